This design comes from an exercise in tuning for small area, a short achievable clock period and few clock cycles per item on the open sky130 flow, not from production work. In this exercise RTL edits were held to simulation tests only and were not proved equivalent to the original. Order is by start time. A run may have started before the one above it ended, and the first run may already hold edits. The series may have gaps, and a smaller design here may also do less where the tests do not look.

==> flow/design.v <==
module present (
  input               clk,
  input               nrst,
  input               start,
  output logic        eoc,
  input        [63:0] plaintext,
  input       [127:0] key,
  output       [63:0] ciphertext
);
function automatic [3:0] sbox(input [3:0] x);
  case (x)
    4'h0: sbox = 4'hC;  4'h1: sbox = 4'h5;  4'h2: sbox = 4'h6;  4'h3: sbox = 4'hB;
    4'h4: sbox = 4'h9;  4'h5: sbox = 4'h0;  4'h6: sbox = 4'hA;  4'h7: sbox = 4'hD;
    4'h8: sbox = 4'h3;  4'h9: sbox = 4'hE;  4'hA: sbox = 4'hF;  4'hB: sbox = 4'h8;
    4'hC: sbox = 4'h4;  4'hD: sbox = 4'h7;  4'hE: sbox = 4'h1;  default: sbox = 4'h2;
  endcase
endfunction
logic [63:0]  state;
logic [127:0] key_r;
logic [4:0]   round;
logic         busy;
logic [63:0] added, sboxed, permuted;
always_comb begin
  added = state ^ key_r[127:64];
  for (int i = 0; i < 16; i++)
    sboxed[4*i +: 4] = sbox(added[4*i +: 4]);
  for (int i = 0; i < 63; i++)
    permuted[(16*i) % 63] = sboxed[i];
  permuted[63] = sboxed[63];
end
logic [127:0] rotated, next_key;
always_comb begin
  rotated = {key_r[66:0], key_r[127:67]};
  next_key = rotated;
  next_key[127:124] = sbox(rotated[127:124]);
  next_key[123:120] = sbox(rotated[123:120]);
  next_key[66:62] = rotated[66:62] ^ round;
end
always_ff @(posedge clk or negedge nrst)
  if (!nrst) begin
    state <= '0;
    key_r <= '0;
    round <= '0;
    busy  <= 1'b0;
    eoc   <= 1'b0;
  end else begin
    eoc <= 1'b0;
    if (start) begin
      state <= plaintext;
      key_r <= key;
      round <= 5'd1;
      busy  <= 1'b1;
    end else if (busy) begin
      state <= permuted;
      key_r <= next_key;
      round <= round + 5'd1;
      if (round == 5'd31) begin
        busy <= 1'b0;
        eoc  <= 1'b1;
      end
    end
  end
assign ciphertext = state ^ key_r[127:64];
endmodule
module avalon_accel(
  input  clk,
  input  reset_n,
  input         avs_write,
  input  [31:0] avs_writedata,
  output [31:0] avs_readdata,
  input  [4:0]  avs_address,
  output        avm_write,
  output        avm_read,
  input         avm_waitrequest,
  output [31:0] avm_writedata,
  input  [31:0] avm_readdata,
  output [31:0] avm_address,
  output  irq
);
logic[31:0] R[0:7];
wire[3:0][31:0] key_reg  = {R[3],R[2],R[1],R[0]};
wire[31:0]      src_addr_reg = R[4];
wire[31:0]     dest_addr_reg = R[5];
wire[31:0]       num_blk_reg = R[6];
wire[31:0]          ctrl_reg = R[7];
wire start_dma = ctrl_reg;
always_ff@(posedge clk or negedge reset_n)
  if(!reset_n)
    for(int i=0; i<8;i++)
      R[i] <= '0;
  else if(avs_write)
      R[avs_address[4:2]] <= avs_writedata;
assign avs_readdata = R[avs_address[4:2]];
logic start;
logic eoc;
logic [63:0] plaintext;
logic [63:0] ciphertext;
present present_inst (
            .clk(clk),
            .nrst(reset_n),
            .start(start),
            .eoc(eoc),
            .plaintext(plaintext),
            .key(key_reg),
            .ciphertext(ciphertext)
);
enum logic[2:0] { I, R1, R2, C, W1, W2, E } state;
logic[31:0] count;
logic[31:0] src_addr;
logic[31:0] dest_addr;
always_ff@(posedge clk or negedge reset_n)
if(!reset_n)
begin
  state <= I;
  count <= 0;
  start <= 0;
  src_addr <= 0;
  dest_addr <= 0;
  plaintext <= 0;
end
else
  case (state)
  I:  if (start_dma == 1)
      begin
        count <= 0;
        state <= R1;
        src_addr <= src_addr_reg;
        dest_addr <= dest_addr_reg;
      end
      else
        state <= I;
  R1: if (!avm_waitrequest)
      begin
        plaintext[31:0] <= avm_readdata;
        state <= R2;
        src_addr <= src_addr + 4;
        count <= count + 1;
      end
      else
        state <= R1;
  R2: if (!avm_waitrequest)
      begin
        plaintext[63:32] <= avm_readdata;
        state <= C;
        start <= 1;
        src_addr <= src_addr + 4;
      end
      else
        begin
        state <= R2;
        end
  C:  begin
      if (start)
        start <= 0;
      if (eoc)
      begin
        state <= W1;
        plaintext <= ciphertext;  
      end
      else
        state <= C;
      end
  W1: if (!avm_waitrequest)
      begin
        state <= W2;
        dest_addr <= dest_addr + 4;
      end
      else
        state <= W1;
  W2: if (!avm_waitrequest)
      begin
        if (count == num_blk_reg)  
          state <= E;
        else
          state <= R1;
        dest_addr <= dest_addr + 4;
      end
      else
        state <= W2;
  E:  if (ctrl_reg == 0)
        state <= I;
      else
           state <= E;
  default:
      state <= I;
  endcase
assign irq = (state == E)? 1 : 0;
assign avm_read = ((state == R1) || (state == R2))? 1 : 0;
assign avm_address = ((state == R1) || (state == R2))? src_addr : dest_addr;
assign avm_write = ((state == W1) || (state == W2))? 1 : 0;
assign avm_writedata = (state == W1)? plaintext[31:0] : plaintext[63:32];  
endmodule
==> flow/run.sh <==
#!/bin/bash
# synth_recipe.tcl (not shown) runs the flow's synth.tcl, then flattens the netlist and writes it again
# the make line also repeats each setting of config.mk as NAME=value (left out here)
make -C /OpenROAD-flow-scripts/flow DESIGN_CONFIG=/design/flow/config.mk WORK_HOME=/design/flow/orfs CLKGATE_MAP_FILE= SYNTH_SCRIPT=/design/flow/synth_recipe.tcl finish
==> flow/config.mk <==
export PLATFORM = sky130hd
export DESIGN_NAME = avalon_accel
export DESIGN_NICKNAME = avalon_accel
export VERILOG_FILES = /design/flow/design.v
export SDC_FILE = /design/flow/constraint.sdc
export NUM_CORES = 4
export LEC_CHECK = 0
export CAP_MARGIN = 20
export CORE_MARGIN = 2
export CORE_UTILIZATION = 40
export SLEW_MARGIN = 20
==> flow/constraint.sdc <==
create_clock -name core_clock -period 5.0 [get_ports {clk}]
set_input_delay 1.0000 -clock core_clock [delete_from_list [all_inputs] [get_ports {clk}]]
set_output_delay 1.0000 -clock core_clock [all_outputs]
set_load 0.01 [all_outputs]
==> results.py, run 1 <==
metrics = {
    "logic_synthesis": {
        "synth_edf_count": 0,
        "synth_area_um2": 33900,
        "synth_area_leaders": "dfrtp_1 (46%), mux2_2 (11%), mux2i_1 (6.4%), nand2_1 (5.1%), o21ai_0 (5.0%)",
        "async_reset_ff_share_pct": 100,
        "ys_seq_area_share_pct": 45.7,
        "netlist.area_leader.share_pct": 45.7,
        "synth_ff_type": "dfrtp_1",
        "yosys_warnings": 3,
        "synth.avg_cell_area_um2": 10.3,
        "synth_top_area_cell": "dfrtp_1",
        "synthDistinctLibCells": 68,
        "ys_ff_latch": 619,
        "syn-instance-count": 3285,
    },
    "floorplanning": {
        "fp.dieH_um": 295,
        "start_util_pct": 40.5,
        "dieWidth_um": 295,
        "row_count": 106,
        "coreArea_um2": 83800,
        "die_area_um2": 87100,
        "ios": 172,
    },
    "timing": {
        "fmax_mhz": 230,
        "drv_slew": 0,
        "fin_tns_setup_ns": 0,
        "layout_min_cycle_time_ns": 4.35,
        "finalWorstSetupSlack_ns": 0.654,
        "hold_viol": 0,
        "finalCritPeriodShare_pct": 86.9,
        "rsz0062_at_grt": "false",
        "skew_ns": 0.0330,
        "worstMarginPinSlew_ns": 1.09,
        "setup_violations": 0,
        "slew_headroom_pct": 26.7,
    },
    "global_routing": {
        "grt_max_degree": 120,
        "grt_pass1_vias": 24600,
        "grt_pass1_wl_mm": 160,
        "antenna_found_initial": 3,
        "grt_overflow": 0,
        "grtUsageTotal_pct": 24.3,
    },
    "cts": {
        "clk_latency_ns": 0.63,
        "cts_resized": 0,
        "cts_sinks": 619,
        "htree_num_levels": 3,
        "cts_buffers": 69,
        "ctsRootBufferMaster": "clkbuf_16",
        "post_cts_buffers": 0,
        "cts_tree": "done",
        "holdBufCountCts": 0,
        "cts.clk_slew.worst_paths_ns": 0.06,
        "clock_path_buffers": 3,
    },
    "worst_setup_path": {
        "slowest_delay_ns": 0.64,
        "cp_slowest_cell": "clkdlybuf4s50_1",
        "cp-start-kind": "input port",
        "worstPathCellList": "buf_4 -> clkinv_1 -> nand3_1 -> buf_4 -> nor2_1 -> a21oi_1 -> clkdlybuf4s50_1",
        "crit_arrival_ns": 3.35,
        "end_kind": "output pin",
        "critPathKind": "in -> out",
        "required_ns": 4.00,
        "cp_max_fo": 35,
        "path_common_cell": "buf_4",
    },
    "cells_and_area": {
        "syn2layout_area_growth_pct": 15.1,
        "reg_top3": "R x256, present_inst.key_r x128",
        "final_nets": 3541,
        "n_fill_cell": 7937,
        "multi_input_area_um2": 17300,
        "largest_reg_flops": 256,
        "seq_area_um2": 15500,
        "drive_above_1_share_pct": 16.8,
        "top_register": "R",
    },
    "route": {
        "wl_per_cell_um": 23.3,
        "via_per_inst": 5.57,
        "wl_mm": 106,
        "firstDrtPassIters": 6,
        "drc_errors": 0,
        "drt_iter0_markers": 2026,
        "antenna_left": 0,
        "via_count": 25400,
    },
    "placed_design": {
        "gp_congestion": 0.879,
        "dpl_worst_slack_ns": 0.684,
        "hpwl_mm": 78.1,
        "io_buffers": 169,
    },
    "flow_run": {
        "max_cap_viol_count": 0,
    },
    "status": {
        "status": "complete, no violations",
    },
    "hold_path": {
        "hp-class": "in -> async",
    },
}
==> worst max-delay path, delay by kind of cell <==
family | cells | cell delay [ns]
buffers and inverters | 4 | 1.64
AOI/OAI and AO/OA | 1 | 0.41
and+or+nand+nor | 2 | 0.25
==> synthesized netlist by cell type (8+ instances only) <==
cell,number
nor3_1,29
inv_1,93
nor4_1,22
a2bb2oi_1,22
mux2i_1,216
o21ai_0,338
mux2_2,320
and4_1,9
nand3_1,55
a22oi_1,8
buf_2,26
xor2_1,27
mux4_2,57
nand2_1,460
xnor2_1,111
o211ai_1,9
o31ai_1,11
nor2b_1,12
ha_1,95
a21oi_1,131
nand4_1,40
a21o_1,17
nor2_1,153
dfrtp_1,619
and3_1,21
a31oi_1,11
o22ai_1,33
a211oi_1,27
o22a_1,12
buf_1,33
o221ai_1,17
clkbuf_1,159
==> placed cells by master, fill, tap and decap left out, types with 11 or more instances in the layout <==
master / synthesis / routed
a31oi_1: 11 / 11
nand2_1: 460 / 458
a2bb2oi_1: 22 / 22
o21ai_0: 338 / 338
o22a_1: 12 / 12
nor2_1: 153 / 151
nand3_1: 55 / 54
mux2i_1: 216 / 216
nor3_1: 29 / 28
mux2_2: 320 / 320
a21o_1: 17 / 17
dfrtp_1: 619 / 617
nand4_1: 40 / 40
clkbuf_16: 0 / 69
clkdlybuf4s50_1: 0 / 165
o22ai_1: 33 / 33
nor2b_1: 12 / 12
inv_1: 93 / 92
ha_1: 95 / 95
xnor2_1: 111 / 111
xor2_1: 27 / 27
a21oi_1: 131 / 130
clkbuf_8: 0 / 12
clkbuf_1: 159 / 18
o31ai_1: 11 / 11
o221ai_1: 17 / 17
buf_4: 0 / 59
and3_1: 21 / 21
mux4_2: 57 / 57
nor4_1: 22 / 21
a211oi_1: 27 / 27
==> per-stage QoR <==
step / std cells / util (%) / hold slack, ns / cell area, um2
floorplan: 3285 / - / 0.439 / 33900
global placement: 4436 / 44.0 / 0.456 / 36900
detailed placement: 4436 / 44.0 / 0.461 / 36900
CTS: 4554 / 46.6 / 0.474 / 39000
global route: 4554 / 46.6 / 0.491 / 39000
finish: 4557 / 46.6 / 0.427 / 39000
==> kinds of logic (layout without fill, tap and decap cells) <==
| logic type | count (synthesis) | after routing | share of synthesized area [%] |
|---|---|---|---|
| buf+inv | 314 | 449 | 3.57 |
| fa+ha+maj | 95 | 95 | 3.50 |
| xor+xnor | 138 | 138 | 3.56 |
| other cells | 0 | 3 | 0 |
| compound gates | 686 | 686 | 11.9 |
| flops | 619 | 619 | 45.7 |
| mux | 595 | 595 | 20.9 |
| simple gates | 838 | 838 | 10.9 |
==> path summary, 6_finish.rpt <==
check,slack (ns),depth (start not counted),from,to
max,0.65,7,avs_address[2],avs_readdata[19]
min,0.43,1,reset_n,plaintext[7]
max reg2reg,1.74,9,state[1],dest_addr[30]
min reg2reg,0.48,2,dest_addr[1],dest_addr[1]
max in group asynchronous,3.42,2,reset_n,src_addr[15]
min in group core_clock,0.48,2,dest_addr[1],dest_addr[1]
==> area by class of cell <==
| type | instances | share of cell area, % |
|---|---|---|
| multi-input cells | 2352 | 44.3 |
| flip-flops and latches | 619 | 39.7 |
| repair buffers | 236 | 5.89 |
| clock buffers | 99 | 5.02 |
| well taps | 1134 | 3.64 |
| inverters | 95 | 0.914 |
| clock inverters | 19 | 0.529 |
| diodes | 3 | 0.0192 |
==> per-layer routing <==
metal  global-route usage [%]  routed length, um
met2                     37.1              47500
met3                     3.20               4860
met4                     6.85               3130
met5                        0                 23
met1                     36.1              50800
Testbench counts, summed over its fixed seeds: cycles 33,427, blocks 799.
Power of run 1 is not shown: the default activity estimate is doubtful for this run.
==> run 2, diff against run 1 <==
==> flow/design.v (replaced) <==
module present_rounds (
  input        [63:0]  s0,
  input       [127:0]  k0,
  input        [2:0]   c,
  output logic [63:0]  s4,
  output logic [127:0] k4,
  output logic [63:0]  ct
);
function automatic [3:0] sbox(input [3:0] x);
  case (x)
    4'h0: sbox = 4'hC;  4'h1: sbox = 4'h5;  4'h2: sbox = 4'h6;  4'h3: sbox = 4'hB;
    4'h4: sbox = 4'h9;  4'h5: sbox = 4'h0;  4'h6: sbox = 4'hA;  4'h7: sbox = 4'hD;
    4'h8: sbox = 4'h3;  4'h9: sbox = 4'hE;  4'hA: sbox = 4'hF;  4'hB: sbox = 4'h8;
    4'hC: sbox = 4'h4;  4'hD: sbox = 4'h7;  4'hE: sbox = 4'h1;  default: sbox = 4'h2;
  endcase
endfunction
function automatic [63:0] round(input [63:0] s, input [63:0] rk);
  logic [63:0] a, b;
  a = s ^ rk;
  for (int i = 0; i < 16; i++)
    b[4*i +: 4] = sbox(a[4*i +: 4]);
  for (int i = 0; i < 63; i++)
    round[(16*i) % 63] = b[i];
  round[63] = b[63];
endfunction
function automatic [127:0] kstep(input [127:0] k, input [4:0] rc);
  logic [127:0] r;
  r = {k[66:0], k[127:67]};
  r[127:124] = sbox(r[127:124]);
  r[123:120] = sbox(r[123:120]);
  r[66:62] = r[66:62] ^ rc;
  kstep = r;
endfunction
logic [63:0]  s1, s2, s3;
logic [127:0] k1, k2, k3;
logic [2:0]   c1;
always_comb begin
  c1 = c + 3'd1;
  s1 = round(s0, k0[127:64]);
  k1 = kstep(k0, {c, 2'd1});
  s2 = round(s1, k1[127:64]);
  k2 = kstep(k1, {c, 2'd2});
  s3 = round(s2, k2[127:64]);
  k3 = kstep(k2, {c, 2'd3});
  s4 = round(s3, k3[127:64]);
  k4 = kstep(k3, {c1, 2'd0});
  ct = s3 ^ k3[127:64];
end
endmodule
module avalon_accel(
  input  clk,
  input  reset_n,
  input         avs_write,
  input  [31:0] avs_writedata,
  output [31:0] avs_readdata,
  input  [4:0]  avs_address,
  output        avm_write,
  output        avm_read,
  input         avm_waitrequest,
  output [31:0] avm_writedata,
  input  [31:0] avm_readdata,
  output [31:0] avm_address,
  output  irq
);
logic [31:0] R [0:7];
always_ff @(posedge clk or negedge reset_n)
  if (!reset_n)
    for (int i = 0; i < 8; i++)
      R[i] <= '0;
  else if (avs_write)
    R[avs_address[4:2]] <= avs_writedata;
assign avs_readdata = R[avs_address[4:2]];
wire ctrl_wr = avs_write && (avs_address[4:2] == 3'd7);
localparam [2:0] B_EMPTY = 3'd0, B_PTLO = 3'd1, B_PTFULL = 3'd2, B_CT = 3'd3, B_CTHI = 3'd4;
logic [2:0]  bst;       
logic        job;       
logic        done;      
logic        run;       
logic [2:0]  c;         
logic [31:0] rrem;      
logic [29:0] rd_addr, wr_addr;
logic [63:0] buff;
logic [63:0] st;
logic [127:0] key;
wire start = ctrl_wr && avs_writedata[0] && !job && !done;
wire clear = ctrl_wr && (avs_writedata == 32'd0);
wire ack     = !avm_waitrequest;
wire rrem_nz = |rrem;
wire rd_lo   = job && (bst == B_EMPTY) && rrem_nz;
wire rd_hi   = (bst == B_PTLO);
wire wr_lo   = (bst == B_CT);
wire wr_hi   = (bst == B_CTHI);
wire rd_req  = rd_lo || rd_hi;
wire wr_req  = wr_lo || wr_hi;
wire rd_done_lo = rd_lo && ack;
wire rd_done_hi = rd_hi && ack;
wire wr_done_hi = wr_hi && ack;
wire [63:0]  s4, ct;
wire [127:0] k4;
present_rounds u_rounds (.s0(st), .k0(key), .c(c), .s4(s4), .k4(k4), .ct(ct));
wire cfin     = run && (c == 3'd7);
wire pt_avail = (bst == B_PTFULL) || rd_done_hi;
wire [63:0] pt = {(bst == B_PTFULL) ? buff[63:32] : avm_readdata, buff[31:0]};
wire load_pt  = pt_avail && (!run || cfin);
wire no_more  = !rrem_nz && (bst != B_PTFULL);
wire ct_last  = cfin && no_more && (bst == B_EMPTY);
wire ct_to_b  = (cfin && pt_avail) || ct_last;
wire advance  = run && !cfin;
wire irq_set = job && wr_done_hi && !rrem_nz && !run;
always_ff @(posedge clk or negedge reset_n)
  if (!reset_n) begin
    bst  <= B_EMPTY;
    job  <= 1'b0;
    done <= 1'b0;
    run  <= 1'b0;
  end else begin
    if (start) job <= 1'b1;
    else if (irq_set) job <= 1'b0;
    if (clear) done <= 1'b0;
    else if (irq_set) done <= 1'b1;
    if (load_pt) run <= 1'b1;
    else if (ct_last) run <= 1'b0;
    case (bst)
      B_EMPTY:  if (ct_last) bst <= B_CT;
                else if (rd_done_lo) bst <= B_PTLO;
      B_PTLO:   if (rd_done_hi) bst <= load_pt ? (cfin ? B_CT : B_EMPTY) : B_PTFULL;
      B_PTFULL: if (load_pt) bst <= cfin ? B_CT : B_EMPTY;
      B_CT:     if (ack) bst <= B_CTHI;
      B_CTHI:   if (ack) bst <= B_EMPTY;
      default:  bst <= B_EMPTY;
    endcase
  end
always_ff @(posedge clk) begin
  if (start) begin
    rd_addr <= R[4][31:2];
    wr_addr <= R[5][31:2];
    rrem    <= R[6];
  end else begin
    if (rd_req && ack) rd_addr <= rd_addr + 30'd1;
    if (wr_req && ack) wr_addr <= wr_addr + 30'd1;
    if (rd_done_hi) rrem <= rrem - 32'd1;
  end
  if (load_pt) begin
    st  <= pt;
    key <= {R[3], R[2], R[1], R[0]};
    c   <= 3'd0;
  end else if (advance) begin
    st  <= s4;
    key <= k4;
    c   <= c + 3'd1;
  end
  if (ct_to_b) buff <= ct;
  else begin
    if (rd_done_lo) buff[31:0] <= avm_readdata;
    if (rd_done_hi) buff[63:32] <= avm_readdata;
  end
end
assign irq           = done || irq_set;
assign avm_read      = rd_req;
assign avm_write     = wr_req;
assign avm_address   = {wr_req ? wr_addr : rd_addr, 2'b00};
assign avm_writedata = wr_hi ? buff[63:32] : buff[31:0];
endmodule
==> results.py, run 2 <==
metrics = {
    "timing": {
        "setup_violations": 18,
        "worstMarginPinSlew_ns": 1.10,
        "finalCritPeriodShare_pct": 103,
        "finalWorstSetupSlack_ns": -0.170,
        "slew_headroom_pct": 26.5,
        "skew_ns": 0.0476,
        "layout_min_cycle_time_ns": 5.17,
        "hold_viol": 0,
        "drv_slew": 0,
        "fin_tns_setup_ns": -0.873,
        "fmax_mhz": 193,
        "rsz0062_at_grt": "true",
    },
    "placed_design": {
        "io_buffers": 167,
        "dpl_worst_slack_ns": -0.693,
        "gp_congestion": 1.03,
        "hpwl_mm": 143,
    },
    "cts": {
        "holdBufCountCts": 0,
        "clk_latency_ns": 0.68,
        "htree_num_levels": 3,
        "cts_buffers": 77,
        "clock_path_buffers": 3,
        "cts.clk_slew.worst_paths_ns": 0.06,
        "cts_tree": "done",
        "cts_sinks": 621,
        "ctsRootBufferMaster": "clkbuf_16",
    },
    "worst_setup_path": {
        "rr_startpoint": "key[65]",
        "critPathKind": "reg -> reg",
        "r2r_slack_ns": -0.17,
        "end_kind": "flip-flop",
        "crit_arrival_ns": 5.66,
        "r2r_end": "st[0]",
        "cp_max_fo": 4,
        "required_ns": 5.49,
        "cp-start-kind": "flip-flop",
        "r2r_cells": 22,
    },
    "floorplanning": {
        "coreArea_um2": 113000,
        "ios": 172,
        "row_count": 123,
        "dieWidth_um": 341,
        "fp.dieH_um": 341,
        "die_area_um2": 116000,
        "start_util_pct": 40.4,
    },
    "cells_and_area": {
        "multi_input_area_um2": 29900,
        "n_fill_cell": 9939,
        "seq_area_um2": 17200,
        "drive_above_1_share_pct": 34.3,
        "largest_reg_flops": 256,
        "syn2layout_area_growth_pct": 35.4,
        "top_register": "R",
        "layout_commonest_cell": "buf_4",
        "reg_top3": "R x256, key x128",
        "final_nets": 5897,
        "final_cell_mix": "buf_4 (764), nand2_1 (735), edfxtp_1 (348), nor2_1 (306), mux2_2 (306)",
    },
    "logic_synthesis": {
        "synthTopCellsByCount": "nand2_1 (742), edfxtp_1 (348), ha_1 (330), nor2_1 (324), mux2_2 (311)",
        "synth.avg_cell_area_um2": 9.96,
        "synth_edf_count": 348,
        "synth_top_area_cell": "edfxtp_1",
        "async_reset_ff_share_pct": 42.2,
        "synth_area_leaders": "edfxtp_1 (23%), dfrtp_1 (14%), ha_1 (9.1%), mux2_2 (7.7%), nand2_1 (6.1%)",
        "syn-instance-count": 4571,
        "yosysMostFrequentCell": "nand2_1",
        "netlist.area_leader.share_pct": 23.0,
        "ys_ff_latch": 621,
        "synthDistinctLibCells": 98,
        "yosys_warnings": 3,
        "synth_ff_type": "edfxtp_1",
        "synth_area_um2": 45500,
        "ys_seq_area_share_pct": 37.9,
    },
    "global_routing": {
        "grt_pass1_vias": 38200,
        "grt_pass1_wl_mm": 260,
        "grt_max_degree": 103,
        "grt_overflow": 0,
        "antenna_found_initial": 6,
        "grtUsageTotal_pct": 30.6,
    },
    "route": {
        "via_count": 39900,
        "wl_per_cell_um": 26.0,
        "via_per_inst": 5.65,
        "wl_mm": 183,
        "drt_iter0_markers": 4058,
        "firstDrtPassIters": 8,
        "antenna_left": 0,
        "drc_errors": 0,
    },
    "hold_path": {
        "hp-class": "in -> async",
    },
    "status": {
        "status": "complete, but fails checks",
        "violatedChecks": "setup timing",
    },
    "flow_run": {
        "max_cap_viol_count": 0,
    },
}
-- run 2: changes by cell type in the layout (fill, tap and decap cells not counted), moves of 96 or more --
cell | previous run | this run
buf_4 | 59 | 764
dfrtp_1 | 617 | 262
edfxtp_1 | 0 | 348
nand2_1 | 458 | 735
o21ai_0 | 338 | 131
nor2_1 | 151 | 306
ha_1 | 95 | 233
inv_1 | 92 | 219
xor2_1 | 27 | 123
-- run 2: final cells by class --
class / instances / share of cell area (%)
Multi-Input combinational cell: 3480 / 48.6
Sequential cell: 621 / 28.0
Timing Repair Buffer: 1029 / 14.3
Clock buffer: 100 / 3.43
Tap cell: 1500 / 3.05
Inverter: 285 / 1.80
Clock inverter: 42 / 0.875
Antenna cell: 4 / 0.0162
-- run 2: per-stage QoR --
step	instance area [um2]	hold slack, ns	cells	util [%]
final	61600	0.307	7061	54.7
after global routing	61600	0.365	7059	54.7
after CTS	59100	0.329	7001	52.5
after detailed placement	54800	0.490	6817	48.6
after global placement	54800	0.481	6817	48.6
after floorplan	45700	0.474	4572	-
-- run 2: cells by family after synthesis --
group | share of synthesized area (%)
and+or+nand+nor | 13.5
other | 0.00824
adders and majority gates | 9.07
buffers and inverters | 3.93
DFF | 37.9
AOI/OAI and AO/OA | 9.42
muxes | 18.0
xor gates and xnor gates | 8.27
-- run 2: critical path, cell delays in order (launching register included) --
cell and delay [ns]:
edfxtp_1 0.43, xor2_2 0.23, ha_1 0.31, inv_1 0.05, or4_1 0.50, o311a_1 0.14
and2_4 0.19, ha_4 0.17, or3_4 0.38, a32oi_2 0.22, buf_6 0.16, xnor2_4 0.12
buf_12 0.15, buf_6 0.10, ha_4 0.20, or3_4 0.39, and4_4 0.16, a2111oi_4 0.26
clkbuf_16 0.22, mux2i_2 0.22, o22ai_2 0.11, a21oi_2 0.13, buf_4 0.17
-- run 2: metal layers --
layer	up-vias	GRT usage [%]	wire, um
li1	18000	-	-
met1	20000	41.1	75900
met2	1556	48.7	84000
met3	341	3.67	12100
met4	2	15.6	11300
met5	-	0	11
-- run 2: how the worst max path moves through the flow --
stage | from | to | slack [ns] | cells after the start
floorplan | st[16] | st[42] | 0.02 | 22
global placement | key[65] | st[0] | -0.67 | 21
detailed placement | key[65] | st[0] | -0.69 | 21
CTS | st[5] | st[58] | -0.11 | 21
global route | st[5] | st[61] | -0.27 | 25
finish | key[65] | st[0] | -0.17 | 22
-- run 2: what timing repair did --
item / CTS / global route
pin swaps: 84 / 138
gates cloned: 0 / 0
buffers inserted: 44 / 68
resized for setup: 243 / 383
setup endpoints to repair: 79 / 77
Testbench counts for the RTL of run 2, summed over its fixed seeds: cycles 8,153, blocks 799.
Power of run 2 is not shown: default switching activity piles up to over one toggle a cycle in this logic, so the estimate is an artifact.
==> run 3, diff against run 2 <==
--- a/flow/design.v
+++ b/flow/design.v
@@ -2,16 +2,18 @@
   input        [63:0]  s0,
   input       [127:0]  k0,
-  input        [2:0]   c,
-  output logic [63:0]  s4,
-  output logic [127:0] k4,
+  input        [4:0]   rc,
+  output logic [63:0]  s3,
+  output logic [127:0] k3,
   output logic [63:0]  ct
 );
 function automatic [3:0] sbox(input [3:0] x);
-  case (x)
-    4'h0: sbox = 4'hC;  4'h1: sbox = 4'h5;  4'h2: sbox = 4'h6;  4'h3: sbox = 4'hB;
-    4'h4: sbox = 4'h9;  4'h5: sbox = 4'h0;  4'h6: sbox = 4'hA;  4'h7: sbox = 4'hD;
-    4'h8: sbox = 4'h3;  4'h9: sbox = 4'hE;  4'hA: sbox = 4'hF;  4'hB: sbox = 4'h8;
-    4'hC: sbox = 4'h4;  4'hD: sbox = 4'h7;  4'hE: sbox = 4'h1;  default: sbox = 4'h2;
-  endcase
+  sbox[0] = (~x[0] & ~x[1] &  x[2] & ~x[3]) | (~x[0] &  x[1] &  x[3]) | (~x[0] & ~x[2] &  x[3]) |
+            ( x[0] & ~x[1] &  x[2] &  x[3]) | ( x[0] &  x[1] & ~x[3]) | ( x[0] & ~x[2] & ~x[3]);
+  sbox[1] = (~x[0] &  x[1] & ~x[2]) | (~x[0] &  x[1] & ~x[3]) | ( x[0] &  x[2] &  x[3]) |
+            (~x[1] & ~x[2] &  x[3]) | ( x[1] & ~x[2] & ~x[3]);
+  sbox[2] = (~x[0] &  x[1] & ~x[2]) | (~x[0] & ~x[2] & ~x[3]) | ( x[0] & ~x[1] & ~x[2]) |
+            ( x[0] &  x[1] &  x[2] & ~x[3]) | (~x[1] &  x[2] &  x[3]);
+  sbox[3] = (~x[0] & ~x[1] & ~x[3]) | (~x[0] &  x[2] & ~x[3]) | ( x[0] &  x[1] & ~x[3]) |
+            ( x[0] & ~x[2] &  x[3]) | ( x[1] & ~x[2] &  x[3]);
 endfunction
 function automatic [63:0] round(input [63:0] s, input [63:0] rk);
@@ -24,26 +26,22 @@
   round[63] = b[63];
 endfunction
-function automatic [127:0] kstep(input [127:0] k, input [4:0] rc);
-  logic [127:0] r;
-  r = {k[66:0], k[127:67]};
-  r[127:124] = sbox(r[127:124]);
-  r[123:120] = sbox(r[123:120]);
-  r[66:62] = r[66:62] ^ rc;
-  kstep = r;
+function automatic [127:0] kstep(input [127:0] k, input [4:0] r);
+  logic [127:0] t;
+  t = {k[66:0], k[127:67]};
+  t[127:124] = sbox(t[127:124]);
+  t[123:120] = sbox(t[123:120]);
+  t[66:62] = t[66:62] ^ r;
+  kstep = t;
 endfunction
-logic [63:0]  s1, s2, s3;
-logic [127:0] k1, k2, k3;
-logic [2:0]   c1;
+logic [63:0]  s1, s2;
+logic [127:0] k1, k2;
 always_comb begin
-  c1 = c + 3'd1;
   s1 = round(s0, k0[127:64]);
-  k1 = kstep(k0, {c, 2'd1});
+  k1 = kstep(k0, rc);
   s2 = round(s1, k1[127:64]);
-  k2 = kstep(k1, {c, 2'd2});
+  k2 = kstep(k1, rc + 5'd1);
   s3 = round(s2, k2[127:64]);
-  k3 = kstep(k2, {c, 2'd3});
-  s4 = round(s3, k3[127:64]);
-  k4 = kstep(k3, {c1, 2'd0});
-  ct = s3 ^ k3[127:64];
+  k3 = kstep(k2, rc + 5'd2);
+  ct = s1 ^ k1[127:64];
 end
 endmodule
@@ -77,5 +75,5 @@
 logic        done;      
 logic        run;       
-logic [2:0]  c;         
+logic [4:0]  rc;        
 logic [31:0] rrem;      
 logic [29:0] rd_addr, wr_addr;
@@ -96,10 +94,10 @@
 wire rd_done_hi = rd_hi && ack;
 wire wr_done_hi = wr_hi && ack;
-wire [63:0]  s4, ct;
-wire [127:0] k4;
-present_rounds u_rounds (.s0(st), .k0(key), .c(c), .s4(s4), .k4(k4), .ct(ct));
-wire cfin     = run && (c == 3'd7);
-wire pt_avail = (bst == B_PTFULL) || rd_done_hi;
-wire [63:0] pt = {(bst == B_PTFULL) ? buff[63:32] : avm_readdata, buff[31:0]};
+wire [63:0]  s3, ct;
+wire [127:0] k3;
+present_rounds u_rounds (.s0(st), .k0(key), .rc(rc), .s3(s3), .k3(k3), .ct(ct));
+wire cfin     = run && (rc == 5'd31);
+wire pt_avail = (bst == B_PTFULL);
+wire [63:0] pt = buff;
 wire load_pt  = pt_avail && (!run || cfin);
 wire no_more  = !rrem_nz && (bst != B_PTFULL);
@@ -124,5 +122,5 @@
       B_EMPTY:  if (ct_last) bst <= B_CT;
                 else if (rd_done_lo) bst <= B_PTLO;
-      B_PTLO:   if (rd_done_hi) bst <= load_pt ? (cfin ? B_CT : B_EMPTY) : B_PTFULL;
+      B_PTLO:   if (rd_done_hi) bst <= B_PTFULL;
       B_PTFULL: if (load_pt) bst <= cfin ? B_CT : B_EMPTY;
       B_CT:     if (ack) bst <= B_CTHI;
@@ -144,9 +142,9 @@
     st  <= pt;
     key <= {R[3], R[2], R[1], R[0]};
-    c   <= 3'd0;
+    rc  <= 5'd1;
   end else if (advance) begin
-    st  <= s4;
-    key <= k4;
-    c   <= c + 3'd1;
+    st  <= s3;
+    key <= k3;
+    rc  <= rc + 5'd3;
   end
   if (ct_to_b) buff <= ct;
==> results.py, run 3 <==
metrics = {
    "route": {
        "antenna_left": 0,
        "drc_errors": 0,
        "wl_mm": 133,
        "via_count": 30100,
        "wl_per_cell_um": 25.8,
        "drt_iter0_markers": 3283,
        "firstDrtPassIters": 7,
        "via_per_inst": 5.85,
    },
    "timing": {
        "slew_headroom_pct": 27.7,
        "drv_slew": 0,
        "setup_violations": 0,
        "fin_tns_setup_ns": 0,
        "layout_min_cycle_time_ns": 4.75,
        "skew_ns": 0.0328,
        "worstMarginPinSlew_ns": 1.08,
        "rsz0062_at_grt": "false",
        "finalCritPeriodShare_pct": 95.0,
        "hold_viol": 0,
        "fmax_mhz": 211,
        "finalWorstSetupSlack_ns": 0.250,
    },
    "cells_and_area": {
        "layout_commonest_cell": "nand2_1",
        "reg_top3": "R x256, key x128",
        "syn2layout_area_growth_pct": 15.3,
        "multi_input_area_um2": 19600,
        "utilization_pct": 46.3,
        "n_fill_cell": 8920,
        "final_nets": 3904,
        "top_register": "R",
        "final_cell_mix": "nand2_1 (621), edfxtp_1 (348), nor2_1 (344), mux2_2 (299), dfrtp_1 (262)",
        "seq_area_um2": 17100,
        "drive_above_1_share_pct": 15.2,
        "largest_reg_flops": 256,
    },
    "worst_setup_path": {
        "crit_arrival_ns": 3.75,
        "cp-start-kind": "flip-flop",
        "worstPathCellList": "or4_1 -> nor4_1 -> nand4_1 -> buf_4 -> o21bai_1 -> clkdlybuf4s50_1",
        "end_kind": "output pin",
        "required_ns": 4.00,
        "cp_max_fo": 7,
        "cp_top_family": "simple AND/OR/NAND/NOR gates",
        "slowest_delay_ns": 0.64,
        "critPathBufInv": 2,
        "critPathKind": "reg -> out",
        "cp_slowest_cell": "or4_1",
    },
    "placed_design": {
        "io_buffers": 167,
        "hpwl_mm": 100,
        "gp_congestion": 1.01,
        "dpl_worst_slack_ns": 0.596,
    },
    "logic_synthesis": {
        "synthDistinctLibCells": 98,
        "synthTopCellsByCount": "nand2_1 (623), edfxtp_1 (348), nor2_1 (346), mux2_2 (299), dfrtp_1 (262)",
        "yosys.area_share.adder_pct": 0.268,
        "yosys_warnings": 3,
        "synth_area_leaders": "edfxtp_1 (28%), dfrtp_1 (18%), mux2_2 (9.0%), nand2_1 (6.3%), xnor2_1 (4.8%)",
        "synth_top_family_by_area": "simple AND/OR/NAND/NOR gates",
        "netlist.area_leader.share_pct": 27.9,
        "syn-instance-count": 3683,
        "synth.avg_cell_area_um2": 10.2,
        "synth_ff_type": "edfxtp_1",
        "synth-xor-area-share_pct": 12.6,
        "ys_ff_latch": 615,
        "yosysMostFrequentCell": "nand2_1",
        "synth_top_area_cell": "edfxtp_1",
        "synth_compound_area_share_pct": 11.6,
        "yosys.area_share.simple_pct": 16.4,
        "ys_seq_area_share_pct": 45.7,
        "async_reset_ff_share_pct": 42.6,
        "synth_area_um2": 37400,
        "synth_mux_area_share_pct": 11.3,
        "synth_edf_count": 348,
    },
    "floorplanning": {
        "die_area_um2": 96000,
        "dieWidth_um": 310,
        "row_count": 112,
        "fp.dieH_um": 310,
        "ios": 172,
        "start_util_pct": 40.2,
        "coreArea_um2": 93000,
    },
    "cts": {
        "cts_buffers": 70,
        "cts_tree": "done",
        "cts_sinks": 615,
        "ctsRootBufferMaster": "clkbuf_16",
        "htree_num_levels": 3,
        "holdBufCountCts": 0,
        "cts.clk_slew.worst_paths_ns": 0.06,
        "cts_resized": 0,
        "post_cts_buffers": 0,
        "clk_latency_ns": 0.66,
        "clock_path_buffers": 3,
    },
    "global_routing": {
        "grt_max_degree": 114,
        "grt_pass1_vias": 27700,
        "grtUsageTotal_pct": 27.3,
        "grt_overflow": 0,
        "antenna_found_initial": 2,
        "grt_pass1_wl_mm": 191,
    },
    "flow_run": {
        "max_cap_viol_count": 0,
    },
    "hold_path": {
        "hp-class": "in -> async",
    },
    "status": {
        "status": "complete, no violations",
    },
}
==> run 3: cell families (layout without fill, tap and decap cells) <==
logic type | Yosys count | count (layout)
AND/OR/NAND/NOR | 1370 | 1370
AO/OA/AOI/OAI | 668 | 668
other | 1 | 4
multiplexers | 360 | 360
XOR/XNOR | 452 | 452
adder cells (fa/ha/maj) | 8 | 8
buffers and inverters | 209 | 404
flip-flops | 615 | 615
==> run 3: metrics by stage <==
| step | area [um2] | std cells | hold slack, ns |
|---|---|---|---|
| after floorplan | 37400 | 3684 | 0.471 |
| after global placement | 40700 | 5005 | 0.480 |
| after detailed placement | 40700 | 5005 | 0.486 |
| after CTS | 43100 | 5133 | 0.371 |
| after global routing | 43100 | 5134 | 0.414 |
| final | 43100 | 5135 | 0.346 |
==> run 3: worst reg2reg max path: stages, from the launching register on <==
cell      delay [ns]
edfxtp_1        0.54
xnor2_1         0.41
o21ai_0         0.15
o22ai_1         0.31
xor2_1          0.61
xnor2_1         0.30
a211oi_2        0.29
xor2_1          0.74
nor2b_1         0.25
a211oi_1        0.07
o32a_1          0.38
==> run 3: final timing paths <==
| kind | cells past startpoint | slack [ns] | from | to |
|---|---|---|---|---|
| hold reg to reg | 1 | 0.50 | R[7][4] | R[7][4] |
| setup / recovery | 6 | 0.25 | rrem[18] | irq |
| setup reg to reg | 10 | 0.71 | key[66] | st[47] |
| max in group asynchronous | 2 | 3.58 | reset_n | R[0][1] |
| hold / removal | 1 | 0.35 | reset_n | R[4][12] |
| min in group core_clock | 1 | 0.50 | R[7][4] | R[7][4] |
==> run 3: final cells by class <==
| cell class | instances | area share, % |
|---|---|---|
| Tap cell | 1254 | 3.64 |
| Clock buffer | 98 | 4.61 |
| Antenna cell | 2 | 0.0116 |
| Inverter | 38 | 0.331 |
| Multi-Input combinational cell | 2860 | 45.5 |
| Timing Repair Buffer | 238 | 5.39 |
| Clock inverter | 30 | 0.888 |
| Sequential cell | 615 | 39.7 |
==> run 3: metal layers <==
layer	vias to the layer above	share of wire (%)	GRT usage (%)
met5	-	0.0098	0
met4	2	5.6	13.3
met3	231	7.3	3.50
met2	1312	44	42.1
met1	14900	43	38.1
li1	13600	-	-
Testbench counts for the RTL of run 3, summed over its fixed seeds: cycles 10,277, blocks 799.
Power of run 3 is left out for the same reason.
==> run 4, diff against run 3 <==
--- a/flow/design.v
+++ b/flow/design.v
@@ -77,4 +77,5 @@
 logic [4:0]  rc;        
 logic [31:0] rrem;      
+logic        all_read;  
 logic [29:0] rd_addr, wr_addr;
 logic [63:0] buff;
@@ -84,5 +85,5 @@
 wire clear = ctrl_wr && (avs_writedata == 32'd0);
 wire ack     = !avm_waitrequest;
-wire rrem_nz = |rrem;
+wire rrem_nz = !all_read;
 wire rd_lo   = job && (bst == B_EMPTY) && rrem_nz;
 wire rd_hi   = (bst == B_PTLO);
@@ -112,4 +113,5 @@
     done <= 1'b0;
     run  <= 1'b0;
+    all_read <= 1'b0;
   end else begin
     if (start) job <= 1'b1;
@@ -117,4 +119,6 @@
     if (clear) done <= 1'b0;
     else if (irq_set) done <= 1'b1;
+    if (start) all_read <= 1'b0;
+    else if (rd_done_hi && rrem == 32'd1) all_read <= 1'b1;
     if (load_pt) run <= 1'b1;
     else if (ct_last) run <= 1'b0;
--- a/flow/config.mk
+++ b/flow/config.mk
@@ -9,3 +9,4 @@
 export CORE_MARGIN = 2
 export CORE_UTILIZATION = 40
+export SETUP_SLACK_MARGIN = 1.3
 export SLEW_MARGIN = 20
==> results.py, run 4 <==
metrics = {
    "status": {
        "status": "complete, no violations",
    },
    "global_routing": {
        "antenna_found_initial": 3,
        "grt_pass1_wl_mm": 199,
        "grt_overflow": 0,
        "grt_max_degree": 144,
        "grt_pass1_vias": 28700,
        "grtUsageTotal_pct": 27.9,
    },
    "route": {
        "via_per_inst": 5.92,
        "antenna_left": 0,
        "firstDrtPassIters": 5,
        "via_count": 31200,
        "drt_iter0_markers": 3769,
        "drc_errors": 0,
        "wl_mm": 140,
        "wl_per_cell_um": 26.6,
    },
    "logic_synthesis": {
        "ys_seq_area_share_pct": 45.3,
        "synth.avg_cell_area_um2": 10.2,
        "synth_top_area_cell": "edfxtp_1",
        "synthTopCellsByCount": "nand2_1 (605), edfxtp_1 (348), nor2_1 (339), mux2_2 (306), dfrtp_1 (263)",
        "synth_ff_type": "edfxtp_1",
        "netlist.area_leader.share_pct": 27.6,
        "synth_edf_count": 348,
        "yosys_warnings": 3,
        "synthDistinctLibCells": 99,
        "synth_area_um2": 37900,
        "yosysMostFrequentCell": "nand2_1",
        "syn-instance-count": 3704,
        "ys_ff_latch": 616,
        "async_reset_ff_share_pct": 42.7,
        "synth_area_leaders": "edfxtp_1 (28%), dfrtp_1 (17%), mux2_2 (9.1%), nand2_1 (6.0%), xnor2_1 (4.5%)",
    },
    "worst_setup_path": {
        "slowest_delay_ns": 0.50,
        "end_kind": "output pin",
        "critPathKind": "in -> out",
        "startpoint": "avs_address[3]",
        "cp-start-kind": "input port",
        "critPathBufInv": 3,
        "required_ns": 4.00,
        "r2r_end": "st[10]",
        "cp_max_fo": 32,
        "r2r_cells": 10,
        "crit_arrival_ns": 2.73,
        "cp_top_family": "buffers and inverters",
        "rr_startpoint": "key[86]",
        "r2r_slack_ns": 1.29,
        "worstPathCellList": "buf_12 -> buf_16 -> mux2i_1 -> o22ai_1 -> o22a_1 -> clkdlybuf4s50_1",
        "cp_slowest_cell": "clkdlybuf4s50_1",
    },
    "timing": {
        "worstMarginPinSlew_ns": 1.16,
        "drv_slew": 0,
        "rsz0062_at_grt": "true",
        "finalCritPeriodShare_pct": 74.6,
        "layout_min_cycle_time_ns": 3.73,
        "slew_headroom_pct": 22.8,
        "hold_viol": 0,
        "skew_ns": 0.0469,
        "setup_violations": 0,
        "fmax_mhz": 268,
        "fin_tns_setup_ns": 0,
    },
    "cts": {
        "ctsRootBufferMaster": "clkbuf_16",
        "htree_num_levels": 3,
        "cts_sinks": 616,
        "clk_latency_ns": 0.67,
        "cts.clk_slew.worst_paths_ns": 0.06,
        "holdBufCountCts": 0,
        "cts_buffers": 74,
        "cts_tree": "done",
        "clock_path_buffers": 3,
    },
    "floorplanning": {
        "coreArea_um2": 93600,
        "start_util_pct": 40.4,
        "fp.dieH_um": 312,
        "die_area_um2": 97100,
        "dieWidth_um": 312,
        "row_count": 112,
        "ios": 172,
    },
    "placed_design": {
        "hpwl_mm": 103,
        "post-place-cells": 5014,
        "io_buffers": 167,
        "gp_congestion": 1.02,
    },
    "cells_and_area": {
        "utilization_pct": 49.7,
        "reg_top3": "R x256, key x128",
        "top_register": "R",
        "n_fill_cell": 8643,
        "layout_commonest_cell": "nand2_1",
        "final_cell_mix": "nand2_1 (603), edfxtp_1 (348), nor2_1 (326), mux2_2 (304), dfrtp_1 (260)",
        "drive_above_1_share_pct": 22.4,
        "layout.cells.non_filler": 5271,
        "final_nets": 4035,
        "largest_reg_flops": 256,
        "syn2layout_area_growth_pct": 22.9,
    },
    "flow_run": {
        "max_cap_viol_count": 0,
    },
    "hold_path": {
        "hp-class": "in -> async",
    },
}
[run 4: worst max path at each step]
stage / end / slack [ns] / cells after the start
after detailed placement: avs_readdata[16] / 0.64 / 8
after global placement: avs_readdata[16] / 0.63 / 8
after CTS: avs_readdata[25] / 1.20 / 8
after global routing: avs_readdata[20] / 1.19 / 10
after floorplan: rd_addr[0] / 1.26 / 9
final: avs_readdata[10] / 1.27 / 6
[run 4: layer usage]
metal  GRT usage (%)  wire length [um]  vias up
li1                -                 -    14000
met1            38.6             58100    15500
met5               0                31        -
met2            43.7             63100     1427
met4            12.4              7520        4
met3            3.81             11300      273
[run 4: logic make-up after synthesis]
logic type                 count (synthesis)  synth area share, %
xor gates and xnor gates                 433                 12.2
adders and majority gates                  9                0.297
other                                      1              0.00991
AOI/OAI and AO/OA                        713                 12.4
buffers and inverters                    208                 2.15
DFF                                      616                 45.3
muxes                                    373                 11.7
and+or+nand+nor                         1351                 16.0
[run 4: cell type report]
| cell class | count | area, um2 | area share, % |
|---|---|---|---|
| Antenna cell | 3 | 7.51 | 0.0161 |
| Tap cell | 1254 | 1570 | 3.37 |
| Timing Repair inverter | 1 | 7.51 | 0.0161 |
| Inverter | 30 | 120 | 0.258 |
| Timing Repair Buffer | 348 | 3520 | 7.56 |
| Multi-Input combinational cell | 2882 | 21600 | 46.4 |
| Clock buffer | 105 | 2130 | 4.58 |
| Sequential cell | 616 | 17100 | 36.8 |
| Clock inverter | 32 | 464 | 0.998 |
[run 4: metrics by stage]
stage	hold WS [ns]	setup WS (ns)	cell area, um2
floorplan	0.474	1.26	37900
global placement	0.481	0.627	41100
detailed placement	0.488	0.639	41100
CTS	0.387	1.20	45100
global route	0.431	1.19	46500
finish	0.346	1.27	46500
[run 4: what timing repair did]
item                                    in CTS  in global routing
gates resized for setup                    154                161
endpoints found under the setup margin     157                 92
setup buffers                               51                 59
gates cloned                                 5                  2
endpoints found under the hold margin        0                  0
pin swaps                                   14                 37
[run 4: worst register-to-register path: cells and delay by family, from the launching register on]
kind	cells	cell delay [ns]
xor+xnor	4	1.15
flops	1	0.66
simple gates	3	0.68
compound gates	3	1.05
Testbench counts for the RTL of run 4, summed over its fixed seeds: cycles 10,277, blocks 799.
Power of run 4 is left out for the same reason.
==> run 5, diff against run 4 <==
--- a/flow/config.mk
+++ b/flow/config.mk
@@ -6,7 +6,8 @@
 export NUM_CORES = 4
 export LEC_CHECK = 0
+export ABC_CLOCK_PERIOD_IN_PS = 3300
 export CAP_MARGIN = 20
 export CORE_MARGIN = 2
 export CORE_UTILIZATION = 40
-export SETUP_SLACK_MARGIN = 1.3
+export SETUP_SLACK_MARGIN = 1.6
 export SLEW_MARGIN = 20
==> results.py, run 5 <==
metrics = {
    "status": {
        "status": "complete, no violations",
    },
    "cts": {
        "clock_path_buffers": 3,
        "htree_num_levels": 3,
        "cts_buffers": 71,
        "cts_sinks": 616,
        "clk_latency_ns": 0.63,
        "holdBufCountCts": 0,
        "cts.clk_slew.worst_paths_ns": 0.06,
        "ctsRootBufferMaster": "clkbuf_16",
        "cts_tree": "done",
    },
    "route": {
        "via_count": 32900,
        "firstDrtPassIters": 5,
        "via_per_inst": 5.96,
        "wl_per_cell_um": 27.2,
        "wl_mm": 150,
        "antenna_left": 0,
        "drt_iter0_markers": 3578,
        "drc_errors": 0,
    },
    "timing": {
        "finalCritPeriodShare_pct": 74.0,
        "layout_min_cycle_time_ns": 3.70,
        "fmax_mhz": 270,
        "worstMarginPinSlew_ns": 1.31,
        "setup_violations": 0,
        "drv_slew": 0,
        "slew_headroom_pct": 12.5,
        "hold_viol": 0,
        "rsz0062_at_grt": "true",
        "fin_tns_setup_ns": 0,
        "skew_ns": 0.0221,
    },
    "worst_setup_path": {
        "cp-start-kind": "flip-flop",
        "end_kind": "flip-flop",
        "rr_startpoint": "key[76]",
        "critPathKind": "reg -> reg",
        "cp-endpoint": "st[42]",
        "startpoint": "key[76]",
        "r2r_slack_ns": 1.30,
        "r2r_cells": 12,
        "cp_max_fo": 5,
        "r2r_end": "st[42]",
        "required_ns": 5.38,
        "crit_arrival_ns": 4.08,
    },
    "logic_synthesis": {
        "synth_top_area_cell": "edfxtp_1",
        "yosysMostFrequentCell": "nand2_1",
        "synthDistinctLibCells": 99,
        "ys_ff_latch": 616,
        "synth_ff_type": "edfxtp_1",
        "ys_seq_area_share_pct": 45.3,
        "yosys_warnings": 3,
        "synth_edf_count": 348,
        "syn-instance-count": 3704,
        "async_reset_ff_share_pct": 42.7,
        "synth.avg_cell_area_um2": 10.2,
        "synthTopCellsByCount": "nand2_1 (605), edfxtp_1 (348), nor2_1 (339), mux2_2 (306), dfrtp_1 (263)",
        "synth_area_um2": 37900,
        "netlist.area_leader.share_pct": 27.6,
        "synth_area_leaders": "edfxtp_1 (28%), dfrtp_1 (17%), mux2_2 (9.1%), nand2_1 (6.0%), xnor2_1 (4.5%)",
    },
    "cells_and_area": {
        "drive_above_1_share_pct": 33.9,
        "largest_reg_flops": 256,
        "final_cell_mix": "nand2_1 (584), edfxtp_1 (348), buf_4 (330), nor2_1 (312), mux2_2 (292)",
        "syn2layout_area_growth_pct": 34.1,
        "reg_top3": "R x256, key x128",
        "layout.cells.non_filler": 5510,
        "n_fill_cell": 8152,
        "layout_commonest_cell": "nand2_1",
        "utilization_pct": 54.2,
        "final_nets": 4279,
        "top_register": "R",
    },
    "floorplanning": {
        "ios": 172,
        "die_area_um2": 97100,
        "row_count": 112,
        "fp.dieH_um": 312,
        "coreArea_um2": 93600,
        "dieWidth_um": 312,
        "start_util_pct": 40.4,
    },
    "global_routing": {
        "grtUsageTotal_pct": 29.6,
        "grt_pass1_wl_mm": 211,
        "grt_pass1_vias": 30500,
        "antenna_found_initial": 3,
        "grt_max_degree": 118,
        "grt_overflow": 0,
    },
    "flow_run": {
        "max_cap_viol_count": 0,
    },
    "hold_path": {
        "hp-class": "in -> async",
    },
    "placed_design": {
        "gp_congestion": 0.979,
        "post-place-cells": 5019,
        "io_buffers": 167,
        "hpwl_mm": 104,
    },
}
-- run 5: cell counts after synthesis --
Identical to the previous run, type by type.
-- run 5: critical path, cell delays in order, from the launching register on --
cell and delay, ns:
edfxtp_1 0.54, xnor2_2 0.32, a211oi_2 0.11, nor4_2 0.41, xnor2_2 0.22, or3b_1 0.40
o211a_1 0.30, buf_4 0.16, o21ai_0 0.32, o311ai_2 0.18, a21boi_2 0.20, o31ai_1 0.10
buf_4 0.16
-- run 5: cells by family after synthesis --
group	after synthesis	share of synthesized area (%)
muxes	373	11.7
and+or+nand+nor	1351	16.0
other	1	0.00991
AOI/OAI and AO/OA	713	12.4
adders and majority gates	9	0.297
buffers and inverters	208	2.15
DFF	616	45.3
xor gates and xnor gates	433	12.2
-- run 5: repair_timing --
| item | in CTS | in global routing |
|---|---|---|
| buffers inserted | 225 | 117 |
| resized for setup | 522 | 456 |
| setup endpoints to repair | 253 | 150 |
| hold endpoints to repair | 0 | 0 |
| gates cloned | 13 | 4 |
| pin swaps | 122 | 174 |
-- run 5: layout make-up --
class | instances | area [um2] | share of cell area [%]
sequential | 616 | 17100 | 33.8
clock buffer | 100 | 2020 | 3.98
timing repair inverter | 1 | 7.51 | 0.0148
tap | 1254 | 1570 | 3.09
clock inverter | 30 | 302 | 0.594
inverter | 30 | 124 | 0.244
timing repair buffer | 593 | 5720 | 11.3
multi-input combinational | 2884 | 23900 | 47.0
antenna | 2 | 5.00 | 0.00986
-- run 5: worst min path at each step --
stage / start / end / slack [ns]
final: reset_n / R[5][30] / 0.44
after global placement: R[7][17] / R[7][17] / 0.48
after floorplan: R[7][11] / R[7][11] / 0.47
after detailed placement: R[7][20] / R[7][20] / 0.49
after global routing: R[7][17] / R[7][17] / 0.50
after CTS: reset_n / R[5][30] / 0.49
-- run 5: routing by layer --
metal	wire, um	vias to the layer above	track usage (%)
met2	68100	1621	46.1
met1	59400	16400	40.2
li1	-	14500	-
met5	16	-	0
met3	13100	340	4.05
met4	9410	2	15.5
-- run 5: metrics by stage --
step	hold slack (ns)	instance area, um2	worst slack, ns
6_report	0.438	50700	1.30
3_3_place_gp	0.481	41200	0.664
3_5_place_dp	0.487	41200	0.698
5_1_grt	0.505	50700	1.26
2_1_floorplan	0.474	37900	1.60
4_1_cts	0.486	48000	1.39
Power of run 5 is left out for the same reason.
==> run 6, diff against run 5 <==
--- a/flow/config.mk
+++ b/flow/config.mk
@@ -6,8 +6,8 @@
 export NUM_CORES = 4
 export LEC_CHECK = 0
-export ABC_CLOCK_PERIOD_IN_PS = 3300
 export CAP_MARGIN = 20
 export CORE_MARGIN = 2
-export CORE_UTILIZATION = 40
-export SETUP_SLACK_MARGIN = 1.6
+export CORE_UTILIZATION = 65
+export PLACE_DENSITY = 0.75
+export SETUP_SLACK_MARGIN = 1.3
 export SLEW_MARGIN = 20
==> results.py, run 6 <==
metrics = {
    "logic_synthesis": {
        "netlist.area_leader.share_pct": 27.6,
        "ys_ff_latch": 616,
        "yosys.area_share.simple_pct": 16.0,
        "synth_ff_type": "edfxtp_1",
        "synth-xor-area-share_pct": 12.2,
        "synth_area_um2": 37900,
        "yosys.area_share.adder_pct": 0.297,
        "synth_top_area_cell": "edfxtp_1",
        "synthDistinctLibCells": 99,
        "synth_area_leaders": "edfxtp_1 (28%), dfrtp_1 (17%), mux2_2 (9.1%), nand2_1 (6.0%), xnor2_1 (4.5%)",
        "syn-instance-count": 3704,
        "ys_seq_area_share_pct": 45.3,
        "yosysMostFrequentCell": "nand2_1",
        "synth_edf_count": 348,
        "synth_compound_area_share_pct": 12.4,
        "synth_mux_area_share_pct": 11.7,
        "synth.avg_cell_area_um2": 10.2,
        "async_reset_ff_share_pct": 42.7,
        "synth_top_family_by_area": "simple AND/OR/NAND/NOR gates",
        "yosys_warnings": 3,
        "synthTopCellsByCount": "nand2_1 (605), edfxtp_1 (348), nor2_1 (339), mux2_2 (306), dfrtp_1 (263)",
    },
    "worst_setup_path": {
        "cp-start-kind": "input port",
        "critPathKind": "in -> out",
        "r2r_cells": 10,
        "rr_startpoint": "key[104]",
        "crit_arrival_ns": 3.13,
        "cp_max_fo": 20,
        "r2r_end": "st[38]",
        "r2r_slack_ns": 1.20,
        "end_kind": "output pin",
        "required_ns": 4.00,
    },
    "hold_path": {
        "hp-class": "in -> async",
    },
    "placed_design": {
        "io_buffers": 167,
        "post-place-cells": 4538,
        "hpwl_mm": 101,
        "dpl_worst_slack_ns": 0.652,
        "placed_area_um2": 40600,
        "gp_congestion": 1.07,
    },
    "cells_and_area": {
        "final_area_um2": 46300,
        "syn2layout_area_growth_pct": 22.4,
        "final_nets": 4091,
        "layout.cells.non_filler": 4832,
        "reg_top3": "R x256, key x128",
        "final_cell_mix": "nand2_1 (601), edfxtp_1 (348), nor2_1 (325), mux2_2 (305), dfrtp_1 (260)",
        "top_register": "R",
        "layout_commonest_cell": "nand2_1",
        "drive_above_1_share_pct": 24.4,
        "n_fill_cell": 3215,
        "largest_reg_flops": 256,
    },
    "cts": {
        "htree_num_levels": 3,
        "cts_tree": "done",
        "cts_buffers": 66,
        "cts_sinks": 616,
        "ctsRootBufferMaster": "clkbuf_16",
        "clk_latency_ns": 0.64,
        "cts.clk_slew.worst_paths_ns": 0.07,
        "clock_path_buffers": 3,
    },
    "flow_run": {
        "max_cap_viol_count": 0,
    },
    "timing": {
        "hold_viol": 0,
        "fin_tns_setup_ns": 0,
        "fmax_mhz": 242,
        "rsz0062_at_grt": "true",
        "layout_min_cycle_time_ns": 4.13,
        "worstMarginPinSlew_ns": 1.16,
        "slew_headroom_pct": 22.2,
        "drv_slew": 0,
        "finalWorstSetupSlack_ns": 0.873,
        "finalCritPeriodShare_pct": 82.5,
        "setup_violations": 0,
        "skew_ns": 0.0229,
    },
    "route": {
        "antenna_left": 0,
        "via_per_inst": 7.30,
        "wl_mm": 156,
        "maxUsedRoutingLayer": "met5",
        "dr_wl_met3_mm": 21.4,
        "via_count": 35300,
        "drc_errors": 0,
        "firstDrtPassIters": 10,
        "wl_per_cell_um": 32.4,
        "drt_iter0_markers": 5687,
        "drt-met1-wl_mm": 50.1,
        "route.met2.wl_mm": 67.4,
    },
    "floorplanning": {
        "coreArea_um2": 57600,
        "fp.dieH_um": 245,
        "start_util_pct": 65.7,
        "row_count": 88,
        "dieWidth_um": 245,
        "ios": 172,
        "die_area_um2": 60200,
    },
    "status": {
        "status": "complete, no violations",
    },
    "global_routing": {
        "grt_pass1_wl_mm": 217,
        "grt_pass1_vias": 32700,
        "grt_max_degree": 162,
        "antenna_found_initial": 18,
        "grtUsageTotal_pct": 49.9,
        "grt_overflow": 0,
    },
}
run 6: logic make-up after synthesis:
group,Yosys count
buf+inv,208
simple gates,1351
flops,616
xor+xnor,433
mux,373
compound gates,713
fa+ha+maj,9
other cells,1
run 6: what timing repair did:
item | CTS | global route
pin swaps | 18 | 58
buffers inserted | 65 | 97
gates resized for setup | 180 | 187
hold buffers | 0 | 0
gates cloned | 3 | 2
endpoints found under the setup margin | 152 | 108
run 6: per-layer routing:
layer	GRT usage (%)	vias up
met3	14.4	1103
met1	59.9	16700
met5	0	-
met2	75.0	3351
met4	40.5	20
li1	-	14100
run 6: critical path: stages:
cell and delay, ns:
buf_12 0.18, clkinvlp_4 0.27, buf_4 0.22, buf_6 0.15, o21ai_0 0.22, a21boi_1 0.29
o22ai_1 0.18, o22a_1 0.29, dlygate4sd2_1 0.32
run 6: cell type report:
| cell class | instances | area (um2) | area share, % |
|---|---|---|---|
| Antenna cell | 6 | 15.0 | 0.0324 |
| Clock buffer | 80 | 1790 | 3.85 |
| Clock inverter | 40 | 508 | 1.10 |
| Inverter | 30 | 124 | 0.267 |
| Multi-Input combinational cell | 2881 | 21900 | 47.2 |
| Sequential cell | 616 | 17100 | 37.0 |
| Tap cell | 765 | 957 | 2.07 |
| Timing Repair Buffer | 413 | 3930 | 8.47 |
| Timing Repair inverter | 1 | 7.51 | 0.0162 |
run 6: worst max path at each step:
stage,startpoint,end,slack [ns],depth (start not counted)
2_1_floorplan,avs_address[2],rd_addr[0],1.26,9
3_3_place_gp,avs_address[3],avs_readdata[24],0.81,7
3_5_place_dp,key[67],st[11],0.65,10
4_1_cts,avs_address[3],avs_readdata[20],1.17,8
5_1_grt,avs_address[2],avs_readdata[17],1.03,9
6_report,avs_address[2],avs_readdata[17],0.87,9
run 6: metrics by stage:
step | utilization, % | hold slack (ns)
finish | 80.5 | 0.402
global route | 80.4 | 0.477
CTS | 77.1 | 0.447
floorplan | - | 0.474
detailed placement | 70.5 | 0.492
global placement | 70.4 | 0.481
Power of run 6 is left out for the same reason.
==> run 7, diff against run 6 <==
--- a/flow/design.v
+++ b/flow/design.v
@@ -3,6 +3,6 @@
   input       [127:0]  k0,
   input        [4:0]   rc,
-  output logic [63:0]  s3,
-  output logic [127:0] k3,
+  output logic [63:0]  s2,
+  output logic [127:0] k2,
   output logic [63:0]  ct
 );
@@ -34,6 +34,6 @@
   kstep = t;
 endfunction
-logic [63:0]  s1, s2;
-logic [127:0] k1, k2;
+logic [63:0]  s1;
+logic [127:0] k1;
 always_comb begin
   s1 = round(s0, k0[127:64]);
@@ -41,6 +41,4 @@
   s2 = round(s1, k1[127:64]);
   k2 = kstep(k1, rc + 5'd1);
-  s3 = round(s2, k2[127:64]);
-  k3 = kstep(k2, rc + 5'd2);
   ct = s1 ^ k1[127:64];
 end
@@ -95,7 +93,7 @@
 wire rd_done_hi = rd_hi && ack;
 wire wr_done_hi = wr_hi && ack;
-wire [63:0]  s3, ct;
-wire [127:0] k3;
-present_rounds u_rounds (.s0(st), .k0(key), .rc(rc), .s3(s3), .k3(k3), .ct(ct));
+wire [63:0]  s2, ct;
+wire [127:0] k2;
+present_rounds u_rounds (.s0(st), .k0(key), .rc(rc), .s2(s2), .k2(k2), .ct(ct));
 wire cfin     = run && (rc == 5'd31);
 wire pt_avail = (bst == B_PTFULL);
@@ -148,7 +146,7 @@
     rc  <= 5'd1;
   end else if (advance) begin
-    st  <= s3;
-    key <= k3;
-    rc  <= rc + 5'd3;
+    st  <= s2;
+    key <= k2;
+    rc  <= rc + 5'd2;
   end
   if (ct_to_b) buff <= ct;
--- a/flow/config.mk
+++ b/flow/config.mk
@@ -8,6 +8,5 @@
 export CAP_MARGIN = 20
 export CORE_MARGIN = 2
-export CORE_UTILIZATION = 65
-export PLACE_DENSITY = 0.75
-export SETUP_SLACK_MARGIN = 1.3
+export CORE_UTILIZATION = 40
+export SETUP_SLACK_MARGIN = 1.9
 export SLEW_MARGIN = 20
==> results.py, run 7 <==
metrics = {
    "status": {
        "status": "complete, no violations",
    },
    "timing": {
        "rsz0062_at_grt": "true",
        "skew_ns": 0.0367,
        "fin_tns_setup_ns": 0,
        "fmax_mhz": 292,
        "worstMarginPinSlew_ns": 1.22,
        "drv_slew": 0,
        "finalCritPeriodShare_pct": 68.4,
        "setup_violations": 0,
        "hold_viol": 0,
        "hold_slack_ns": 0.412,
        "layout_min_cycle_time_ns": 3.42,
        "slew_headroom_pct": 17.7,
    },
    "worst_setup_path": {
        "cp_slowest_cell": "dlygate4sd2_1",
        "r2r_cells": 7,
        "cp_num_cells": 8,
        "end_kind": "output pin",
        "r2r_slack_ns": 1.97,
        "crit_arrival_ns": 2.42,
        "rr_startpoint": "key[122]",
        "critPathBufInv": 4,
        "slowest_delay_ns": 0.29,
        "path_common_cell": "buf_16",
        "critPathKind": "in -> out",
        "cp-start-kind": "input port",
        "worstPathCellList": "buf_16 -> buf_16 -> nor2b_4 -> buf_6 -> a22oi_1 -> o21ai_1 -> o21a_1 -> dlygate4sd2_1",
        "cp_max_fo": 6,
        "required_ns": 4.00,
        "cp_top_family": "buffers and inverters",
        "r2r_end": "st[47]",
    },
    "logic_synthesis": {
        "synth_top_area_cell": "edfxtp_1",
        "synth_edf_count": 348,
        "ys_seq_area_share_pct": 49.6,
        "yosys_warnings": 3,
        "synth-xor-area-share_pct": 9.62,
        "synth_ff_type": "edfxtp_1",
        "synth_compound_area_share_pct": 11.0,
        "synth_area_leaders": "edfxtp_1 (30%), dfrtp_1 (19%), mux2_2 (9.3%), nand2_1 (6.9%), xnor2_1 (4.3%)",
        "async_reset_ff_share_pct": 42.8,
        "yosysMostFrequentCell": "nand2_1",
        "yosys.area_share.simple_pct": 15.1,
        "syn-instance-count": 3278,
        "synth_mux_area_share_pct": 12.2,
        "synth.avg_cell_area_um2": 10.5,
        "synth_top_family_by_area": "simple AND/OR/NAND/NOR gates",
        "netlist.area_leader.share_pct": 30.3,
        "ys_ff_latch": 615,
        "synthDistinctLibCells": 93,
        "synthTopCellsByCount": "nand2_1 (638), edfxtp_1 (348), mux2_2 (286), dfrtp_1 (263), nor2_1 (240)",
        "yosys.area_share.adder_pct": 0.182,
        "synth_area_um2": 34500,
    },
    "global_routing": {
        "grt_pass1_wl_mm": 178,
        "grt_overflow": 0,
        "antenna_found_initial": 4,
        "grt_max_degree": 158,
        "grt_pass1_vias": 25900,
        "grtUsageTotal_pct": 27.6,
    },
    "floorplanning": {
        "coreArea_um2": 85300,
        "start_util_pct": 40.4,
        "row_count": 107,
        "ios": 172,
        "die_area_um2": 88500,
        "dieWidth_um": 298,
        "fp.dieH_um": 298,
    },
    "placed_design": {
        "post-place-cells": 4475,
        "gp_congestion": 0.927,
        "io_buffers": 167,
        "hpwl_mm": 88.0,
    },
    "cells_and_area": {
        "largest_reg_flops": 256,
        "final_cell_mix": "nand2_1 (623), edfxtp_1 (348), dfrtp_1 (260), mux2_2 (219), nor2_1 (218)",
        "utilization_pct": 50.7,
        "final_nets": 3626,
        "reg_top3": "R x256, key x128",
        "drive_above_1_share_pct": 24.9,
        "top_register": "R",
        "layout_commonest_cell": "nand2_1",
        "layout.cells.non_filler": 4748,
        "syn2layout_area_growth_pct": 25.5,
    },
    "route": {
        "firstDrtPassIters": 6,
        "via_count": 28000,
        "via_per_inst": 5.91,
        "antenna_left": 0,
        "drt_iter0_markers": 3012,
        "drc_errors": 0,
        "wl_per_cell_um": 26.9,
        "wl_mm": 128,
    },
    "cts": {
        "cts_buffers": 72,
        "cts.clk_slew.worst_paths_ns": 0.06,
        "cts_tree": "done",
        "clock_path_buffers": 3,
        "cts_sinks": 615,
        "htree_num_levels": 3,
        "ctsRootBufferMaster": "clkbuf_16",
        "clk_latency_ns": 0.65,
        "holdBufCountCts": 0,
    },
    "flow_run": {
        "max_cap_viol_count": 0,
    },
    "hold_path": {
        "hp-class": "in -> async",
    },
}
[run 7: cell count changes in the layout (fill, tap and decap cells not counted), moves of 31 or more]
cell,change
a21oi_1,-110
buf_4,-147
buf_6,+109
clkdlybuf4s50_1,-70
mux2_1,+31
mux2_2,-86
mux2_4,+66
nor2_1,-107
o21ai_0,+45
xnor2_2,-40
xor2_2,-39
[run 7: cell type report]
type	count	area [um2]
timing repair buffer	350	4240
inverter	31	169
clock inverter	29	383
antenna	2	5.00
tap	1144	1430
multi-input combinational	2478	17900
sequential	615	17100
fill	7605	42000
clock buffer	99	2010
[run 7: worst register-to-register path: stages (launching register included)]
cell and delay, ns:
edfxtp_1 0.50, xnor2_2 0.43, a31oi_1 0.15, o22ai_1 0.43
xnor2_1 0.26, or2_1 0.30, o211a_1 0.22, nor3_2 0.45
[run 7: worst max-delay path by stage]
stage              startpoint          endpoint  slack, ns
5_1_grt        avs_address[2]  avs_readdata[17]       1.51
2_1_floorplan  avs_address[2]  avs_readdata[21]       1.71
3_3_place_gp   avs_address[2]  avs_readdata[24]       0.54
6_report       avs_address[2]  avs_readdata[17]       1.58
4_1_cts                bst[1]               irq       1.59
3_5_place_dp   avs_address[2]  avs_readdata[24]       0.54
[run 7: cells by family (layout without fill, tap and decap cells)]
family	after synthesis	after routing
flops	615	615
xor+xnor	331	331
mux	362	362
compound gates	591	592
buf+inv	188	509
other cells	1	4
fa+ha+maj	5	5
simple gates	1185	1186
[run 7: per-layer routing]
metal	global-route usage [%]	part of all wire, %
met1	37.1	40
met2	42.9	45
met3	7.13	11
met4	9.88	4.2
met5	0	0.036
[run 7: timing repair]
action	4_1_cts	5_1_grt
gates resized for setup	672	174
pin swaps	57	62
endpoints found under the setup margin	173	162
cloned	22	7
setup buffers	82	32
[run 7: per-stage QoR]
stage | setup slack, ns | cell area (um2)
2_1_floorplan | 1.71 | 34600
6_report | 1.58 | 43300
5_1_grt | 1.51 | 43300
3_5_place_dp | 0.543 | 37500
4_1_cts | 1.59 | 42000
3_3_place_gp | 0.545 | 37500
Testbench counts for the RTL of run 7, summed over its fixed seeds: cycles 14,161, blocks 799.
Power of run 7 is not shown: the default activity estimate is doubtful for this run.
==> run 8, diff against run 7 <==
==> flow/design.v (replaced) <==
module present_rounds (
  input       [127:0]  s0,
  input       [127:0]  k0,
  input        [4:0]   rc,
  output logic [127:0] s2,
  output logic [127:0] k2,
  output logic [127:0] ct
);
function automatic [3:0] sbox(input [3:0] x);
  sbox[0] = (~x[0] & ~x[1] &  x[2] & ~x[3]) | (~x[0] &  x[1] &  x[3]) | (~x[0] & ~x[2] &  x[3]) |
            ( x[0] & ~x[1] &  x[2] &  x[3]) | ( x[0] &  x[1] & ~x[3]) | ( x[0] & ~x[2] & ~x[3]);
  sbox[1] = (~x[0] &  x[1] & ~x[2]) | (~x[0] &  x[1] & ~x[3]) | ( x[0] &  x[2] &  x[3]) |
            (~x[1] & ~x[2] &  x[3]) | ( x[1] & ~x[2] & ~x[3]);
  sbox[2] = (~x[0] &  x[1] & ~x[2]) | (~x[0] & ~x[2] & ~x[3]) | ( x[0] & ~x[1] & ~x[2]) |
            ( x[0] &  x[1] &  x[2] & ~x[3]) | (~x[1] &  x[2] &  x[3]);
  sbox[3] = (~x[0] & ~x[1] & ~x[3]) | (~x[0] &  x[2] & ~x[3]) | ( x[0] &  x[1] & ~x[3]) |
            ( x[0] & ~x[2] &  x[3]) | ( x[1] & ~x[2] &  x[3]);
endfunction
function automatic [63:0] round(input [63:0] s, input [63:0] rk);
  logic [63:0] a, b;
  a = s ^ rk;
  for (int i = 0; i < 16; i++)
    b[4*i +: 4] = sbox(a[4*i +: 4]);
  for (int i = 0; i < 63; i++)
    round[(16*i) % 63] = b[i];
  round[63] = b[63];
endfunction
function automatic [127:0] kstep(input [127:0] k, input [4:0] r);
  logic [127:0] t;
  t = {k[66:0], k[127:67]};
  t[127:124] = sbox(t[127:124]);
  t[123:120] = sbox(t[123:120]);
  t[66:62] = t[66:62] ^ r;
  kstep = t;
endfunction
logic [127:0] s1;
logic [127:0] k1;
always_comb begin
  k1 = kstep(k0, rc);
  k2 = kstep(k1, rc + 5'd1);
  s1[63:0]   = round(s0[63:0],   k0[127:64]);
  s1[127:64] = round(s0[127:64], k0[127:64]);
  s2[63:0]   = round(s1[63:0],   k1[127:64]);
  s2[127:64] = round(s1[127:64], k1[127:64]);
  ct = s1 ^ {k1[127:64], k1[127:64]};
end
endmodule
module avalon_accel(
  input  clk,
  input  reset_n,
  input         avs_write,
  input  [31:0] avs_writedata,
  output [31:0] avs_readdata,
  input  [4:0]  avs_address,
  output        avm_write,
  output        avm_read,
  input         avm_waitrequest,
  output [31:0] avm_writedata,
  input  [31:0] avm_readdata,
  output [31:0] avm_address,
  output  irq
);
logic [31:0] R [0:7];
always_ff @(posedge clk or negedge reset_n)
  if (!reset_n)
    for (int i = 0; i < 8; i++)
      R[i] <= '0;
  else if (avs_write)
    R[avs_address[4:2]] <= avs_writedata;
assign avs_readdata = R[avs_address[4:2]];
wire ctrl_wr = avs_write && (avs_address[4:2] == 3'd7);
localparam [1:0] M_FILL = 2'd0, M_FULL = 2'd1, M_CT = 2'd2;
logic [1:0]   bmode;     
logic [1:0]   widx;      
logic         bsingle;   
logic         csingle;   
logic         job;       
logic         done;      
logic         run;       
logic [4:0]   rc;        
logic [31:0]  rrem;      
logic         all_read;  
logic [29:0]  rd_addr, wr_addr;
logic [127:0] buff;
logic [127:0] st;
logic [127:0] key;
wire start = ctrl_wr && avs_writedata[0] && !job && !done;
wire clear = ctrl_wr && (avs_writedata == 32'd0);
wire ack      = !avm_waitrequest;
wire filling  = (bmode == M_FILL);
wire draining = (bmode == M_CT);
wire rd_req   = job && filling && !all_read;
wire rd_done  = rd_req && ack;
wire wr_done  = draining && ack;
wire dummy    = filling && all_read && widx[1];
wire shift    = rd_done || wr_done || dummy;
wire wr_last  = (widx == 2'd3) || (bsingle && widx == 2'd1);
wire [127:0] s2, ct, k2;
present_rounds u_rounds (.s0(st), .k0(key), .rc(rc), .s2(s2), .k2(k2), .ct(ct));
wire cfin     = run && (rc == 5'd31);
wire pt_avail = (bmode == M_FULL);
wire load_pt  = pt_avail && (!run || cfin);
wire no_more  = all_read && filling && (widx == 2'd0);
wire ct_last  = cfin && no_more;
wire ct_to_b  = (cfin && pt_avail) || ct_last;
wire advance  = run && !cfin;
wire irq_set = job && wr_done && wr_last && all_read && !run;
always_ff @(posedge clk or negedge reset_n)
  if (!reset_n) begin
    bmode    <= M_FILL;
    widx     <= 2'd0;
    job      <= 1'b0;
    done     <= 1'b0;
    run      <= 1'b0;
    all_read <= 1'b0;
  end else begin
    if (start) job <= 1'b1;
    else if (irq_set) job <= 1'b0;
    if (clear) done <= 1'b0;
    else if (irq_set) done <= 1'b1;
    if (start) all_read <= 1'b0;
    else if (rd_done && widx[0] && rrem == 32'd1) all_read <= 1'b1;
    if (load_pt) run <= 1'b1;
    else if (ct_last) run <= 1'b0;
    if (ct_to_b) begin
      bmode <= M_CT;
      widx  <= 2'd0;
    end else if (load_pt) begin
      bmode <= M_FILL;
      widx  <= 2'd0;
    end else if (shift) begin
      widx <= widx + 2'd1;
      if (filling && widx == 2'd3) bmode <= M_FULL;
      if (draining && wr_last) begin
        bmode <= M_FILL;
        widx  <= 2'd0;
      end
    end
  end
always_ff @(posedge clk) begin
  if (start) begin
    rd_addr <= R[4][31:2];
    wr_addr <= R[5][31:2];
    rrem    <= R[6];
  end else begin
    if (rd_done) rd_addr <= rd_addr + 30'd1;
    if (wr_done) wr_addr <= wr_addr + 30'd1;
    if (rd_done && widx[0]) rrem <= rrem - 32'd1;
  end
  if (filling && shift && widx == 2'd3) bsingle <= dummy;
  else if (ct_to_b) bsingle <= csingle;
  if (load_pt) begin
    st      <= buff;
    key     <= {R[3], R[2], R[1], R[0]};
    rc      <= 5'd1;
    csingle <= bsingle;
  end else if (advance) begin
    st  <= s2;
    key <= k2;
    rc  <= rc + 5'd2;
  end
  if (ct_to_b) buff <= ct;
  else if (shift) buff <= {avm_readdata, buff[127:32]};
end
assign irq           = done || irq_set;
assign avm_read      = rd_req;
assign avm_write     = draining;
assign avm_address   = {draining ? wr_addr : rd_addr, 2'b00};
assign avm_writedata = buff[31:0];
endmodule
--- a/flow/config.mk
+++ b/flow/config.mk
@@ -9,4 +9,4 @@
 export CORE_MARGIN = 2
 export CORE_UTILIZATION = 40
-export SETUP_SLACK_MARGIN = 1.9
+export SETUP_SLACK_MARGIN = 1.5
 export SLEW_MARGIN = 20
==> results.py, run 8 <==
metrics = {
    "route": {
        "firstDrtPassIters": 8,
        "wl_mm": 162,
        "via_count": 36600,
        "via_per_inst": 5.89,
        "drc_errors": 0,
        "wl_per_cell_um": 26.1,
        "antenna_left": 0,
        "drt_iter0_markers": 4277,
    },
    "cells_and_area": {
        "utilization_pct": 46.4,
        "seq_area_um2": 21100,
        "syn2layout_area_growth_pct": 15.5,
        "multi_input_area_um2": 23100,
        "top_register": "R",
        "drive_above_1_share_pct": 14.1,
        "diodes": 0,
        "final_area_um2": 52000,
        "final_nets": 4709,
        "layout.cells.non_filler": 6201,
        "largest_reg_flops": 256,
        "final_cell_mix": "nand2_1 (914), edfxtp_1 (478), nor2_1 (310), xnor2_1 (283), mux2_2 (274)",
        "layout_commonest_cell": "nand2_1",
        "n_fill_cell": 10600,
    },
    "placed_design": {
        "gp_congestion": 0.966,
        "io_buffers": 167,
        "post-place-cells": 6005,
        "hpwl_mm": 120,
        "placed_area_um2": 48200,
    },
    "cts": {
        "clk_latency_ns": 0.69,
        "ctsRootBufferMaster": "clkbuf_16",
        "cts_tree": "done",
        "clock_path_buffers": 3,
        "cts.clk_slew.worst_paths_ns": 0.06,
        "htree_num_levels": 3,
        "holdBufCountCts": 0,
        "cts_buffers": 86,
        "cts_sinks": 746,
    },
    "timing": {
        "drv_slew": 0,
        "rsz0062_at_grt": "true",
        "fmax_mhz": 281,
        "slew_headroom_pct": 27.6,
        "setup_violations": 0,
        "skew_ns": 0.0378,
        "hold_slack_ns": 0.328,
        "hold_viol": 0,
        "layout_min_cycle_time_ns": 3.56,
        "worstMarginPinSlew_ns": 1.08,
        "finalCritPeriodShare_pct": 71.3,
    },
    "floorplanning": {
        "die_area_um2": 115000,
        "fp.dieH_um": 340,
        "row_count": 123,
        "dieWidth_um": 340,
        "ios": 172,
        "start_util_pct": 40.2,
        "coreArea_um2": 112000,
    },
    "worst_setup_path": {
        "rr_startpoint": "key[65]",
        "slowest_delay_ns": 0.66,
        "required_ns": 5.37,
        "crit_arrival_ns": 3.94,
        "cp_slowest_cell": "edfxtp_1",
        "end_kind": "flip-flop",
        "r2r_slack_ns": 1.44,
        "cp-start-kind": "flip-flop",
        "r2r_cells": 7,
        "worstPathCellList": "xnor2_1 -> nand2b_1 -> and3_1 -> nor3_1 -> or2_1 -> o22ai_1 -> o21ai_0",
        "critPathKind": "reg -> reg",
        "r2r_end": "st[88]",
        "cp_max_fo": 11,
    },
    "global_routing": {
        "grtUsageTotal_pct": 27.3,
        "antenna_found_initial": 5,
        "grt_overflow": 0,
        "grt_max_degree": 150,
        "grt_pass1_vias": 33900,
        "grt_pass1_wl_mm": 233,
    },
    "logic_synthesis": {
        "async_reset_ff_share_pct": 35.4,
        "netlist.area_leader.share_pct": 31.9,
        "synth.avg_cell_area_um2": 9.92,
        "synthDistinctLibCells": 101,
        "yosys_warnings": 3,
        "synth_edf_count": 478,
        "synth_top_area_cell": "edfxtp_1",
        "ys_ff_latch": 746,
        "yosysMostFrequentCell": "nand2_1",
        "synth_area_leaders": "edfxtp_1 (32%), dfrtp_1 (15%), nand2_1 (7.6%), mux2_2 (6.9%), xnor2_1 (5.6%)",
        "synthTopCellsByCount": "nand2_1 (917), edfxtp_1 (478), nor2_1 (329), xnor2_1 (288), mux2_2 (275)",
        "ys_seq_area_share_pct": 46.7,
        "syn-instance-count": 4541,
        "synth_area_um2": 45100,
        "synth_ff_type": "edfxtp_1",
    },
    "status": {
        "status": "complete, no violations",
    },
    "flow_run": {
        "max_cap_viol_count": 0,
    },
    "hold_path": {
        "hp-class": "in -> async",
    },
}
## run 8: cell count changes in the layout (fill, tap and decap cells not counted), sizes merged, moves of 24 or more
cell / before / now
a211oi: 28 / 73
a21oi: 130 / 238
buf: 268 / 92
clkdlybuf4s50: 66 / 126
edfxtp: 348 / 478
mux2: 317 / 275
nand2: 639 / 917
nand3: 82 / 124
nor2: 240 / 329
nor3: 48 / 80
o21ai: 201 / 235
o22ai: 22 / 46
xnor2: 178 / 297
xor2: 139 / 212
## run 8: what timing repair did
item                       in CTS  in global routing
setup buffers                  18                 10
gates resized for setup        99                 47
hold endpoints to repair        0                  0
pin swaps                      12                  8
cloned                          5                  2
setup endpoints to repair      68                 52
## run 8: worst max path at each step
stage               cells past startpoint     end  slack (ns)       startpoint
floorplan                               5  key[0]       -0.08            rc[1]
global placement                        5     irq        0.63  avm_waitrequest
detailed placement                      5     irq        0.61  avm_waitrequest
CTS                                     7     irq        1.38          widx[1]
global route                            7  st[88]        1.37          key[65]
finish                                  7  st[88]        1.44          key[65]
## run 8: cells by family after synthesis
group,Yosys count,share of synthesized area [%]
buf+inv,297,2.88
compound gates,905,12.9
other cells,1,0.00832
flops,746,46.7
fa+ha+maj,8,0.222
mux,324,8.66
xor+xnor,543,11.9
simple gates,1717,16.7
## run 8: critical path: cells and delay by family, from the launching register on
kind | cells | cell delay [ns]
flops | 1 | 0.66
compound gates | 2 | 0.78
simple gates | 4 | 1.31
xor+xnor | 1 | 0.53
## run 8: metrics by stage
stage | TNS [ns] | setup slack [ns]
finish | 0 | 1.44
global route | 0 | 1.37
CTS | 0 | 1.38
detailed placement | 0 | 0.608
global placement | 0 | 0.633
floorplan | -19.38 | -0.0757
## run 8: area by class of cell
class	count	share of cell area [%]
Timing Repair Buffer	260	5.32
Tap cell	1500	3.61
Clock buffer	121	4.98
Multi-Input combinational cell	3499	44.4
Clock inverter	40	0.938
Sequential cell	746	40.5
Inverter	35	0.293
## run 8: per-layer routing
layer	global-route usage, %	part of all wire, %
met1	37.4	42
met5	0	0.0080
met2	43.2	45
met3	4.36	7.5
met4	11.1	4.8
Testbench counts for the RTL of run 8, summed over its fixed seeds: cycles 8,822, blocks 799.
Power of run 8 is not shown: default switching activity piles up to over one toggle a cycle in this logic, so the estimate is an artifact.
==> run 9, diff against run 8 <==
==> flow/flow/run.sh (new file) <==
#!/bin/bash
# The standard layout, with the input and output port buffers inserted as
# buf_4 cells instead of buffer_ports' default delay buffers.
set -euo pipefail
export BUFFER_PORTS_ARGS="-buffer_cell sky130_fd_sc_hd__buf_4"
bash standard.sh > standard.log 2>&1
==> flow/standard.sh (new file) <==
#!/bin/bash
# synth_recipe.tcl (not shown) runs the flow's synth.tcl, then flattens the netlist and writes it again
# the make line also repeats each setting of config.mk as NAME=value (left out here)
make -C /OpenROAD-flow-scripts/flow DESIGN_CONFIG=/design/flow/config.mk WORK_HOME=/design/flow/orfs CLKGATE_MAP_FILE= SYNTH_SCRIPT=/design/flow/synth_recipe.tcl "${@:-finish}"
--- a/flow/config.mk
+++ b/flow/config.mk
@@ -9,4 +9,4 @@
 export CORE_MARGIN = 2
 export CORE_UTILIZATION = 40
-export SETUP_SLACK_MARGIN = 1.5
+export SETUP_SLACK_MARGIN = 1.7
 export SLEW_MARGIN = 20
removed: flow/run.sh
==> results.py, run 9 <==
metrics = {
    "status": {
        "status": "complete, no violations",
    },
    "timing": {
        "skew_ns": 0.0230,
        "setup_violations": 0,
        "finalWorstSetupSlack_ns": 1.48,
        "drv_slew": 0,
        "fin_tns_setup_ns": 0,
        "worstMarginPinSlew_ns": 1.07,
        "rsz0062_at_grt": "true",
        "hold_viol": 0,
        "finalCritPeriodShare_pct": 70.3,
        "fmax_mhz": 284,
        "slew_headroom_pct": 28.4,
        "layout_min_cycle_time_ns": 3.52,
    },
    "floorplanning": {
        "ios": 172,
        "row_count": 123,
        "coreArea_um2": 112000,
        "fp.dieH_um": 340,
        "start_util_pct": 40.2,
        "dieWidth_um": 340,
        "die_area_um2": 115000,
    },
    "logic_synthesis": {
        "synth_top_area_cell": "edfxtp_1",
        "yosys_warnings": 3,
        "synthTopCellsByCount": "nand2_1 (917), edfxtp_1 (478), nor2_1 (329), xnor2_1 (288), mux2_2 (275)",
        "yosysMostFrequentCell": "nand2_1",
        "ys_ff_latch": 746,
        "synth_edf_count": 478,
        "netlist.area_leader.share_pct": 31.9,
        "synth.avg_cell_area_um2": 9.92,
        "synth_area_um2": 45100,
        "synth_ff_type": "edfxtp_1",
        "syn-instance-count": 4541,
        "synth_area_leaders": "edfxtp_1 (32%), dfrtp_1 (15%), nand2_1 (7.6%), mux2_2 (6.9%), xnor2_1 (5.6%)",
        "synthDistinctLibCells": 101,
        "ys_seq_area_share_pct": 46.7,
        "async_reset_ff_share_pct": 35.4,
    },
    "placed_design": {
        "placed_area_um2": 47800,
        "post-place-cells": 6012,
        "dpl_worst_slack_ns": 0.949,
        "gp_congestion": 0.978,
        "io_buffers": 167,
        "hpwl_mm": 120,
    },
    "global_routing": {
        "grtUsageTotal_pct": 27.1,
        "grt_pass1_wl_mm": 230,
        "grt_max_degree": 129,
        "grt_pass1_vias": 33300,
        "antenna_found_initial": 7,
        "grt_overflow": 0,
    },
    "worst_setup_path": {
        "r2r_cells": 7,
        "critPathKind": "reg -> out",
        "crit_arrival_ns": 2.52,
        "required_ns": 4.00,
        "r2r_end": "st[107]",
        "r2r_slack_ns": 1.74,
        "rr_startpoint": "key[114]",
        "cp_max_fo": 3,
        "end_kind": "output pin",
        "cp-start-kind": "flip-flop",
    },
    "cells_and_area": {
        "final_nets": 4737,
        "n_fill_cell": 10600,
        "drive_above_1_share_pct": 19.0,
        "largest_reg_flops": 256,
        "final_area_um2": 52200,
        "top_register": "R",
        "layout.cells.non_filler": 6227,
        "final_cell_mix": "nand2_1 (911), edfxtp_1 (478), nor2_1 (292), mux2_2 (274), xnor2_1 (269)",
        "syn2layout_area_growth_pct": 15.9,
        "layout_commonest_cell": "nand2_1",
    },
    "cts": {
        "htree_num_levels": 3,
        "clk_latency_ns": 0.67,
        "cts_buffers": 85,
        "cts_sinks": 746,
        "cts_tree": "done",
        "holdBufCountCts": 0,
        "clock_path_buffers": 3,
        "ctsRootBufferMaster": "clkbuf_16",
        "cts.clk_slew.worst_paths_ns": 0.06,
    },
    "route": {
        "firstDrtPassIters": 6,
        "drc_errors": 0,
        "antenna_left": 0,
        "via_count": 36500,
        "wl_per_cell_um": 26.1,
        "wl_mm": 162,
        "drt_iter0_markers": 3963,
        "drt-met1-wl_mm": 68.1,
        "maxUsedRoutingLayer": "met5",
        "route.met2.wl_mm": 73.0,
        "dr_wl_met3_mm": 12.1,
        "via_per_inst": 5.87,
    },
    "hold_path": {
        "hp-class": "in -> async",
    },
    "flow_run": {
        "max_cap_viol_count": 0,
    },
}
run 9: cell counts after synthesis:
No cell type changed its count.
run 9: worst max path at each step:
| stage | startpoint | to | cells past startpoint |
|---|---|---|---|
| 2_1_floorplan | rc[1] | key[0] | 5 |
| 3_3_place_gp | avs_address[2] | avs_readdata[6] | 7 |
| 3_5_place_dp | avs_address[2] | avs_readdata[6] | 7 |
| 4_1_cts | widx[1] | irq | 7 |
| 5_1_grt | widx[1] | irq | 7 |
| 6_report | widx[1] | irq | 7 |
run 9: logic make-up after synthesis:
family	after synthesis	synth area share (%)
DFF	746	46.7
other	1	0.00832
xor gates and xnor gates	543	11.9
and+or+nand+nor	1717	16.7
adders and majority gates	8	0.222
buffers and inverters	297	2.88
AOI/OAI and AO/OA	905	12.9
muxes	324	8.66
run 9: what timing repair did:
| item | in CTS | in global routing |
|---|---|---|
| setup buffers | 21 | 23 |
| hold endpoints to repair | 0 | 0 |
| pin swaps | 10 | 13 |
| cloned | 9 | 4 |
| setup endpoints to repair | 74 | 88 |
| resized for setup | 100 | 103 |
run 9: per-layer routing:
layer	global-route usage (%)	vias to the layer above
met5	0	-
li1	-	16600
met4	13.0	2
met3	3.61	302
met2	42.2	1624
met1	37.4	18000
run 9: cell type report:
cell class              count  area (um2)  share of cell area [%]
diodes                      2        5.00                 0.00959
clock buffers             120        2440                    4.68
clock inverters            36         417                   0.798
inverters                  35         158                   0.302
multi-input cells        3499       23500                    45.0
flip-flops and latches    746       21100                    40.3
well taps                1500        1880                    3.59
repair buffers            287        2740                    5.26
repair inverters            2        15.0                  0.0288
run 9: critical path: stages, from the launching register on:
cell     delay, ns
dfrtp_1       0.42
inv_2         0.10
ha_4          0.12
a21oi_1       0.06
or3_4         0.41
nor3b_4       0.35
a21o_1        0.27
buf_6         0.14
run 9: per-stage QoR:
stage          hold WS, ns  utilization, %
2_1_floorplan        0.427               -
3_3_place_gp         0.477            42.6
3_5_place_dp         0.486            42.6
4_1_cts              0.383            45.9
5_1_grt              0.417            46.6
6_report             0.322            46.6
Power of run 9 is left out for the same reason.
==> run 10, diff against run 9 <==
==> flow/run.sh (new file) <==
#!/bin/bash
# synth_recipe.tcl (not shown) runs the flow's synth.tcl, then flattens the netlist and writes it again
# the make line also repeats each setting of config.mk as NAME=value (left out here)
make -C /OpenROAD-flow-scripts/flow DESIGN_CONFIG=/design/flow/config.mk WORK_HOME=/design/flow/orfs CLKGATE_MAP_FILE= SYNTH_SCRIPT=/design/flow/synth_recipe.tcl finish
--- a/flow/config.mk
+++ b/flow/config.mk
@@ -9,4 +9,4 @@
 export CORE_MARGIN = 2
 export CORE_UTILIZATION = 40
-export SETUP_SLACK_MARGIN = 1.7
+export SETUP_SLACK_MARGIN = 1.8
 export SLEW_MARGIN = 20
removed: flow/flow/run.sh
removed: flow/standard.sh
==> results.py, run 10 <==
metrics = {
    "timing": {
        "slew_headroom_pct": 24.7,
        "layout_min_cycle_time_ns": 3.47,
        "rsz0062_at_grt": "true",
        "finalCritPeriodShare_pct": 69.4,
        "hold_viol": 0,
        "fmax_mhz": 288,
        "skew_ns": 0.0325,
        "setup_violations": 0,
        "finalWorstSetupSlack_ns": 1.53,
        "drv_slew": 0,
        "worstMarginPinSlew_ns": 1.13,
    },
    "route": {
        "via_per_inst": 5.88,
        "drc_errors": 0,
        "antenna_left": 0,
        "via_count": 36800,
        "wl_mm": 164,
        "firstDrtPassIters": 6,
        "dr_wl_met3_mm": 12.5,
        "drt_iter0_markers": 4088,
        "wl_per_cell_um": 26.1,
        "route.met2.wl_mm": 74.9,
        "maxUsedRoutingLayer": "met5",
        "drt-met1-wl_mm": 68.2,
    },
    "cells_and_area": {
        "largest_reg_flops": 256,
        "drive_above_1_share_pct": 18.2,
        "final_cell_mix": "nand2_1 (908), edfxtp_1 (478), nor2_1 (286), mux2_2 (272), dfrtp_1 (261)",
        "n_fill_cell": 10400,
        "layout_commonest_cell": "nand2_1",
        "top_register": "R",
        "syn2layout_area_growth_pct": 19.1,
        "final_area_um2": 53700,
        "final_nets": 4774,
    },
    "floorplanning": {
        "start_util_pct": 40.2,
        "die_area_um2": 115000,
        "coreArea_um2": 112000,
        "ios": 172,
        "row_count": 123,
        "fp.dieH_um": 340,
        "dieWidth_um": 340,
    },
    "logic_synthesis": {
        "synth_area_leaders": "edfxtp_1 (32%), dfrtp_1 (15%), nand2_1 (7.6%), mux2_2 (6.9%), xnor2_1 (5.6%)",
        "syn-instance-count": 4541,
        "ys_seq_area_share_pct": 46.7,
        "yosys_warnings": 3,
        "ys_ff_latch": 746,
        "synth_edf_count": 478,
        "synth_area_um2": 45100,
        "async_reset_ff_share_pct": 35.4,
        "synth_top_area_cell": "edfxtp_1",
        "synth.avg_cell_area_um2": 9.92,
        "synthDistinctLibCells": 101,
        "synth_ff_type": "edfxtp_1",
        "yosysMostFrequentCell": "nand2_1",
        "synthTopCellsByCount": "nand2_1 (917), edfxtp_1 (478), nor2_1 (329), xnor2_1 (288), mux2_2 (275)",
        "netlist.area_leader.share_pct": 31.9,
    },
    "global_routing": {
        "antenna_found_initial": 4,
        "grt_max_degree": 130,
        "grtUsageTotal_pct": 27.5,
        "grt_pass1_wl_mm": 234,
        "grt_pass1_vias": 34000,
        "grt_overflow": 0,
    },
    "status": {
        "status": "complete, no violations",
    },
    "worst_setup_path": {
        "end_kind": "output pin",
        "critPathKind": "in -> out",
        "required_ns": 4.00,
        "crit_arrival_ns": 2.47,
        "r2r_cells": 7,
        "r2r_slack_ns": 1.84,
        "cp_max_fo": 3,
        "rr_startpoint": "key[81]",
        "r2r_end": "st[41]",
        "startpoint": "avm_waitrequest",
        "cp-endpoint": "irq",
        "cp-start-kind": "input port",
    },
    "flow_run": {
        "max_cap_viol_count": 0,
    },
    "placed_design": {
        "hpwl_mm": 120,
        "dpl_worst_slack_ns": 0.596,
        "io_buffers": 167,
        "placed_area_um2": 48100,
        "gp_congestion": 0.954,
    },
    "cts": {
        "clock_path_buffers": 3,
        "cts_sinks": 746,
        "ctsRootBufferMaster": "clkbuf_16",
        "clk_latency_ns": 0.68,
        "cts_buffers": 86,
        "cts.clk_slew.worst_paths_ns": 0.06,
        "htree_num_levels": 3,
        "holdBufCountCts": 0,
        "cts_tree": "done",
    },
    "hold_path": {
        "hp-class": "in -> async",
    },
}
## run 10: cell counts after synthesis
No cell type changed its count.
## run 10: per-stage QoR
| stage | util (%) | instances | hold slack (ns) | setup TNS, ns |
|---|---|---|---|---|
| global route | 47.9 | 6265 | 0.387 | 0 |
| floorplan | - | 4542 | 0.427 | -19.38 |
| finish | 47.9 | 6266 | 0.317 | 0 |
| detailed placement | 43.0 | 6004 | 0.485 | 0 |
| CTS | 47.1 | 6235 | 0.354 | 0 |
| global placement | 43.0 | 6003 | 0.479 | 0 |
## run 10: cell families after synthesis
family	Yosys count	synth area share [%]
fa+ha+maj	8	0.222
simple gates	1717	16.7
mux	324	8.66
other cells	1	0.00832
xor+xnor	543	11.9
compound gates	905	12.9
buf+inv	297	2.88
flops	746	46.7
## run 10: worst min path at each step
| stage | start | endpoint | slack [ns] | cells after the start |
|---|---|---|---|---|
| global placement | bsingle | csingle | 0.48 | 0 |
| detailed placement | R[7][24] | R[7][24] | 0.48 | 1 |
| finish | reset_n | R[5][18] | 0.32 | 1 |
| floorplan | bsingle | csingle | 0.43 | 0 |
| CTS | reset_n | R[4][23] | 0.35 | 1 |
| global route | reset_n | R[4][23] | 0.39 | 1 |
## run 10: per-layer routing
layer  global-route usage (%)  up-vias
li1                         -    16700
met1                     37.8    18100
met2                     43.6     1682
met3                     3.55      311
met4                     11.9        6
met5                        0        -
## run 10: worst max-delay path, stage by stage
cell,delay (ns)
dlygate4sd2_1,0.33
or3_4,0.46
nor3b_4,0.33
a21o_4,0.23
buf_6,0.11
## run 10: area by class of cell
type	instances	area, um2	area share (%)
Timing Repair inverter	2	15.0	0.0280
Multi-Input combinational cell	3499	23900	44.6
Clock buffer	120	2540	4.73
Tap cell	1500	1880	3.50
Inverter	35	163	0.303
Timing Repair Buffer	323	3590	6.69
Sequential cell	746	21100	39.2
Clock inverter	40	490	0.914
Antenna cell	1	2.50	0.00466
## run 10: timing repair
item | CTS | global route
pin swaps | 30 | 40
setup endpoints to repair | 95 | 81
cloned | 14 | 2
setup buffers | 57 | 27
gates resized for setup | 335 | 151
Power of run 10 is left out for the same reason.
==> run 11, diff against run 10 <==
--- a/flow/design.v
+++ b/flow/design.v
@@ -73,4 +73,5 @@
 logic [1:0]   bmode;     
 logic [1:0]   widx;      
+logic         wlast;     
 logic         bsingle;   
 logic         csingle;   
@@ -95,5 +96,4 @@
 wire dummy    = filling && all_read && widx[1];
 wire shift    = rd_done || wr_done || dummy;
-wire wr_last  = (widx == 2'd3) || (bsingle && widx == 2'd1);
 wire [127:0] s2, ct, k2;
 present_rounds u_rounds (.s0(st), .k0(key), .rc(rc), .s2(s2), .k2(k2), .ct(ct));
@@ -105,9 +105,10 @@
 wire ct_to_b  = (cfin && pt_avail) || ct_last;
 wire advance  = run && !cfin;
-wire irq_set = job && wr_done && wr_last && all_read && !run;
+wire irq_set = job && all_read && !run && wlast && wr_done;
 always_ff @(posedge clk or negedge reset_n)
   if (!reset_n) begin
     bmode    <= M_FILL;
     widx     <= 2'd0;
+    wlast    <= 1'b0;
     job      <= 1'b0;
     done     <= 1'b0;
@@ -123,4 +124,6 @@
     if (load_pt) run <= 1'b1;
     else if (ct_last) run <= 1'b0;
+    if (ct_to_b) wlast <= 1'b0;
+    else if (wr_done) wlast <= !wlast && (widx == 2'd2 || (bsingle && widx == 2'd0));
     if (ct_to_b) begin
       bmode <= M_CT;
@@ -132,5 +135,5 @@
       widx <= widx + 2'd1;
       if (filling && widx == 2'd3) bmode <= M_FULL;
-      if (draining && wr_last) begin
+      if (draining && wlast) begin
         bmode <= M_FILL;
         widx  <= 2'd0;
==> flow/flow/run.sh (new file) <==
#!/bin/bash
# The standard layout, with the input and output port buffers inserted as
# buf_4 cells instead of buffer_ports' default delay buffers.
set -euo pipefail
export BUFFER_PORTS_ARGS="-buffer_cell sky130_fd_sc_hd__buf_4"
bash standard.sh > standard.log 2>&1
==> flow/standard.sh (new file) <==
#!/bin/bash
# synth_recipe.tcl (not shown) runs the flow's synth.tcl, then flattens the netlist and writes it again
# the make line also repeats each setting of config.mk as NAME=value (left out here)
make -C /OpenROAD-flow-scripts/flow DESIGN_CONFIG=/design/flow/config.mk WORK_HOME=/design/flow/orfs CLKGATE_MAP_FILE= SYNTH_SCRIPT=/design/flow/synth_recipe.tcl "${@:-finish}"
--- a/flow/config.mk
+++ b/flow/config.mk
@@ -9,4 +9,4 @@
 export CORE_MARGIN = 2
 export CORE_UTILIZATION = 40
-export SETUP_SLACK_MARGIN = 1.8
+export SETUP_SLACK_MARGIN = 1.7
 export SLEW_MARGIN = 20
removed: flow/run.sh
==> results.py, run 11 <==
metrics = {
    "logic_synthesis": {
        "synth_area_um2": 44700,
        "yosysMostFrequentCell": "nand2_1",
        "synth_area_leaders": "edfxtp_1 (32%), dfrtp_1 (15%), nand2_1 (8.0%), mux2_2 (7.1%), xnor2_1 (5.7%)",
        "yosys_warnings": 3,
        "ys_ff_latch": 747,
        "synth_edf_count": 478,
        "synth_ff_type": "edfxtp_1",
        "synth.avg_cell_area_um2": 9.96,
        "async_reset_ff_share_pct": 35.5,
        "synthTopCellsByCount": "nand2_1 (956), edfxtp_1 (478), o21ai_0 (306), xnor2_1 (292), mux2_2 (283)",
        "netlist.area_leader.share_pct": 32.1,
        "syn-instance-count": 4486,
        "ys_seq_area_share_pct": 47.2,
        "synthDistinctLibCells": 91,
        "synth_top_area_cell": "edfxtp_1",
    },
    "cells_and_area": {
        "layout_commonest_cell": "nand2_1",
        "final_cell_mix": "nand2_1 (947), edfxtp_1 (478), o21ai_0 (297), mux2_2 (279), xnor2_1 (271)",
        "largest_reg_flops": 256,
        "syn2layout_area_growth_pct": 17.2,
        "n_fill_cell": 10300,
        "final_nets": 4698,
        "utilization_pct": 47.3,
        "drive_above_1_share_pct": 19.7,
        "top_register": "R",
    },
    "worst_setup_path": {
        "critPathKind": "in -> out",
        "end_kind": "output pin",
        "worstPathCellList": "buf_16 -> buf_12 -> buf_16 -> mux4_2 -> a21oi_4 -> nor2_4 -> buf_4",
        "slowest_delay_ns": 0.57,
        "required_ns": 4.00,
        "startpoint": "avs_address[2]",
        "cp-start-kind": "input port",
        "path_common_cell": "buf_16",
        "crit_arrival_ns": 2.37,
        "rr_startpoint": "key[112]",
        "cp_slowest_cell": "mux4_2",
        "r2r_slack_ns": 1.74,
        "cp_max_fo": 7,
    },
    "global_routing": {
        "grt_overflow": 0,
        "antenna_found_initial": 9,
        "grt_pass1_vias": 33600,
        "grt_pass1_wl_mm": 238,
        "grtUsageTotal_pct": 28.5,
        "grt_max_degree": 122,
    },
    "floorplanning": {
        "fp.dieH_um": 338,
        "start_util_pct": 40.4,
        "row_count": 122,
        "coreArea_um2": 111000,
        "ios": 172,
        "dieWidth_um": 338,
        "die_area_um2": 114000,
    },
    "timing": {
        "finalWorstSetupSlack_ns": 1.63,
        "fmax_mhz": 297,
        "setup_violations": 0,
        "drv_slew": 0,
        "slew_headroom_pct": 28.2,
        "layout_min_cycle_time_ns": 3.37,
        "fin_tns_setup_ns": 0,
        "hold_viol": 0,
        "rsz0062_at_grt": "true",
        "finalCritPeriodShare_pct": 67.4,
        "worstMarginPinSlew_ns": 1.07,
        "hold_slack_ns": 0.278,
        "skew_ns": 0.0699,
    },
    "route": {
        "drt_iter0_markers": 4651,
        "wl_mm": 169,
        "antenna_left": 0,
        "via_per_inst": 5.97,
        "firstDrtPassIters": 5,
        "wl_per_cell_um": 27.3,
        "via_count": 36900,
        "drc_errors": 0,
    },
    "cts": {
        "cts_buffers": 88,
        "cts_tree": "done",
        "ctsRootBufferMaster": "clkbuf_16",
        "cts.clk_slew.worst_paths_ns": 0.06,
        "clock_path_buffers": 3,
        "holdBufCountCts": 0,
        "cts_sinks": 747,
        "clk_latency_ns": 0.72,
        "htree_num_levels": 3,
    },
    "placed_design": {
        "hpwl_mm": 124,
        "io_buffers": 167,
        "gp_congestion": 0.959,
        "dpl_worst_slack_ns": 0.921,
    },
    "flow_run": {
        "max_cap_viol_count": 0,
    },
    "status": {
        "status": "complete, no violations",
    },
    "hold_path": {
        "hp-class": "in -> async",
    },
}
[run 11: cell count changes in the layout (fill, tap and decap cells not counted), sizes merged, moves of 24 or more]
cell and change:
nand3 -26, dlygate4sd2 -27, nand2 +39, a21oi -81, clkdlybuf4s50 -98, xor2 +24, o21ai +74, nor2 -70
buf +112
[run 11: cells by family (layout without fill, tap and decap cells)]
family                     Yosys count  in the layout  synth area share [%]
and+or+nand+nor                   1690           1690                  16.7
buffers and inverters              297            499                  2.90
xor gates and xnor gates           558            558                  11.9
DFF                                747            747                  47.2
other                                1              5               0.00840
adders and majority gates            8              8                 0.224
muxes                              325            325                  8.75
AOI/OAI and AO/OA                  860            860                  12.4
[run 11: what timing repair did]
action | in CTS | in global routing
resized for setup | 130 | 83
gates cloned | 11 | 2
setup buffers | 26 | 27
endpoints found under the setup margin | 93 | 116
pin swaps | 22 | 29
[run 11: cell type report]
| cell class | count | area, um2 | share of cell area (%) |
|---|---|---|---|
| inverter | 34 | 146 | 0.280 |
| sequential | 747 | 21100 | 40.2 |
| multi-input combinational | 3443 | 23200 | 44.3 |
| tap | 1488 | 1860 | 3.56 |
| clock buffer | 119 | 2440 | 4.66 |
| clock inverter | 43 | 598 | 1.14 |
| timing repair buffer | 303 | 3020 | 5.77 |
| antenna | 3 | 7.51 | 0.0143 |
[run 11: worst paths after layout]
kind                       cells after the start                to
min reg2reg                                    0           csingle
min in group core_clock                        0           csingle
max in group asynchronous                      2           widx[1]
min                                            1          R[1][18]
max                                            7  avs_readdata[26]
max reg2reg                                    6            st[11]
[run 11: per-stage QoR]
step,instances,cell area (um2)
finish,6180,52400
global route,6177,52400
CTS,6148,51600
detailed placement,5949,47400
global placement,5949,47400
floorplan,4487,44800
[run 11: worst max-delay path, delay by kind of cell]
family	cells	cell delay, ns
AO/OA/AOI/OAI	1	0.18
buffers and inverters	4	0.55
multiplexers	1	0.57
AND/OR/NAND/NOR	1	0.07
[run 11: layer usage]
layer	up-vias	GRT usage, %	wire [um]
met5	-	0	0
met4	0	10.4	7090
met3	281	4.81	15900
met2	1735	42.9	74000
met1	18500	41.1	72000
li1	16400	-	-
Testbench counts for the RTL of run 11, summed over its fixed seeds: cycles 8,822, blocks 799.
Power of run 11 is not shown: the default activity estimate is doubtful for this run.
==> run 12, diff against run 11 <==
--- a/flow/design.v
+++ b/flow/design.v
@@ -80,5 +80,5 @@
 logic         run;       
 logic [4:0]   rc;        
-logic [31:0]  rrem;      
+logic [29:0]  rrem;      
 logic         all_read;  
 logic [29:0]  rd_addr, wr_addr;
@@ -105,4 +105,6 @@
 wire ct_to_b  = (cfin && pt_avail) || ct_last;
 wire advance  = run && !cfin;
+wire [29:0] cur_addr  = draining ? wr_addr : rd_addr;
+wire [29:0] next_addr = cur_addr + 30'd1;
 wire irq_set = job && all_read && !run && wlast && wr_done;
 always_ff @(posedge clk or negedge reset_n)
@@ -121,5 +123,5 @@
     else if (irq_set) done <= 1'b1;
     if (start) all_read <= 1'b0;
-    else if (rd_done && widx[0] && rrem == 32'd1) all_read <= 1'b1;
+    else if (rd_done && widx[0] && rrem == 30'd1) all_read <= 1'b1;
     if (load_pt) run <= 1'b1;
     else if (ct_last) run <= 1'b0;
@@ -145,9 +147,9 @@
     rd_addr <= R[4][31:2];
     wr_addr <= R[5][31:2];
-    rrem    <= R[6];
+    rrem    <= R[6][29:0];
   end else begin
-    if (rd_done) rd_addr <= rd_addr + 30'd1;
-    if (wr_done) wr_addr <= wr_addr + 30'd1;
-    if (rd_done && widx[0]) rrem <= rrem - 32'd1;
+    if (rd_done) rd_addr <= next_addr;
+    if (wr_done) wr_addr <= next_addr;
+    if (rd_done && widx[0]) rrem <= rrem - 30'd1;
   end
   if (filling && shift && widx == 2'd3) bsingle <= dummy;
@@ -169,5 +171,5 @@
 assign avm_read      = rd_req;
 assign avm_write     = draining;
-assign avm_address   = {draining ? wr_addr : rd_addr, 2'b00};
+assign avm_address   = {cur_addr, 2'b00};
 assign avm_writedata = buff[31:0];
 endmodule
==> flow/flow/run.sh (replaced) <==
#!/bin/bash
# The standard layout, with the input and output port buffers inserted as
# buf_2 cells instead of buffer_ports' default delay buffers.
set -euo pipefail
export BUFFER_PORTS_ARGS="-buffer_cell sky130_fd_sc_hd__buf_2"
bash standard.sh > standard.log 2>&1
==> results.py, run 12 <==
metrics = {
    "status": {
        "status": "complete, no violations",
    },
    "cts": {
        "ctsRootBufferMaster": "clkbuf_16",
        "clock_path_buffers": 3,
        "cts_buffers": 87,
        "holdBufCountCts": 0,
        "cts.clk_slew.worst_paths_ns": 0.06,
        "htree_num_levels": 3,
        "clk_latency_ns": 0.73,
        "cts_sinks": 745,
        "cts_tree": "done",
    },
    "timing": {
        "hold_viol": 0,
        "layout_min_cycle_time_ns": 3.41,
        "finalCritPeriodShare_pct": 68.2,
        "slew_headroom_pct": 25.9,
        "setup_violations": 0,
        "fmax_mhz": 293,
        "drv_slew": 0,
        "skew_ns": 0.0903,
        "worstMarginPinSlew_ns": 1.11,
        "fin_tns_setup_ns": 0,
        "rsz0062_at_grt": "true",
    },
    "route": {
        "drt_iter0_markers": 4208,
        "firstDrtPassIters": 5,
        "antenna_left": 0,
        "wl_mm": 165,
        "via_count": 36200,
        "via_per_inst": 6.03,
        "wl_per_cell_um": 27.5,
        "drc_errors": 0,
    },
    "worst_setup_path": {
        "cp_max_fo": 7,
        "rr_startpoint": "key[119]",
        "r2r_end": "st[83]",
        "r2r_slack_ns": 1.76,
        "crit_arrival_ns": 2.41,
        "r2r_cells": 6,
        "critPathKind": "in -> out",
        "cp-start-kind": "input port",
        "end_kind": "output pin",
        "required_ns": 4.00,
    },
    "logic_synthesis": {
        "syn-instance-count": 4290,
        "synth.avg_cell_area_um2": 10.4,
        "synthTopCellsByCount": "nand2_1 (833), edfxtp_1 (476), mux2_2 (314), dfrtp_1 (265), o21ai_0 (248)",
        "synth_ff_type": "edfxtp_1",
        "yosysMostFrequentCell": "nand2_1",
        "synth_area_um2": 44600,
        "synth_area_leaders": "edfxtp_1 (32%), dfrtp_1 (15%), mux2_2 (7.9%), nand2_1 (7.0%), xnor2_1 (4.4%)",
        "ys_seq_area_share_pct": 47.1,
        "synth_top_area_cell": "edfxtp_1",
        "synth_edf_count": 476,
        "synthDistinctLibCells": 101,
        "async_reset_ff_share_pct": 35.6,
        "yosys_warnings": 3,
        "netlist.area_leader.share_pct": 32.1,
        "ys_ff_latch": 745,
    },
    "global_routing": {
        "grt_pass1_wl_mm": 234,
        "grt_max_degree": 191,
        "grt_overflow": 0,
        "grt_pass1_vias": 33100,
        "grtUsageTotal_pct": 28.4,
        "antenna_found_initial": 11,
    },
    "placed_design": {
        "gp_congestion": 0.964,
        "post-place-cells": 5774,
        "hpwl_mm": 122,
        "io_buffers": 167,
    },
    "floorplanning": {
        "fp.dieH_um": 338,
        "coreArea_um2": 111000,
        "ios": 172,
        "row_count": 122,
        "die_area_um2": 114000,
        "start_util_pct": 40.3,
        "dieWidth_um": 338,
    },
    "cells_and_area": {
        "final_cell_mix": "nand2_1 (819), edfxtp_1 (476), mux2_2 (314), dfrtp_1 (263), o21ai_0 (216)",
        "drive_above_1_share_pct": 22.4,
        "final_nets": 4526,
        "layout_commonest_cell": "nand2_1",
        "syn2layout_area_growth_pct": 17.0,
        "top_register": "R",
        "largest_reg_flops": 256,
        "layout.cells.non_filler": 6008,
    },
    "hold_path": {
        "hp-class": "in -> async",
    },
    "flow_run": {
        "max_cap_viol_count": 0,
    },
}
-- run 12: changes by cell type after synthesis, moves of 41 or more --
cell and change:
xor2_1 -55, clkbuf_1 -41, o21ai_0 -58, a21oi_1 -44, nand2_1 -123, xnor2_1 -66
-- run 12: worst max-delay path: stages --
cell and delay (ns):
buf_16 0.12, buf_16 0.14, buf_12 0.14, mux4_2 0.58, a21oi_4 0.18, nor2_4 0.07, buf_2 0.15
-- run 12: how the worst max path moves through the flow --
stage               depth (start not counted)  slack, ns            from                to
floorplan                                   7       1.68  avs_address[4]   avs_readdata[2]
global placement                           10       0.76  avs_address[3]  avs_readdata[22]
detailed placement                          8       0.76  avs_address[3]  avs_readdata[23]
CTS                                         8       1.57  avs_address[3]  avs_readdata[21]
global route                                9       1.55  avs_address[3]  avs_readdata[26]
finish                                      7       1.59  avs_address[2]   avs_readdata[7]
-- run 12: cell families after synthesis --
family,share of synthesized area [%]
buffers and inverters,2.73
multiplexers,10.1
XOR/XNOR,10.8
other,0.00841
flip-flops,47.1
AND/OR/NAND/NOR,15.8
adder cells (fa/ha/maj),0.197
AO/OA/AOI/OAI,13.2
-- run 12: layout make-up --
type	instances	area, um2
Antenna cell	2	5.00
Tap cell	1488	1860
Sequential cell	745	21000
Fill cell	10300	58400
Inverter	38	178
Timing Repair Buffer	305	2630
Clock buffer	113	2330
Multi-Input combinational cell	3269	23400
Clock inverter	48	688
-- run 12: metrics by stage --
| stage | utilization, % | hold WS, ns | worst slack [ns] | instance area [um2] |
|---|---|---|---|---|
| floorplan | - | 0.427 | 1.68 | 44700 |
| global placement | 42.5 | 0.459 | 0.763 | 46900 |
| detailed placement | 42.5 | 0.458 | 0.761 | 47000 |
| CTS | 46.2 | 0.362 | 1.57 | 51000 |
| global route | 47.2 | 0.402 | 1.55 | 52100 |
| finish | 47.2 | 0.344 | 1.59 | 52100 |
-- run 12: what timing repair did --
item / in CTS / in global routing
buffers inserted: 26 / 33
endpoints found under the setup margin: 112 / 104
cloned: 7 / 4
resized for setup: 147 / 136
pin swaps: 23 / 46
-- run 12: routing by layer --
| layer | global-route usage [%] | share of wire (%) |
|---|---|---|
| met5 | 0 | 0.030 |
| met4 | 9.88 | 4.0 |
| met3 | 4.79 | 8.8 |
| met2 | 43.9 | 45 |
| met1 | 40.3 | 42 |
Testbench counts for the RTL of run 12, summed over its fixed seeds: cycles 8,822, blocks 799.
Power of run 12 is not shown: the default activity estimate is doubtful for this run.
==> run 13, diff against run 12 <==
==> flow/flow/run.sh (replaced) <==
#!/bin/bash
# The standard layout, with the input and output port buffers inserted as
# buf_4 cells instead of buffer_ports' default delay buffers.
set -euo pipefail
export BUFFER_PORTS_ARGS="-buffer_cell sky130_fd_sc_hd__buf_4"
bash standard.sh > standard.log 2>&1
--- a/flow/config.mk
+++ b/flow/config.mk
@@ -9,4 +9,7 @@
 export CORE_MARGIN = 2
 export CORE_UTILIZATION = 40
+export CTS_BUF_LIST = sky130_fd_sc_hd__clkbuf_8
+export CTS_CLUSTER_DIAMETER = 50
+export CTS_CLUSTER_SIZE = 16
 export SETUP_SLACK_MARGIN = 1.7
 export SLEW_MARGIN = 20
==> results.py, run 13 <==
metrics = {
    "status": {
        "status": "complete, no violations",
    },
    "global_routing": {
        "grt_max_degree": 170,
        "grt_overflow": 0,
        "antenna_found_initial": 6,
        "grtUsageTotal_pct": 28.8,
        "grt_pass1_vias": 33200,
        "grt_pass1_wl_mm": 237,
    },
    "logic_synthesis": {
        "syn-instance-count": 4290,
        "ys_ff_latch": 745,
        "yosysMostFrequentCell": "nand2_1",
        "synthTopCellsByCount": "nand2_1 (833), edfxtp_1 (476), mux2_2 (314), dfrtp_1 (265), o21ai_0 (248)",
        "async_reset_ff_share_pct": 35.6,
        "synth_ff_type": "edfxtp_1",
        "ys_seq_area_share_pct": 47.1,
        "netlist.area_leader.share_pct": 32.1,
        "synth_top_area_cell": "edfxtp_1",
        "synth.avg_cell_area_um2": 10.4,
        "yosys_warnings": 3,
        "synth_area_leaders": "edfxtp_1 (32%), dfrtp_1 (15%), mux2_2 (7.9%), nand2_1 (7.0%), xnor2_1 (4.4%)",
        "synth_area_um2": 44600,
        "synthDistinctLibCells": 101,
        "synth_edf_count": 476,
    },
    "route": {
        "wl_per_cell_um": 27.8,
        "dr_wl_met3_mm": 15.4,
        "drc_errors": 0,
        "maxUsedRoutingLayer": "met5",
        "route.met2.wl_mm": 72.6,
        "wl_mm": 168,
        "via_count": 36300,
        "firstDrtPassIters": 6,
        "via_per_inst": 6.03,
        "drt-met1-wl_mm": 71.2,
        "drt_iter0_markers": 4314,
        "antenna_left": 0,
    },
    "placed_design": {
        "io_buffers": 167,
        "dpl_worst_slack_ns": 0.850,
        "hpwl_mm": 124,
        "gp_congestion": 0.969,
    },
    "floorplanning": {
        "die_area_um2": 114000,
        "dieWidth_um": 338,
        "ios": 172,
        "start_util_pct": 40.3,
        "row_count": 122,
        "fp.dieH_um": 338,
        "coreArea_um2": 111000,
    },
    "cells_and_area": {
        "top_register": "R",
        "layout_commonest_cell": "nand2_1",
        "final_nets": 4522,
        "seq_area_um2": 21000,
        "largest_reg_flops": 256,
        "syn2layout_area_growth_pct": 16.4,
        "final_cell_mix": "nand2_1 (825), edfxtp_1 (476), mux2_2 (311), dfrtp_1 (263), buf_4 (232)",
        "n_fill_cell": 10400,
        "multi_input_area_um2": 23500,
        "drive_above_1_share_pct": 22.9,
    },
    "cts": {
        "cts.clk_slew.worst_paths_ns": 0.08,
        "ctsRootBufferMaster": "clkbuf_8",
        "cts_buffers": 102,
        "clock_path_buffers": 3,
        "clk_latency_ns": 0.87,
        "cts_tree": "done",
        "cts_sinks": 745,
        "htree_num_levels": 3,
    },
    "worst_setup_path": {
        "cp-start-kind": "flip-flop",
        "end_kind": "output pin",
        "rr_startpoint": "key[77]",
        "worstPathCellList": "nand2b_4 -> clkinv_8 -> buf_12 -> buf_16 -> mux2_2 -> buf_4",
        "r2r_cells": 6,
        "critPathBufInv": 4,
        "slowest_delay_ns": 0.43,
        "cp_max_fo": 7,
        "crit_arrival_ns": 2.33,
        "r2r_end": "st[104]",
        "required_ns": 4.00,
        "cp_top_family": "buffers and inverters",
        "cp_slowest_cell": "dfrtp_2",
        "r2r_slack_ns": 1.72,
        "critPathKind": "reg -> out",
    },
    "timing": {
        "hold_viol": 0,
        "layout_min_cycle_time_ns": 3.33,
        "finalCritPeriodShare_pct": 66.6,
        "fmax_mhz": 301,
        "drv_slew": 0,
        "rsz0062_at_grt": "true",
        "finalWorstSetupSlack_ns": 1.67,
        "fin_tns_setup_ns": 0,
        "setup_violations": 0,
        "skew_ns": 0.101,
        "slew_headroom_pct": 24.5,
        "worstMarginPinSlew_ns": 1.13,
    },
    "flow_run": {
        "max_cap_viol_count": 0,
    },
    "hold_path": {
        "hp-class": "in -> reg",
        "min_from": "avm_readdata[15]",
        "whs_endpoint": "buff[111]",
        "min_path_cells": 3,
    },
}
==> run 13: cell families (layout without fill, tap and decap cells) <==
logic type / Yosys count / count (layout) / synth area share (%)
xor+xnor: 468 / 468 / 10.8
simple gates: 1536 / 1536 / 15.8
mux: 386 / 386 / 10.1
fa+ha+maj: 7 / 7 / 0.197
flops: 745 / 745 / 47.1
buf+inv: 277 / 518 / 2.73
compound gates: 870 / 870 / 13.2
other cells: 1 / 3 / 0.00841
==> run 13: metrics by stage <==
step	std cells	hold slack [ns]	area (um2)	util, %
after global placement	5771	0.467	47400	42.9
after floorplan	4291	0.427	44700	-
after detailed placement	5772	0.476	47400	42.9
final	6021	0.461	51900	46.9
after CTS	6000	0.391	51000	46.1
after global routing	6021	0.433	51900	46.9
==> run 13: worst max-delay path by stage <==
stage                    from          endpoint  slack [ns]  cells past startpoint
2_1_floorplan  avs_address[4]   avs_readdata[2]        1.68                      7
3_3_place_gp   avs_address[3]  avs_readdata[19]        0.81                      8
3_5_place_dp   avs_address[3]  avs_readdata[19]        0.85                      8
4_1_cts              bmode[0]               irq        1.58                      7
5_1_grt               key[66]           st[127]        1.54                      6
6_report             bmode[0]    avm_address[7]        1.67                      6
==> run 13: layout make-up <==
type | count | area share, %
clock buffers | 105 | 2.79
repair buffers | 286 | 5.58
well taps | 1488 | 3.59
inverters | 38 | 0.338
flip-flops and latches | 745 | 40.5
multi-input cells | 3269 | 45.3
clock inverters | 89 | 1.91
diodes | 1 | 0.00482
==> run 13: layer usage <==
metal | track usage (%) | up-vias
met5 | 0 | -
met1 | 41.4 | 18200
li1 | - | 16100
met3 | 4.88 | 286
met4 | 12.4 | 4
met2 | 42.9 | 1696
==> run 13: what timing repair did <==
item / in CTS / in global routing
pin swaps: 20 / 26
endpoints found under the hold margin: 30 / 0
buffers inserted: 23 / 17
gates resized for setup: 159 / 107
gates cloned: 10 / 2
hold buffers: 1 / 0
setup endpoints to repair: 87 / 103
==> run 13: worst reg2reg max path, delay by kind of cell, from the launching register on <==
| family | cells | cell delay [ns] |
|---|---|---|
| flip-flops | 1 | 0.59 |
| AO/OA/AOI/OAI | 3 | 1.21 |
| XOR/XNOR | 1 | 0.40 |
| AND/OR/NAND/NOR | 2 | 0.75 |
Power of run 13 is not shown: the default activity estimate is doubtful for this run.
==> run 14, diff against run 13 <==
--- a/flow/config.mk
+++ b/flow/config.mk
@@ -9,7 +9,5 @@
 export CORE_MARGIN = 2
 export CORE_UTILIZATION = 40
-export CTS_BUF_LIST = sky130_fd_sc_hd__clkbuf_8
-export CTS_CLUSTER_DIAMETER = 50
-export CTS_CLUSTER_SIZE = 16
 export SETUP_SLACK_MARGIN = 1.7
 export SLEW_MARGIN = 20
+export TNS_END_PERCENT = 10
==> results.py, run 14 <==
metrics = {
    "logic_synthesis": {
        "ys_ff_latch": 745,
        "synthDistinctLibCells": 101,
        "synthTopCellsByCount": "nand2_1 (833), edfxtp_1 (476), mux2_2 (314), dfrtp_1 (265), o21ai_0 (248)",
        "synth_area_um2": 44600,
        "yosys.area_share.simple_pct": 15.8,
        "async_reset_ff_share_pct": 35.6,
        "synth_top_family_by_area": "simple AND/OR/NAND/NOR gates",
        "synth_ff_type": "edfxtp_1",
        "netlist.area_leader.share_pct": 32.1,
        "synth_mux_area_share_pct": 10.1,
        "synth_edf_count": 476,
        "synth_top_area_cell": "edfxtp_1",
        "ys_seq_area_share_pct": 47.1,
        "yosys.area_share.adder_pct": 0.197,
        "yosysMostFrequentCell": "nand2_1",
        "synth_compound_area_share_pct": 13.2,
        "synth-xor-area-share_pct": 10.8,
        "yosys_warnings": 3,
        "synth.avg_cell_area_um2": 10.4,
        "synth_area_leaders": "edfxtp_1 (32%), dfrtp_1 (15%), mux2_2 (7.9%), nand2_1 (7.0%), xnor2_1 (4.4%)",
        "syn-instance-count": 4290,
    },
    "cts": {
        "cts_sinks": 745,
        "cts_buffers": 87,
        "clk_latency_ns": 0.71,
        "cts.clk_slew.worst_paths_ns": 0.06,
        "htree_num_levels": 3,
        "cts_tree": "done",
        "clock_path_buffers": 3,
        "ctsRootBufferMaster": "clkbuf_16",
    },
    "placed_design": {
        "hpwl_mm": 122,
        "gp_congestion": 0.971,
        "placed_area_um2": 47300,
        "io_buffers": 167,
        "dpl_worst_slack_ns": 0.827,
    },
    "route": {
        "via_count": 35600,
        "antenna_left": 0,
        "wl_per_cell_um": 27.4,
        "drt_iter0_markers": 4152,
        "drc_errors": 0,
        "wl_mm": 163,
        "firstDrtPassIters": 6,
        "via_per_inst": 5.98,
    },
    "worst_setup_path": {
        "cp-start-kind": "flip-flop",
        "r2r_cells": 7,
        "crit_arrival_ns": 3.89,
        "cp_slowest_cell": "nor4_1",
        "cp_num_cells": 7,
        "startpoint": "key[91]",
        "cp-endpoint": "st[105]",
        "r2r_end": "st[105]",
        "slowest_delay_ns": 0.84,
        "critPathBufInv": 0,
        "cp_top_family": "simple AND/OR/NAND/NOR gates",
        "required_ns": 5.43,
        "r2r_slack_ns": 1.54,
        "worstPathCellList": "xnor2_1 -> nand2b_1 -> nor2_1 -> nor4_1 -> a211oi_1 -> a2111oi_0 -> and3b_1",
        "end_kind": "flip-flop",
        "cp_max_fo": 6,
        "rr_startpoint": "key[91]",
        "critPathKind": "reg -> reg",
    },
    "timing": {
        "hold_viol": 0,
        "fmax_mhz": 289,
        "finalWorstSetupSlack_ns": 1.54,
        "hold_slack_ns": 0.417,
        "skew_ns": 0.0504,
        "drv_slew": 0,
        "worstMarginPinSlew_ns": 1.13,
        "rsz0062_at_grt": "true",
        "finalCritPeriodShare_pct": 69.1,
        "slew_headroom_pct": 24.0,
        "fin_tns_setup_ns": 0,
        "layout_min_cycle_time_ns": 3.46,
        "setup_violations": 0,
    },
    "cells_and_area": {
        "seq_area_um2": 21000,
        "drive_above_1_share_pct": 19.1,
        "final_nets": 4475,
        "multi_input_area_um2": 22800,
        "top_register": "R",
        "final_area_um2": 50900,
        "layout_commonest_cell": "nand2_1",
        "final_cell_mix": "nand2_1 (829), edfxtp_1 (476), mux2_2 (314), dfrtp_1 (265), o21ai_0 (234)",
        "n_fill_cell": 10300,
        "largest_reg_flops": 256,
        "syn2layout_area_growth_pct": 14.3,
    },
    "global_routing": {
        "grt_max_degree": 167,
        "grtUsageTotal_pct": 28.2,
        "grt_overflow": 0,
        "grt_pass1_vias": 32700,
        "grt_pass1_wl_mm": 231,
        "antenna_found_initial": 3,
    },
    "floorplanning": {
        "start_util_pct": 40.3,
        "coreArea_um2": 111000,
        "row_count": 122,
        "fp.dieH_um": 338,
        "die_area_um2": 114000,
        "dieWidth_um": 338,
        "ios": 172,
    },
    "hold_path": {
        "hp-class": "in -> async",
    },
    "status": {
        "status": "complete, no violations",
    },
    "flow_run": {
        "max_cap_viol_count": 0,
    },
}
-- run 14: cell counts after synthesis --
No cell type changed its count.
-- run 14: cell families (layout without fill, tap and decap cells) --
kind of cell | after synthesis | in the layout
fa+ha+maj | 7 | 7
compound gates | 870 | 870
other cells | 1 | 4
mux | 386 | 386
buf+inv | 277 | 452
xor+xnor | 468 | 468
flops | 745 | 745
simple gates | 1536 | 1537
-- run 14: worst register-to-register path, cell delays in order (launching register included) --
cell,delay (ns)
edfxtp_1,0.62
xnor2_1,0.50
nand2b_1,0.19
nor2_1,0.08
nor4_1,0.84
a211oi_1,0.17
a2111oi_0,0.50
and3b_1,0.29
-- run 14: metrics by stage --
stage	cells	util [%]
2_1_floorplan	4291	-
3_3_place_gp	5775	42.8
3_5_place_dp	5775	42.8
4_1_cts	5948	45.8
5_1_grt	5956	46.1
6_report	5957	46.1
-- run 14: worst min path at each step --
stage	startpoint	to	slack [ns]	cells after the start
global placement	bsingle	csingle	0.46	0
finish	reset_n	R[4][31]	0.42	1
global route	reset_n	R[4][31]	0.49	1
floorplan	bsingle	csingle	0.43	0
detailed placement	bsingle	csingle	0.47	0
CTS	reset_n	R[4][31]	0.42	1
-- run 14: timing repair --
action / CTS / global route
gates cloned: 3 / 1
gates resized for setup: 87 / 34
buffers inserted: 9 / 6
hold buffers: 0 / 0
setup endpoints to repair: 137 / 208
pin swaps: 12 / 1
-- run 14: cell type report --
class / instances / area share, %
Multi-Input combinational cell: 3270 / 44.8
Sequential cell: 745 / 41.2
Clock buffer: 123 / 4.72
Timing Repair Buffer: 253 / 4.39
Tap cell: 1488 / 3.66
Clock inverter: 38 / 0.823
Inverter: 38 / 0.344
Antenna cell: 2 / 0.00983
-- run 14: per-layer routing --
metal  global-route usage, %  share of wire [%]  wire, um
met3                    5.51                9.2     15100
met5                       0             0.0098        16
met4                    11.7                4.5      7430
met2                    42.3                 44     71900
met1                    39.7                 42     69000
Power of run 14 is not shown: the default activity estimate is doubtful for this run.
==> run 15, diff against run 14 <==
--- a/flow/config.mk
+++ b/flow/config.mk
@@ -11,3 +11,2 @@
 export SETUP_SLACK_MARGIN = 1.7
 export SLEW_MARGIN = 20
-export TNS_END_PERCENT = 10
==> results.py, run 15 <==
metrics = {
    "route": {
        "drc_errors": 0,
        "via_count": 36100,
        "firstDrtPassIters": 6,
        "via_per_inst": 6.05,
        "drt_iter0_markers": 4165,
        "antenna_left": 0,
        "wl_mm": 167,
        "wl_per_cell_um": 28.0,
    },
    "placed_design": {
        "post-place-cells": 5772,
        "hpwl_mm": 124,
        "gp_congestion": 0.969,
        "io_buffers": 167,
    },
    "logic_synthesis": {
        "synthTopCellsByCount": "nand2_1 (833), edfxtp_1 (476), mux2_2 (314), dfrtp_1 (265), o21ai_0 (248)",
        "ys_seq_area_share_pct": 47.1,
        "synth_area_leaders": "edfxtp_1 (32%), dfrtp_1 (15%), mux2_2 (7.9%), nand2_1 (7.0%), xnor2_1 (4.4%)",
        "synthDistinctLibCells": 101,
        "yosys_warnings": 3,
        "synth_edf_count": 476,
        "async_reset_ff_share_pct": 35.6,
        "ys_ff_latch": 745,
        "synth_area_um2": 44600,
        "synth.avg_cell_area_um2": 10.4,
        "netlist.area_leader.share_pct": 32.1,
        "syn-instance-count": 4290,
        "yosysMostFrequentCell": "nand2_1",
        "synth_top_area_cell": "edfxtp_1",
        "synth_ff_type": "edfxtp_1",
    },
    "cts": {
        "clock_path_buffers": 3,
        "cts_tree": "done",
        "clk_latency_ns": 0.71,
        "ctsRootBufferMaster": "clkbuf_16",
        "htree_num_levels": 3,
        "cts_buffers": 87,
        "cts.clk_slew.worst_paths_ns": 0.06,
        "cts_sinks": 745,
    },
    "worst_setup_path": {
        "cp-start-kind": "input port",
        "end_kind": "output pin",
        "crit_arrival_ns": 2.36,
        "required_ns": 4.00,
        "critPathKind": "in -> out",
        "cp_max_fo": 5,
    },
    "timing": {
        "skew_ns": 0.0570,
        "worstMarginPinSlew_ns": 1.18,
        "layout_min_cycle_time_ns": 3.36,
        "slew_headroom_pct": 20.9,
        "drv_slew": 0,
        "hold_viol": 0,
        "finalCritPeriodShare_pct": 67.2,
        "setup_violations": 0,
        "fin_tns_setup_ns": 0,
        "fmax_mhz": 298,
        "rsz0062_at_grt": "true",
    },
    "cells_and_area": {
        "drive_above_1_share_pct": 21.2,
        "multi_input_area_um2": 23400,
        "final_nets": 4493,
        "layout_commonest_cell": "nand2_1",
        "layout.cells.non_filler": 5974,
        "final_cell_mix": "nand2_1 (826), edfxtp_1 (476), mux2_2 (312), dfrtp_1 (263), o21ai_0 (228)",
        "seq_area_um2": 21000,
        "n_fill_cell": 10300,
        "syn2layout_area_growth_pct": 17.1,
        "largest_reg_flops": 256,
        "top_register": "R",
    },
    "floorplanning": {
        "coreArea_um2": 111000,
        "ios": 172,
        "row_count": 122,
        "dieWidth_um": 338,
        "die_area_um2": 114000,
        "start_util_pct": 40.3,
        "fp.dieH_um": 338,
    },
    "status": {
        "status": "complete, no violations",
    },
    "flow_run": {
        "max_cap_viol_count": 0,
    },
    "hold_path": {
        "hp-class": "in -> async",
    },
    "global_routing": {
        "grt_overflow": 0,
        "grt_max_degree": 170,
        "grtUsageTotal_pct": 28.9,
        "grt_pass1_vias": 33100,
        "antenna_found_initial": 6,
        "grt_pass1_wl_mm": 237,
    },
}
run 15: per-stage QoR:
step | util, % | setup WS [ns] | area [um2] | hold WS, ns
after global placement | 42.9 | 0.811 | 47400 | 0.467
after floorplan | - | 1.68 | 44700 | 0.427
after CTS | 46.6 | 1.61 | 51500 | 0.125
final | 47.2 | 1.64 | 52200 | 0.156
after detailed placement | 42.9 | 0.850 | 47400 | 0.476
after global routing | 47.2 | 1.60 | 52200 | 0.166
run 15: path summary, 6_finish.rpt:
| kind | startpoint | end | slack (ns) | depth (start not counted) |
|---|---|---|---|---|
| setup / recovery | avs_address[2] | avs_readdata[2] | 1.64 | 9 |
| hold / removal | reset_n | R[4][31] | 0.16 | 1 |
| min in group core_clock | bsingle | csingle | 0.49 | 0 |
| hold reg to reg | bsingle | csingle | 0.49 | 0 |
| max in group asynchronous | reset_n | bmode[1] | 3.54 | 2 |
| setup reg to reg | key[116] | st[83] | 1.73 | 6 |
run 15: layer usage:
layer  global-route usage [%]  vias to the layer above  wire (um)
li1                         -                    16000          -
met4                     12.1                        4       8460
met3                     4.36                      297      15000
met5                        0                        -         22
met1                     41.8                    18200      71300
met2                     43.1                     1623      72500
run 15: cell families (layout without fill, tap and decap cells):
logic type | count (synthesis) | in the layout | synth area share, %
AND/OR/NAND/NOR | 1536 | 1536 | 15.8
other | 1 | 4 | 0.00841
AO/OA/AOI/OAI | 870 | 870 | 13.2
flip-flops | 745 | 745 | 47.1
multiplexers | 386 | 386 | 10.1
buffers and inverters | 277 | 470 | 2.73
XOR/XNOR | 468 | 468 | 10.8
adder cells (fa/ha/maj) | 7 | 7 | 0.197
run 15: worst max-delay path: stages:
cell and delay (ns):
buf_16 0.13, buf_12 0.13, buf_16 0.14, buf_6 0.12, mux2i_1 0.13, o21ai_2 0.16
o22ai_1 0.13, o21ai_2 0.24, buf_4 0.17
run 15: what timing repair did:
action / CTS / global route
hold buffers: 0 / 0
endpoints found under the setup margin: 122 / 115
gates cloned: 10 / 1
endpoints found under the hold margin: 0 / 0
buffers inserted: 22 / 6
pin swaps: 19 / 29
gates resized for setup: 136 / 110
run 15: cell type report:
type | count | area share [%]
diodes | 2 | 0.00959
clock buffers | 111 | 4.42
clock inverters | 49 | 1.31
inverters | 38 | 0.321
multi-input cells | 3269 | 44.8
flip-flops and latches | 745 | 40.3
well taps | 1488 | 3.57
repair buffers | 272 | 5.30
Power of run 15 is not shown: the default activity estimate is doubtful for this run.
==> run 16, diff against run 15 <==
--- a/flow/config.mk
+++ b/flow/config.mk
@@ -9,4 +9,5 @@
 export CORE_MARGIN = 2
 export CORE_UTILIZATION = 40
+export PLACE_DENSITY = 0.7
 export SETUP_SLACK_MARGIN = 1.7
 export SLEW_MARGIN = 20
==> results.py, run 16 <==
metrics = {
    "floorplanning": {
        "fp.dieH_um": 338,
        "row_count": 122,
        "dieWidth_um": 338,
        "coreArea_um2": 111000,
        "start_util_pct": 40.3,
        "die_area_um2": 114000,
        "ios": 172,
    },
    "cts": {
        "clock_path_buffers": 3,
        "cts.clk_slew.worst_paths_ns": 0.06,
        "clk_latency_ns": 0.70,
        "cts_sinks": 745,
        "cts_tree": "done",
        "ctsRootBufferMaster": "clkbuf_16",
        "cts_buffers": 84,
        "htree_num_levels": 3,
    },
    "logic_synthesis": {
        "netlist.area_leader.share_pct": 32.1,
        "ys_seq_area_share_pct": 47.1,
        "synthDistinctLibCells": 101,
        "synth_top_area_cell": "edfxtp_1",
        "synth_area_um2": 44600,
        "synth.avg_cell_area_um2": 10.4,
        "yosysMostFrequentCell": "nand2_1",
        "synth_edf_count": 476,
        "async_reset_ff_share_pct": 35.6,
        "yosys_warnings": 3,
        "synth_ff_type": "edfxtp_1",
        "synth_area_leaders": "edfxtp_1 (32%), dfrtp_1 (15%), mux2_2 (7.9%), nand2_1 (7.0%), xnor2_1 (4.4%)",
        "ys_ff_latch": 745,
        "syn-instance-count": 4290,
        "synthTopCellsByCount": "nand2_1 (833), edfxtp_1 (476), mux2_2 (314), dfrtp_1 (265), o21ai_0 (248)",
    },
    "timing": {
        "hold_viol": 0,
        "drv_slew": 0,
        "setup_violations": 0,
        "fmax_mhz": 298,
        "slew_headroom_pct": 25.0,
        "finalWorstSetupSlack_ns": 1.64,
        "rsz0062_at_grt": "true",
        "fin_tns_setup_ns": 0,
        "skew_ns": 0.0513,
        "layout_min_cycle_time_ns": 3.36,
        "worstMarginPinSlew_ns": 1.12,
        "finalCritPeriodShare_pct": 67.1,
    },
    "cells_and_area": {
        "top_register": "R",
        "final_cell_mix": "nand2_1 (824), edfxtp_1 (476), mux2_2 (314), dfrtp_1 (263), o21ai_0 (227)",
        "final_nets": 4481,
        "drive_above_1_share_pct": 21.1,
        "largest_reg_flops": 256,
        "layout_commonest_cell": "nand2_1",
        "syn2layout_area_growth_pct": 16.2,
        "final_area_um2": 51800,
    },
    "hold_path": {
        "hp-class": "in -> async",
    },
    "worst_setup_path": {
        "slowest_delay_ns": 0.33,
        "crit_arrival_ns": 2.36,
        "cp_slowest_cell": "a22oi_2",
        "cp-start-kind": "input port",
        "required_ns": 4.00,
        "critPathKind": "in -> out",
        "end_kind": "output pin",
        "worstPathCellList": "buf_16 -> nor2b_4 -> buf_12 -> a22oi_2 -> nand2_1 -> o21ai_2 -> nand2_1 -> o21ai_1 -> a22oi_2 -> buf_4",
        "cp_max_fo": 11,
    },
    "placed_design": {
        "gp_congestion": 0.986,
        "hpwl_mm": 119,
        "placed_area_um2": 47300,
        "io_buffers": 167,
        "dpl_worst_slack_ns": 0.690,
    },
    "route": {
        "firstDrtPassIters": 6,
        "via_per_inst": 6.10,
        "wl_mm": 163,
        "via_count": 36400,
        "antenna_left": 0,
        "drc_errors": 0,
        "drt_iter0_markers": 4814,
        "wl_per_cell_um": 27.3,
    },
    "flow_run": {
        "max_cap_viol_count": 0,
    },
    "global_routing": {
        "grt_max_degree": 191,
        "grt_pass1_wl_mm": 228,
        "antenna_found_initial": 11,
        "grtUsageTotal_pct": 27.5,
        "grt_overflow": 0,
        "grt_pass1_vias": 33000,
    },
    "status": {
        "status": "complete, no violations",
    },
}
==> run 16: cell counts after synthesis <==
No cell type changed its count.
==> run 16: critical path: cells and delay by family <==
kind	cells	cell delay (ns)
buffers and inverters	3	0.44
AO/OA/AOI/OAI	4	0.53
AND/OR/NAND/NOR	3	0.37
==> run 16: what timing repair did <==
action,in CTS,in global routing
resized for setup,105,118
pin swaps,10,29
endpoints found under the setup margin,95,111
buffers inserted,10,19
hold buffers,0,0
cloned,8,3
==> run 16: stage by stage <==
| step | cells | utilization [%] | hold WS (ns) |
|---|---|---|---|
| final | 5961 | 46.8 | 0.367 |
| after global routing | 5960 | 46.8 | 0.456 |
| after CTS | 5935 | 46.0 | 0.410 |
| after detailed placement | 5762 | 42.8 | 0.460 |
| after global placement | 5761 | 42.7 | 0.457 |
| after floorplan | 4291 | - | 0.427 |
==> run 16: logic make-up after synthesis <==
family | synth area share [%]
and+or+nand+nor | 15.8
adders and majority gates | 0.197
xor gates and xnor gates | 10.8
muxes | 10.1
AOI/OAI and AO/OA | 13.2
DFF | 47.1
buffers and inverters | 2.73
other | 0.00841
==> run 16: cell type report <==
| class | count | area [um2] |
|---|---|---|
| inverter | 38 | 174 |
| sequential | 745 | 21000 |
| tap | 1488 | 1860 |
| clock inverter | 44 | 457 |
| multi-input combinational | 3270 | 23300 |
| clock buffer | 111 | 2370 |
| antenna | 3 | 7.51 |
| timing repair buffer | 262 | 2570 |
| fill | 10000 | 58800 |
==> run 16: per-layer routing <==
metal,part of all wire (%),track usage [%],vias to the layer above
li1,-,-,16000
met1,38,37.0,18000
met2,44,41.7,2040
met3,11,6.00,398
met4,6.3,14.3,2
met5,0.0080,0,-
==> run 16: worst paths after layout <==
check                                    start               end  slack (ns)  cells after the start
worst min register to register         bsingle           csingle        0.47                      0
max in group asynchronous              reset_n          R[1][15]        3.51                      2
worst min-delay path                   reset_n          R[5][25]        0.37                      1
worst max register to register         key[75]            st[20]        1.74                      7
worst max-delay path            avs_address[3]  avs_readdata[22]        1.64                     10
min in group core_clock                bsingle           csingle        0.47                      0
Power of run 16 is not shown: the default activity estimate is doubtful for this run.

[afterwards: timing with drivers on the ports]
The results above use ideal ports. As a check the final layouts listed here were re-extracted and re-timed, cells and wires unchanged. Step 1 assumes that a clkbuf_16 drives the clock port and a buf_2 every other input. Step 2 times the ports against the registers' clock, not the clock port: input delays grow and output delays shrink by t, the midpoint of the rising clock arrivals with the driver on. a / b / c = no drivers / after step 1 / after step 2; a / b = the first two.
| run | t (ns) | setup slack, ns | hold WS [ns] | latest minus earliest clock arrival (ns) | pins driven straight from the clock port |
|---|---|---|---|---|---|
| run 1 | 0.681 | 0.654 / 0.612 / 0.612 | 0.427 / 0.410 / 0.479 | 0.033 / 0.033 | 1 |
| run 2 | 0.731 | -0.170 / -0.170 / -0.170 | 0.307 / 0.279 / 0.502 | 0.049 / 0.048 | 1 |
| run 3 | 0.712 | 0.250 / 0.182 / 0.508 | 0.346 / 0.347 / 0.499 | 0.034 / 0.034 | 1 |
| run 4 | 0.708 | 1.269 / 1.150 / 1.055 | 0.346 / 0.330 / 0.504 | 0.047 / 0.047 | 1 |
| run 5 | 0.688 | 1.300 / 1.300 / 1.004 | 0.438 / 0.428 / 0.503 | 0.022 / 0.022 | 1 |
| run 6 | 0.698 | 0.873 / 0.811 / 0.701 | 0.402 / 0.382 / 0.507 | 0.024 / 0.024 | 1 |
| run 7 | 0.703 | 1.579 / 1.340 / 1.134 | 0.412 / 0.390 / 0.500 | 0.042 / 0.042 | 1 |
| run 8 | 0.744 | 1.437 / 1.347 / 1.205 | 0.328 / 0.320 / 0.497 | 0.044 / 0.045 | 1 |
| run 9 | 0.728 | 1.484 / 1.415 / 1.392 | 0.322 / 0.310 / 0.501 | 0.023 / 0.024 | 1 |
| run 10 | 0.737 | 1.530 / 1.381 / 1.235 | 0.317 / 0.308 / 0.501 | 0.036 / 0.036 | 1 |
| run 11 | 0.760 | 1.631 / 1.405 / 1.314 | 0.278 / 0.258 / 0.457 | 0.071 / 0.070 | 1 |
| run 12 | 0.760 | 1.591 / 1.387 / 1.297 | 0.344 / 0.316 / 0.464 | 0.091 / 0.091 | 1 |
| run 13 | 0.885 | 1.672 / 1.454 / 1.399 | 0.461 / 0.421 / 0.495 | 0.102 / 0.103 | 1 |
| run 14 | 0.754 | 1.544 / 1.477 / 1.110 | 0.417 / 0.394 / 0.474 | 0.052 / 0.052 | 1 |
| run 15 | 0.758 | 1.639 / 1.420 / 1.391 | 0.156 / 0.133 / 0.491 | 0.057 / 0.057 | 1 |
| run 16 | 0.750 | 1.645 / 1.431 / 1.244 | 0.367 / 0.342 / 0.470 | 0.055 / 0.055 | 1 |
For run 7, which loses most, drivers alone change the setup slack by -0.239 ns; drivers and shift together by -0.445 ns.
